Context: an optimization exercise on an open-source flow, tuned for a short achievable clock period and few clock cycles. The choices shown serve that exercise and are no tape-out recipe. Where RTL was checked, it was by simulation tests only, not by an equivalence proof against the original. The runs stand in the order in which they began. Some may have run side by side, so a run need not build on the results above it, and the first need not be the original design. Not every run is shown, and edits may drop behaviour that the tests do not exercise. Only the layout flow was run in runs 1 to 3 and 5 to 7; the RTL was not checked for function there. No activity file was given, so power comes from the tool's default toggle rates.

File: constraint.sdc
create_clock -name core_clock -period 5.0 [get_ports {clk}]
set_input_delay 1.0000 -clock core_clock [delete_from_list [all_inputs] [get_ports {clk}]]
set_output_delay 1.0000 -clock core_clock [all_outputs]
set_load 0.01 [all_outputs]
File: run.sh
#!/bin/bash
# synth_recipe.tcl (not shown) runs the flow's synth.tcl, then flattens the netlist and writes it again
# the make line also repeats each setting of config.mk as NAME=value (left out here)
make -C /OpenROAD-flow-scripts/flow DESIGN_CONFIG=/design/flow/config.mk WORK_HOME=/design/flow/orfs CLKGATE_MAP_FILE= SYNTH_SCRIPT=/design/flow/synth_recipe.tcl finish
File: design.v
module instruction_fetch (
  input clk,
  input rstn,
  input suspend_cpu,
  input       pc_take_branch,    
  input [7:0] pc_branch_target,  
  output [7:0] pc_instruction_address
);
reg [7:0] pc;
always @(posedge clk or negedge rstn) begin
  if (rstn == 1'b0) begin
    pc <= 8'd0;
  end else if (pc_take_branch == 1'b1) begin
    pc <= pc_branch_target;
  end else if (suspend_cpu == 1'b0) begin
    pc <= pc + 8'd1;
  end
end
assign pc_instruction_address = pc;
endmodule
module instruction_decode (
  input clk,
  input rstn,
  input suspend_cpu,
  input [20:0] instruction,
  input [15:0] wb_regfile_writeback,  
  input  [3:0] wb_rd_id,              
  input        wb_reg_write,          
  output reg [4:0] opcode,
  output reg alu_src,
  output reg mem_branch,
  output reg mem_write,
  output reg mem_read,
  output reg reg_write,
  output reg mem_to_reg,
  output reg sema_read,
  output reg sema_write,
  output reg  [3:0] rd_id,
  output reg [15:0] rs1,
  output reg [15:0] rs2,
  output reg [15:0] imm
);
localparam ADD = 5'd0;
localparam SUB = 5'd1;
localparam MUL = 5'd2;
localparam DIV = 5'd3;
localparam AND = 5'd4;
localparam OR = 5'd5;
localparam XOR = 5'd6;
localparam NOT = 5'd7;
localparam ADDI = 5'd8;
localparam SUBI = 5'd9;
localparam MULI = 5'd10;
localparam DIVI = 5'd11;
localparam ANDI = 5'd12;
localparam ORI = 5'd13;
localparam XORI = 5'd14;
localparam SHL = 5'd15;
localparam SHR = 5'd16;
localparam SHLI = 5'd17;
localparam SHRI = 5'd18;
localparam BEQ = 5'd19;
localparam BNE = 5'd20;
localparam BGT = 5'd21;
localparam BLT = 5'd22;
localparam CEQ = 5'd23;
localparam CNE = 5'd24;
localparam CGT = 5'd25;
localparam CLT = 5'd26;
localparam LD = 5'd27;
localparam ST = 5'd28;
localparam SEMA_RD = 5'd29;
localparam SEMA_WR = 5'd30;
localparam JALR = 5'd31;
wire [4:0] op_i;
wire [3:0] rs1_id;
wire [3:0] rs2_id;
wire [7:0] i_imm;
wire [7:0] b_imm;
reg [15:0] regfile [1:15];
assign op_i   = instruction[4:0];
assign i_imm  = instruction[20:13];
assign b_imm  = {instruction[20:17], instruction[8:5]};
assign rs1_id = instruction[12:9];
assign rs2_id = instruction[16:13];
wire [15:0] rs1_val = (rs1_id == 4'd0) ? 16'd0 : regfile[rs1_id];
wire [15:0] rs2_val = (rs2_id == 4'd0) ? 16'd0 : regfile[rs2_id];
always @(posedge clk or negedge rstn) begin
  if (rstn == 1'b0) begin
    opcode <= 5'd0;
    alu_src <= 1'b0;
    mem_branch <= 1'b0;
    mem_write <= 1'b0;
    mem_read <= 1'b0;
    reg_write <= 1'b0;
    mem_to_reg <= 1'b0;
    sema_read <= 1'b0;
    sema_write <= 1'b0;
    rd_id <= 4'd0;
    rs1 <= 16'd0;
    rs2 <= 16'd0;
    imm <= 16'd0;
  end else if (suspend_cpu == 1'b0) begin
    opcode <= op_i;
    rd_id <= instruction[8:5];
    rs1 <= rs1_val;
    rs2 <= rs2_val;
    alu_src <= 1'b0;
    mem_branch <= 1'b0;
    mem_write <= 1'b0;
    mem_read <= 1'b0;
    reg_write <= 1'b0;
    mem_to_reg <= 1'b0;
    sema_read <= 1'b0;
    sema_write <= 1'b0;
    imm <= 16'd0;
    case (op_i)
      ADD, SUB, MUL, DIV, AND, OR, XOR, NOT, SHL, SHR: begin
        reg_write <= 1'b1;
      end
      ADDI, SUBI, MULI, DIVI, ANDI, ORI, XORI, SHLI, SHRI: begin
        alu_src <= 1'b1;
        reg_write <= 1'b1;
        imm <= {8'd0, i_imm};
      end
      BEQ, BNE, BGT, BLT: begin
        mem_branch <= 1'b1;
        imm <= {8'd0, b_imm};
      end
      CEQ, CNE, CGT, CLT: begin
        sema_write <= 1'b1;
      end
      LD: begin
        mem_read <= 1'b1;
        reg_write <= 1'b1;
        mem_to_reg <= 1'b1;
        imm <= {8'd0, i_imm};
      end
      ST: begin
        mem_write <= 1'b1;
        imm <= {8'd0, i_imm};
      end
      SEMA_RD: begin
        reg_write <= 1'b1;
        mem_to_reg <= 1'b1;
        sema_read <= 1'b1;
      end
      SEMA_WR: begin
        sema_write <= 1'b1;
      end
      JALR: begin
        mem_branch <= 1'b1;
        reg_write <= 1'b1;
      end
      default: begin
      end
    endcase
  end
end
integer i_reg;
always @(posedge clk or negedge rstn) begin
  if (rstn == 1'b0) begin
    for (i_reg = 1; i_reg < 16; i_reg = i_reg + 1) begin
      regfile[i_reg] <= 16'd0;
    end
  end else if ((wb_reg_write == 1'b1) && (wb_rd_id != 4'd0)) begin
    regfile[wb_rd_id] <= wb_regfile_writeback;
  end
end
endmodule
module instruction_execute (
  input  clk,
  input  rstn,
  input  suspend_cpu,
  output phase_done,
  input [4:0] id_opcode,
  input [7:0] id_pc,       
  input id_alu_src,
  input id_mem_branch,
  input id_mem_write,
  input id_mem_read,
  input id_reg_write,
  input id_mem_to_reg,
  input id_sema_read,
  input id_sema_write,
  input [3:0]  id_rd_id,
  input [15:0] id_rs1,
  input [15:0] id_rs2,
  input [15:0] id_imm,
  output reg [15:0] alu_result,
  output reg  [7:0] branch_target_address,
  output reg        branch_taken,
  output reg  [3:0] ex_rd_id,
  output reg        ex_mem_branch,
  output reg        ex_mem_write,
  output reg        ex_mem_read,
  output reg        ex_reg_write,
  output reg        ex_mem_to_reg,
  output reg        ex_sema_read,
  output reg        ex_sema_write,
  output reg  [7:0] ex_mem_addr,
  output reg [15:0] ex_mem_write_data
);
localparam ADD = 5'd0;
localparam SUB = 5'd1;
localparam MUL = 5'd2;
localparam DIV = 5'd3;
localparam AND = 5'd4;
localparam OR = 5'd5;
localparam XOR = 5'd6;
localparam NOT = 5'd7;
localparam ADDI = 5'd8;
localparam SUBI = 5'd9;
localparam MULI = 5'd10;
localparam DIVI = 5'd11;
localparam ANDI = 5'd12;
localparam ORI = 5'd13;
localparam XORI = 5'd14;
localparam SHL = 5'd15;
localparam SHR = 5'd16;
localparam SHLI = 5'd17;
localparam SHRI = 5'd18;
localparam BEQ = 5'd19;
localparam BNE = 5'd20;
localparam BGT = 5'd21;
localparam BLT = 5'd22;
localparam CEQ = 5'd23;
localparam CNE = 5'd24;
localparam CGT = 5'd25;
localparam CLT = 5'd26;
localparam JALR = 5'd31;
wire [15:0] alu_in1;
wire [15:0] alu_in2;
reg  [15:0] alu_single_cycle_out;
reg         cond;
wire is_multi_cycle = (id_opcode == MUL) || (id_opcode == MULI) ||
                      (id_opcode == DIV) || (id_opcode == DIVI);
wire is_div = (id_opcode == DIV) || (id_opcode == DIVI);
assign alu_in1 = id_rs1;
assign alu_in2 = (id_alu_src == 1'b1) ? id_imm : id_rs2;
always @(*) begin
  case (id_opcode)
    ADD, ADDI: alu_single_cycle_out = alu_in1 + alu_in2;
    SUB, SUBI: alu_single_cycle_out = alu_in1 - alu_in2;
    AND, ANDI: alu_single_cycle_out = alu_in1 & alu_in2;
    OR, ORI:   alu_single_cycle_out = alu_in1 | alu_in2;
    XOR, XORI: alu_single_cycle_out = alu_in1 ^ alu_in2;
    NOT:       alu_single_cycle_out = ~alu_in1;
    SHL, SHLI: alu_single_cycle_out = alu_in1 << alu_in2[3:0];
    SHR, SHRI: alu_single_cycle_out = alu_in1 >> alu_in2[3:0];
    JALR:      alu_single_cycle_out = {8'd0, id_pc};
    default:   alu_single_cycle_out = 16'b0;
  endcase
end
always @(*) begin
  case (id_opcode)
    BEQ, CEQ: cond = (alu_in1 == alu_in2);
    BNE, CNE: cond = (alu_in1 != alu_in2);
    BGT, CGT: cond = (alu_in1 > alu_in2);
    BLT, CLT: cond = (alu_in1 < alu_in2);
    JALR:     cond = 1'b1;
    default:  cond = 1'b0;
  endcase
end
reg [15:0] mul_acc;
reg [16:0] div_temp;
reg [15:0] dividend;
reg [15:0] divisor;
reg [15:0] multiplicand;
reg  [4:0] cycle_count;
wire [16:0] div_shift = {div_temp[15:0], dividend[15]};
wire [16:0] div_diff  = div_shift - {1'b0, divisor};
always @(posedge clk or negedge rstn) begin
  if (rstn == 1'b0) begin
    mul_acc <= 16'd0;
    div_temp <= 17'd0;
    dividend <= 16'd0;
    divisor <= 16'd0;
    multiplicand <= 16'd0;
    cycle_count <= 5'd0;
  end else if ((suspend_cpu == 1'b0) && is_multi_cycle) begin
    if (cycle_count == 5'd0) begin
      mul_acc <= 16'd0;
      div_temp <= 17'd0;
      multiplicand <= alu_in1;
      dividend <= is_div ? alu_in1 : alu_in2;
      divisor <= alu_in2;
      cycle_count <= 5'd1;
    end else if (cycle_count <= 5'd16) begin
      if (is_div) begin
        if (div_diff[16] == 1'b0) begin
          div_temp <= div_diff;
          dividend <= {dividend[14:0], 1'b1};
        end else begin
          div_temp <= div_shift;
          dividend <= {dividend[14:0], 1'b0};
        end
      end else begin
        if (dividend[0]) begin
          mul_acc <= mul_acc + multiplicand;
        end
        multiplicand <= multiplicand << 1;
        dividend <= dividend >> 1;
      end
      cycle_count <= cycle_count + 5'd1;
    end
  end else begin
    cycle_count <= 5'd0;
  end
end
assign phase_done = is_multi_cycle ? (cycle_count == 5'd17) : 1'b1;
always @(posedge clk or negedge rstn) begin
  if (rstn == 1'b0) begin
    alu_result    <= 16'd0;
    branch_target_address <= 8'd0;
    branch_taken  <= 1'b0;
    ex_rd_id      <= 4'b0;
    ex_mem_branch <= 1'b0;
    ex_mem_write  <= 1'b0;
    ex_mem_read   <= 1'b0;
    ex_reg_write  <= 1'b0;
    ex_mem_to_reg <= 1'b0;
    ex_sema_read  <= 1'b0;
    ex_sema_write <= 1'b0;
    ex_mem_addr   <= 8'd0;
    ex_mem_write_data <= 16'd0;
  end else if ((suspend_cpu == 1'b0) && phase_done) begin
    alu_result    <= is_multi_cycle ? (is_div ? dividend : mul_acc) : alu_single_cycle_out;
    branch_target_address <= (id_opcode == JALR) ? alu_in1[7:0] : id_imm[7:0];
    branch_taken  <= cond;
    ex_rd_id      <= id_rd_id;
    ex_mem_branch <= id_mem_branch;
    ex_mem_write  <= id_mem_write;
    ex_mem_read   <= id_mem_read;
    ex_reg_write  <= id_reg_write;
    ex_mem_to_reg <= id_mem_to_reg;
    ex_sema_read  <= id_sema_read;
    ex_sema_write <= id_sema_write;
    ex_mem_addr   <= id_imm[7:0];
    ex_mem_write_data <= (id_opcode == CEQ || id_opcode == CNE ||
                          id_opcode == CGT || id_opcode == CLT) ? {15'd0, cond} : id_rs1;
  end
end
endmodule
module memory_access (
  input clk,
  input rstn,
  input suspend_cpu,
  output phase_done,
  input sema_valid,
  input sema_data_in,
  input sema_is_empty,
  output sema_ready,
  output sema_write,
  output sema_data_out,
  input [15:0] ex_alu_result,
  input  [7:0] ex_branch_target_address,
  input        ex_branch_taken,
  input  [3:0] ex_rd_id,
  input        ex_mem_branch,
  input        ex_mem_write,
  input        ex_mem_read,
  input        ex_reg_write,
  input        ex_mem_to_reg,
  input        ex_sema_read,
  input        ex_sema_write,
  input  [7:0] ex_mem_addr,
  input [15:0] ex_mem_write_data,
  input [15:0] data_memory_read_data,
  output  [7:0] data_memory_address,
  output        data_memory_write_en,
  output [15:0] data_memory_write_data,
  output reg [15:0] mem_alu_result,
  output reg  [3:0] mem_rd_id,
  output reg        mem_reg_write,
  output            mem_take_branch,
  output      [7:0] mem_branch_target_address
);
assign data_memory_address = ex_mem_addr;
assign data_memory_write_en = ex_mem_write & ~suspend_cpu;
assign data_memory_write_data = ex_mem_write_data;
assign mem_take_branch = ex_branch_taken & ex_mem_branch & ~suspend_cpu;
assign mem_branch_target_address = ex_branch_target_address;
assign sema_write    = ex_sema_write & ~suspend_cpu;
assign sema_data_out = ex_mem_write_data[0];
assign sema_ready    = ex_sema_read & ~suspend_cpu;
assign phase_done = ex_sema_write ? sema_is_empty :
                    ex_sema_read  ? sema_valid    : 1'b1;
always @(posedge clk or negedge rstn) begin
  if (rstn == 1'b0) begin
    mem_alu_result <= 16'd0;
    mem_rd_id      <= 4'd0;
    mem_reg_write  <= 1'b0;
  end else if ((suspend_cpu == 1'b0) && phase_done) begin
    if (ex_mem_to_reg == 1'b1) begin
      mem_alu_result <= ex_sema_read ? {15'd0, sema_data_in} : data_memory_read_data;
    end else begin
      mem_alu_result <= ex_alu_result;
    end
    mem_rd_id      <= ex_rd_id;
    mem_reg_write  <= ex_reg_write;
  end
end
endmodule
module register_writeback (
  input suspend_cpu,
  input [15:0] mem_alu_result,
  input  [3:0] mem_rd_id,
  input        mem_reg_write,
  output [15:0] wb_regfile_writeback,
  output  [3:0] wb_rd_id,
  output        wb_reg_write
);
assign wb_reg_write = mem_reg_write & ~suspend_cpu;
assign wb_rd_id = mem_rd_id;
assign wb_regfile_writeback = mem_alu_result;
endmodule
module byte_unit_top (
  input clk,
  input rstn,
  output  [7:0] imem_addr,
  input  [20:0] imem_data,
  output  [7:0] dmem_addr,
  output        dmem_we,
  output [15:0] dmem_wdata,
  input  [15:0] dmem_rdata,
  input  sema_valid_i,  
  input  sema_data_i,   
  output sema_ready_o,  
  input  sema_is_empty_i,  
  output sema_write_o,     
  output sema_data_o,      
  output halted
);
wire [7:0]  if_instruction_address_o;
reg  [20:0] if_instruction;
wire [4:0]  id_opcode_o;
wire        id_alu_src_o;
wire        id_mem_branch_o;
wire        id_mem_write_o;
wire        id_mem_read_o;
wire        id_reg_write_o;
wire        id_mem_to_reg_o;
wire        id_sema_read_o;
wire        id_sema_write_o;
wire [3:0]  id_rd_id_o;
wire [15:0] id_rs1_o;
wire [15:0] id_rs2_o;
wire [15:0] id_imm_o;
wire        ex_phase_done_o;
wire [15:0] ex_alu_result_o;
wire  [7:0] ex_branch_target_address_o;
wire        ex_branch_taken_o;
wire  [3:0] ex_rd_id_o;
wire        ex_mem_branch_o;
wire        ex_mem_write_o;
wire        ex_mem_read_o;
wire        ex_reg_write_o;
wire        ex_mem_to_reg_o;
wire        ex_sema_read_o;
wire        ex_sema_write_o;
wire  [7:0] ex_mem_addr_o;
wire [15:0] ex_mem_write_data_o;
wire        mem_phase_done_o;
wire [15:0] mem_alu_result_o;
wire [3:0]  mem_rd_id_o;
wire        mem_reg_write_o;
wire        mem_take_branch_o;
wire  [7:0] mem_branch_target_address_o;
wire [15:0] wb_regfile_writeback_o;
wire  [3:0] wb_rd_id_o;
wire        wb_reg_write_o;
localparam [2:0] IF = 3'd0, ID = 3'd1, EX = 3'd2, MEM = 3'd3, WB = 3'd4, HALT = 3'd5;
reg [2:0] cpu_phase;
wire if_suspend_cpu_i  = (cpu_phase != IF);
wire id_suspend_cpu_i  = (cpu_phase != ID);
wire ex_suspend_cpu_i  = (cpu_phase != EX);
wire mem_suspend_cpu_i = (cpu_phase != MEM);
wire wb_suspend_cpu_i  = (cpu_phase != WB);
always @(posedge clk or negedge rstn) begin
  if (rstn == 1'b0) begin
    cpu_phase <= IF;
  end else begin
    case (cpu_phase)
      IF:  cpu_phase <= (&imem_data) ? HALT : ID;
      ID:  cpu_phase <= EX;
      EX:  if (ex_phase_done_o) cpu_phase <= MEM;
      MEM: if (mem_phase_done_o) cpu_phase <= WB;
      WB:  cpu_phase <= IF;
      default: cpu_phase <= HALT;
    endcase
  end
end
always @(posedge clk or negedge rstn) begin
  if (rstn == 1'b0) begin
    if_instruction <= {{16{1'b0}}, 5'b01111};  
  end else if (if_suspend_cpu_i == 1'b0) begin
    if_instruction <= imem_data;
  end
end
assign imem_addr = if_instruction_address_o;
assign halted = (cpu_phase == HALT);
instruction_fetch instruction_fetch_inst (
  .clk (clk),
  .rstn (rstn),
  .suspend_cpu (if_suspend_cpu_i),
  .pc_take_branch (mem_take_branch_o),
  .pc_branch_target (mem_branch_target_address_o),
  .pc_instruction_address (if_instruction_address_o)
);
instruction_decode instruction_decode_inst (
  .clk (clk),
  .rstn (rstn),
  .suspend_cpu (id_suspend_cpu_i),
  .instruction (if_instruction),
  .wb_regfile_writeback (wb_regfile_writeback_o),
  .wb_reg_write (wb_reg_write_o),
  .wb_rd_id (wb_rd_id_o),
  .opcode (id_opcode_o),
  .alu_src (id_alu_src_o),
  .mem_branch (id_mem_branch_o),
  .mem_write (id_mem_write_o),
  .mem_read (id_mem_read_o),
  .reg_write (id_reg_write_o),
  .mem_to_reg (id_mem_to_reg_o),
  .sema_read (id_sema_read_o),
  .sema_write (id_sema_write_o),
  .rd_id (id_rd_id_o),
  .rs1 (id_rs1_o),
  .rs2 (id_rs2_o),
  .imm (id_imm_o)
);
instruction_execute instruction_execute_inst (
  .clk (clk),
  .rstn (rstn),
  .suspend_cpu (ex_suspend_cpu_i),
  .phase_done (ex_phase_done_o),
  .id_opcode (id_opcode_o),
  .id_pc (if_instruction_address_o),
  .id_alu_src (id_alu_src_o),
  .id_mem_branch (id_mem_branch_o),
  .id_mem_write (id_mem_write_o),
  .id_mem_read (id_mem_read_o),
  .id_reg_write (id_reg_write_o),
  .id_mem_to_reg (id_mem_to_reg_o),
  .id_sema_read (id_sema_read_o),
  .id_sema_write (id_sema_write_o),
  .id_rd_id (id_rd_id_o),
  .id_rs1 (id_rs1_o),
  .id_rs2 (id_rs2_o),
  .id_imm (id_imm_o),
  .alu_result (ex_alu_result_o),
  .branch_target_address (ex_branch_target_address_o),
  .branch_taken (ex_branch_taken_o),
  .ex_rd_id (ex_rd_id_o),
  .ex_mem_branch (ex_mem_branch_o),
  .ex_mem_write (ex_mem_write_o),
  .ex_mem_read (ex_mem_read_o),
  .ex_reg_write (ex_reg_write_o),
  .ex_mem_to_reg (ex_mem_to_reg_o),
  .ex_sema_read (ex_sema_read_o),
  .ex_sema_write (ex_sema_write_o),
  .ex_mem_addr (ex_mem_addr_o),
  .ex_mem_write_data (ex_mem_write_data_o)
);
memory_access memory_access_inst (
  .clk (clk),
  .rstn (rstn),
  .suspend_cpu (mem_suspend_cpu_i),
  .phase_done (mem_phase_done_o),
  .sema_valid (sema_valid_i),
  .sema_data_in (sema_data_i),
  .sema_is_empty (sema_is_empty_i),
  .sema_ready (sema_ready_o),
  .sema_write (sema_write_o),
  .sema_data_out (sema_data_o),
  .ex_alu_result (ex_alu_result_o),
  .ex_branch_target_address (ex_branch_target_address_o),
  .ex_branch_taken (ex_branch_taken_o),
  .ex_rd_id (ex_rd_id_o),
  .ex_mem_branch (ex_mem_branch_o),
  .ex_mem_write (ex_mem_write_o),
  .ex_mem_read (ex_mem_read_o),
  .ex_reg_write (ex_reg_write_o),
  .ex_mem_to_reg (ex_mem_to_reg_o),
  .ex_sema_read (ex_sema_read_o),
  .ex_sema_write (ex_sema_write_o),
  .ex_mem_addr (ex_mem_addr_o),
  .ex_mem_write_data (ex_mem_write_data_o),
  .data_memory_read_data (dmem_rdata),
  .data_memory_address (dmem_addr),
  .data_memory_write_en (dmem_we),
  .data_memory_write_data (dmem_wdata),
  .mem_alu_result (mem_alu_result_o),
  .mem_rd_id (mem_rd_id_o),
  .mem_reg_write (mem_reg_write_o),
  .mem_take_branch (mem_take_branch_o),
  .mem_branch_target_address (mem_branch_target_address_o)
);
register_writeback register_writeback_inst (
  .suspend_cpu (wb_suspend_cpu_i),
  .mem_alu_result (mem_alu_result_o),
  .mem_rd_id (mem_rd_id_o),
  .mem_reg_write (mem_reg_write_o),
  .wb_regfile_writeback (wb_regfile_writeback_o),
  .wb_rd_id (wb_rd_id_o),
  .wb_reg_write (wb_reg_write_o)
);
endmodule
File: config.mk
export PLATFORM = sky130hd
export DESIGN_NAME = byte_unit_top
export DESIGN_NICKNAME = byte_unit_top
export VERILOG_FILES = /design/flow/design.v
export SDC_FILE = /design/flow/constraint.sdc
export NUM_CORES = 4
export LEC_CHECK = 0
export CAP_MARGIN = 20
export CORE_MARGIN = 2
export CORE_UTILIZATION = 40
export SLEW_MARGIN = 20
==> results of run 1 <==
## routing by layer
layer / track usage (%) / up-vias
li1: - / 10640
met1: 36.48 / 12400
met2: 44.56 / 1309
met3: 5.450 / 334
met4: 11.66 / 0
met5: 0 / -
## cell usage after synthesis (42+ instances only)
cell	count
a21oi_1	122
a22o_1	54
a22oi_1	112
clkbuf_1	150
dfrtp_1	489
ha_1	84
inv_1	76
mux2_2	266
mux2i_1	73
nand2_1	359
nand3_1	76
nand4_1	44
nor2_1	180
nor3_1	53
o21ai_0	105
o221ai_1	42
## area by class of cell
cell class,count,area (µm²),area share [%]
multi-input combinational,2080,15240,47.06
sequential,493,12340,38.12
clock buffer,76,1543,4.764
timing repair buffer,157,1490,4.602
tap,940,1176,3.632
inverter,81,306.5,0.9466
clock inverter,22,285.3,0.8810
## metrics by stage
stage,hold slack [ns],utilization [%],area (µm²),std cells
after floorplan,0.4374,-,28510,2858
after global placement,0.4516,43.27,30410,3744
after detailed placement,0.4563,43.35,30470,3747
after CTS,0.4384,45.96,32290,3845
after global routing,0.4588,46.08,32380,3849
final,0.3847,46.08,32380,3849
## path summary, 6_finish.rpt
check / end / slack (ns) / cells past startpoint
min in group core_clock: instruction_execute_inst.ex_sema_write / 0.47 / 2
worst min-delay path: instruction_execute_inst.cycle_count[0] / 0.38 / 1
worst min register to register: instruction_execute_inst.ex_sema_write / 0.47 / 2
max in group asynchronous: instruction_decode_inst.regfile[14][9] / 3.32 / 2
worst max-delay path: instruction_execute_inst.alu_result[12] / 1.21 / 10
worst max register to register: instruction_execute_inst.alu_result[12] / 1.21 / 10
## logic make-up after synthesis
logic type,count (synthesis)
simple gates,880
compound gates,713
flops,493
mux,363
buf+inv,285
fa+ha+maj,88
xor+xnor,36
## worst max-delay path, stage by stage (launching register included)
cell	delay (ns)
dfrtp_1	0.55
buf_4	0.31
mux2i_1	0.32
ha_1	0.42
or3b_1	0.20
a31oi_2	0.14
o311ai_0	0.82
a31oi_1	0.23
o31a_1	0.35
o21ai_0	0.19
a21oi_1	0.10
==> metrics.cfg, run 1 <==
[synthesis]
synth_seq_area_share_pct=43.29
synthTopCellsByArea=dfrtp_1, mux2_2, nand2_1
syn_nets=2988
yosysWarnings=6
netlist.area_leader.share_pct=42.92
synth-compound-area-share_pct=18.20
synth_edf_count=0
synth.area.mux_share_pct=14.96
synth_top_family_by_area=compound AO/OA/AOI/OAI gates
synth-simple-area-share_pct=14.38
syn_area_um2=28510
synth-adder-area-share_pct=3.967
ys_types=98
async_reset_ff_share_pct=100.0
synth_top_flop_cell=dfrtp_1
yosysTopAreaCell=dfrtp_1
ys_ff_latch=493
synth_cells=2858
syn_area_per_cell_um2=9.976
synth_xor_area_share_pct=1.106

[final_layout]
largest_registers=instruction_decode_inst.regfile (240), if_instruction (21)
diodes=0
fin_nets=2996
regMostFlops=instruction_decode_inst.regfile
layout_common_cells=dfrtp_1, nand2_1, mux2_2
layout-drive-gt1-share_pct=18.73
fill_cells=6595
final_common_cell=dfrtp_1
largest_register_ffs=240
area_delta_synth_final_pct=13.58

[sta]
fmax_mhz=263.9
skew_ns=0.03631
rsz0062_at_grt=no
slew_violations=0
setup_violations=0
finalCritPeriodShare_pct=75.78
worstMarginPinSlew_ns=1.220
hold_violations=0
fin_crit_ns=3.789
tns_ns=0
slew-limit-headroom_pct=18.60
setup_ws_ns=1.211

[routing]
top_layer_used=met4
route.met2.wl_um=47740
viasPerCell=6.414
drt-pass1-iter-count=9
drc=0
wire_per_inst_um=26.88
met1_length_um=42750
routed_wl_um=103500
first_iter_violations=3239
met3_wirelength_um=8375
vias=24690
drtAntennaViolNets=0

[clock_network]
cts_resized=0
clkTransAtPathRegs_ns=0.06
cts_setup_buffers=0
cts.sinks=493
clk_latency_ns=0.66
cts_tree=done
numCtsBuffers=53
hold_buffers=0
clock_path_buffers=3
htreeDepth=2
cts-root-buf=clkbuf_16

[min_path]
hold_path_class=in -> async

[place]
gp_congestion=0.9618
io_buffers=78
dp_hpwl_um=69180
pre_cts_ws_ns=1.271

[global_route]
grt_remaining_overflow=0
antenna_found_initial=1
grt_max_degree=103
grt_pass1_vias=24640
grt_util_all_layers_pct=27.73
grt_pass1_wl_um=156900

[floorplanning]
die_x_um=271.0
dieArea_um2=73430
coreArea_um2=70270
die_y_um=271.0
fp-row-count=97
io_pins=79
start_util_pct=40.57

[worst_setup_path]
critPathLaunchType=flip-flop
critical_path_class=reg -> reg
worstPathMaxFanout=14
crit_required_ns=5.49
crit_start=instruction_decode_inst.alu_src
worstSetupEndpointType=flip-flop
r2r_start=instruction_decode_inst.alu_src
crit_arrival_ns=4.28

[run_status]
status=finished clean

[run]
drv_cap=0

Power of run 1 is not shown: the default activity estimate is doubtful for this run.
==> run 2, diff against run 1 <==
==> design.v (replaced) <==
module byte_unit_top (
  input clk,
  input rstn,
  output  [7:0] imem_addr,
  input  [20:0] imem_data,
  output  [7:0] dmem_addr,
  output        dmem_we,
  output [15:0] dmem_wdata,
  input  [15:0] dmem_rdata,
  input  sema_valid_i,
  input  sema_data_i,
  output sema_ready_o,
  input  sema_is_empty_i,
  output sema_write_o,
  output sema_data_o,
  output halted
);
localparam [4:0] ADD = 5'd0, SUB = 5'd1, MUL = 5'd2, DIV = 5'd3, AND = 5'd4, OR = 5'd5,
  XOR = 5'd6, NOT = 5'd7, ADDI = 5'd8, SUBI = 5'd9, MULI = 5'd10, DIVI = 5'd11, ANDI = 5'd12,
  ORI = 5'd13, XORI = 5'd14, SHL = 5'd15, SHR = 5'd16, SHLI = 5'd17, SHRI = 5'd18, BEQ = 5'd19,
  BNE = 5'd20, BGT = 5'd21, BLT = 5'd22, CEQ = 5'd23, CNE = 5'd24, CGT = 5'd25, CLT = 5'd26,
  LD = 5'd27, ST = 5'd28, SEMA_RD = 5'd29, SEMA_WR = 5'd30, JALR = 5'd31;
reg  [7:0] pc;
reg [20:0] ir;
reg        ir_v;
reg  [7:0] ir_pcn;      
reg        ir_pt;       
reg  [7:0] ir_ptgt;     
reg        e_v;
reg  [3:0] e_rd;
reg        e_wen;       
reg        e_mres;      
reg [15:0] e_a, e_b;
reg        e_fa, e_fb;  
reg  [7:0] e_imm8;
reg  [7:0] e_bt;
reg  [7:0] e_pcn;
reg        e_pt;
reg  [7:0] e_ptgt;
reg        e_halt;
reg        e_isbr, e_isjalr, e_iscmp, e_isld, e_isst, e_issr, e_issw, e_ismul, e_isdiv;
reg  [1:0] e_cc;        
reg        e_sadd, e_ssub, e_sand, e_sor, e_sxor, e_snot, e_sshl, e_sshr, e_slink;
reg        m_wen;
reg  [3:0] m_rd;
reg [15:0] m_res;
reg        m_isld, m_issr, m_ismul;
reg        m_we;
reg  [7:0] m_addr;
reg [15:0] m_sdata;
reg        m_sw, m_sr, m_sbit;
reg        m_halt;
reg [15:0] m_mr0, m_mr1, m_mr2, m_mr3;
reg [15:0] rf [1:15];
wire gstall = m_halt | (m_sw & ~sema_is_empty_i) | (m_sr & ~sema_valid_i);
wire e_ready;           
wire d_haz;             
wire e_mispred;
wire [7:0] e_redir_pc;
wire e_adv    = ~gstall & (~e_v | e_ready);           
wire d_go     = e_adv & ir_v & ~d_haz;                
wire redirect = ~gstall & e_v & e_mispred;            
wire f_take   = ~gstall & (~ir_v | d_go);             
wire [4:0] f_op   = imem_data[4:0];
wire       f_halt = &imem_data;
wire [7:0] f_bt   = {imem_data[20:17], imem_data[8:5]};
wire       f_li   = ir_v & (ir[4:0] == ADDI) & (ir[12:9] == 4'd0) & (ir[8:5] == imem_data[12:9]) &
                    (ir[8:5] != 4'd0);
wire       f_pbne = (f_op == BNE);
wire       f_pj   = (f_op == JALR) & ~f_halt & f_li;
wire [7:0] f_pcn  = pc + 8'd1;
always @(posedge clk or negedge rstn) begin
  if (!rstn) begin
    pc <= 8'd0;
    ir_v <= 1'b0;
  end else if (redirect) begin
    pc <= e_redir_pc;
    ir_v <= 1'b0;
  end else if (f_take) begin
    pc <= f_halt ? pc : f_pbne ? f_bt : f_pj ? ir[20:13] : f_pcn;
    ir_v <= 1'b1;
  end else if (d_go) begin
    ir_v <= 1'b0;
  end
end
always @(posedge clk) begin
  if (f_take) begin
    ir      <= imem_data;
    ir_pcn  <= f_pcn;
    ir_pt   <= f_pbne | f_pj;
    ir_ptgt <= ir[20:13];
  end
end
assign imem_addr = pc;
wire [4:0] d_op   = ir[4:0];
wire [3:0] d_rd   = ir[8:5];
wire [3:0] d_rs1  = ir[12:9];
wire [3:0] d_rs2  = ir[16:13];
wire [7:0] d_imm8 = ir[20:13];
wire       d_halt = &ir;
wire d_immop  = (d_op >= ADDI && d_op <= XORI) || d_op == SHLI || d_op == SHRI;
wire d_use1   = ~(d_op == LD || d_op == SEMA_RD) & ~d_halt;
wire d_use2   = ((d_op <= XOR) || d_op == SHL || d_op == SHR || (d_op >= BEQ && d_op <= CLT));
wire d_wr     = ((d_op <= SHRI) || d_op == LD || d_op == SEMA_RD || d_op == JALR) & ~d_halt &
                (d_rd != 4'd0);
wire d_mres   = d_op == MUL || d_op == MULI || d_op == LD || d_op == SEMA_RD;
wire [15:0] wb_data;
wire [15:0] rf1 = (d_rs1 == 4'd0) ? 16'd0 : rf[d_rs1];
wire [15:0] rf2 = (d_rs2 == 4'd0) ? 16'd0 : rf[d_rs2];
wire        byp1 = m_wen & (m_rd == d_rs1);
wire        byp2 = m_wen & (m_rd == d_rs2);
wire [15:0] d_v1 = byp1 ? wb_data : rf1;
wire [15:0] d_v2 = byp2 ? wb_data : rf2;
wire hit1 = e_v & e_wen & (e_rd == d_rs1) & d_use1;
wire hit2 = e_v & e_wen & (e_rd == d_rs2) & d_use2;
assign d_haz = (hit1 | hit2) & e_mres;
always @(posedge clk or negedge rstn) begin
  if (!rstn) begin
    e_v <= 1'b0;
  end else if (e_adv) begin
    e_v <= d_go & ~redirect;
  end
end
always @(posedge clk) begin
  if (e_adv & d_go) begin
    e_rd    <= d_rd;
    e_wen   <= d_wr;
    e_mres  <= d_mres;
    e_a     <= d_v1;
    e_b     <= d_immop ? {8'd0, d_imm8} : d_v2;
    e_fa    <= hit1 & ~e_mres;
    e_fb    <= hit2 & ~e_mres & ~d_immop;
    e_imm8  <= d_imm8;
    e_bt    <= {ir[20:17], ir[8:5]};
    e_pcn   <= ir_pcn;
    e_pt    <= ir_pt;
    e_ptgt  <= ir_ptgt;
    e_halt  <= d_halt;
    e_isbr  <= d_op >= BEQ && d_op <= BLT;
    e_isjalr <= d_op == JALR && ~d_halt;
    e_iscmp <= d_op >= CEQ && d_op <= CLT;
    e_isld  <= d_op == LD;
    e_isst  <= d_op == ST;
    e_issr  <= d_op == SEMA_RD;
    e_issw  <= d_op == SEMA_WR;
    e_ismul <= d_op == MUL || d_op == MULI;
    e_isdiv <= d_op == DIV || d_op == DIVI;
    e_cc    <= (d_op >= CEQ) ? (d_op - CEQ) : (d_op - BEQ);
    e_sadd  <= d_op == ADD || d_op == ADDI;
    e_ssub  <= d_op == SUB || d_op == SUBI;
    e_sand  <= d_op == AND || d_op == ANDI;
    e_sor   <= d_op == OR || d_op == ORI;
    e_sxor  <= d_op == XOR || d_op == XORI;
    e_snot  <= d_op == NOT;
    e_sshl  <= d_op == SHL || d_op == SHLI;
    e_sshr  <= d_op == SHR || d_op == SHRI;
    e_slink <= d_op == JALR;
  end
end
wire [15:0] a = e_fa ? m_res : e_a;
wire [15:0] b = e_fb ? m_res : e_b;
wire [16:0] diff = {1'b0, a} - {1'b0, b};
wire        lt   = diff[16];
wire        eq   = (a == b);
wire        gt   = ~lt & ~eq;
reg         cond;
always @(*) begin
  case (e_cc)
    2'd0: cond = eq;
    2'd1: cond = ~eq;
    2'd2: cond = gt;
    default: cond = lt;
  endcase
end
assign e_mispred = (e_isbr & (cond != e_pt)) | (e_isjalr & (~e_pt | (e_ptgt != a[7:0])));
assign e_redir_pc = e_isjalr ? a[7:0] : (cond ? e_bt : e_pcn);
localparam [1:0] DV_IDLE = 2'd0, DV_SETUP = 2'd1, DV_ITER = 2'd2;
reg  [1:0] dv_st;
reg [15:0] dv_A, dv_B;
reg [15:0] dv_R;
reg [16:0] dv_X;        
reg [17:0] dv_X3;       
reg [15:0] dv_Q;
reg  [3:0] dv_cnt;
function [4:0] bitlen(input [15:0] v);
  integer i;
  begin
    bitlen = 5'd0;
    for (i = 0; i < 16; i = i + 1)
      if (v[i]) bitlen = i + 1;
  end
endfunction
wire        b_zero = (b == 16'd0);
wire  [4:0] la = bitlen(dv_A);
wire  [4:0] lb = bitlen(dv_B);
wire  [4:0] dv_s = la - lb;                  
wire  [3:0] dv_np = (dv_s + 5'd2) >> 1;      
wire  [4:0] dv_sh = {dv_np, 1'b0} - 5'd2;    
wire [17:0] dv_B3 = {2'b00, dv_B} + {1'b0, dv_B, 1'b0};
wire [18:0] dv_r1 = {3'b000, dv_R} - {2'b00, dv_X};
wire [18:0] dv_r2 = {3'b000, dv_R} - {1'b0, dv_X, 1'b0};
wire [18:0] dv_r3 = {3'b000, dv_R} - {1'b0, dv_X3};
wire  [1:0] dv_q  = ~dv_r3[18] ? 2'd3 : ~dv_r2[18] ? 2'd2 : ~dv_r1[18] ? 2'd1 : 2'd0;
wire [15:0] dv_Rn = ~dv_r3[18] ? dv_r3[15:0] : ~dv_r2[18] ? dv_r2[15:0] :
                    ~dv_r1[18] ? dv_r1[15:0] : dv_R;
wire [15:0] dv_Qn = {dv_Q[13:0], dv_q};
wire dv_triv = b_zero | lt;
wire dv_last = (dv_st == DV_ITER) & (dv_cnt == 4'd1);
wire [15:0] div_res = (dv_st == DV_ITER) ? dv_Qn : {16{b_zero}};
always @(posedge clk or negedge rstn) begin
  if (!rstn) begin
    dv_st <= DV_IDLE;
  end else if (~gstall & e_v & e_isdiv) begin
    case (dv_st)
      DV_IDLE:  if (~dv_triv) dv_st <= DV_SETUP;
      DV_SETUP: dv_st <= DV_ITER;
      default:  if (dv_cnt == 4'd1) dv_st <= DV_IDLE;
    endcase
  end
end
always @(posedge clk) begin
  if (~gstall & e_v & e_isdiv) begin
    case (dv_st)
      DV_IDLE: begin
        dv_A <= a;
        dv_B <= b;
      end
      DV_SETUP: begin
        dv_R   <= dv_A;
        dv_X   <= {1'b0, dv_B} << dv_sh;
        dv_X3  <= dv_B3 << dv_sh;
        dv_Q   <= 16'd0;
        dv_cnt <= dv_np;
      end
      default: begin
        dv_R   <= dv_Rn;
        dv_X   <= dv_X >> 2;
        dv_X3  <= dv_X3 >> 2;
        dv_Q   <= dv_Qn;
        dv_cnt <= dv_cnt - 4'd1;
      end
    endcase
  end
end
assign e_ready = ~e_isdiv | (dv_st == DV_IDLE & dv_triv) | dv_last;
function [31:0] csa(input [15:0] x, input [15:0] y, input [15:0] z);
  reg [15:0] s, c;
  begin
    s = x ^ y ^ z;
    c = (x & y) | (x & z) | (y & z);
    csa = {c[14:0], 1'b0, s};
  end
endfunction
wire [15:0] pp [0:15];
genvar gi;
generate
  for (gi = 0; gi < 16; gi = gi + 1) begin : g_pp
    assign pp[gi] = b[gi] ? (a << gi) : 16'd0;
  end
endgenerate
wire [31:0] l1_0 = csa(pp[0], pp[1], pp[2]);
wire [31:0] l1_1 = csa(pp[3], pp[4], pp[5]);
wire [31:0] l1_2 = csa(pp[6], pp[7], pp[8]);
wire [31:0] l1_3 = csa(pp[9], pp[10], pp[11]);
wire [31:0] l1_4 = csa(pp[12], pp[13], pp[14]);
wire [31:0] l2_0 = csa(l1_0[15:0], l1_0[31:16], l1_1[15:0]);
wire [31:0] l2_1 = csa(l1_1[31:16], l1_2[15:0], l1_2[31:16]);
wire [31:0] l2_2 = csa(l1_3[15:0], l1_3[31:16], l1_4[15:0]);
wire [31:0] l3_0 = csa(l2_0[15:0], l2_0[31:16], l2_1[15:0]);
wire [31:0] l3_1 = csa(l2_1[31:16], l2_2[15:0], l2_2[31:16]);
wire [31:0] l4_0 = csa(l3_0[15:0], l3_0[31:16], l3_1[15:0]);
wire [31:0] l4_1 = csa(l3_1[31:16], l1_4[31:16], pp[15]);
wire [15:0] alu_res =
    ({16{e_sadd}} & (a + b)) |
    ({16{e_ssub}} & diff[15:0]) |
    ({16{e_sand}} & (a & b)) |
    ({16{e_sor}}  & (a | b)) |
    ({16{e_sxor}} & (a ^ b)) |
    ({16{e_snot}} & ~a) |
    ({16{e_sshl}} & (a << b[3:0])) |
    ({16{e_sshr}} & (a >> b[3:0])) |
    ({16{e_slink}} & {8'd0, e_pcn}) |
    ({16{e_isdiv}} & div_res);
wire e_go = e_v & e_ready;
always @(posedge clk or negedge rstn) begin
  if (!rstn) begin
    m_wen  <= 1'b0;
    m_we   <= 1'b0;
    m_sw   <= 1'b0;
    m_sr   <= 1'b0;
    m_halt <= 1'b0;
  end else if (~gstall) begin
    m_wen  <= e_go & e_wen;
    m_we   <= e_go & e_isst;
    m_sw   <= e_go & (e_issw | e_iscmp);
    m_sr   <= e_go & e_issr;
    m_halt <= e_go & e_halt;
  end
end
always @(posedge clk) begin
  if (~gstall & e_go) begin
    m_rd    <= e_rd;
    m_res   <= alu_res;
    m_isld  <= e_isld;
    m_issr  <= e_issr;
    m_ismul <= e_ismul;
    m_addr  <= e_imm8;
    m_sdata <= a;
    m_sbit  <= e_iscmp ? cond : a[0];
    m_mr0   <= l4_0[15:0];
    m_mr1   <= l4_0[31:16];
    m_mr2   <= l4_1[15:0];
    m_mr3   <= l4_1[31:16];
  end
end
wire [31:0] l5_0 = csa(m_mr0, m_mr1, m_mr2);
wire [31:0] l6_0 = csa(l5_0[15:0], l5_0[31:16], m_mr3);
wire [15:0] mul_res = l6_0[15:0] + l6_0[31:16];
assign wb_data = m_isld  ? dmem_rdata :
                 m_issr  ? {15'd0, sema_data_i} :
                 m_ismul ? mul_res : m_res;
integer k;
always @(posedge clk or negedge rstn) begin
  if (!rstn) begin
    for (k = 1; k < 16; k = k + 1) rf[k] <= 16'd0;
  end else if (~gstall & m_wen) begin
    rf[m_rd] <= wb_data;
  end
end
assign dmem_addr    = m_addr;
assign dmem_we      = m_we;
assign dmem_wdata   = m_sdata;
assign sema_write_o = m_sw;
assign sema_data_o  = m_sbit;
assign sema_ready_o = m_sr;
assign halted       = m_halt;
endmodule
==> run 2 against run 1 <==
Net effect: utilization about the same; die area grew 28%; cell count increased by 33%.
==> metrics.cfg, run 2 <==
[synthesis]
synth_top_flop_cell=edfxtp_1  ; was dfrtp_1
synth_common_cells=nor2_1, nand2_1, a21oi_1  ; was dfrtp_1, nand2_1, mux2_2
yosysWarnings=2  ; was 6
synth_edf_count=307  ; was 0
synth_seq_area_share_pct=42.76  ; was 43.29%
netlist.area_leader.share_pct=25.19  ; was 42.92%
yosysTopAreaCell=edfxtp_1  ; was dfrtp_1
synth.most_common_cell=nor2_1  ; was dfrtp_1
syn_nets=4134  ; was 2,988
syn_area_per_cell_um2=9.557  ; was 9.976 µm²
syn_area_um2=36600  ; was 28,510 µm²
ys_ff_latch=564  ; was 493
synth_cells=3830  ; was 2,858
async_reset_ff_share_pct=45.57  ; was 100.0%
ys_types=103  ; was 98
synthTopCellsByArea=edfxtp_1, dfrtp_1, ha_1  ; was dfrtp_1, mux2_2, nand2_1

[sta]
setup_violations=0  ; unchanged
skew_ns=0.05539  ; was 0.03631 ns
finalCritPeriodShare_pct=93.43  ; was 75.78%
setup_ws_ns=0.3283  ; was 1.211 ns
fmax_mhz=214.1  ; was 263.9 MHz
hold_violations=0  ; unchanged
fin_crit_ns=4.672  ; was 3.789 ns
slew_violations=0  ; unchanged
hold_ws_ns=0.3647  ; was 0.3847 ns
worstMarginPinSlew_ns=1.280  ; was 1.220 ns
slew-limit-headroom_pct=14.40  ; was 18.60%
rsz0062_at_grt=no  ; unchanged
tns_ns=0  ; unchanged

[place]
dp_hpwl_um=94020  ; was 69,180 µm
pre_cts_ws_ns=0.4029  ; was 1.271 ns
gp_congestion=1.005  ; was 0.9618
io_buffers=78  ; unchanged
place_area_um2=39320  ; was 30,470 µm²

[floorplanning]
die_y_um=306.5  ; was 271.0 µm
io_pins=79  ; unchanged
coreArea_um2=90290  ; was 70,270 µm²
fp-row-count=110  ; was 97
die_x_um=306.5  ; was 271.0 µm
start_util_pct=40.54  ; was 40.57%
dieArea_um2=93950  ; was 73,430 µm²

[pwr]
power.leakage_nw=16.62
ir_drop_mv=0.3236
p_per_area_nw_per_um2=572.5

[routing]
first_iter_violations=3502  ; was 3,239
drtAntennaViolNets=0  ; unchanged
wire_per_inst_um=26.23  ; was 26.88 µm
routed_wl_um=134400  ; was 103,500 µm
drc=0  ; unchanged
vias=31420  ; was 24,690
viasPerCell=6.134  ; was 6.414
drt-pass1-iter-count=8  ; was 9

[clock_network]
cts_setup_buffers=0  ; unchanged
cts_tree=done  ; unchanged
cts-root-buf=clkbuf_16  ; unchanged
cts.sinks=564  ; was 493
clkTransAtPathRegs_ns=0.06  ; about the same
hold_buffers=0  ; unchanged
cts_resized=0  ; unchanged
numCtsBuffers=68  ; was 53
clk_latency_ns=0.65  ; was 0.66 ns
htreeDepth=3  ; was 2
clock_path_buffers=3  ; unchanged

[worst_setup_path]
critical_path_class=reg -> reg  ; unchanged
crit_arrival_ns=5.04  ; was 4.28 ns
worstSetupEndpointType=flip-flop  ; unchanged
ff2ff_path_depth=19  ; was 10
critPathLaunchType=flip-flop  ; unchanged
worstPathMaxFanout=12  ; was 14
crit_required_ns=5.36  ; was 5.49 ns

[run]
drv_cap=0  ; unchanged

[global_route]
grt_util_all_layers_pct=28.49  ; was 27.73%
grt_pass1_wl_um=201200  ; was 156,900 µm
antenna_found_initial=3  ; was 1
grt_max_degree=102  ; was 103
grt_remaining_overflow=0  ; unchanged
grt_pass1_vias=30900  ; was 24,640

[run_status]
status=finished clean  ; unchanged

[final_layout]
multi_input_area_um2=19430  ; was 15,240 µm²
final_area_um2=41650  ; was 32,380 µm²
final_common_cell=nor2_1  ; was dfrtp_1
fin_nets=4195  ; was 2,996
regMostFlops=rf  ; was instruction_decode_inst.regfile
post-route-util_pct=46.13  ; was 46.08%
largest_registers=rf (240), ir (21), dv_X3 (18)  ; was instruction_decode_inst.regfile (240), if_instruction (21)
area_delta_synth_final_pct=13.78  ; was 13.58%
layout-drive-gt1-share_pct=9.252  ; was 18.73%
register_area_um2=15650  ; was 12,340 µm²
fill_cells=8644  ; was 6,595
layout_common_cells=nor2_1, nand2_1, edfxtp_1  ; was dfrtp_1, nand2_1, mux2_2
largest_register_ffs=240  ; unchanged

[min_path]
hold_path_class=in -> async  ; unchanged

[run 2: cell types whose count changed after synthesis, sizes merged, moves of 53 or more]
cell	delta
xnor2	+53
dfrtp	-232
a21oi	+187
edfxtp	+307
o21ai	+191
inv	+113
fa	+87
nor2	+232
clkbuf	+59
mux2	-249
ha	+87
[run 2: layout make-up]
class / count / area share [%]
multi-input cells: 2825 / 46.66
flip-flops and latches: 564 / 37.58
repair buffers: 237 / 4.951
clock buffers: 75 / 4.275
well taps: 1176 / 3.533
inverters: 195 / 1.758
clock inverters: 49 / 1.238
diodes: 1 / 0.006009
[run 2: through the flow]
step	std cells	power [mW]
2_1_floorplan	3830	14.68
3_3_place_gp	4994	18.38
3_5_place_dp	4996	18.58
4_1_cts	5120	23.79
5_1_grt	5121	25.44
6_report	5122	23.84
[run 2: worst max-delay path, cell delays in order (launching register included)]
cell,delay [ns]
edfxtp_1,0.46
inv_1,0.21
ha_1,0.18
o21bai_1,0.07
a21oi_1,0.15
o21ai_0,0.09
a21oi_1,0.15
o21bai_1,0.08
a21oi_1,0.16
o21bai_1,0.08
a221o_1,0.27
ha_1,0.24
fa_1,0.57
inv_1,0.06
ha_1,0.52
inv_1,0.31
a221oi_1,0.42
nor3_1,0.10
o2bb2ai_1,0.23
a41oi_1,0.07
[run 2: logic make-up (layout without fill, tap and decap cells)]
| family | after synthesis | after routing | synth area share, % |
|---|---|---|---|
| XOR/XNOR | 126 | 126 | 3.015 |
| other | 0 | 1 | 0 |
| buffers and inverters | 441 | 556 | 4.844 |
| multiplexers | 125 | 125 | 3.736 |
| AND/OR/NAND/NOR | 1144 | 1144 | 14.24 |
| AO/OA/AOI/OAI | 1168 | 1168 | 20.59 |
| flip-flops | 564 | 564 | 42.76 |
| adder cells (fa/ha/maj) | 262 | 262 | 10.82 |
[run 2: final timing paths]
kind	slack (ns)	endpoint	start
worst max-delay path	0.33	dv_X3[16]	dv_B[1]
worst min-delay path	0.36	rf[5][8]	rstn
worst max register to register	0.33	dv_X3[16]	dv_B[1]
worst min register to register	0.42	e_ptgt[7]	ir_ptgt[7]
max in group asynchronous	3.61	dv_st[1]	rstn
min in group core_clock	0.42	e_ptgt[7]	ir_ptgt[7]
[run 2: per-layer routing]
layer	GRT usage [%]	up-vias	part of all wire (%)
met4	17.09	4	7.0
li1	-	14120	-
met1	35.46	15200	39
met5	0	-	0.014
met3	4.817	503	7.4
met2	46.58	1592	47
[run 2: report_power, final]
part	switching [mW]	internal [mW]
sequential	1.18	6.70
clock	2.15	2.98
combinational	6.66	4.18
total	9.99	13.9
==> run 3, diff against run 2 <==
--- a/config.mk
+++ b/config.mk
@@ -6,6 +6,8 @@
 export NUM_CORES = 4
 export LEC_CHECK = 0
+export ABC_CLOCK_PERIOD_IN_PS = 2400
 export CAP_MARGIN = 20
 export CORE_MARGIN = 2
 export CORE_UTILIZATION = 40
+export SETUP_SLACK_MARGIN = 2.6
 export SLEW_MARGIN = 20
==> run 3 against run 2 <==
Net effect: still clean; wire length is 24% higher; worst hold slack gained 0.0032 ns; area after synthesis is the same; non-clock buffer count rose by 511; first-iteration DRC count is 59% higher; critical endpoint is now dv_X[15].
==> metrics.cfg, run 3 <==
[floorplanning]
die_x_um=306.5  ; unchanged
fp-row-count=110  ; unchanged
coreArea_um2=90290  ; unchanged
die_y_um=306.5  ; unchanged
dieArea_um2=93950  ; unchanged
start_util_pct=40.54  ; unchanged
io_pins=79  ; unchanged

[worst_setup_path]
cp_common_cell=ha_4
r2r_end=dv_X[15]  ; was dv_X3[16]
crit_arrival_ns=4.48  ; was 5.04 ns
r2r_start=dv_B[1]  ; unchanged
critical_path_class=reg -> reg  ; unchanged
critPathTopFamily=adder cells  ; was compound AO/OA/AOI/OAI gates
r2r_slack_ns=0.90  ; was 0.33 ns
critPathBufInv=8  ; was 3
cpMaxStageDelayCell=fa_2  ; was fa_1
worstSetupEndpointType=flip-flop  ; unchanged
worstPathCellList=inv_4 > buf_6 > ha_4 > o31ai_4 > a311oi_2 > nor3_1 > nor3_1 > nor2_1 > ha_2 > inv_2 > ha_4 > fa_2 > inv_2 > ha_4 > buf_8 > buf_12 > buf_4 > buf_6 > mux4_2 > nand2_1 > a21oi_1  ; was inv_1 > ha_1 > o21bai_1 > a21oi_1 > o21ai_0 > a21oi_1 > o21bai_1 > a21oi_1 > o21bai_1 > a221o_1 > ha_1 > fa_1 > inv_1 > ha_1 > inv_1 > a221oi_1 > nor3_1 > o2bb2ai_1 > a41oi_1
critPathLaunchType=flip-flop  ; unchanged
ff2ff_path_depth=21  ; was 19
slowest_delay_ns=0.56  ; was 0.57 ns
worstPathMaxFanout=6  ; was 12
crit_required_ns=5.38  ; was 5.36 ns

[routing]
drt-pass1-iter-count=10  ; was 8
drtAntennaViolNets=0  ; unchanged
wire_per_inst_um=29.47  ; was 26.23 µm
first_iter_violations=5553  ; was 3,502
viasPerCell=6.437  ; was 6.134
vias=36320  ; was 31,420
drc=0  ; unchanged
routed_wl_um=166300  ; was 134,400 µm

[sta]
setup_violations=0  ; unchanged
slew-limit-headroom_pct=30.06  ; was 14.40%
worstMarginPinSlew_ns=1.038  ; was 1.280 ns
hold_violations=0  ; unchanged
skew_ns=0.03787  ; was 0.05539 ns
finalCritPeriodShare_pct=81.99  ; was 93.43%
fin_crit_ns=4.099  ; was 4.672 ns
tns_ns=0  ; unchanged
fmax_mhz=243.9  ; was 214.1 MHz
rsz0062_at_grt=yes  ; was no
slew_violations=0  ; unchanged

[global_route]
grt_pass1_wl_um=229900  ; was 201,200 µm
grt_max_degree=99  ; was 102
grt_remaining_overflow=0  ; unchanged
grt_pass1_vias=34650  ; was 30,900
grt_util_all_layers_pct=32.79  ; was 28.49%
antenna_found_initial=6  ; was 3

[synthesis]
netlist.area_leader.share_pct=25.19  ; unchanged
syn_nets=4134  ; unchanged
async_reset_ff_share_pct=45.57  ; unchanged
synth_common_cells=nor2_1, nand2_1, a21oi_1  ; unchanged
ys_types=103  ; unchanged
yosysWarnings=2  ; unchanged
synth_top_flop_cell=edfxtp_1  ; unchanged
yosysTopAreaCell=edfxtp_1  ; unchanged
syn_area_per_cell_um2=9.557  ; unchanged
syn_area_um2=36600  ; unchanged
synth.most_common_cell=nor2_1  ; unchanged
ys_ff_latch=564  ; unchanged
synthTopCellsByArea=edfxtp_1, dfrtp_1, ha_1  ; unchanged
synth_edf_count=307  ; unchanged
synth_seq_area_share_pct=42.76  ; unchanged
synth_cells=3830  ; unchanged

[pwr]
ir_drop_mv=0.3510  ; was 0.3236 mV
clkPwrFrac_pct=16.9  ; was 21.5%
intPower_mw=17.21  ; was 13.86 mW
p_per_area_nw_per_um2=569.5  ; was 572.5 nW/µm²
switching_power_mw=12.62  ; was 9.986 mW
power.leakage_nw=20.70  ; was 16.62 nW
pwr-share-comb_pct=56.5  ; was 45.5%
seq_power_share_pct=26.6  ; was 33.0%
swShare_pct=42.30  ; was 41.88%
total_power_mw=29.83  ; was 23.84 mW

[final_layout]
diodes=0  ; was 1
fin_nets=4718  ; was 4,195
fill_cells=7288  ; was 8,644
regMostFlops=rf  ; unchanged
largest_register_ffs=240  ; unchanged
final_common_cell=nand2_1  ; was nor2_1
largest_registers=rf (240), ir (21), dv_X3 (18)  ; unchanged
register_area_um2=15660  ; was 15,650 µm²
layout_common_cells=nand2_1, nor2_1, buf_4  ; was nor2_1, nand2_1, edfxtp_1
multi_input_area_um2=23480  ; was 19,430 µm²
layout-drive-gt1-share_pct=33.54  ; was 9.252%
area_delta_synth_final_pct=43.07  ; was 13.78%

[clock_network]
clk_latency_ns=0.66  ; was 0.65 ns
htreeDepth=3  ; unchanged
hold_buffers=0  ; unchanged
clock_path_buffers=3  ; unchanged
cts.sinks=564  ; unchanged
numCtsBuffers=67  ; was 68
cts-root-buf=clkbuf_16  ; unchanged
cts_tree=done  ; unchanged
clkTransAtPathRegs_ns=0.06  ; about the same

[run_status]
status=finished clean  ; unchanged

[place]
io_buffers=78  ; unchanged
dp_hpwl_um=97260  ; was 94,020 µm
gp_congestion=1.029  ; was 1.005

[min_path]
hold_path_class=in -> async  ; unchanged

[run]
drv_cap=0  ; unchanged

run 3: cell counts after synthesis:
No cell type changed its count.
run 3: routing by layer:
layer / vias to the layer above / wire length, µm / global-route usage (%)
met1: 17500 / 57190 / 38.86
met3: 929 / 17960 / 7.367
li1: 15230 / - / -
met4: 6 / 15860 / 22.97
met2: 2660 / 75230 / 52.99
met5: - / 40 / 0
run 3: power groups by stage:
| stage | logic (mW) | clock network [mW] | registers, mW |
|---|---|---|---|
| final | 16.9 | 5.05 | 7.92 |
| after global routing | 17.9 | 5.22 | 8.01 |
| after CTS | 14.7 | 5.05 | 7.82 |
| after detailed placement | 11.0 | 0 | 7.91 |
| after global placement | 10.7 | 0 | 7.91 |
| after floorplan | 7.58 | 0 | 7.44 |
run 3: what timing repair did:
item / CTS / global route
gates resized for setup: 911 / 445
buffers inserted: 328 / 117
endpoints found under the setup margin: 702 / 684
pin swaps: 248 / 211
hold endpoints to repair: 0 / 0
gates cloned: 50 / 21
run 3: cells by family after synthesis:
| family | after synthesis | share of synthesized area [%] |
|---|---|---|
| AOI/OAI and AO/OA | 1168 | 20.59 |
| buffers and inverters | 441 | 4.844 |
| muxes | 125 | 3.736 |
| adders and majority gates | 262 | 10.82 |
| DFF | 564 | 42.76 |
| and+or+nand+nor | 1144 | 14.24 |
| xor gates and xnor gates | 126 | 3.015 |
run 3: per-stage QoR:
step	util (%)	setup slack, ns	cells	hold slack, ns	cell area, µm²
global placement	43.97	0.5696	5005	0.4007	39700
detailed placement	43.97	0.5094	5005	0.4045	39700
CTS	54.51	1.000	5504	0.4078	49220
finish	58.00	0.9005	5642	0.3679	52370
global route	58.00	0.7742	5642	0.4224	52370
floorplan	-	0.5476	3830	0.4003	37280
run 3: worst max-delay path by stage:
stage / startpoint / end / slack [ns] / cells after the start
final: dv_B[1] / dv_X[15] / 0.90 / 21
after global routing: dv_B[1] / dv_X[13] / 0.77 / 22
after CTS: dv_B[1] / dv_X[14] / 1.00 / 20
after detailed placement: dv_B[1] / dv_X3[17] / 0.51 / 19
after global placement: e_fb / m_mr0[8] / 0.57 / 10
after floorplan: e_fb / ir[0] / 0.55 / 15
run 3: layout make-up:
class	instances	share of cell area, %
Timing Repair Buffer	748	16.66
Clock inverter	29	0.5184
Inverter	195	1.551
Tap cell	1176	2.810
Clock buffer	92	3.718
Timing Repair inverter	1	0.01195
Sequential cell	564	29.90
Multi-Input combinational cell	2837	44.83
==> run 4, diff against run 3 <==
--- a/design.v
+++ b/design.v
@@ -31,6 +31,6 @@
 reg        e_wen;       
 reg        e_mres;      
-reg [15:0] e_a, e_b;
-reg        e_fa, e_fb;  
+reg        e_ismul;
+reg        e_isdiv;
 reg  [7:0] e_imm8;
 reg  [7:0] e_bt;
@@ -39,11 +39,13 @@
 reg  [7:0] e_ptgt;
 reg        e_halt;
-reg        e_isbr, e_isjalr, e_iscmp, e_isld, e_isst, e_issr, e_issw, e_ismul, e_isdiv;
+reg        e_isbr, e_isjalr, e_iscmp, e_isld, e_isst, e_issr, e_issw;
 reg  [1:0] e_cc;        
 reg        e_sadd, e_ssub, e_sand, e_sor, e_sxor, e_snot, e_sshl, e_sshr, e_slink;
+reg [15:0] ea_a, ea_b, el_a, el_b, ex_a, ex_b, ev_a, ev_b;
+reg        ea_fa, ea_fb, el_fa, el_fb, ex_fa, ex_fb, ev_fa, ev_fb;
 reg        m_wen;
 reg  [3:0] m_rd;
-reg [15:0] m_res;
-reg        m_isld, m_issr, m_ismul;
+reg [15:0] m_res;       
+reg        m_isld, m_issr;
 reg        m_we;
 reg  [7:0] m_addr;
@@ -51,7 +53,12 @@
 reg        m_sw, m_sr, m_sbit;
 reg        m_halt;
-reg [15:0] m_mr0, m_mr1, m_mr2, m_mr3;
+reg        m_mul;       
+reg [15:0] m_mr0, m_mr1, m_mr2, m_mr3, m_mr4, m_mr5;
+reg        w_mul;
+reg  [3:0] w_rd;
+reg [15:0] w_s, w_c;
 reg [15:0] rf [1:15];
-wire gstall = m_halt | (m_sw & ~sema_is_empty_i) | (m_sr & ~sema_valid_i);
+wire sstall = (m_sw & ~sema_is_empty_i) | (m_sr & ~sema_valid_i);
+wire gstall = m_halt | sstall;
 wire e_ready;           
 wire d_haz;             
@@ -70,16 +77,19 @@
 wire       f_pj   = (f_op == JALR) & ~f_halt & f_li;
 wire [7:0] f_pcn  = pc + 8'd1;
+wire [7:0] f_next = f_halt ? pc : f_pbne ? f_bt : f_pj ? ir[20:13] : f_pcn;
 always @(posedge clk or negedge rstn) begin
   if (!rstn) begin
     pc <= 8'd0;
-    ir_v <= 1'b0;
   end else if (redirect) begin
     pc <= e_redir_pc;
-    ir_v <= 1'b0;
   end else if (f_take) begin
-    pc <= f_halt ? pc : f_pbne ? f_bt : f_pj ? ir[20:13] : f_pcn;
-    ir_v <= 1'b1;
-  end else if (d_go) begin
+    pc <= f_next;
+  end
+end
+always @(posedge clk or negedge rstn) begin
+  if (!rstn) begin
     ir_v <= 1'b0;
+  end else if (~gstall) begin
+    ir_v <= ~redirect & (f_take | ~d_go & ir_v);
   end
 end
@@ -104,5 +114,13 @@
 wire d_wr     = ((d_op <= SHRI) || d_op == LD || d_op == SEMA_RD || d_op == JALR) & ~d_halt &
                 (d_rd != 4'd0);
-wire d_mres   = d_op == MUL || d_op == MULI || d_op == LD || d_op == SEMA_RD;
+wire d_mres   = d_op == LD || d_op == SEMA_RD;
+wire d_ismul  = d_op == MUL || d_op == MULI;
+wire d_isdiv  = d_op == DIV || d_op == DIVI;
+wire d_isadd  = d_op == ADD || d_op == ADDI || d_op == SUB || d_op == SUBI ||
+                (d_op >= BEQ && d_op <= CLT) || (d_op == JALR && ~d_halt);
+wire d_islog  = d_op == AND || d_op == ANDI || d_op == OR || d_op == ORI || d_op == XOR ||
+                d_op == XORI || d_op == NOT || d_op == SHL || d_op == SHLI || d_op == SHR ||
+                d_op == SHRI;
+wire d_isvop  = d_isdiv || d_op == ST || d_op == SEMA_WR;
 wire [15:0] wb_data;
 wire [15:0] rf1 = (d_rs1 == 4'd0) ? 16'd0 : rf[d_rs1];
@@ -112,7 +130,12 @@
 wire [15:0] d_v1 = byp1 ? wb_data : rf1;
 wire [15:0] d_v2 = byp2 ? wb_data : rf2;
+wire [15:0] d_b  = d_immop ? {8'd0, d_imm8} : d_v2;
 wire hit1 = e_v & e_wen & (e_rd == d_rs1) & d_use1;
 wire hit2 = e_v & e_wen & (e_rd == d_rs2) & d_use2;
-assign d_haz = (hit1 | hit2) & e_mres;
+wire mhit1 = d_use1 & ((m_mul & (m_rd == d_rs1)) | (w_mul & (w_rd == d_rs1)));
+wire mhit2 = d_use2 & ((m_mul & (m_rd == d_rs2)) | (w_mul & (w_rd == d_rs2)));
+assign d_haz = ((hit1 | hit2) & (e_mres | e_ismul)) | mhit1 | mhit2;
+wire f1 = hit1 & ~e_mres & ~e_ismul;
+wire f2 = hit2 & ~e_mres & ~e_ismul & ~d_immop;
 always @(posedge clk or negedge rstn) begin
   if (!rstn) begin
@@ -123,12 +146,10 @@
 end
 always @(posedge clk) begin
-  if (e_adv & d_go) begin
+  if (e_adv) begin
     e_rd    <= d_rd;
     e_wen   <= d_wr;
     e_mres  <= d_mres;
-    e_a     <= d_v1;
-    e_b     <= d_immop ? {8'd0, d_imm8} : d_v2;
-    e_fa    <= hit1 & ~e_mres;
-    e_fb    <= hit2 & ~e_mres & ~d_immop;
+    e_ismul <= d_ismul;
+    e_isdiv <= d_isdiv;
     e_imm8  <= d_imm8;
     e_bt    <= {ir[20:17], ir[8:5]};
@@ -144,6 +165,4 @@
     e_issr  <= d_op == SEMA_RD;
     e_issw  <= d_op == SEMA_WR;
-    e_ismul <= d_op == MUL || d_op == MULI;
-    e_isdiv <= d_op == DIV || d_op == DIVI;
     e_cc    <= (d_op >= CEQ) ? (d_op - CEQ) : (d_op - BEQ);
     e_sadd  <= d_op == ADD || d_op == ADDI;
@@ -157,10 +176,28 @@
     e_slink <= d_op == JALR;
   end
+  if (e_adv & d_isadd) begin
+    ea_a <= d_v1; ea_b <= d_b; ea_fa <= f1; ea_fb <= f2;
+  end
+  if (e_adv & d_islog) begin
+    el_a <= d_v1; el_b <= d_b; el_fa <= f1; el_fb <= f2;
+  end
+  if (e_adv & d_ismul) begin
+    ex_a <= d_v1; ex_b <= d_b; ex_fa <= f1; ex_fb <= f2;
+  end
+  if (e_adv & d_isvop) begin
+    ev_a <= d_v1; ev_b <= d_b; ev_fa <= f1; ev_fb <= f2;
+  end
 end
-wire [15:0] a = e_fa ? m_res : e_a;
-wire [15:0] b = e_fb ? m_res : e_b;
-wire [16:0] diff = {1'b0, a} - {1'b0, b};
+wire [15:0] aa = ea_fa ? m_res : ea_a;
+wire [15:0] ab = ea_fb ? m_res : ea_b;
+wire [15:0] la = el_fa ? m_res : el_a;
+wire [15:0] lb = el_fb ? m_res : el_b;
+wire [15:0] xa = ex_fa ? m_res : ex_a;
+wire [15:0] xb = ex_fb ? m_res : ex_b;
+wire [15:0] va = ev_fa ? m_res : ev_a;
+wire [15:0] vb = ev_fb ? m_res : ev_b;
+wire [16:0] diff = {1'b0, aa} - {1'b0, ab};
 wire        lt   = diff[16];
-wire        eq   = (a == b);
+wire        eq   = (aa == ab);
 wire        gt   = ~lt & ~eq;
 reg         cond;
@@ -173,9 +210,13 @@
   endcase
 end
-assign e_mispred = (e_isbr & (cond != e_pt)) | (e_isjalr & (~e_pt | (e_ptgt != a[7:0])));
-assign e_redir_pc = e_isjalr ? a[7:0] : (cond ? e_bt : e_pcn);
-localparam [1:0] DV_IDLE = 2'd0, DV_SETUP = 2'd1, DV_ITER = 2'd2;
+assign e_mispred = (e_isbr & (cond != e_pt)) | (e_isjalr & (~e_pt | (e_ptgt != aa[7:0])));
+assign e_redir_pc = e_isjalr ? aa[7:0] : (e_pt ? e_pcn : e_bt);
+localparam [1:0] DV_IDLE = 2'd0, DV_CHK = 2'd1, DV_ITER = 2'd2;
 reg  [1:0] dv_st;
-reg [15:0] dv_A, dv_B;
+reg [15:0] dv_A;
+reg [15:0] dv_B;
+reg [17:0] dv_B3;
+reg  [4:0] dv_la, dv_lb;
+reg        dv_triv, dv_bz;
 reg [15:0] dv_R;
 reg [16:0] dv_X;        
@@ -191,11 +232,7 @@
   end
 endfunction
-wire        b_zero = (b == 16'd0);
-wire  [4:0] la = bitlen(dv_A);
-wire  [4:0] lb = bitlen(dv_B);
-wire  [4:0] dv_s = la - lb;                  
-wire  [3:0] dv_np = (dv_s + 5'd2) >> 1;      
-wire  [4:0] dv_sh = {dv_np, 1'b0} - 5'd2;    
-wire [17:0] dv_B3 = {2'b00, dv_B} + {1'b0, dv_B, 1'b0};
+wire  [4:0] dv_s  = dv_la - dv_lb;               
+wire  [3:0] dv_np = (dv_s + 5'd2) >> 1;          
+wire  [4:0] dv_sh = {dv_np, 1'b0} - 5'd2;        
 wire [18:0] dv_r1 = {3'b000, dv_R} - {2'b00, dv_X};
 wire [18:0] dv_r2 = {3'b000, dv_R} - {1'b0, dv_X, 1'b0};
@@ -205,7 +242,6 @@
                     ~dv_r1[18] ? dv_r1[15:0] : dv_R;
 wire [15:0] dv_Qn = {dv_Q[13:0], dv_q};
-wire dv_triv = b_zero | lt;
 wire dv_last = (dv_st == DV_ITER) & (dv_cnt == 4'd1);
-wire [15:0] div_res = (dv_st == DV_ITER) ? dv_Qn : {16{b_zero}};
+wire [15:0] div_res = (dv_st == DV_ITER) ? dv_Qn : {16{dv_bz}};
 always @(posedge clk or negedge rstn) begin
   if (!rstn) begin
@@ -213,7 +249,7 @@
   end else if (~gstall & e_v & e_isdiv) begin
     case (dv_st)
-      DV_IDLE:  if (~dv_triv) dv_st <= DV_SETUP;
-      DV_SETUP: dv_st <= DV_ITER;
-      default:  if (dv_cnt == 4'd1) dv_st <= DV_IDLE;
+      DV_IDLE: dv_st <= DV_CHK;
+      DV_CHK:  dv_st <= dv_triv ? DV_IDLE : DV_ITER;
+      default: if (dv_cnt == 4'd1) dv_st <= DV_IDLE;
     endcase
   end
@@ -223,8 +259,13 @@
     case (dv_st)
       DV_IDLE: begin
-        dv_A <= a;
-        dv_B <= b;
+        dv_A    <= va;
+        dv_B    <= vb;
+        dv_B3   <= {2'b00, vb} + {1'b0, vb, 1'b0};
+        dv_la   <= bitlen(va);
+        dv_lb   <= bitlen(vb);
+        dv_bz   <= (vb == 16'd0);
+        dv_triv <= (vb == 16'd0) | (va < vb);
       end
-      DV_SETUP: begin
+      DV_CHK: begin
         dv_R   <= dv_A;
         dv_X   <= {1'b0, dv_B} << dv_sh;
@@ -243,5 +284,5 @@
   end
 end
-assign e_ready = ~e_isdiv | (dv_st == DV_IDLE & dv_triv) | dv_last;
+assign e_ready = ~e_isdiv | (dv_st == DV_CHK & dv_triv) | dv_last;
 function [31:0] csa(input [15:0] x, input [15:0] y, input [15:0] z);
   reg [15:0] s, c;
@@ -256,5 +297,5 @@
 generate
   for (gi = 0; gi < 16; gi = gi + 1) begin : g_pp
-    assign pp[gi] = b[gi] ? (a << gi) : 16'd0;
+    assign pp[gi] = xb[gi] ? (xa << gi) : 16'd0;
   end
 endgenerate
@@ -269,16 +310,14 @@
 wire [31:0] l3_0 = csa(l2_0[15:0], l2_0[31:16], l2_1[15:0]);
 wire [31:0] l3_1 = csa(l2_1[31:16], l2_2[15:0], l2_2[31:16]);
-wire [31:0] l4_0 = csa(l3_0[15:0], l3_0[31:16], l3_1[15:0]);
-wire [31:0] l4_1 = csa(l3_1[31:16], l1_4[31:16], pp[15]);
 wire [15:0] alu_res =
-    ({16{e_sadd}} & (a + b)) |
+    ({16{e_sadd}} & (aa + ab)) |
     ({16{e_ssub}} & diff[15:0]) |
-    ({16{e_sand}} & (a & b)) |
-    ({16{e_sor}}  & (a | b)) |
-    ({16{e_sxor}} & (a ^ b)) |
-    ({16{e_snot}} & ~a) |
-    ({16{e_sshl}} & (a << b[3:0])) |
-    ({16{e_sshr}} & (a >> b[3:0])) |
     ({16{e_slink}} & {8'd0, e_pcn}) |
+    ({16{e_sand}} & (la & lb)) |
+    ({16{e_sor}}  & (la | lb)) |
+    ({16{e_sxor}} & (la ^ lb)) |
+    ({16{e_snot}} & ~la) |
+    ({16{e_sshl}} & (la << lb[3:0])) |
+    ({16{e_sshr}} & (la >> lb[3:0])) |
     ({16{e_isdiv}} & div_res);
 wire e_go = e_v & e_ready;
@@ -290,10 +329,12 @@
     m_sr   <= 1'b0;
     m_halt <= 1'b0;
+    m_mul  <= 1'b0;
   end else if (~gstall) begin
-    m_wen  <= e_go & e_wen;
+    m_wen  <= e_go & e_wen & ~e_ismul;
     m_we   <= e_go & e_isst;
     m_sw   <= e_go & (e_issw | e_iscmp);
     m_sr   <= e_go & e_issr;
     m_halt <= e_go & e_halt;
+    m_mul  <= e_go & e_wen & e_ismul;
   end
 end
@@ -304,26 +345,49 @@
     m_isld  <= e_isld;
     m_issr  <= e_issr;
-    m_ismul <= e_ismul;
     m_addr  <= e_imm8;
-    m_sdata <= a;
-    m_sbit  <= e_iscmp ? cond : a[0];
-    m_mr0   <= l4_0[15:0];
-    m_mr1   <= l4_0[31:16];
-    m_mr2   <= l4_1[15:0];
-    m_mr3   <= l4_1[31:16];
+    m_sdata <= va;
+    m_sbit  <= e_iscmp ? cond : va[0];
+  end
+  if (~gstall & e_go & e_ismul) begin
+    m_mr0   <= l3_0[15:0];
+    m_mr1   <= l3_0[31:16];
+    m_mr2   <= l3_1[15:0];
+    m_mr3   <= l3_1[31:16];
+    m_mr4   <= l1_4[31:16];
+    m_mr5   <= pp[15];
+  end
+end
+wire [31:0] l4_0 = csa(m_mr0, m_mr1, m_mr2);
+wire [31:0] l4_1 = csa(m_mr3, m_mr4, m_mr5);
+wire [31:0] l5_0 = csa(l4_0[15:0], l4_0[31:16], l4_1[15:0]);
+wire [31:0] l6_0 = csa(l5_0[15:0], l5_0[31:16], l4_1[31:16]);
+assign wb_data = m_isld ? dmem_rdata :
+                 m_issr ? {15'd0, sema_data_i} : m_res;
+always @(posedge clk or negedge rstn) begin
+  if (!rstn) begin
+    w_mul <= 1'b0;
+  end else begin
+    w_mul <= ~gstall & m_mul;
+  end
+end
+always @(posedge clk) begin
+  if (~gstall & m_mul) begin
+    w_rd <= m_rd;
+    w_s  <= l6_0[15:0];
+    w_c  <= l6_0[31:16];
   end
 end
-wire [31:0] l5_0 = csa(m_mr0, m_mr1, m_mr2);
-wire [31:0] l6_0 = csa(l5_0[15:0], l5_0[31:16], m_mr3);
-wire [15:0] mul_res = l6_0[15:0] + l6_0[31:16];
-assign wb_data = m_isld  ? dmem_rdata :
-                 m_issr  ? {15'd0, sema_data_i} :
-                 m_ismul ? mul_res : m_res;
+wire [15:0] mul_res = w_s + w_c;
 integer k;
 always @(posedge clk or negedge rstn) begin
   if (!rstn) begin
     for (k = 1; k < 16; k = k + 1) rf[k] <= 16'd0;
-  end else if (~gstall & m_wen) begin
-    rf[m_rd] <= wb_data;
+  end else begin
+    for (k = 1; k < 16; k = k + 1) begin
+      if (~gstall & m_wen & (m_rd == k))
+        rf[k] <= wb_data;
+      else if (w_mul & (w_rd == k))
+        rf[k] <= mul_res;
+    end
   end
 end
--- a/config.mk
+++ b/config.mk
@@ -6,8 +6,9 @@
 export NUM_CORES = 4
 export LEC_CHECK = 0
-export ABC_CLOCK_PERIOD_IN_PS = 2400
+export ABC_CLOCK_PERIOD_IN_PS = 2000
 export CAP_MARGIN = 20
 export CORE_MARGIN = 2
-export CORE_UTILIZATION = 40
-export SETUP_SLACK_MARGIN = 2.6
+export CORE_UTILIZATION = 30
+export PLACE_DENSITY = 0.5
+export SETUP_SLACK_MARGIN = 2.2
 export SLEW_MARGIN = 20
==> run 4 against run 3 <==
Net effect: sequential cell count is 173 higher; synthesized cell count increased by 25%; register-to-register slack better by 0.82 ns; fmax grew 25%; cell count is 29% higher; clock power grew 37%; wire length rose by 17%; highest routed layer unchanged.
==> metrics.cfg, run 4 <==
[synthesis]
syn_area_um2=46760  ; was 36,600 µm²
async_reset_ff_share_pct=35.14  ; was 45.57%
synth_top_flop_cell=edfxtp_1  ; unchanged
ys_ff_latch=737  ; was 564
netlist.area_leader.share_pct=30.70  ; was 25.19%
synth_edf_count=478  ; was 307
synthTopCellsByArea=edfxtp_1, dfrtp_1, ha_1  ; unchanged
yosysWarnings=18  ; was 2
synth_cells=4804  ; was 3,830
synth.most_common_cell=nand2_1  ; was nor2_1
ys_types=96  ; was 103
syn_nets=5146  ; was 4,134
synth_common_cells=nand2_1, edfxtp_1, nor2_1  ; was nor2_1, nand2_1, a21oi_1
syn_area_per_cell_um2=9.733  ; was 9.557 µm²
synth_seq_area_share_pct=44.56  ; was 42.76%
yosysTopAreaCell=edfxtp_1  ; unchanged

[sta]
hold_violations=0  ; unchanged
worstMarginPinSlew_ns=1.141  ; was 1.038 ns
skew_ns=0.04476  ; was 0.03787 ns
fin_crit_ns=3.281  ; was 4.099 ns
hold_ws_ns=0.3313  ; was 0.3679 ns
slew-limit-headroom_pct=23.82  ; was 30.06%
rsz0062_at_grt=yes  ; unchanged
finalCritPeriodShare_pct=65.61  ; was 81.99%
fmax_mhz=304.8  ; was 243.9 MHz
setup_violations=0  ; unchanged
tns_ns=0  ; unchanged
slew_violations=0  ; unchanged

[worst_setup_path]
worstSetupEndpointType=flip-flop  ; unchanged
crit_arrival_ns=3.73  ; was 4.48 ns
worstPathMaxFanout=9  ; was 6
r2r_start=m_res[8]  ; was dv_B[1]
r2r_end=m_res[13]  ; was dv_X[15]
critical_path_class=reg -> reg  ; unchanged
r2r_slack_ns=1.72  ; was 0.90 ns
ff2ff_path_depth=10  ; was 21
crit_required_ns=5.45  ; was 5.38 ns
crit_start=m_res[8]  ; was dv_B[1]
critPathLaunchType=flip-flop  ; unchanged

[pwr]
p_per_area_nw_per_um2=428.9  ; was 569.5 nW/µm²
power.leakage_nw=23.50  ; was 20.70 nW
ir_drop_mv=0.2882  ; was 0.3510 mV
total_power_mw=26.16  ; was 29.83 mW

[floorplanning]
start_util_pct=30.28  ; was 40.54%
die_x_um=398.8  ; was 306.5 µm
fp-row-count=144  ; was 110
dieArea_um2=159000  ; was 93,950 µm²
io_pins=79  ; unchanged
die_y_um=398.8  ; was 306.5 µm
coreArea_um2=154400  ; was 90,290 µm²

[clock_network]
cts_tree=done  ; unchanged
clkTransAtPathRegs_ns=0.06  ; about the same
numCtsBuffers=90  ; was 67
cts-root-buf=clkbuf_16  ; unchanged
htreeDepth=3  ; unchanged
cts.sinks=737  ; was 564
hold_buffers=0  ; unchanged
clk_latency_ns=0.73  ; was 0.66 ns
clock_path_buffers=3  ; unchanged

[global_route]
grt_remaining_overflow=0  ; unchanged
grt_pass1_vias=39970  ; was 34,650
antenna_found_initial=5  ; was 6
grt_max_degree=88  ; was 99
grt_pass1_wl_um=279800  ; was 229,900 µm
grt_util_all_layers_pct=23.81  ; was 32.79%

[routing]
viasPerCell=5.673  ; was 6.437
routed_wl_um=195300  ; was 166,300 µm
drtAntennaViolNets=0  ; unchanged
drc=0  ; unchanged
wire_per_inst_um=26.76  ; was 29.47 µm
first_iter_violations=5417  ; was 5,553
drt-pass1-iter-count=9  ; was 10
vias=41410  ; was 36,320

[final_layout]
largest_registers=rf (240), ir (21), dv_X3 (18)  ; unchanged
final_common_cell=nand2_1  ; unchanged
final_cells=7299  ; was 5,642
fin_nets=5523  ; was 4,718
layout-drive-gt1-share_pct=25.60  ; was 33.54%
regMostFlops=rf  ; unchanged
area_delta_synth_final_pct=30.43  ; was 43.07%
largest_register_ffs=240  ; unchanged
layout_common_cells=nand2_1, edfxtp_1, nor2_1  ; was nand2_1, nor2_1, buf_4

[run]
drv_cap=0  ; unchanged

[place]
gp_congestion=0.9208  ; was 1.029
io_buffers=78  ; unchanged
dp_hpwl_um=126900  ; was 97,260 µm
dp_cells=6763  ; was 5,005

[run_status]
status=finished clean  ; unchanged

[min_path]
hold_path_class=in -> async  ; unchanged

run 4: worst max-delay path by stage:
stage	to
after floorplan	dv_A[0]
after global placement	pc[0]
after detailed placement	pc[6]
after CTS	pc[0]
after global routing	m_res[14]
final	m_res[13]
run 4: cell families after synthesis:
group,after synthesis,synth area share [%]
multiplexers,302,7.172
XOR/XNOR,128,2.398
AND/OR/NAND/NOR,1551,14.80
AO/OA/AOI/OAI,1237,17.02
flip-flops,737,44.56
adder cells (fa/ha/maj),300,9.489
buffers and inverters,549,4.560
run 4: cell type report:
| cell class | count | area (µm²) |
|---|---|---|
| Antenna cell | 5 | 12.51 |
| Clock buffer | 111 | 2381 |
| Clock inverter | 50 | 680.7 |
| Fill cell | 14830 | 93420 |
| Inverter | 231 | 894.6 |
| Multi-Input combinational cell | 3525 | 27650 |
| Sequential cell | 737 | 20840 |
| Tap cell | 2044 | 2557 |
| Timing Repair Buffer | 595 | 5963 |
| Timing Repair inverter | 1 | 7.507 |
run 4: worst max-delay path: stages (launching register included):
cell and delay, ns:
edfxtp_1 0.39, buf_4 0.23, mux2i_1 0.68, inv_1 0.24, mux2i_1 0.28, mux4_2 0.29, nand2b_1 0.11, o211ai_1 0.18
nand3b_1 0.25, o21bai_1 0.18, a32o_1 0.20
run 4: stage by stage:
step | worst slack (ns) | util, % | area [µm²]
after floorplan | 1.553 | - | 47340
after global placement | 0.7753 | 32.79 | 50630
after detailed placement | 0.7198 | 32.79 | 50640
after CTS | 1.846 | 38.05 | 58760
after global routing | 1.682 | 39.49 | 60970
final | 1.719 | 39.50 | 60990
run 4: what timing repair did:
item | CTS | global route
gates cloned | 12 | 8
setup buffers | 257 | 92
gates resized for setup | 546 | 306
setup endpoints to repair | 626 | 562
pin swaps | 159 | 167
run 4: metal layers:
layer | routed length, µm | track usage (%) | up-vias | share of wire [%]
li1 | - | - | 18280 | -
met1 | 81890 | 32.29 | 20580 | 42
met2 | 87690 | 37.04 | 2077 | 45
met3 | 17460 | 5.024 | 476 | 8.9
met4 | 8277 | 9.178 | 2 | 4.2
met5 | 13 | 0.3329 | - | 0.0067
run 4: report_power, final:
group	switching (mW)	internal [mW]	total, mW	leakage [nW]
registers	1.44	8.31	9.75	7.27
logic	5.56	3.91	9.47	14.7
clock network	2.89	4.04	6.94	1.49
total	9.90	16.3	26.2	23.5
Testbench counts for the RTL of run 4, summed over its fixed seeds: cycles 21,809.
==> run 5, diff against run 4 <==
--- a/design.v
+++ b/design.v
@@ -61,9 +61,8 @@
 wire sstall = (m_sw & ~sema_is_empty_i) | (m_sr & ~sema_valid_i);
 wire gstall = m_halt | sstall;
-wire e_ready;           
 wire d_haz;             
 wire e_mispred;
 wire [7:0] e_redir_pc;
-wire e_adv    = ~gstall & (~e_v | e_ready);           
+wire e_adv    = ~gstall;                              
 wire d_go     = e_adv & ir_v & ~d_haz;                
 wire redirect = ~gstall & e_v & e_mispred;            
@@ -74,5 +73,6 @@
 wire       f_li   = ir_v & (ir[4:0] == ADDI) & (ir[12:9] == 4'd0) & (ir[8:5] == imem_data[12:9]) &
                     (ir[8:5] != 4'd0);
-wire       f_pbne = (f_op == BNE);
+wire       f_same = (imem_data[12:9] == imem_data[16:13]);
+wire       f_pbne = ((f_op == BNE) & ~f_same) | ((f_op == BEQ) & f_same);
 wire       f_pj   = (f_op == JALR) & ~f_halt & f_li;
 wire [7:0] f_pcn  = pc + 8'd1;
@@ -135,7 +135,16 @@
 wire mhit1 = d_use1 & ((m_mul & (m_rd == d_rs1)) | (w_mul & (w_rd == d_rs1)));
 wire mhit2 = d_use2 & ((m_mul & (m_rd == d_rs2)) | (w_mul & (w_rd == d_rs2)));
-assign d_haz = ((hit1 | hit2) & (e_mres | e_ismul)) | mhit1 | mhit2;
-wire f1 = hit1 & ~e_mres & ~e_ismul;
-wire f2 = hit2 & ~e_mres & ~e_ismul & ~d_immop;
+wire dv_busy;
+wire dv_free;           
+reg  [3:0] dv_rd;
+reg        dv_wen;
+wire vhit1 = d_use1 & dv_busy & dv_wen & (dv_rd == d_rs1);
+wire vhit2 = d_use2 & dv_busy & dv_wen & (dv_rd == d_rs2);
+wire e_div = e_v & e_isdiv;
+assign d_haz = ((hit1 | hit2) & (e_mres | e_ismul | e_isdiv)) | mhit1 | mhit2 | vhit1 | vhit2 |
+               ((d_isdiv | d_halt) & (e_div | ~dv_free));
+wire f1 = hit1 & ~e_mres & ~e_ismul & ~e_isdiv;
+wire f2 = hit2 & ~e_mres & ~e_ismul & ~e_isdiv & ~d_immop;
+wire d_kill = d_go & ~redirect & d_wr;
 always @(posedge clk or negedge rstn) begin
   if (!rstn) begin
@@ -189,16 +198,36 @@
   end
 end
-wire [15:0] aa = ea_fa ? m_res : ea_a;
-wire [15:0] ab = ea_fb ? m_res : ea_b;
-wire [15:0] la = el_fa ? m_res : el_a;
-wire [15:0] lb = el_fb ? m_res : el_b;
-wire [15:0] xa = ex_fa ? m_res : ex_a;
-wire [15:0] xb = ex_fb ? m_res : ex_b;
-wire [15:0] va = ev_fa ? m_res : ev_a;
-wire [15:0] vb = ev_fb ? m_res : ev_b;
-wire [16:0] diff = {1'b0, aa} - {1'b0, ab};
+reg [15:0] mra, mrl, mrx, mrv;
+wire [15:0] la = el_fa ? mrl : el_a;
+wire [15:0] lb = el_fb ? mrl : el_b;
+wire [15:0] xa = ex_fa ? mrx : ex_a;
+wire [15:0] xb = ex_fb ? mrx : ex_b;
+wire [15:0] va = ev_fa ? mrv : ev_a;
+wire [15:0] vb = ev_fb ? mrv : ev_b;
+wire [16:0] d00 = {1'b0, ea_a} - {1'b0, ea_b};
+wire [16:0] d10 = {1'b0, mra} - {1'b0, ea_b};
+wire [16:0] d01 = {1'b0, ea_a} - {1'b0, mra};
+wire [15:0] s00 = ea_a + ea_b;
+wire [15:0] s10 = mra + ea_b;
+wire [15:0] s01 = ea_a + mra;
+wire [15:0] s11 = {mra[14:0], 1'b0};
+wire        q00 = (ea_a == ea_b);
+wire        q10 = (mra == ea_b);
+wire        q01 = (ea_a == mra);
+reg  [16:0] diff;
+reg  [15:0] sum;
+reg         eq;
+always @(*) begin
+  case ({ea_fa, ea_fb})
+    2'b00: begin diff = d00; sum = s00; eq = q00; end
+    2'b10: begin diff = d10; sum = s10; eq = q10; end
+    2'b01: begin diff = d01; sum = s01; eq = q01; end
+    default: begin diff = 17'd0; sum = s11; eq = 1'b1; end
+  endcase
+end
 wire        lt   = diff[16];
-wire        eq   = (aa == ab);
 wire        gt   = ~lt & ~eq;
+wire  [7:0] aa8  = ea_fa ? mra[7:0] : ea_a[7:0];
+wire        jbad = ea_fa ? (e_ptgt != mra[7:0]) : (e_ptgt != ea_a[7:0]);
 reg         cond;
 always @(*) begin
@@ -210,6 +239,6 @@
   endcase
 end
-assign e_mispred = (e_isbr & (cond != e_pt)) | (e_isjalr & (~e_pt | (e_ptgt != aa[7:0])));
-assign e_redir_pc = e_isjalr ? aa[7:0] : (e_pt ? e_pcn : e_bt);
+assign e_mispred = (e_isbr & (cond != e_pt)) | (e_isjalr & (~e_pt | jbad));
+assign e_redir_pc = e_isjalr ? aa8 : (e_pt ? e_pcn : e_bt);
 localparam [1:0] DV_IDLE = 2'd0, DV_CHK = 2'd1, DV_ITER = 2'd2;
 reg  [1:0] dv_st;
@@ -242,47 +271,56 @@
                     ~dv_r1[18] ? dv_r1[15:0] : dv_R;
 wire [15:0] dv_Qn = {dv_Q[13:0], dv_q};
-wire dv_last = (dv_st == DV_ITER) & (dv_cnt == 4'd1);
+wire dv_done = ((dv_st == DV_CHK) & dv_triv) | ((dv_st == DV_ITER) & (dv_cnt == 4'd1));
 wire [15:0] div_res = (dv_st == DV_ITER) ? dv_Qn : {16{dv_bz}};
+assign dv_busy = (dv_st != DV_IDLE);
+assign dv_free = ~dv_busy | dv_done;
+wire dv_take = ~gstall & e_div;
 always @(posedge clk or negedge rstn) begin
   if (!rstn) begin
-    dv_st <= DV_IDLE;
-  end else if (~gstall & e_v & e_isdiv) begin
+    dv_st  <= DV_IDLE;
+    dv_wen <= 1'b0;
+  end else begin
     case (dv_st)
-      DV_IDLE: dv_st <= DV_CHK;
       DV_CHK:  dv_st <= dv_triv ? DV_IDLE : DV_ITER;
-      default: if (dv_cnt == 4'd1) dv_st <= DV_IDLE;
+      DV_ITER: if (dv_cnt == 4'd1) dv_st <= DV_IDLE;
+      default: ;
     endcase
+    if (dv_take) begin
+      dv_st  <= DV_CHK;
+      dv_wen <= e_wen & ~(d_kill & (d_rd == e_rd));
+    end else if (d_kill & (d_rd == dv_rd)) begin
+      dv_wen <= 1'b0;
+    end
   end
 end
 always @(posedge clk) begin
-  if (~gstall & e_v & e_isdiv) begin
-    case (dv_st)
-      DV_IDLE: begin
-        dv_A    <= va;
-        dv_B    <= vb;
-        dv_B3   <= {2'b00, vb} + {1'b0, vb, 1'b0};
-        dv_la   <= bitlen(va);
-        dv_lb   <= bitlen(vb);
-        dv_bz   <= (vb == 16'd0);
-        dv_triv <= (vb == 16'd0) | (va < vb);
-      end
-      DV_CHK: begin
-        dv_R   <= dv_A;
-        dv_X   <= {1'b0, dv_B} << dv_sh;
-        dv_X3  <= dv_B3 << dv_sh;
-        dv_Q   <= 16'd0;
-        dv_cnt <= dv_np;
-      end
-      default: begin
-        dv_R   <= dv_Rn;
-        dv_X   <= dv_X >> 2;
-        dv_X3  <= dv_X3 >> 2;
-        dv_Q   <= dv_Qn;
-        dv_cnt <= dv_cnt - 4'd1;
-      end
-    endcase
-  end
+  if (dv_take) begin
+    dv_rd   <= e_rd;
+    dv_A    <= va;
+    dv_B    <= vb;
+    dv_B3   <= {2'b00, vb} + {1'b0, vb, 1'b0};
+    dv_la   <= bitlen(va);
+    dv_lb   <= bitlen(vb);
+    dv_bz   <= (vb == 16'd0);
+    dv_triv <= (vb == 16'd0) | (va < vb);
+  end
+  case (dv_st)
+    DV_CHK: begin
+      dv_R   <= dv_A;
+      dv_X   <= {1'b0, dv_B} << dv_sh;
+      dv_X3  <= dv_B3 << dv_sh;
+      dv_Q   <= 16'd0;
+      dv_cnt <= dv_np;
+    end
+    DV_ITER: begin
+      dv_R   <= dv_Rn;
+      dv_X   <= dv_X >> 2;
+      dv_X3  <= dv_X3 >> 2;
+      dv_Q   <= dv_Qn;
+      dv_cnt <= dv_cnt - 4'd1;
+    end
+    default: ;
+  endcase
 end
-assign e_ready = ~e_isdiv | (dv_st == DV_CHK & dv_triv) | dv_last;
 function [31:0] csa(input [15:0] x, input [15:0] y, input [15:0] z);
   reg [15:0] s, c;
@@ -311,5 +349,5 @@
 wire [31:0] l3_1 = csa(l2_1[31:16], l2_2[15:0], l2_2[31:16]);
 wire [15:0] alu_res =
-    ({16{e_sadd}} & (aa + ab)) |
+    ({16{e_sadd}} & sum) |
     ({16{e_ssub}} & diff[15:0]) |
     ({16{e_slink}} & {8'd0, e_pcn}) |
@@ -319,7 +357,6 @@
     ({16{e_snot}} & ~la) |
     ({16{e_sshl}} & (la << lb[3:0])) |
-    ({16{e_sshr}} & (la >> lb[3:0])) |
-    ({16{e_isdiv}} & div_res);
-wire e_go = e_v & e_ready;
+    ({16{e_sshr}} & (la >> lb[3:0]));
+wire e_go = e_v;
 always @(posedge clk or negedge rstn) begin
   if (!rstn) begin
@@ -331,5 +368,5 @@
     m_mul  <= 1'b0;
   end else if (~gstall) begin
-    m_wen  <= e_go & e_wen & ~e_ismul;
+    m_wen  <= e_go & e_wen & ~e_ismul & ~e_isdiv;
     m_we   <= e_go & e_isst;
     m_sw   <= e_go & (e_issw | e_iscmp);
@@ -349,4 +386,8 @@
     m_sbit  <= e_iscmp ? cond : va[0];
   end
+  if (~gstall & d_isadd) mra <= alu_res;
+  if (~gstall & d_islog) mrl <= alu_res;
+  if (~gstall & d_ismul) mrx <= alu_res;
+  if (~gstall & d_isvop) mrv <= alu_res;
   if (~gstall & e_go & e_ismul) begin
     m_mr0   <= l3_0[15:0];
@@ -387,4 +428,6 @@
       if (~gstall & m_wen & (m_rd == k))
         rf[k] <= wb_data;
+      else if (dv_done & dv_wen & (dv_rd == k))
+        rf[k] <= div_res;
       else if (w_mul & (w_rd == k))
         rf[k] <= mul_res;
--- a/config.mk
+++ b/config.mk
@@ -6,9 +6,8 @@
 export NUM_CORES = 4
 export LEC_CHECK = 0
-export ABC_CLOCK_PERIOD_IN_PS = 2000
+export ABC_CLOCK_PERIOD_IN_PS = 2400
 export CAP_MARGIN = 20
 export CORE_MARGIN = 2
-export CORE_UTILIZATION = 30
-export PLACE_DENSITY = 0.5
-export SETUP_SLACK_MARGIN = 2.2
+export CORE_UTILIZATION = 40
+export SETUP_SLACK_MARGIN = 2.6
 export SLEW_MARGIN = 20
==> run 5 against run 4 <==
Net effect: critical path type unchanged; critical endpoint is now pc[7]; sequential power rose by 11%; wire length rose by 41%; total power rose by 30%; fmax fell by 14%; largest cell class unchanged; largest power group is now combinational logic; sequential cell count rose by 69; global-route usage rose by 13 points; synthesized cell count rose by 17%; clock skew rose by 0.0029 ns; worst hold slack got worse by 0.029 ns.
==> metrics.cfg, run 5 <==
[run_status]
status=finished clean  ; unchanged

[synthesis]
async_reset_ff_share_pct=32.26  ; was 35.14%
syn_nets=6021  ; was 5,146
ys_ff_latch=806  ; was 737
syn_area_per_cell_um2=9.410  ; was 9.733 µm²
ys_types=89  ; was 96
synthTopCellsByArea=edfxtp_1, dfrtp_1, ha_1  ; unchanged
synth_common_cells=nor2_1, nand2_1, edfxtp_1  ; was nand2_1, edfxtp_1, nor2_1
yosysWarnings=18  ; unchanged
synth_top_flop_cell=edfxtp_1  ; unchanged
netlist.area_leader.share_pct=30.97  ; was 30.70%
syn_area_um2=52940  ; was 46,760 µm²
synth_edf_count=546  ; was 478
yosysTopAreaCell=edfxtp_1  ; unchanged
synth.most_common_cell=nor2_1  ; was nand2_1
synth_seq_area_share_pct=43.26  ; was 44.56%
synth_cells=5626  ; was 4,804

[sta]
tns_ns=0  ; unchanged
setup_violations=0  ; unchanged
fmax_mhz=262.7  ; was 304.8 MHz
hold_ws_ns=0.3027  ; was 0.3313 ns
hold_violations=0  ; unchanged
fin_crit_ns=3.807  ; was 3.281 ns
finalCritPeriodShare_pct=76.13  ; was 65.61%
rsz0062_at_grt=yes  ; unchanged
worstMarginPinSlew_ns=1.222  ; was 1.141 ns
slew_violations=0  ; unchanged
slew-limit-headroom_pct=18.20  ; was 23.82%
skew_ns=0.04770  ; was 0.04476 ns
setup_ws_ns=1.193  ; was 1.719 ns

[floorplanning]
fp-row-count=133  ; was 144
coreArea_um2=131500  ; was 154,400 µm²
start_util_pct=40.27  ; was 30.28%
die_x_um=367.8  ; was 398.8 µm
dieArea_um2=135300  ; was 159,000 µm²
io_pins=79  ; unchanged
die_y_um=367.8  ; was 398.8 µm

[final_layout]
area_delta_synth_final_pct=46.11  ; was 30.43%
layout_common_cells=edfxtp_1, buf_4, nand2_1  ; was nand2_1, edfxtp_1, nor2_1
fin_nets=6905  ; was 5,523
final_common_cell=edfxtp_1  ; was nand2_1
regMostFlops=rf  ; unchanged
layout-drive-gt1-share_pct=37.13  ; was 25.60%
final_cells=8365  ; was 7,299
largest_registers=rf (240), ir (21), dv_X3 (18)  ; unchanged
largest_register_ffs=240  ; unchanged

[clock_network]
clock_path_buffers=3  ; unchanged
cts_tree=done  ; unchanged
hold_buffers=0  ; unchanged
htreeDepth=3  ; unchanged
numCtsBuffers=92  ; was 90
cts.sinks=806  ; was 737
clk_latency_ns=0.74  ; was 0.73 ns
cts-root-buf=clkbuf_16  ; unchanged
clkTransAtPathRegs_ns=0.06  ; about the same

[pwr]
ir_drop_mv=0.3574  ; was 0.2882 mV
p_per_area_nw_per_um2=439.2  ; was 428.9 nW/µm²
power.leakage_nw=30.17  ; was 23.50 nW
switching_power_mw=14.05  ; was 9.895 mW
intPower_mw=19.92  ; was 16.26 mW
pwr-share-comb_pct=47.3  ; was 36.2%
clkPwrFrac_pct=21.0  ; was 26.5%
seq_power_share_pct=31.6  ; was 37.3%
swShare_pct=41.36  ; was 37.83%

[worst_setup_path]
worstSetupEndpointType=flip-flop  ; unchanged
critPathLaunchType=flip-flop  ; unchanged
ff2ff_path_depth=15  ; was 10
critical_path_class=reg -> reg  ; unchanged
crit_required_ns=5.61  ; was 5.45 ns
crit_arrival_ns=4.42  ; was 3.73 ns
worstPathMaxFanout=5  ; was 9

[global_route]
grt_remaining_overflow=0  ; unchanged
grt_pass1_vias=50980  ; was 39,970
grt_util_all_layers_pct=37.16  ; was 23.81%
grt_max_degree=100  ; was 88
grt_pass1_wl_um=364900  ; was 279,800 µm
antenna_found_initial=20  ; was 5

[min_path]
hold_path_class=in -> async  ; unchanged

[routing]
drt-pass1-iter-count=12  ; was 9
viasPerCell=6.678  ; was 5.673
drc=0  ; unchanged
routed_wl_um=274700  ; was 195,300 µm
vias=55860  ; was 41,410
first_iter_violations=8655  ; was 5,417
wire_per_inst_um=32.84  ; was 26.76 µm
drtAntennaViolNets=0  ; unchanged

[place]
io_buffers=78  ; unchanged
gp_congestion=1.028  ; was 0.9208
pre_cts_ws_ns=0.5862  ; was 0.7198 ns
dp_cells=7347  ; was 6,763
dp_hpwl_um=160100  ; was 126,900 µm

[run]
drv_cap=0  ; unchanged

[run 5: changes by cell type after synthesis, moves of 34 or more]
cell      change
a21oi_1     +214
nor2_1      +175
o21ai_0     +153
o21ai_1     -121
edfxtp_1     +68
mux2i_1      -56
o211ai_1     +56
xnor2_1      +55
ha_1         +50
clkbuf_1     +44
a211oi_1     +43
o22ai_1      +37
a31oi_1      -34
[run 5: final timing paths]
path | to | slack (ns) | from
hold reg to reg | e_ptgt[1] | 0.41 | ir_ptgt[1]
setup reg to reg | pc[7] | 1.19 | mra[0]
setup / recovery | pc[7] | 1.19 | mra[0]
hold / removal | rf[14][9] | 0.30 | rstn
max in group asynchronous | pc[3] | 3.31 | rstn
min in group core_clock | e_ptgt[1] | 0.41 | ir_ptgt[1]
[run 5: through the flow]
step / total power [mW] / instance area, µm² / utilization, %
floorplan: 17.17 / 53580 / -
global route: 35.05 / 77310 / 58.81
global placement: 21.33 / 56930 / 43.30
detailed placement: 21.47 / 56930 / 43.31
finish: 33.97 / 77360 / 58.84
CTS: 31.15 / 70990 / 54.00
[run 5: critical path, stage by stage, from the launching register on]
cell,delay (ns)
edfxtp_1,0.44
inv_2,0.13
ha_4,0.14
inv_2,0.03
fa_2,0.36
nand3_4,0.11
a21oi_2,0.06
or3_4,0.37
a31oi_1,0.18
a31o_2,0.26
o32ai_4,0.16
or4b_4,0.57
a311oi_4,0.25
buf_4,0.17
buf_12,0.12
mux2_2,0.34
[run 5: kinds of logic (layout without fill, tap and decap cells)]
family                   after synthesis  in the layout  share of synthesized area [%]
AO/OA/AOI/OAI                       1679           1691                          20.19
adder cells (fa/ha/maj)              353            353                          9.676
multiplexers                         227            229                          4.436
other                                  0             22                              0
XOR/XNOR                             211            211                          3.491
flip-flops                           806            806                          43.26
AND/OR/NAND/NOR                     1740           1751                          14.53
buffers and inverters                610           1547                          4.429
[run 5: timing repair]
item	4_1_cts	5_1_grt
gates resized for setup	1482	992
setup buffers	516	223
pin swaps	454	483
endpoints found under the setup margin	1105	915
cloned	60	25
[run 5: layout make-up]
cell class / count / area, µm²
fillers: 10460 / 54110
well taps: 1755 / 2196
multi-input cells: 4235 / 35020
inverters: 258 / 1001
flip-flops and latches: 806 / 22910
clock inverters: 48 / 490.5
clock buffers: 124 / 2587
repair buffers: 1117 / 13100
diodes: 22 / 55.05
[run 5: metal layers]
layer	vias up	wire, µm	global-route usage, %
li1	22480	-	-
met1	27050	95710	45.64
met2	4619	113200	54.16
met3	1693	39610	14.52
met4	18	25960	23.87
met5	-	233	0.9259
[run 5: power by group through the flow]
stage / clock (mW) / combinational (mW) / sequential (mW)
3_3_place_gp: 0 / 10.7 / 10.6
5_1_grt: 7.36 / 16.9 / 10.8
6_report: 7.14 / 16.1 / 10.8
4_1_cts: 7.10 / 13.6 / 10.5
3_5_place_dp: 0 / 10.8 / 10.6
2_1_floorplan: 0 / 7.22 / 9.95
==> run 6, diff against run 5 <==
--- a/design.v
+++ b/design.v
@@ -43,5 +43,5 @@
 reg        e_sadd, e_ssub, e_sand, e_sor, e_sxor, e_snot, e_sshl, e_sshr, e_slink;
 reg [15:0] ea_a, ea_b, el_a, el_b, ex_a, ex_b, ev_a, ev_b;
-reg        ea_fa, ea_fb, el_fa, el_fb, ex_fa, ex_fb, ev_fa, ev_fb;
+reg        ea_fa, ea_fb, el_fa, el_fb, ev_fa, ev_fb;
 reg        m_wen;
 reg  [3:0] m_rd;
@@ -142,5 +142,6 @@
 wire vhit2 = d_use2 & dv_busy & dv_wen & (dv_rd == d_rs2);
 wire e_div = e_v & e_isdiv;
-assign d_haz = ((hit1 | hit2) & (e_mres | e_ismul | e_isdiv)) | mhit1 | mhit2 | vhit1 | vhit2 |
+assign d_haz = ((hit1 | hit2) & (e_mres | e_ismul | e_isdiv | d_ismul | d_isdiv)) |
+               mhit1 | mhit2 | vhit1 | vhit2 |
                ((d_isdiv | d_halt) & (e_div | ~dv_free));
 wire f1 = hit1 & ~e_mres & ~e_ismul & ~e_isdiv;
@@ -192,5 +193,5 @@
   end
   if (e_adv & d_ismul) begin
-    ex_a <= d_v1; ex_b <= d_b; ex_fa <= f1; ex_fb <= f2;
+    ex_a <= d_v1; ex_b <= d_b;
   end
   if (e_adv & d_isvop) begin
@@ -198,11 +199,12 @@
   end
 end
-reg [15:0] mra, mrl, mrx, mrv;
+reg [15:0] mra, mrl, mrv;
 wire [15:0] la = el_fa ? mrl : el_a;
 wire [15:0] lb = el_fb ? mrl : el_b;
-wire [15:0] xa = ex_fa ? mrx : ex_a;
-wire [15:0] xb = ex_fb ? mrx : ex_b;
-wire [15:0] va = ev_fa ? mrv : ev_a;
-wire [15:0] vb = ev_fb ? mrv : ev_b;
+wire [15:0] xa = ex_a;
+wire [15:0] xb = ex_b;
+wire [15:0] va = ev_fa ? mrv : ev_a;    
+wire [15:0] da = ev_a;                  
+wire [15:0] db = ev_b;
 wire [16:0] d00 = {1'b0, ea_a} - {1'b0, ea_b};
 wire [16:0] d10 = {1'b0, mra} - {1'b0, ea_b};
@@ -297,11 +299,11 @@
   if (dv_take) begin
     dv_rd   <= e_rd;
-    dv_A    <= va;
-    dv_B    <= vb;
-    dv_B3   <= {2'b00, vb} + {1'b0, vb, 1'b0};
-    dv_la   <= bitlen(va);
-    dv_lb   <= bitlen(vb);
-    dv_bz   <= (vb == 16'd0);
-    dv_triv <= (vb == 16'd0) | (va < vb);
+    dv_A    <= da;
+    dv_B    <= db;
+    dv_B3   <= {2'b00, db} + {1'b0, db, 1'b0};
+    dv_la   <= bitlen(da);
+    dv_lb   <= bitlen(db);
+    dv_bz   <= (db == 16'd0);
+    dv_triv <= (db == 16'd0) | (da < db);
   end
   case (dv_st)
@@ -388,6 +390,5 @@
   if (~gstall & d_isadd) mra <= alu_res;
   if (~gstall & d_islog) mrl <= alu_res;
-  if (~gstall & d_ismul) mrx <= alu_res;
-  if (~gstall & d_isvop) mrv <= alu_res;
+  if (~gstall & d_isvop & ~d_isdiv) mrv <= alu_res;
   if (~gstall & e_go & e_ismul) begin
     m_mr0   <= l3_0[15:0];
==> run 6 against run 5 <==
Net effect: largest power group unchanged; critical path depth fell by 8; sequential share of layout area fell by 0.43 points; via count fell by 0.89%; critical path type unchanged; utilization rose by 0.42 points; cell count fell by 0.26%; first-iteration DRC count rose by 17%; sequential power fell by 6%; still clean; register-to-register slack barely moved; clock skew rose by 0.0055 ns; non-clock buffer count rose by 63.
==> metrics.cfg, run 6 <==
[run_status]
status=finished clean  ; unchanged

[final_layout]
final_cells=8343  ; was 8,365
largest_register_ffs=240  ; unchanged
fill_cells=10290  ; was 10,460
post-route-util_pct=59.27  ; was 58.84%
area_delta_synth_final_pct=47.33  ; was 46.11%
final_common_cell=edfxtp_1  ; unchanged
layout-drive-gt1-share_pct=38.67  ; was 37.13%
multi_input_area_um2=34650  ; was 35,020 µm²
register_area_um2=22340  ; was 22,910 µm²
layout_common_cells=edfxtp_1, buf_4, nand2_1  ; unchanged
regMostFlops=rf  ; unchanged
final_area_um2=76540  ; was 77,360 µm²
largest_registers=rf (240), ir (21), dv_X3 (18)  ; unchanged
fin_nets=6911  ; was 6,905

[synthesis]
synth_top_flop_cell=edfxtp_1  ; unchanged
ys_types=97  ; was 89
syn_area_um2=51950  ; was 52,940 µm²
ys_ff_latch=787  ; was 806
synth_common_cells=nand2_1, nor2_1, edfxtp_1  ; was nor2_1, nand2_1, edfxtp_1
synth_seq_area_share_pct=42.98  ; was 43.26%
yosysTopAreaCell=edfxtp_1  ; unchanged
syn_nets=5956  ; was 6,021
synth_cells=5561  ; was 5,626
yosysWarnings=18  ; unchanged
async_reset_ff_share_pct=33.04  ; was 32.26%
synthTopCellsByArea=edfxtp_1, dfrtp_1, ha_1  ; unchanged
synth_edf_count=527  ; was 546
netlist.area_leader.share_pct=30.46  ; was 30.97%
synth.most_common_cell=nand2_1  ; was nor2_1
syn_area_per_cell_um2=9.343  ; was 9.410 µm²

[worst_setup_path]
crit_start=w_rd[0]  ; was mra[0]
worstSetupEndpointType=flip-flop  ; unchanged
crit_required_ns=5.62  ; was 5.61 ns
r2r_slack_ns=1.18  ; was 1.19 ns
worstPathMaxFanout=8  ; was 5
crit_arrival_ns=4.44  ; was 4.42 ns
critical_path_class=reg -> reg  ; unchanged
r2r_start=w_rd[0]  ; was mra[0]
critPathLaunchType=flip-flop  ; unchanged

[min_path]
hold_path_class=in -> async  ; unchanged

[sta]
skew_ns=0.05317  ; was 0.04770 ns
worstMarginPinSlew_ns=1.289  ; was 1.222 ns
setup_violations=0  ; unchanged
finalCritPeriodShare_pct=76.41  ; was 76.13%
setup_ws_ns=1.180  ; was 1.193 ns
rsz0062_at_grt=yes  ; unchanged
slew_violations=0  ; unchanged
slew-limit-headroom_pct=13.78  ; was 18.20%
fmax_mhz=261.7  ; was 262.7 MHz
tns_ns=0  ; unchanged
hold_violations=0  ; unchanged
fin_crit_ns=3.821  ; was 3.807 ns

[pwr]
ir_drop_mv=0.3629  ; was 0.3574 mV
power.leakage_nw=29.96  ; was 30.17 nW
p_per_area_nw_per_um2=410.9  ; was 439.2 nW/µm²

[routing]
vias=55360  ; was 55,860
drc=0  ; unchanged
routed_wl_um=266800  ; was 274,700 µm
wire_per_inst_um=31.98  ; was 32.84 µm
first_iter_violations=10130  ; was 8,655
viasPerCell=6.636  ; was 6.678
drt-pass1-iter-count=14  ; was 12
drtAntennaViolNets=0  ; unchanged

[clock_network]
clk_latency_ns=0.76  ; was 0.74 ns
htreeDepth=3  ; unchanged
cts_tree=done  ; unchanged
hold_buffers=0  ; unchanged
clkTransAtPathRegs_ns=0.06  ; about the same
cts-root-buf=clkbuf_16  ; unchanged
cts.sinks=787  ; was 806
clock_path_buffers=3  ; unchanged
numCtsBuffers=90  ; was 92

[floorplanning]
die_y_um=364.4  ; was 367.8 µm
die_x_um=364.4  ; was 367.8 µm
dieArea_um2=132800  ; was 135,300 µm²
coreArea_um2=129200  ; was 131,500 µm²
io_pins=79  ; unchanged
fp-row-count=132  ; was 133
start_util_pct=40.23  ; was 40.27%

[global_route]
grt_remaining_overflow=0  ; unchanged
grt_pass1_wl_um=357900  ; was 364,900 µm
grt_pass1_vias=50990  ; was 50,980
antenna_found_initial=12  ; was 20
grt_max_degree=116  ; was 100
grt_util_all_layers_pct=37.13  ; was 37.16%

[place]
dp_hpwl_um=154700  ; was 160,100 µm
dp_cells=7260  ; was 7,347
gp_congestion=1.096  ; was 1.028
io_buffers=78  ; unchanged
pre_cts_ws_ns=0.7567  ; was 0.5862 ns
place_area_um2=56050  ; was 56,930 µm²

[run]
drv_cap=0  ; unchanged

-- run 6: layout make-up --
class / instances / share of cell area [%]
flip-flops and latches: 787 / 29.18
multi-input cells: 4176 / 45.27
clock buffers: 114 / 3.125
repair buffers: 1180 / 17.42
repair inverters: 2 / 0.01798
diodes: 14 / 0.04577
inverters: 279 / 1.420
clock inverters: 49 / 0.6800
well taps: 1742 / 2.847
-- run 6: path summary, 6_finish.rpt --
kind,cells after the start,endpoint
max reg2reg,7,rf[9][0]
min in group core_clock,0,e_ptgt[5]
max,7,rf[9][0]
min,1,rf[15][14]
max in group asynchronous,2,pc[0]
min reg2reg,0,e_ptgt[5]
-- run 6: stage by stage --
stage	power, mW	hold slack [ns]
2_1_floorplan	15.63	0.4003
3_3_place_gp	18.89	0.4015
3_5_place_dp	19.01	0.4045
4_1_cts	29.18	0.1735
5_1_grt	32.48	0.1787
6_report	31.45	0.1532
-- run 6: per-layer routing --
layer	share of wire (%)	wire length, µm	up-vias	global-route usage [%]
met5	0.36	956	-	1.779
li1	-	-	22340	-
met1	35	93350	26660	45.64
met4	9.3	24740	32	25.07
met3	14	38210	1752	13.51
met2	41	109600	4585	54.25
-- run 6: worst max-delay path: stages, from the launching register on --
cell      delay, ns
edfxtp_1       1.00
nand2_1        0.16
nor2_1         0.94
nand2_1        0.77
nand2_1        0.27
nand2_1        0.17
o22ai_2        0.30
a21oi_2        0.05
-- run 6: what timing repair did --
item / CTS / global route
gates resized for setup: 1611 / 813
endpoints found under the setup margin: 1044 / 808
pin swaps: 528 / 470
setup buffers: 587 / 208
gates cloned: 77 / 26
-- run 6: power by group --
group,leakage [nW],total [mW],switching [mW],internal (mW)
logic,20.7,14.6,8.24,6.36
clock network,1.42,6.79,3.10,3.69
registers,7.82,10.1,1.52,8.54
-- run 6: kinds of logic (layout without fill, tap and decap cells) --
| family | after synthesis | in the layout | share of synthesized area, % |
|---|---|---|---|
| AOI/OAI and AO/OA | 1721 | 1734 | 20.89 |
| adders and majority gates | 353 | 353 | 9.859 |
| buffers and inverters | 631 | 1624 | 4.715 |
| muxes | 147 | 147 | 3.005 |
| and+or+nand+nor | 1704 | 1723 | 14.87 |
| DFF | 787 | 787 | 42.98 |
| other | 0 | 14 | 0 |
| xor gates and xnor gates | 218 | 219 | 3.675 |
==> run 7, diff against run 6 <==
--- a/design.v
+++ b/design.v
@@ -59,4 +59,41 @@
 reg [15:0] w_s, w_c;
 reg [15:0] rf [1:15];
+function [16:0] ks16(input [15:0] a, input [15:0] b, input cin);
+  reg [15:0] p, g, pp, gg;
+  integer i, d;
+  begin
+    p = a ^ b;
+    g = a & b;
+    g[0] = g[0] | (p[0] & cin);
+    gg = g;
+    pp = p;
+    for (d = 1; d < 16; d = d * 2)
+      for (i = 15; i >= d; i = i - 1) begin
+        gg[i] = gg[i] | (pp[i] & gg[i-d]);
+        pp[i] = pp[i] & pp[i-d];
+      end
+    ks16[0] = p[0] ^ cin;
+    for (i = 1; i < 16; i = i + 1) ks16[i] = p[i] ^ gg[i-1];
+    ks16[16] = gg[15];
+  end
+endfunction
+function [19:0] ks20(input [19:0] a, input [19:0] b, input cin);
+  reg [19:0] p, g, pp, gg;
+  integer i, d;
+  begin
+    p = a ^ b;
+    g = a & b;
+    g[0] = g[0] | (p[0] & cin);
+    gg = g;
+    pp = p;
+    for (d = 1; d < 20; d = d * 2)
+      for (i = 19; i >= d; i = i - 1) begin
+        gg[i] = gg[i] | (pp[i] & gg[i-d]);
+        pp[i] = pp[i] & pp[i-d];
+      end
+    ks20[0] = p[0] ^ cin;
+    for (i = 1; i < 20; i = i + 1) ks20[i] = p[i] ^ gg[i-1];
+  end
+endfunction
 wire sstall = (m_sw & ~sema_is_empty_i) | (m_sr & ~sema_valid_i);
 wire gstall = m_halt | sstall;
@@ -207,10 +244,10 @@
 wire [15:0] da = ev_a;                  
 wire [15:0] db = ev_b;
-wire [16:0] d00 = {1'b0, ea_a} - {1'b0, ea_b};
-wire [16:0] d10 = {1'b0, mra} - {1'b0, ea_b};
-wire [16:0] d01 = {1'b0, ea_a} - {1'b0, mra};
-wire [15:0] s00 = ea_a + ea_b;
-wire [15:0] s10 = mra + ea_b;
-wire [15:0] s01 = ea_a + mra;
+wire [16:0] d00 = ks16(ea_a, ~ea_b, 1'b1);
+wire [16:0] d10 = ks16(mra, ~ea_b, 1'b1);
+wire [16:0] d01 = ks16(ea_a, ~mra, 1'b1);
+wire [15:0] s00 = ks16(ea_a, ea_b, 1'b0);
+wire [15:0] s10 = ks16(mra, ea_b, 1'b0);
+wire [15:0] s01 = ks16(ea_a, mra, 1'b0);
 wire [15:0] s11 = {mra[14:0], 1'b0};
 wire        q00 = (ea_a == ea_b);
@@ -225,8 +262,8 @@
     2'b10: begin diff = d10; sum = s10; eq = q10; end
     2'b01: begin diff = d01; sum = s01; eq = q01; end
-    default: begin diff = 17'd0; sum = s11; eq = 1'b1; end
+    default: begin diff = 17'h10000; sum = s11; eq = 1'b1; end
   endcase
 end
-wire        lt   = diff[16];
+wire        lt   = ~diff[16];
 wire        gt   = ~lt & ~eq;
 wire  [7:0] aa8  = ea_fa ? mra[7:0] : ea_a[7:0];
@@ -266,10 +303,10 @@
 wire  [3:0] dv_np = (dv_s + 5'd2) >> 1;          
 wire  [4:0] dv_sh = {dv_np, 1'b0} - 5'd2;        
-wire [18:0] dv_r1 = {3'b000, dv_R} - {2'b00, dv_X};
-wire [18:0] dv_r2 = {3'b000, dv_R} - {1'b0, dv_X, 1'b0};
-wire [18:0] dv_r3 = {3'b000, dv_R} - {1'b0, dv_X3};
-wire  [1:0] dv_q  = ~dv_r3[18] ? 2'd3 : ~dv_r2[18] ? 2'd2 : ~dv_r1[18] ? 2'd1 : 2'd0;
-wire [15:0] dv_Rn = ~dv_r3[18] ? dv_r3[15:0] : ~dv_r2[18] ? dv_r2[15:0] :
-                    ~dv_r1[18] ? dv_r1[15:0] : dv_R;
+wire [19:0] dv_r1 = ks20({4'd0, dv_R}, ~{3'd0, dv_X}, 1'b1);
+wire [19:0] dv_r2 = ks20({4'd0, dv_R}, ~{2'd0, dv_X, 1'b0}, 1'b1);
+wire [19:0] dv_r3 = ks20({4'd0, dv_R}, ~{2'd0, dv_X3}, 1'b1);
+wire  [1:0] dv_q  = ~dv_r3[19] ? 2'd3 : ~dv_r2[19] ? 2'd2 : ~dv_r1[19] ? 2'd1 : 2'd0;
+wire [15:0] dv_Rn = ~dv_r3[19] ? dv_r3[15:0] : ~dv_r2[19] ? dv_r2[15:0] :
+                    ~dv_r1[19] ? dv_r1[15:0] : dv_R;
 wire [15:0] dv_Qn = {dv_Q[13:0], dv_q};
 wire dv_done = ((dv_st == DV_CHK) & dv_triv) | ((dv_st == DV_ITER) & (dv_cnt == 4'd1));
@@ -278,4 +315,5 @@
 assign dv_free = ~dv_busy | dv_done;
 wire dv_take = ~gstall & e_div;
+wire [16:0] dv_ge = ks16(da, ~db, 1'b1);        
 always @(posedge clk or negedge rstn) begin
   if (!rstn) begin
@@ -305,5 +343,5 @@
     dv_lb   <= bitlen(db);
     dv_bz   <= (db == 16'd0);
-    dv_triv <= (db == 16'd0) | (da < db);
+    dv_triv <= (db == 16'd0) | ~dv_ge[16];
   end
   case (dv_st)
@@ -420,5 +458,5 @@
   end
 end
-wire [15:0] mul_res = w_s + w_c;
+wire [15:0] mul_res = ks16(w_s, w_c, 1'b0);
 integer k;
 always @(posedge clk or negedge rstn) begin
==> run 7 against run 6 <==
Net effect: first-iteration DRC count is 30% lower; die area increased by 1.2%; synthesized cell count increased by 1.0%; total power grew 3.2%; setup slack got worse by 0.0018 ns; wire length decreased by 9.1%; cell count shrank 1.8%; critical path depth increased by 7; utilization down 2.4 points; register-to-register slack hardly changed; largest cell class unchanged; largest power group unchanged.
==> metrics.cfg, run 7 <==
[place]
io_buffers=78  ; unchanged
dp_cells=7256  ; was 7,260
place_area_um2=56480  ; was 56,050 µm²
gp_congestion=1.001  ; was 1.096
dp_hpwl_um=152900  ; was 154,700 µm

[global_route]
grt_pass1_vias=48790  ; was 50,990
grt_max_degree=102  ; was 116
antenna_found_initial=8  ; was 12
grt_pass1_wl_um=331400  ; was 357,900 µm
grt_remaining_overflow=0  ; unchanged
grt_util_all_layers_pct=33.05  ; was 37.13%

[clock_network]
cts.sinks=787  ; unchanged
cts-root-buf=clkbuf_16  ; unchanged
htreeDepth=3  ; unchanged
clkTransAtPathRegs_ns=0.06  ; about the same
hold_buffers=0  ; unchanged
numCtsBuffers=90  ; unchanged
clock_path_buffers=3  ; unchanged
cts_tree=done  ; unchanged
clk_latency_ns=0.72  ; was 0.76 ns

[floorplanning]
dieArea_um2=134400  ; was 132,800 µm²
coreArea_um2=131000  ; was 129,200 µm²
die_y_um=366.6  ; was 364.4 µm
start_util_pct=40.16  ; was 40.23%
die_x_um=366.6  ; was 364.4 µm
fp-row-count=133  ; was 132
io_pins=79  ; unchanged

[worst_setup_path]
ff2ff_path_depth=14  ; was 7
cpMaxStageDelayCell=or4_4  ; was edfxtp_1
r2r_start=ea_a[0]  ; was w_rd[0]
critPathLaunchType=flip-flop  ; unchanged
critPathBufInv=2  ; was 0
crit_arrival_ns=4.40  ; was 4.44 ns
worstPathCellList=inv_2 > ha_4 > inv_2 > fa_2 > a21o_1 > a41o_1 > or4_4 > a31o_1 > a211o_4 > o2111a_2 > o21ai_2 > nand2_2 > nor2_4 > mux2_4  ; was nand2_1 > nor2_1 > nand2_1 > nand2_1 > nand2_1 > o22ai_2 > a21oi_2
slowest_delay_ns=0.43  ; was 1.00 ns
crit_required_ns=5.58  ; was 5.62 ns
r2r_slack_ns=1.18  ; about the same
critical_path_class=reg -> reg  ; unchanged
worstSetupEndpointType=flip-flop  ; unchanged
r2r_end=pc[1]  ; was rf[9][0]
worstPathMaxFanout=5  ; was 8
cp_common_cell=inv_2  ; was nand2_1
critPathTopFamily=compound AO/OA/AOI/OAI gates  ; was simple AND/OR/NAND/NOR gates

[sta]
slew_violations=0  ; unchanged
hold_violations=0  ; unchanged
setup_violations=0  ; unchanged
finalCritPeriodShare_pct=76.45  ; was 76.41%
hold_ws_ns=0.3213  ; was 0.1532 ns
fmax_mhz=261.6  ; was 261.7 MHz
worstMarginPinSlew_ns=1.398  ; was 1.289 ns
fin_crit_ns=3.822  ; was 3.821 ns
slew-limit-headroom_pct=6.831  ; was 13.78%
tns_ns=0  ; unchanged
rsz0062_at_grt=yes  ; unchanged
skew_ns=0.04590  ; was 0.05317 ns

[synthesis]
netlist.area_leader.share_pct=30.09  ; was 30.46%
synth_top_flop_cell=edfxtp_1  ; unchanged
syn_area_um2=52590  ; was 51,950 µm²
async_reset_ff_share_pct=33.04  ; unchanged
synthTopCellsByArea=edfxtp_1, dfrtp_1, ha_1  ; unchanged
syn_nets=6028  ; was 5,956
synth_common_cells=a21oi_1, nor2_1, edfxtp_1  ; was nand2_1, nor2_1, edfxtp_1
synth.most_common_cell=a21oi_1  ; was nand2_1
ys_ff_latch=787  ; unchanged
syn_area_per_cell_um2=9.363  ; was 9.343 µm²
synth_cells=5617  ; was 5,561
synth_seq_area_share_pct=42.46  ; was 42.98%
yosysTopAreaCell=edfxtp_1  ; unchanged
synth_edf_count=527  ; unchanged
ys_types=85  ; was 97
yosysWarnings=18  ; unchanged

[min_path]
hold_path_class=in -> async  ; unchanged

[run_status]
status=finished clean  ; unchanged

[pwr]
p_per_area_nw_per_um2=436.0  ; was 410.9 nW/µm²
power.leakage_nw=29.30  ; was 29.96 nW
ir_drop_mv=0.3122  ; was 0.3629 mV
total_power_mw=32.47  ; was 31.45 mW

[final_layout]
regMostFlops=rf  ; unchanged
final_common_cell=edfxtp_1  ; unchanged
largest_register_ffs=240  ; unchanged
fin_nets=6766  ; was 6,911
final_cells=8192  ; was 8,343
layout-drive-gt1-share_pct=35.82  ; was 38.67%
area_delta_synth_final_pct=41.58  ; was 47.33%
largest_registers=rf (240), ir (21)  ; was rf (240), ir (21), dv_X3 (18)
final_area_um2=74470  ; was 76,540 µm²
layout_common_cells=edfxtp_1, buf_4, a21oi_1  ; was edfxtp_1, buf_4, nand2_1

[routing]
drt-pass1-iter-count=9  ; was 14
drtAntennaViolNets=0  ; unchanged
drc=0  ; unchanged
viasPerCell=6.354  ; was 6.636
wire_per_inst_um=29.59  ; was 31.98 µm
routed_wl_um=242400  ; was 266,800 µm
vias=52050  ; was 55,360
first_iter_violations=7078  ; was 10,130

[run]
drv_cap=0  ; unchanged

[run 7: cell types whose count changed in the layout (fill, tap and decap cells not counted), moves of 25 or more]
| cell | change |
|---|---|
| buf_6 | -82 |
| nand2_1 | -77 |
| buf_4 | -68 |
| o21ai_0 | -51 |
| ha_1 | +38 |
| a22oi_2 | +34 |
| a21oi_1 | +32 |
| mux2i_1 | +32 |
| buf_12 | -29 |
| o22ai_1 | +29 |
| nor2_1 | +25 |
| o21ai_1 | +25 |
[run 7: routing by layer]
metal | share of wire (%) | global-route usage (%) | vias to the layer above
met5 | 0.0054 | 0.1425 | -
met4 | 8.1 | 18.30 | 2
met3 | 12 | 7.841 | 1087
met2 | 44 | 51.51 | 3529
met1 | 37 | 42.23 | 25320
li1 | - | - | 22110
[run 7: repair_timing]
action / 4_1_cts / 5_1_grt
gates resized for setup: 1160 / 812
buffers inserted: 486 / 184
pin swaps: 435 / 509
cloned: 56 / 36
setup endpoints to repair: 982 / 780
[run 7: cell families (layout without fill, tap and decap cells)]
kind of cell               count (synthesis)  count (layout)  share of synthesized area, %
DFF                                      787             787                         42.46
buffers and inverters                    647            1424                         4.639
adders and majority gates                369             369                         10.12
muxes                                    174             174                         3.647
AOI/OAI and AO/OA                       1776            1780                         21.04
xor gates and xnor gates                 237             238                         3.947
and+or+nand+nor                         1627            1660                         14.14
other                                      0               5                             0
[run 7: worst max path at each step]
stage                 startpoint    endpoint  slack (ns)  depth (start not counted)
finish                   ea_a[0]       pc[1]        1.18                         14
global route             ea_a[0]       pc[0]        1.08                         14
CTS                      ea_a[0]       pc[1]        1.17                         14
detailed placement  sema_valid_i  rf[15][14]        0.82                          9
global placement    sema_valid_i  rf[15][14]        0.80                          9
floorplan                ea_a[0]       pc[0]        1.34                         14
[run 7: report_power, final]
group | leakage [nW] | switching [mW] | internal [mW]
combinational | 19.7 | 8.52 | 6.19
sequential | 8.05 | 1.80 | 8.76
clock | 1.53 | 3.02 | 4.17
[run 7: area by class of cell]
type / instances / area [µm²]
Clock buffer: 113 / 2400
Antenna cell: 5 / 12.51
Clock inverter: 56 / 753.2
Tap cell: 1755 / 2196
Fill cell: 10940 / 56500
Sequential cell: 787 / 22340
Multi-Input combinational cell: 4221 / 34820
Timing Repair Buffer: 974 / 10850
Inverter: 281 / 1091
[run 7: per-stage QoR]
step | util [%] | setup WS, ns
after floorplan | - | 1.340
after global placement | 43.10 | 0.8025
after CTS | 52.77 | 1.172
after global routing | 56.85 | 1.076
after detailed placement | 43.12 | 0.8213
final | 56.86 | 1.178
==> run 8, diff against run 7 <==
--- a/design.v
+++ b/design.v
@@ -43,5 +43,5 @@
 reg        e_sadd, e_ssub, e_sand, e_sor, e_sxor, e_snot, e_sshl, e_sshr, e_slink;
 reg [15:0] ea_a, ea_b, el_a, el_b, ex_a, ex_b, ev_a, ev_b;
-reg        ea_fa, ea_fb, el_fa, el_fb, ev_fa, ev_fb;
+reg        ea_fa, ea_fb, el_fa, el_fb, ex_fa, ex_fb, ev_fa, ev_fb;
 reg        m_wen;
 reg  [3:0] m_rd;
@@ -59,41 +59,4 @@
 reg [15:0] w_s, w_c;
 reg [15:0] rf [1:15];
-function [16:0] ks16(input [15:0] a, input [15:0] b, input cin);
-  reg [15:0] p, g, pp, gg;
-  integer i, d;
-  begin
-    p = a ^ b;
-    g = a & b;
-    g[0] = g[0] | (p[0] & cin);
-    gg = g;
-    pp = p;
-    for (d = 1; d < 16; d = d * 2)
-      for (i = 15; i >= d; i = i - 1) begin
-        gg[i] = gg[i] | (pp[i] & gg[i-d]);
-        pp[i] = pp[i] & pp[i-d];
-      end
-    ks16[0] = p[0] ^ cin;
-    for (i = 1; i < 16; i = i + 1) ks16[i] = p[i] ^ gg[i-1];
-    ks16[16] = gg[15];
-  end
-endfunction
-function [19:0] ks20(input [19:0] a, input [19:0] b, input cin);
-  reg [19:0] p, g, pp, gg;
-  integer i, d;
-  begin
-    p = a ^ b;
-    g = a & b;
-    g[0] = g[0] | (p[0] & cin);
-    gg = g;
-    pp = p;
-    for (d = 1; d < 20; d = d * 2)
-      for (i = 19; i >= d; i = i - 1) begin
-        gg[i] = gg[i] | (pp[i] & gg[i-d]);
-        pp[i] = pp[i] & pp[i-d];
-      end
-    ks20[0] = p[0] ^ cin;
-    for (i = 1; i < 20; i = i + 1) ks20[i] = p[i] ^ gg[i-1];
-  end
-endfunction
 wire sstall = (m_sw & ~sema_is_empty_i) | (m_sr & ~sema_valid_i);
 wire gstall = m_halt | sstall;
@@ -179,6 +142,5 @@
 wire vhit2 = d_use2 & dv_busy & dv_wen & (dv_rd == d_rs2);
 wire e_div = e_v & e_isdiv;
-assign d_haz = ((hit1 | hit2) & (e_mres | e_ismul | e_isdiv | d_ismul | d_isdiv)) |
-               mhit1 | mhit2 | vhit1 | vhit2 |
+assign d_haz = ((hit1 | hit2) & (e_mres | e_ismul | e_isdiv)) | mhit1 | mhit2 | vhit1 | vhit2 |
                ((d_isdiv | d_halt) & (e_div | ~dv_free));
 wire f1 = hit1 & ~e_mres & ~e_ismul & ~e_isdiv;
@@ -230,5 +192,5 @@
   end
   if (e_adv & d_ismul) begin
-    ex_a <= d_v1; ex_b <= d_b;
+    ex_a <= d_v1; ex_b <= d_b; ex_fa <= f1; ex_fb <= f2;
   end
   if (e_adv & d_isvop) begin
@@ -236,37 +198,16 @@
   end
 end
-reg [15:0] mra, mrl, mrv;
-wire [15:0] la = el_fa ? mrl : el_a;
-wire [15:0] lb = el_fb ? mrl : el_b;
-wire [15:0] xa = ex_a;
-wire [15:0] xb = ex_b;
-wire [15:0] va = ev_fa ? mrv : ev_a;    
-wire [15:0] da = ev_a;                  
-wire [15:0] db = ev_b;
-wire [16:0] d00 = ks16(ea_a, ~ea_b, 1'b1);
-wire [16:0] d10 = ks16(mra, ~ea_b, 1'b1);
-wire [16:0] d01 = ks16(ea_a, ~mra, 1'b1);
-wire [15:0] s00 = ks16(ea_a, ea_b, 1'b0);
-wire [15:0] s10 = ks16(mra, ea_b, 1'b0);
-wire [15:0] s01 = ks16(ea_a, mra, 1'b0);
-wire [15:0] s11 = {mra[14:0], 1'b0};
-wire        q00 = (ea_a == ea_b);
-wire        q10 = (mra == ea_b);
-wire        q01 = (ea_a == mra);
-reg  [16:0] diff;
-reg  [15:0] sum;
-reg         eq;
-always @(*) begin
-  case ({ea_fa, ea_fb})
-    2'b00: begin diff = d00; sum = s00; eq = q00; end
-    2'b10: begin diff = d10; sum = s10; eq = q10; end
-    2'b01: begin diff = d01; sum = s01; eq = q01; end
-    default: begin diff = 17'h10000; sum = s11; eq = 1'b1; end
-  endcase
-end
-wire        lt   = ~diff[16];
+wire [15:0] aa = ea_fa ? m_res : ea_a;
+wire [15:0] ab = ea_fb ? m_res : ea_b;
+wire [15:0] la = el_fa ? m_res : el_a;
+wire [15:0] lb = el_fb ? m_res : el_b;
+wire [15:0] xa = ex_fa ? m_res : ex_a;
+wire [15:0] xb = ex_fb ? m_res : ex_b;
+wire [15:0] va = ev_fa ? m_res : ev_a;
+wire [15:0] vb = ev_fb ? m_res : ev_b;
+wire [16:0] diff = {1'b0, aa} - {1'b0, ab};
+wire        lt   = diff[16];
+wire        eq   = (aa == ab);
 wire        gt   = ~lt & ~eq;
-wire  [7:0] aa8  = ea_fa ? mra[7:0] : ea_a[7:0];
-wire        jbad = ea_fa ? (e_ptgt != mra[7:0]) : (e_ptgt != ea_a[7:0]);
 reg         cond;
 always @(*) begin
@@ -278,6 +219,6 @@
   endcase
 end
-assign e_mispred = (e_isbr & (cond != e_pt)) | (e_isjalr & (~e_pt | jbad));
-assign e_redir_pc = e_isjalr ? aa8 : (e_pt ? e_pcn : e_bt);
+assign e_mispred = (e_isbr & (cond != e_pt)) | (e_isjalr & (~e_pt | (e_ptgt != aa[7:0])));
+assign e_redir_pc = e_isjalr ? aa[7:0] : (e_pt ? e_pcn : e_bt);
 localparam [1:0] DV_IDLE = 2'd0, DV_CHK = 2'd1, DV_ITER = 2'd2;
 reg  [1:0] dv_st;
@@ -303,10 +244,10 @@
 wire  [3:0] dv_np = (dv_s + 5'd2) >> 1;          
 wire  [4:0] dv_sh = {dv_np, 1'b0} - 5'd2;        
-wire [19:0] dv_r1 = ks20({4'd0, dv_R}, ~{3'd0, dv_X}, 1'b1);
-wire [19:0] dv_r2 = ks20({4'd0, dv_R}, ~{2'd0, dv_X, 1'b0}, 1'b1);
-wire [19:0] dv_r3 = ks20({4'd0, dv_R}, ~{2'd0, dv_X3}, 1'b1);
-wire  [1:0] dv_q  = ~dv_r3[19] ? 2'd3 : ~dv_r2[19] ? 2'd2 : ~dv_r1[19] ? 2'd1 : 2'd0;
-wire [15:0] dv_Rn = ~dv_r3[19] ? dv_r3[15:0] : ~dv_r2[19] ? dv_r2[15:0] :
-                    ~dv_r1[19] ? dv_r1[15:0] : dv_R;
+wire [18:0] dv_r1 = {3'b000, dv_R} - {2'b00, dv_X};
+wire [18:0] dv_r2 = {3'b000, dv_R} - {1'b0, dv_X, 1'b0};
+wire [18:0] dv_r3 = {3'b000, dv_R} - {1'b0, dv_X3};
+wire  [1:0] dv_q  = ~dv_r3[18] ? 2'd3 : ~dv_r2[18] ? 2'd2 : ~dv_r1[18] ? 2'd1 : 2'd0;
+wire [15:0] dv_Rn = ~dv_r3[18] ? dv_r3[15:0] : ~dv_r2[18] ? dv_r2[15:0] :
+                    ~dv_r1[18] ? dv_r1[15:0] : dv_R;
 wire [15:0] dv_Qn = {dv_Q[13:0], dv_q};
 wire dv_done = ((dv_st == DV_CHK) & dv_triv) | ((dv_st == DV_ITER) & (dv_cnt == 4'd1));
@@ -315,5 +256,4 @@
 assign dv_free = ~dv_busy | dv_done;
 wire dv_take = ~gstall & e_div;
-wire [16:0] dv_ge = ks16(da, ~db, 1'b1);        
 always @(posedge clk or negedge rstn) begin
   if (!rstn) begin
@@ -337,11 +277,11 @@
   if (dv_take) begin
     dv_rd   <= e_rd;
-    dv_A    <= da;
-    dv_B    <= db;
-    dv_B3   <= {2'b00, db} + {1'b0, db, 1'b0};
-    dv_la   <= bitlen(da);
-    dv_lb   <= bitlen(db);
-    dv_bz   <= (db == 16'd0);
-    dv_triv <= (db == 16'd0) | ~dv_ge[16];
+    dv_A    <= va;
+    dv_B    <= vb;
+    dv_B3   <= {2'b00, vb} + {1'b0, vb, 1'b0};
+    dv_la   <= bitlen(va);
+    dv_lb   <= bitlen(vb);
+    dv_bz   <= (vb == 16'd0);
+    dv_triv <= (vb == 16'd0) | (va < vb);
   end
   case (dv_st)
@@ -389,5 +329,5 @@
 wire [31:0] l3_1 = csa(l2_1[31:16], l2_2[15:0], l2_2[31:16]);
 wire [15:0] alu_res =
-    ({16{e_sadd}} & sum) |
+    ({16{e_sadd}} & (aa + ab)) |
     ({16{e_ssub}} & diff[15:0]) |
     ({16{e_slink}} & {8'd0, e_pcn}) |
@@ -426,7 +366,4 @@
     m_sbit  <= e_iscmp ? cond : va[0];
   end
-  if (~gstall & d_isadd) mra <= alu_res;
-  if (~gstall & d_islog) mrl <= alu_res;
-  if (~gstall & d_isvop & ~d_isdiv) mrv <= alu_res;
   if (~gstall & e_go & e_ismul) begin
     m_mr0   <= l3_0[15:0];
@@ -458,5 +395,5 @@
   end
 end
-wire [15:0] mul_res = ks16(w_s, w_c, 1'b0);
+wire [15:0] mul_res = w_s + w_c;
 integer k;
 always @(posedge clk or negedge rstn) begin
==> run 8 against run 7 <==
Net effect: now fails the layout checks on capacitance limit, slew limit; setup slack improved by 0.29 ns; clock power fell by 5.1%; cell count fell by 5.5%; area after synthesis fell by 7.0%; combinational power rose by 12%; largest power group unchanged.
==> metrics.cfg, run 8 <==
[run_status]
status=failed layout checks  ; was finished clean
violations=capacitance limit, slew limit

[place]
gp_congestion=1.023  ; was 1.001
dp_cells=6721  ; was 7,256
io_buffers=78  ; unchanged
pre_cts_ws_ns=0.6634  ; was 0.8213 ns
dp_hpwl_um=147400  ; was 152,900 µm

[synthesis]
ys_ff_latch=742  ; was 787
synth-simple-area-share_pct=14.27  ; was 14.14%
syn_area_um2=48890  ; was 52,590 µm²
synth_common_cells=nor2_1, a21oi_1, edfxtp_1  ; was a21oi_1, nor2_1, edfxtp_1
yosysTopAreaCell=edfxtp_1  ; unchanged
synth_edf_count=482  ; was 527
ys_types=96  ; was 85
synth-adder-area-share_pct=9.151  ; was 10.12%
synth_cells=5189  ; was 5,617
syn_nets=5534  ; was 6,028
synth_top_flop_cell=edfxtp_1  ; unchanged
synth.area.mux_share_pct=5.940  ; was 3.647%
synth_xor_area_share_pct=2.651  ; was 3.947%
yosysWarnings=18  ; unchanged
synth.most_common_cell=nor2_1  ; was a21oi_1
async_reset_ff_share_pct=35.04  ; was 33.04%
syn_area_per_cell_um2=9.422  ; was 9.363 µm²
netlist.area_leader.share_pct=29.60  ; was 30.09%
synth-compound-area-share_pct=20.36  ; was 21.04%
synth_seq_area_share_pct=42.91  ; was 42.46%
synthTopCellsByArea=edfxtp_1, dfrtp_1, ha_1  ; unchanged
synth_top_family_by_area=compound AO/OA/AOI/OAI gates  ; unchanged

[sta]
setup_violations=0  ; unchanged
rsz0062_at_grt=yes  ; unchanged
tns_ns=0  ; unchanged
slew_violations=35  ; was 0
worstMarginPinSlew_ns=1.578  ; was 1.398 ns
fmax_mhz=283.1  ; was 261.6 MHz
fin_crit_ns=3.533  ; was 3.822 ns
slew-limit-headroom_pct=-5.199  ; was 6.831%
skew_ns=0.06315  ; was 0.04590 ns
setup_ws_ns=1.467  ; was 1.178 ns
hold_violations=0  ; unchanged
finalCritPeriodShare_pct=70.66  ; was 76.45%
hold_ws_ns=0.3660  ; was 0.3213 ns

[floorplanning]
die_y_um=353.6  ; was 366.6 µm
fp-row-count=128  ; was 133
coreArea_um2=121600  ; was 131,000 µm²
start_util_pct=40.22  ; was 40.16%
die_x_um=353.6  ; was 366.6 µm
dieArea_um2=125000  ; was 134,400 µm²
io_pins=79  ; unchanged

[worst_setup_path]
r2r_slack_ns=1.47  ; was 1.18 ns
worstSetupEndpointType=flip-flop  ; unchanged
critPathLaunchType=flip-flop  ; unchanged
r2r_start=ea_fa  ; was ea_a[0]
crit_required_ns=5.61  ; was 5.58 ns
crit_arrival_ns=4.15  ; was 4.40 ns
worstPathMaxFanout=3  ; was 5
critical_path_class=reg -> reg  ; unchanged
ff2ff_path_depth=15  ; was 14
r2r_end=dv_wen  ; was pc[1]

[global_route]
grt_max_degree=115  ; was 102
grt_util_all_layers_pct=37.72  ; was 33.05%
grt_remaining_overflow=0  ; unchanged
grt_pass1_wl_um=342300  ; was 331,400 µm
grt_pass1_vias=47310  ; was 48,790
antenna_found_initial=24  ; was 8

[routing]
drt-pass1-iter-count=19  ; was 9
drc=0  ; unchanged
wire_per_inst_um=33.35  ; was 29.59 µm
viasPerCell=6.731  ; was 6.354
routed_wl_um=258200  ; was 242,400 µm
drtAntennaViolNets=0  ; unchanged
vias=52110  ; was 52,050
first_iter_violations=9140  ; was 7,078

[final_layout]
area_delta_synth_final_pct=49.95  ; was 41.58%
final_cells=7742  ; was 8,192
fin_nets=6361  ; was 6,766
layout_common_cells=edfxtp_1, nor2_1, buf_4  ; was edfxtp_1, buf_4, a21oi_1
largest_registers=rf (240), ir (21), dv_X3 (18)  ; was rf (240), ir (21)
layout-drive-gt1-share_pct=40.18  ; was 35.82%
largest_register_ffs=240  ; unchanged
regMostFlops=rf  ; unchanged
final_common_cell=edfxtp_1  ; unchanged

[clock_network]
cts-root-buf=clkbuf_16  ; unchanged
cts.sinks=742  ; was 787
clock_path_buffers=3  ; unchanged
numCtsBuffers=87  ; was 90
clkTransAtPathRegs_ns=0.06  ; about the same
cts_tree=done  ; unchanged
htreeDepth=3  ; unchanged
clk_latency_ns=0.72  ; about the same

[pwr]
p_per_area_nw_per_um2=454.7  ; was 436.0 nW/µm²
total_power_mw=33.34  ; was 32.47 mW
power.leakage_nw=28.23  ; was 29.30 nW
ir_drop_mv=0.4833  ; was 0.3122 mV

[run]
drv_cap=3  ; was 0

[min_path]
hold_path_class=in -> async  ; unchanged

## run 8: cell count changes after synthesis, moves of 36 or more
cell,change
mux2i_1,+73
o21ai_0,-67
o22ai_1,+37
a21oi_1,-90
nand2_1,-88
buf_2,+36
xnor2_1,-69
inv_1,-50
clkbuf_1,-51
and2_1,-81
edfxtp_1,-45
nor2_1,+128
ha_1,-63
## run 8: area by class of cell
| cell class | count | area [µm²] |
|---|---|---|
| well taps | 1625 | 2033 |
| repair buffers | 1077 | 12860 |
| clock inverters | 43 | 533.0 |
| inverters | 228 | 908.4 |
| diodes | 29 | 72.57 |
| multi-input cells | 3879 | 33460 |
| repair inverters | 1 | 11.26 |
| fillers | 9328 | 48240 |
| flip-flops and latches | 742 | 20990 |
| clock buffers | 118 | 2445 |
## run 8: worst max path at each step
stage                          from   endpoint
floorplan           sema_is_empty_i     dv_wen
global placement    sema_is_empty_i  rf[9][12]
detailed placement  sema_is_empty_i  rf[9][14]
CTS                           ea_fa  m_res[14]
global route                  ea_fa  m_res[14]
finish                        ea_fa     dv_wen
## run 8: stage by stage
| stage | instance area, µm² | util (%) |
|---|---|---|
| 2_1_floorplan | 50980 | - |
| 3_3_place_gp | 53400 | 43.93 |
| 3_5_place_dp | 53420 | 43.95 |
| 4_1_cts | 67410 | 55.45 |
| 5_1_grt | 73270 | 60.27 |
| 6_report | 73320 | 60.31 |
## run 8: cell families after synthesis
group,Yosys count
compound gates,1566
xor+xnor,148
fa+ha+maj,303
buf+inv,593
flops,742
mux,273
simple gates,1564
## run 8: power by group
group / switching [mW] / internal [mW]
Clock: 2.90 / 3.92
Combinational: 9.19 / 7.23
Sequential: 1.70 / 8.41
## run 8: timing repair
action,4_1_cts,5_1_grt
hold buffers,0,0
buffers inserted,524,217
pin swaps,418,477
endpoints found under the setup margin,981,726
cloned,63,25
gates resized for setup,1243,794
## run 8: per-layer routing
metal  up-vias  track usage (%)  part of all wire [%]
li1      20810                -                     -
met1     25120            46.50                    35
met2      4585            52.67                    40
met3      1558            17.76                    16
met4        36            23.75                   9.2
met5         -            2.226                  0.39
## run 8: critical path: stages (launching register included)
cell,delay [ns]
edfxtp_1,0.41
buf_6,0.16
mux2i_4,0.31
ha_4,0.18
inv_2,0.04
fa_2,0.41
a21oi_4,0.21
nor2b_4,0.07
o311ai_4,0.31
nand2_1,0.11
a211o_4,0.38
o311ai_4,0.37
o21ai_4,0.11
buf_6,0.13
buf_6,0.11
a41oi_2,0.14
Testbench counts for the RTL of run 8, summed over its fixed seeds: cycles 20,189.
==> run 9, diff against run 8 <==
==> design.v: back to that of run 4 <==
==> run 9 against run 8 <==
Net effect: the run now finishes clean; die area is 4.3% lower; via count is 13% lower; worst hold slack better by 0.012 ns; fmax is 6.8% higher; utilization is 4.4 points lower; global-route usage is 5.2 points lower; non-clock buffer count is 238 lower; critical endpoint is now pc[2]; largest cell class unchanged; highest routed layer unchanged.
==> metrics.cfg, run 9 <==
[run_status]
status=finished clean  ; was failed layout checks

[floorplanning]
die_x_um=345.9  ; was 353.6 µm
start_util_pct=40.29  ; was 40.22%
fp-row-count=125  ; was 128
io_pins=79  ; unchanged
dieArea_um2=119600  ; was 125,000 µm²
coreArea_um2=116000  ; was 121,600 µm²
die_y_um=345.9  ; was 353.6 µm

[routing]
drtAntennaViolNets=0  ; unchanged
drc=0  ; unchanged
viasPerCell=6.442  ; was 6.731
first_iter_violations=7305  ; was 9,140
drt-pass1-iter-count=11  ; was 19
vias=45350  ; was 52,110
routed_wl_um=207000  ; was 258,200 µm
wire_per_inst_um=29.41  ; was 33.35 µm

[place]
dp_hpwl_um=117300  ; was 147,400 µm
place_area_um2=50050  ; was 53,420 µm²
gp_congestion=0.9718  ; was 1.023
dp_cells=6246  ; was 6,721
io_buffers=78  ; unchanged

[synthesis]
synthTopCellsByArea=edfxtp_1, dfrtp_1, ha_1  ; unchanged
synth_cells=4804  ; was 5,189
syn_nets=5146  ; was 5,534
synth_xor_area_share_pct=2.398  ; was 2.651%
synth.most_common_cell=nand2_1  ; was nor2_1
ys_types=96  ; unchanged
syn_area_um2=46760  ; was 48,890 µm²
yosysWarnings=18  ; unchanged
synth_top_flop_cell=edfxtp_1  ; unchanged
netlist.area_leader.share_pct=30.70  ; was 29.60%
synth_seq_area_share_pct=44.56  ; was 42.91%
syn_area_per_cell_um2=9.733  ; was 9.422 µm²
synth_common_cells=nand2_1, edfxtp_1, nor2_1  ; was nor2_1, a21oi_1, edfxtp_1
synth-simple-area-share_pct=14.80  ; was 14.27%
async_reset_ff_share_pct=35.14  ; was 35.04%
yosysTopAreaCell=edfxtp_1  ; unchanged
ys_ff_latch=737  ; was 742
synth-adder-area-share_pct=9.489  ; was 9.151%
synth-compound-area-share_pct=17.02  ; was 20.36%
synth_edf_count=478  ; was 482
synth_top_family_by_area=compound AO/OA/AOI/OAI gates  ; unchanged
synth.area.mux_share_pct=7.172  ; was 5.940%

[final_layout]
final_common_cell=nand2_1  ; was edfxtp_1
regMostFlops=rf  ; unchanged
fin_nets=5783  ; was 6,361
largest_registers=rf (240), ir (21), dv_X3 (18)  ; unchanged
layout-drive-gt1-share_pct=31.59  ; was 40.18%
largest_register_ffs=240  ; unchanged
post-route-util_pct=55.94  ; was 60.31%
final_area_um2=64920  ; was 73,320 µm²
final_cells=7040  ; was 7,742
layout_common_cells=nand2_1, edfxtp_1, buf_4  ; was edfxtp_1, nor2_1, buf_4
area_delta_synth_final_pct=38.85  ; was 49.95%

[pwr]
p_per_area_nw_per_um2=421.7  ; was 454.7 nW/µm²
power.leakage_nw=25.75  ; was 28.23 nW
total_power_mw=27.37  ; was 33.34 mW
ir_drop_mv=0.3772  ; was 0.4833 mV

[clock_network]
htreeDepth=3  ; unchanged
numCtsBuffers=85  ; was 87
clk_latency_ns=0.71  ; was 0.72 ns
clkTransAtPathRegs_ns=0.06  ; about the same
cts.sinks=737  ; was 742
clock_path_buffers=3  ; unchanged
cts-root-buf=clkbuf_16  ; unchanged
cts_tree=done  ; unchanged

[global_route]
use_met2_pct=47.74  ; was 52.67%
grt_pass1_wl_um=288900  ; was 342,300 µm
met1_usage_pct=41.26  ; was 46.50%
grt_pass1_vias=42500  ; was 47,310
antenna_found_initial=9  ; was 24
grt_util_all_layers_pct=32.48  ; was 37.72%
grt_remaining_overflow=0  ; unchanged
grtUsageMet3_pct=10.81  ; was 17.76%
grt_busiest_layer=met2  ; unchanged
grt_max_degree=111  ; was 115

[sta]
slew_violations=0  ; was 35
hold_violations=0  ; unchanged
tns_ns=0  ; unchanged
fmax_mhz=302.3  ; was 283.1 MHz
skew_ns=0.07708  ; was 0.06315 ns
worstMarginPinSlew_ns=1.137  ; was 1.578 ns
fin_crit_ns=3.308  ; was 3.533 ns
rsz0062_at_grt=yes  ; unchanged
slew-limit-headroom_pct=23.97  ; was -5.199%
finalCritPeriodShare_pct=66.16  ; was 70.66%
setup_violations=0  ; unchanged

[worst_setup_path]
r2r_end=pc[2]  ; was dv_wen
ff2ff_path_depth=14  ; was 15
crit_arrival_ns=3.90  ; was 4.15 ns
crit_required_ns=5.59  ; was 5.61 ns
worstPathMaxFanout=5  ; was 3
critPathLaunchType=flip-flop  ; unchanged
r2r_slack_ns=1.69  ; was 1.47 ns
r2r_start=ea_fa  ; unchanged
worstSetupEndpointType=flip-flop  ; unchanged
crit_start=ea_fa  ; unchanged
critical_path_class=reg -> reg  ; unchanged
endpoint=pc[2]  ; was dv_wen

[min_path]
hold_path_class=in -> async  ; unchanged

[run]
drv_cap=0  ; was 3

run 9: cells by family after synthesis:
logic type / after synthesis
AOI/OAI and AO/OA: 1237
xor gates and xnor gates: 128
adders and majority gates: 300
buffers and inverters: 549
DFF: 737
muxes: 302
and+or+nand+nor: 1551
run 9: how the worst min path moves through the flow:
stage | start | end | slack [ns] | cells past startpoint
after floorplan | ir_pcn[0] | e_pcn[0] | 0.40 | 0
after global placement | m_mr0[2] | w_s[2] | 0.40 | 0
after detailed placement | ir_pcn[2] | e_pcn[2] | 0.40 | 0
after CTS | rstn | rf[12][3] | 0.41 | 1
after global routing | ir_pcn[2] | e_pcn[2] | 0.42 | 0
final | rstn | rf[9][3] | 0.38 | 1
run 9: area by class of cell:
type | count | area [µm²]
Antenna cell | 5 | 12.51
Sequential cell | 737 | 20840
Multi-Input combinational cell | 3546 | 28970
Clock inverter | 49 | 700.7
Clock buffer | 108 | 2253
Timing Repair inverter | 1 | 7.507
Inverter | 231 | 900.9
Timing Repair Buffer | 839 | 9339
Tap cell | 1524 | 1907
Fill cell | 9503 | 51130
run 9: timing repair:
action                     in CTS  in global routing
pin swaps                     305                332
buffers inserted              407                158
setup endpoints to repair     925                721
gates resized for setup       928                475
cloned                         45                 21
hold buffers                    0                  0
run 9: through the flow:
stage	setup slack (ns)	hold WS [ns]
6_report	1.692	0.3784
5_1_grt	1.595	0.4154
4_1_cts	1.832	0.4061
3_5_place_dp	0.7996	0.4045
3_3_place_gp	0.7936	0.4010
2_1_floorplan	1.557	0.4003
run 9: power breakdown:
| group | internal (mW) | leakage, nW | switching, mW |
|---|---|---|---|
| clock network | 3.95 | 1.42 | 2.87 |
| logic | 4.63 | 17.1 | 6.13 |
| registers | 8.30 | 7.27 | 1.49 |
run 9: per-layer routing:
layer / share of wire [%] / wire length [µm] / vias up
li1: - / - / 18870
met1: 36 / 75450 / 22020
met2: 42 / 87080 / 3417
met3: 13 / 27780 / 1032
met4: 8.0 / 16560 / 10
met5: 0.079 / 163 / -
run 9: critical path, stage by stage (launching register included):
cell	delay (ns)
edfxtp_1	0.45
buf_4	0.18
buf_6	0.12
buf_16	0.13
mux2_4	0.34
ha_4	0.25
a211oi_2	0.24
nor2_2	0.09
buf_6	0.13
o311a_1	0.34
o21ai_2	0.17
a31oi_4	0.14
mux2i_4	0.23
o21ai_4	0.16
mux2i_1	0.25
Testbench counts for the RTL of run 9, summed over its fixed seeds: cycles 21,809.
==> run 10, diff against run 9 <==
--- a/design.v
+++ b/design.v
@@ -1,2 +1,96 @@
+module divider (
+  input             clk,
+  input             rstn,
+  input             take,       
+  input      [15:0] a,
+  input      [15:0] b,
+  input       [3:0] rd,
+  input             wen,
+  input             kill,       
+  output            busy,
+  output            done,
+  output            idle,
+  output reg  [3:0] q_rd,
+  output reg        q_wen,
+  output reg [15:0] q
+);
+localparam [1:0] DV_IDLE = 2'd0, DV_CHK = 2'd1, DV_ITER = 2'd2, DV_DONE = 2'd3;
+reg  [1:0] st;
+reg [15:0] dA;
+reg [15:0] dB;
+reg [17:0] dB3;
+reg  [3:0] np;          
+reg [15:0] R;
+reg [16:0] X;           
+reg [17:0] X3;          
+reg  [3:0] cnt;
+function [4:0] bitlen(input [15:0] v);
+  integer i;
+  begin
+    bitlen = 5'd0;
+    for (i = 0; i < 16; i = i + 1)
+      if (v[i]) bitlen = i + 1;
+  end
+endfunction
+wire  [4:0] a_len = bitlen(a);
+wire  [4:0] b_len = bitlen(b);
+wire  [4:0] a_s   = a_len - b_len;              
+wire        bz    = (b == 16'd0);
+wire        triv  = bz | (a < b);
+wire  [4:0] sh    = {np, 1'b0} - 5'd2;          
+wire [18:0] r1 = {3'b000, R} - {2'b00, X};
+wire [18:0] r2 = {3'b000, R} - {1'b0, X, 1'b0};
+wire [18:0] r3 = {3'b000, R} - {1'b0, X3};
+wire  [1:0] qd = ~r3[18] ? 2'd3 : ~r2[18] ? 2'd2 : ~r1[18] ? 2'd1 : 2'd0;
+wire [15:0] Rn = ~r3[18] ? r3[15:0] : ~r2[18] ? r2[15:0] : ~r1[18] ? r1[15:0] : R;
+assign done = (st == DV_DONE);
+assign idle = (st == DV_IDLE);
+assign busy = ~idle;
+always @(posedge clk or negedge rstn) begin
+  if (!rstn) begin
+    st    <= DV_IDLE;
+    q_wen <= 1'b0;
+  end else begin
+    case (st)
+      DV_CHK:  st <= DV_ITER;
+      DV_ITER: if (cnt == 4'd1) st <= DV_DONE;
+      DV_DONE: st <= DV_IDLE;
+      default: ;
+    endcase
+    if (take) begin
+      st    <= triv ? DV_DONE : DV_CHK;
+      q_wen <= wen;
+    end else if (kill) begin
+      q_wen <= 1'b0;
+    end
+  end
+end
+always @(posedge clk) begin
+  if (take) begin
+    q_rd <= rd;
+    dA   <= a;
+    dB   <= b;
+    dB3  <= {2'b00, b} + {1'b0, b, 1'b0};
+    np   <= (a_s + 5'd2) >> 1;
+    q    <= {16{bz}};
+  end
+  case (st)
+    DV_CHK: begin
+      R   <= dA;
+      X   <= {1'b0, dB} << sh;
+      X3  <= dB3 << sh;
+      cnt <= np;
+    end
+    DV_ITER: begin
+      R   <= Rn;
+      X   <= X >> 2;
+      X3  <= X3 >> 2;
+      q   <= {q[13:0], qd};
+      cnt <= cnt - 4'd1;
+    end
+    default: ;
+  endcase
+end
+endmodule
 module byte_unit_top (
   input clk,
@@ -43,5 +137,5 @@
 reg        e_sadd, e_ssub, e_sand, e_sor, e_sxor, e_snot, e_sshl, e_sshr, e_slink;
 reg [15:0] ea_a, ea_b, el_a, el_b, ex_a, ex_b, ev_a, ev_b;
-reg        ea_fa, ea_fb, el_fa, el_fb, ex_fa, ex_fb, ev_fa, ev_fb;
+reg        ea_fa, ea_fb, el_fa, el_fb, ev_fa, ev_fb;
 reg        m_wen;
 reg  [3:0] m_rd;
@@ -61,9 +155,8 @@
 wire sstall = (m_sw & ~sema_is_empty_i) | (m_sr & ~sema_valid_i);
 wire gstall = m_halt | sstall;
-wire e_ready;           
 wire d_haz;             
 wire e_mispred;
 wire [7:0] e_redir_pc;
-wire e_adv    = ~gstall & (~e_v | e_ready);           
+wire e_adv    = ~gstall;                              
 wire d_go     = e_adv & ir_v & ~d_haz;                
 wire redirect = ~gstall & e_v & e_mispred;            
@@ -74,5 +167,75 @@
 wire       f_li   = ir_v & (ir[4:0] == ADDI) & (ir[12:9] == 4'd0) & (ir[8:5] == imem_data[12:9]) &
                     (ir[8:5] != 4'd0);
-wire       f_pbne = (f_op == BNE);
+wire [3:0] f_rd   = imem_data[8:5];
+wire [3:0] f_rs1  = imem_data[12:9];
+wire [3:0] f_rs2  = imem_data[16:13];
+wire [7:0] f_imm  = imem_data[20:13];
+wire       f_same = (f_rs1 == f_rs2);
+reg        tk_v   [0:2];
+reg  [3:0] tk_r   [0:2];
+reg  [7:0] tk_val [0:2];
+wire [4:0] i_op   = ir[4:0];
+wire [3:0] i_rd   = ir[8:5];
+wire [3:0] i_rs1  = ir[12:9];
+wire [7:0] i_imm  = ir[20:13];
+wire       i_wrd  = ir_v & ((i_op <= SHRI) || i_op == LD || i_op == SEMA_RD || i_op == JALR) & ~(&ir);
+wire       i_li0  = ir_v & (i_op == ADDI) & (i_rs1 == 4'd0) & (i_rd != 4'd0);
+wire       i_dec1 = (i_op == SUBI) & (i_rd == i_rs1) & (i_imm == 8'd1);
+wire       f_bz   = (f_op == BEQ || f_op == BNE) & ((f_rs2 == 4'd0) | (f_rs1 == 4'd0));
+wire [3:0] f_bzr  = (f_rs2 == 4'd0) ? f_rs1 : f_rs2;
+reg        f_tkz, f_zero;
+reg        tkn_v   [0:2];
+reg  [7:0] tkn_val [0:2];
+reg        t_wr, t_step;
+integer t;
+always @(*) begin
+  f_tkz = 1'b0;
+  f_zero = 1'b0;
+  for (t = 2; t >= 0; t = t - 1) begin
+    t_wr       = i_wrd & (i_rd == tk_r[t]);
+    t_step     = t_wr & i_dec1;
+    tkn_v[t]   = tk_v[t] & ~(t_wr & ~t_step);
+    tkn_val[t] = t_step ? tk_val[t] - 8'd1 : tk_val[t];
+    if (tkn_v[t] & f_bz & (tk_r[t] == f_bzr) & (f_bzr != 4'd0)) begin
+      f_tkz = 1'b1;
+      f_zero = t_step ? (tk_val[t] == 8'd1) : (tk_val[t] == 8'd0);
+    end
+  end
+end
+always @(posedge clk or negedge rstn) begin
+  if (!rstn) begin
+    tk_v[0] <= 1'b0;
+    tk_v[1] <= 1'b0;
+    tk_v[2] <= 1'b0;
+  end else if (d_go) begin
+    if (i_li0) begin
+      tk_v[0] <= 1'b1;
+      tk_v[1] <= tkn_v[0];
+      tk_v[2] <= tkn_v[1];
+    end else begin
+      tk_v[0] <= tkn_v[0];
+      tk_v[1] <= tkn_v[1];
+      tk_v[2] <= tkn_v[2];
+    end
+  end
+end
+always @(posedge clk) begin
+  if (d_go) begin
+    if (i_li0) begin
+      tk_r[0]   <= i_rd;
+      tk_val[0] <= i_imm;
+      tk_r[1]   <= tk_r[0];
+      tk_val[1] <= tkn_val[0];
+      tk_r[2]   <= tk_r[1];
+      tk_val[2] <= tkn_val[1];
+    end else begin
+      tk_val[0] <= tkn_val[0];
+      tk_val[1] <= tkn_val[1];
+      tk_val[2] <= tkn_val[2];
+    end
+  end
+end
+wire       f_pbne = f_tkz ? ((f_op == BNE) ^ f_zero) :
+                    ((f_op == BNE) & ~f_same) | ((f_op == BEQ) & f_same);
 wire       f_pj   = (f_op == JALR) & ~f_halt & f_li;
 wire [7:0] f_pcn  = pc + 8'd1;
@@ -135,7 +298,21 @@
 wire mhit1 = d_use1 & ((m_mul & (m_rd == d_rs1)) | (w_mul & (w_rd == d_rs1)));
 wire mhit2 = d_use2 & ((m_mul & (m_rd == d_rs2)) | (w_mul & (w_rd == d_rs2)));
-assign d_haz = ((hit1 | hit2) & (e_mres | e_ismul)) | mhit1 | mhit2;
-wire f1 = hit1 & ~e_mres & ~e_ismul;
-wire f2 = hit2 & ~e_mres & ~e_ismul & ~d_immop;
+wire       dv0_busy, dv0_done, dv0_idle, dv0_wen;
+wire       dv1_busy, dv1_done, dv1_idle, dv1_wen;
+wire [3:0] dv0_rd, dv1_rd;
+wire [15:0] dv0_q, dv1_q;
+wire vhit1 = d_use1 & ((dv0_busy & dv0_wen & (dv0_rd == d_rs1)) |
+                       (dv1_busy & dv1_wen & (dv1_rd == d_rs1)));
+wire vhit2 = d_use2 & ((dv0_busy & dv0_wen & (dv0_rd == d_rs2)) |
+                       (dv1_busy & dv1_wen & (dv1_rd == d_rs2)));
+wire e_div = e_v & e_isdiv;
+wire dv0_free = dv0_idle | dv0_done;
+wire dv1_free = dv1_idle | dv1_done;
+wire dv_room  = e_div ? (dv0_free & dv1_free) : (dv0_free | dv1_free);
+wire dv_quiet = ~e_div & dv0_free & dv1_free;
+assign d_haz = ((hit1 | hit2) & (e_mres | e_ismul | e_isdiv | d_isdiv | d_ismul)) | mhit1 | mhit2 |
+               vhit1 | vhit2 | (d_isdiv & ~dv_room) | (d_halt & ~dv_quiet);
+wire f1 = hit1 & ~e_mres & ~e_ismul & ~e_isdiv;
+wire f2 = hit2 & ~e_mres & ~e_ismul & ~e_isdiv & ~d_immop;
 always @(posedge clk or negedge rstn) begin
   if (!rstn) begin
@@ -183,5 +360,5 @@
   end
   if (e_adv & d_ismul) begin
-    ex_a <= d_v1; ex_b <= d_b; ex_fa <= f1; ex_fb <= f2;
+    ex_a <= d_v1; ex_b <= d_b;
   end
   if (e_adv & d_isvop) begin
@@ -193,6 +370,6 @@
 wire [15:0] la = el_fa ? m_res : el_a;
 wire [15:0] lb = el_fb ? m_res : el_b;
-wire [15:0] xa = ex_fa ? m_res : ex_a;
-wire [15:0] xb = ex_fb ? m_res : ex_b;
+wire [15:0] xa = ex_a;                  
+wire [15:0] xb = ex_b;
 wire [15:0] va = ev_fa ? m_res : ev_a;
 wire [15:0] vb = ev_fb ? m_res : ev_b;
@@ -212,77 +389,20 @@
 assign e_mispred = (e_isbr & (cond != e_pt)) | (e_isjalr & (~e_pt | (e_ptgt != aa[7:0])));
 assign e_redir_pc = e_isjalr ? aa[7:0] : (e_pt ? e_pcn : e_bt);
-localparam [1:0] DV_IDLE = 2'd0, DV_CHK = 2'd1, DV_ITER = 2'd2;
-reg  [1:0] dv_st;
-reg [15:0] dv_A;
-reg [15:0] dv_B;
-reg [17:0] dv_B3;
-reg  [4:0] dv_la, dv_lb;
-reg        dv_triv, dv_bz;
-reg [15:0] dv_R;
-reg [16:0] dv_X;        
-reg [17:0] dv_X3;       
-reg [15:0] dv_Q;
-reg  [3:0] dv_cnt;
-function [4:0] bitlen(input [15:0] v);
-  integer i;
-  begin
-    bitlen = 5'd0;
-    for (i = 0; i < 16; i = i + 1)
-      if (v[i]) bitlen = i + 1;
-  end
-endfunction
-wire  [4:0] dv_s  = dv_la - dv_lb;               
-wire  [3:0] dv_np = (dv_s + 5'd2) >> 1;          
-wire  [4:0] dv_sh = {dv_np, 1'b0} - 5'd2;        
-wire [18:0] dv_r1 = {3'b000, dv_R} - {2'b00, dv_X};
-wire [18:0] dv_r2 = {3'b000, dv_R} - {1'b0, dv_X, 1'b0};
-wire [18:0] dv_r3 = {3'b000, dv_R} - {1'b0, dv_X3};
-wire  [1:0] dv_q  = ~dv_r3[18] ? 2'd3 : ~dv_r2[18] ? 2'd2 : ~dv_r1[18] ? 2'd1 : 2'd0;
-wire [15:0] dv_Rn = ~dv_r3[18] ? dv_r3[15:0] : ~dv_r2[18] ? dv_r2[15:0] :
-                    ~dv_r1[18] ? dv_r1[15:0] : dv_R;
-wire [15:0] dv_Qn = {dv_Q[13:0], dv_q};
-wire dv_last = (dv_st == DV_ITER) & (dv_cnt == 4'd1);
-wire [15:0] div_res = (dv_st == DV_ITER) ? dv_Qn : {16{dv_bz}};
-always @(posedge clk or negedge rstn) begin
-  if (!rstn) begin
-    dv_st <= DV_IDLE;
-  end else if (~gstall & e_v & e_isdiv) begin
-    case (dv_st)
-      DV_IDLE: dv_st <= DV_CHK;
-      DV_CHK:  dv_st <= dv_triv ? DV_IDLE : DV_ITER;
-      default: if (dv_cnt == 4'd1) dv_st <= DV_IDLE;
-    endcase
-  end
-end
-always @(posedge clk) begin
-  if (~gstall & e_v & e_isdiv) begin
-    case (dv_st)
-      DV_IDLE: begin
-        dv_A    <= va;
-        dv_B    <= vb;
-        dv_B3   <= {2'b00, vb} + {1'b0, vb, 1'b0};
-        dv_la   <= bitlen(va);
-        dv_lb   <= bitlen(vb);
-        dv_bz   <= (vb == 16'd0);
-        dv_triv <= (vb == 16'd0) | (va < vb);
-      end
-      DV_CHK: begin
-        dv_R   <= dv_A;
-        dv_X   <= {1'b0, dv_B} << dv_sh;
-        dv_X3  <= dv_B3 << dv_sh;
-        dv_Q   <= 16'd0;
-        dv_cnt <= dv_np;
-      end
-      default: begin
-        dv_R   <= dv_Rn;
-        dv_X   <= dv_X >> 2;
-        dv_X3  <= dv_X3 >> 2;
-        dv_Q   <= dv_Qn;
-        dv_cnt <= dv_cnt - 4'd1;
-      end
-    endcase
-  end
-end
-assign e_ready = ~e_isdiv | (dv_st == DV_CHK & dv_triv) | dv_last;
+wire [15:0] da = ev_a;                           
+wire [15:0] db = ev_b;
+wire dv0_take = ~gstall & e_div & dv0_idle;
+wire dv1_take = ~gstall & e_div & ~dv0_idle;
+wire dv0_kill = ~gstall & e_v & e_wen & (e_rd == dv0_rd);
+wire dv1_kill = ~gstall & e_v & e_wen & (e_rd == dv1_rd);
+divider dv0 (
+  .clk(clk), .rstn(rstn), .take(dv0_take), .a(da), .b(db), .rd(e_rd), .wen(e_wen),
+  .kill(dv0_kill), .busy(dv0_busy), .done(dv0_done), .idle(dv0_idle),
+  .q_rd(dv0_rd), .q_wen(dv0_wen), .q(dv0_q)
+);
+divider dv1 (
+  .clk(clk), .rstn(rstn), .take(dv1_take), .a(da), .b(db), .rd(e_rd), .wen(e_wen),
+  .kill(dv1_kill), .busy(dv1_busy), .done(dv1_done), .idle(dv1_idle),
+  .q_rd(dv1_rd), .q_wen(dv1_wen), .q(dv1_q)
+);
 function [31:0] csa(input [15:0] x, input [15:0] y, input [15:0] z);
   reg [15:0] s, c;
@@ -319,7 +439,6 @@
     ({16{e_snot}} & ~la) |
     ({16{e_sshl}} & (la << lb[3:0])) |
-    ({16{e_sshr}} & (la >> lb[3:0])) |
-    ({16{e_isdiv}} & div_res);
-wire e_go = e_v & e_ready;
+    ({16{e_sshr}} & (la >> lb[3:0]));
+wire e_go = e_v;
 always @(posedge clk or negedge rstn) begin
   if (!rstn) begin
@@ -331,5 +450,5 @@
     m_mul  <= 1'b0;
   end else if (~gstall) begin
-    m_wen  <= e_go & e_wen & ~e_ismul;
+    m_wen  <= e_go & e_wen & ~e_ismul & ~e_isdiv;
     m_we   <= e_go & e_isst;
     m_sw   <= e_go & (e_issw | e_iscmp);
@@ -342,5 +461,4 @@
   if (~gstall & e_go) begin
     m_rd    <= e_rd;
-    m_res   <= alu_res;
     m_isld  <= e_isld;
     m_issr  <= e_issr;
@@ -349,5 +467,8 @@
     m_sbit  <= e_iscmp ? cond : va[0];
   end
-  if (~gstall & e_go & e_ismul) begin
+end
+always @(posedge clk) begin
+  m_res <= alu_res;
+  begin
     m_mr0   <= l3_0[15:0];
     m_mr1   <= l3_0[31:16];
@@ -372,5 +493,5 @@
 end
 always @(posedge clk) begin
-  if (~gstall & m_mul) begin
+  begin
     w_rd <= m_rd;
     w_s  <= l6_0[15:0];
@@ -387,4 +508,8 @@
       if (~gstall & m_wen & (m_rd == k))
         rf[k] <= wb_data;
+      else if (dv0_done & dv0_wen & (dv0_rd == k))
+        rf[k] <= dv0_q;
+      else if (dv1_done & dv1_wen & (dv1_rd == k))
+        rf[k] <= dv1_q;
       else if (w_mul & (w_rd == k))
         rf[k] <= mul_res;
--- a/config.mk
+++ b/config.mk
@@ -7,7 +7,7 @@
 export LEC_CHECK = 0
 export ABC_CLOCK_PERIOD_IN_PS = 2400
-export CAP_MARGIN = 20
+export CAP_MARGIN = 40
 export CORE_MARGIN = 2
 export CORE_UTILIZATION = 40
 export SETUP_SLACK_MARGIN = 2.6
-export SLEW_MARGIN = 20
+export SLEW_MARGIN = 40
==> run 10 against run 9 <==
Net effect: non-clock buffer count grew 246; design area grew 28%; via count grew 39%; wire length grew 44%; total power grew 64%; utilization shrank 0.30 points; sequential cell count grew 166; fmax shrank 2.2%; area after synthesis grew 29%; critical path type unchanged; largest power group unchanged; highest routed layer unchanged.
==> metrics.cfg, run 10 <==
[place]
gp_congestion=1.021  ; was 0.9718
io_buffers=78  ; unchanged
dp_hpwl_um=165400  ; was 117,300 µm
dp_cells=8462  ; was 6,246
place_area_um2=64240  ; was 50,050 µm²

[sta]
slew_violations=0  ; unchanged
fmax_mhz=295.7  ; was 302.3 MHz
finalCritPeriodShare_pct=67.63  ; was 66.16%
hold_violations=0  ; unchanged
tns_ns=0  ; unchanged
fin_crit_ns=3.382  ; was 3.308 ns
rsz0062_at_grt=yes  ; unchanged
slew-limit-headroom_pct=3.150  ; was 23.97%
skew_ns=0.1244  ; was 0.07708 ns
setup_violations=0  ; unchanged
worstMarginPinSlew_ns=1.451  ; was 1.137 ns
hold_ws_ns=0.09293  ; was 0.3784 ns

[routing]
viasPerCell=6.635  ; was 6.442
drt-pass1-iter-count=22  ; was 11
drc=0  ; unchanged
wire_per_inst_um=31.40  ; was 29.41 µm
vias=62960  ; was 45,350
drtAntennaViolNets=0  ; unchanged
routed_wl_um=298000  ; was 207,000 µm
first_iter_violations=11040  ; was 7,305

[run]
drv_cap=0  ; unchanged

[floorplanning]
die_y_um=392.5  ; was 345.9 µm
coreArea_um2=149800  ; was 116,000 µm²
fp-row-count=142  ; was 125
die_x_um=392.5  ; was 345.9 µm
start_util_pct=40.31  ; was 40.29%
dieArea_um2=154100  ; was 119,600 µm²
io_pins=79  ; unchanged

[synthesis]
syn_area_per_cell_um2=9.118  ; was 9.733 µm²
synth_top_flop_cell=edfxtp_1  ; unchanged
yosysTopAreaCell=edfxtp_1  ; unchanged
ys_types=95  ; was 96
synth_edf_count=546  ; was 478
synthTopCellsByArea=edfxtp_1, dfrtp_1, ha_1  ; unchanged
syn_area_um2=60370  ; was 46,760 µm²
ys_ff_latch=903  ; was 737
async_reset_ff_share_pct=29.46  ; was 35.14%
synth_common_cells=nor2_1, a21oi_1, nand2_1  ; was nand2_1, edfxtp_1, nor2_1
synth_cells=6621  ; was 4,804
syn_nets=7032  ; was 5,146
netlist.area_leader.share_pct=27.16  ; was 30.70%
synth.most_common_cell=nor2_1  ; was nand2_1
synth_seq_area_share_pct=41.20  ; was 44.56%
yosysWarnings=24  ; was 18

[worst_setup_path]
r2r_end=pc[0]  ; was pc[2]
r2r_start=ea_fa  ; unchanged
worstPathMaxFanout=7  ; was 5
critPathLaunchType=flip-flop  ; unchanged
crit_arrival_ns=4.01  ; was 3.90 ns
ff2ff_path_depth=23  ; was 14
worstSetupEndpointType=flip-flop  ; unchanged
r2r_slack_ns=1.62  ; was 1.69 ns
critical_path_class=reg -> reg  ; unchanged
crit_required_ns=5.62  ; was 5.59 ns

[min_path]
hold_path_class=in -> async  ; unchanged

[clock_network]
htreeDepth=3  ; unchanged
clock_path_buffers=3  ; unchanged
clkTransAtPathRegs_ns=0.07  ; was 0.06 ns
clk_latency_ns=0.81  ; was 0.71 ns
numCtsBuffers=104  ; was 85
cts_tree=done  ; unchanged
cts-root-buf=clkbuf_16  ; unchanged
cts.sinks=903  ; was 737

[global_route]
grt_pass1_vias=56230  ; was 42,500
grt_util_all_layers_pct=34.18  ; was 32.48%
grt_pass1_wl_um=385200  ; was 288,900 µm
grt_max_degree=124  ; was 111
grt_remaining_overflow=0  ; unchanged
antenna_found_initial=21  ; was 9

[final_layout]
layout-drive-gt1-share_pct=30.65  ; was 31.59%
largest_registers=rf (240), tk_val (24), ir (21)  ; was rf (240), ir (21), dv_X3 (18)
final_common_cell=nor2_1  ; was nand2_1
largest_register_ffs=240  ; unchanged
final_cells=9490  ; was 7,040
post-route-util_pct=55.64  ; was 55.94%
final_area_um2=83330  ; was 64,920 µm²
regMostFlops=rf  ; unchanged
layout_common_cells=nor2_1, nand2_1, a21oi_1  ; was nand2_1, edfxtp_1, buf_4
fill_cells=12400  ; was 9,503
area_delta_synth_final_pct=38.03  ; was 38.85%
fin_nets=7771  ; was 5,783

[run_status]
status=finished clean  ; unchanged

[pwr]
ir_drop_mv=0.3468  ; was 0.3772 mV
power.leakage_nw=33.10  ; was 25.75 nW
p_per_area_nw_per_um2=540.0  ; was 421.7 nW/µm²

==> run 10: critical path: stages (launching register included) <==
cell and delay, ns:
edfxtp_1 0.38, buf_6 0.12, buf_12 0.15, mux2i_4 0.32
inv_2 0.09, buf_4 0.14, buf_4 0.13, buf_4 0.13
buf_4 0.12, buf_4 0.13, buf_4 0.12, buf_4 0.12
buf_4 0.12, buf_4 0.12, buf_4 0.12, buf_4 0.12
buf_4 0.12, buf_4 0.12, buf_4 0.12, buf_4 0.13
o21ai_2 0.13, nand2_1 0.07, o21ai_0 0.07, a31oi_1 0.06
==> run 10: report_power, final <==
part | leakage, nW | total [mW] | switching [mW] | internal [mW]
registers | 8.70 | 13.6 | 2.98 | 10.6
logic | 22.6 | 23.1 | 13.0 | 10.1
clock network | 1.75 | 8.30 | 3.61 | 4.69
==> run 10: per-stage QoR <==
stage,power (mW),setup slack [ns]
final,45.00,1.618
after global routing,46.82,1.518
after CTS,41.39,1.756
after detailed placement,29.22,0.6237
after floorplan,23.50,1.399
after global placement,28.85,0.6441
==> run 10: final cells by class <==
class / count / area (µm²) / area share [%]
flip-flops and latches: 903 / 24900 / 29.87
repair inverters: 3 / 22.52 / 0.02703
clock buffers: 137 / 2848 / 3.417
inverters: 318 / 1239 / 1.486
clock inverters: 61 / 792.0 / 0.9504
diodes: 22 / 55.05 / 0.06606
well taps: 2016 / 2522 / 3.027
repair buffers: 1085 / 12210 / 14.66
multi-input cells: 4945 / 38750 / 46.50
==> run 10: worst max path at each step <==
stage | start | endpoint | slack, ns | cells after the start
global placement | imem_data[13] | pc[6] | 0.64 | 12
global route | ea_fa | pc[2] | 1.52 | 16
floorplan | sema_valid_i | dv1.q[0] | 1.40 | 9
finish | ea_fa | pc[0] | 1.62 | 23
detailed placement | imem_data[13] | pc[5] | 0.62 | 12
CTS | ir[1] | pc[5] | 1.76 | 14
==> run 10: kinds of logic (layout without fill, tap and decap cells) <==
family,Yosys count,in the layout,share of synthesized area [%]
flip-flops,903,903,41.20
AND/OR/NAND/NOR,2007,2013,14.91
multiplexers,329,329,6.041
XOR/XNOR,247,247,3.583
other,0,22,0
adder cells (fa/ha/maj),369,369,8.816
buffers and inverters,785,1604,4.941
AO/OA/AOI/OAI,1981,1987,20.51
==> run 10: layer usage <==
metal  vias to the layer above  routed length (µm)  track usage [%]
li1                      25500                   -                -
met1                     30380              105400            43.45
met2                      5200              119200            49.41
met3                      1844               45080            12.20
met4                        45               26840            20.61
met5                         -                1487            1.850
==> run 10: timing repair <==
item | CTS | global route
setup buffers | 453 | 266
gates resized for setup | 1136 | 984
pin swaps | 371 | 479
hold buffers | 0 | 0
cloned | 44 | 38
endpoints found under the setup margin | 964 | 707
Testbench counts for the RTL of run 10, summed over its fixed seeds: cycles 19,378.
==> run 11, diff against run 10 <==
--- a/config.mk
+++ b/config.mk
@@ -6,8 +6,8 @@
 export NUM_CORES = 4
 export LEC_CHECK = 0
-export ABC_CLOCK_PERIOD_IN_PS = 2400
+export ABC_CLOCK_PERIOD_IN_PS = 2000
 export CAP_MARGIN = 40
 export CORE_MARGIN = 2
-export CORE_UTILIZATION = 40
+export CORE_UTILIZATION = 45
 export SETUP_SLACK_MARGIN = 2.6
 export SLEW_MARGIN = 40
==> run 11 against run 10 <==
Net effect: still clean on timing, DRC and antenna; combinational power rose by 2%; first-iteration DRC count is 1.9% lower; clock power down 3.9%; critical path depth shrank 10; synthesized cell count did not move; non-clock buffer count shrank 21; utilization up 6.2 points; sequential share of layout area is 0.34 points higher; cell count shrank 3.0%; setup slack worse by 0.052 ns; largest cell class unchanged; largest power group unchanged.
==> metrics.cfg, run 11 <==
[run_status]
status=finished clean  ; unchanged

[synthesis]
ys_ff_latch=903  ; unchanged
async_reset_ff_share_pct=29.46  ; unchanged
syn_area_um2=60370  ; unchanged
netlist.area_leader.share_pct=27.16  ; unchanged
synth_edf_count=546  ; unchanged
synth_cells=6621  ; unchanged
synth_common_cells=nor2_1, a21oi_1, nand2_1  ; unchanged
syn_area_per_cell_um2=9.118  ; unchanged
synthTopCellsByArea=edfxtp_1, dfrtp_1, ha_1  ; unchanged
yosysTopAreaCell=edfxtp_1  ; unchanged
synth_seq_area_share_pct=41.20  ; unchanged
yosysWarnings=24  ; unchanged
synth.most_common_cell=nor2_1  ; unchanged
syn_nets=7032  ; unchanged
ys_types=95  ; unchanged
synth_top_flop_cell=edfxtp_1  ; unchanged

[sta]
hold_ws_ns=0.09578  ; was 0.09293 ns
hold_violations=0  ; unchanged
slew-limit-headroom_pct=28.77  ; was 3.150%
setup_violations=0  ; unchanged
skew_ns=0.1250  ; was 0.1244 ns
worstMarginPinSlew_ns=1.068  ; was 1.451 ns
slew_violations=0  ; unchanged
rsz0062_at_grt=yes  ; unchanged
fin_crit_ns=3.434  ; was 3.382 ns
tns_ns=0  ; unchanged
finalCritPeriodShare_pct=68.67  ; was 67.63%
fmax_mhz=291.2  ; was 295.7 MHz

[pwr]
ir_drop_mv=0.3623  ; was 0.3468 mV
p_per_area_nw_per_um2=548.1  ; was 540.0 nW/µm²
power.leakage_nw=32.94  ; was 33.10 nW
total_power_mw=45.17  ; was 45.00 mW

[place]
io_buffers=78  ; unchanged
gp_congestion=1.009  ; was 1.021
dp_hpwl_um=163100  ; was 165,400 µm

[floorplanning]
fp-row-count=134  ; was 142
start_util_pct=45.29  ; was 40.31%
coreArea_um2=133300  ; was 149,800 µm²
die_y_um=370.3  ; was 392.5 µm
die_x_um=370.3  ; was 392.5 µm
dieArea_um2=137100  ; was 154,100 µm²
io_pins=79  ; unchanged

[clock_network]
htreeDepth=3  ; unchanged
clk_latency_ns=0.85  ; was 0.81 ns
clkTransAtPathRegs_ns=0.07  ; about the same
numCtsBuffers=103  ; was 104
cts-root-buf=clkbuf_16  ; unchanged
cts.sinks=903  ; unchanged
cts_tree=done  ; unchanged
clock_path_buffers=3  ; unchanged

[worst_setup_path]
critical_path_class=reg -> reg  ; unchanged
worstPathMaxFanout=8  ; was 7
critPathLaunchType=flip-flop  ; unchanged
worstSetupEndpointType=flip-flop  ; unchanged
crit_arrival_ns=4.10  ; was 4.01 ns
ff2ff_path_depth=13  ; was 23
r2r_start=ea_fb  ; was ea_fa
r2r_slack_ns=1.57  ; was 1.62 ns
r2r_end=pc[1]  ; was pc[0]
crit_required_ns=5.67  ; was 5.62 ns

[global_route]
antenna_found_initial=18  ; was 21
met1_usage_pct=47.84  ; was 43.45%
grt_pass1_vias=56290  ; was 56,230
grt_pass1_wl_um=385000  ; was 385,200 µm
grt_max_degree=74  ; was 124
grtUsageMet3_pct=16.48  ; was 12.20%
grt_util_all_layers_pct=38.40  ; was 34.18%
grt_remaining_overflow=0  ; unchanged
use_met2_pct=55.39  ; was 49.41%
grt_busiest_layer=met2  ; unchanged

[final_layout]
largest_registers=rf (240), tk_val (24), ir (21)  ; unchanged
final_common_cell=nor2_1  ; unchanged
layout_common_cells=nor2_1, a21oi_1, nand2_1  ; was nor2_1, nand2_1, a21oi_1
layout-drive-gt1-share_pct=30.15  ; was 30.65%
largest_register_ffs=240  ; unchanged
fin_nets=7744  ; was 7,771
fill_cells=10550  ; was 12,400
regMostFlops=rf  ; unchanged
area_delta_synth_final_pct=36.49  ; was 38.03%

[routing]
drt-pass1-iter-count=29  ; was 22
drc=0  ; unchanged
first_iter_violations=10840  ; was 11,040
routed_wl_um=292000  ; was 298,000 µm
wire_per_inst_um=31.71  ; was 31.40 µm
viasPerCell=6.782  ; was 6.635
drtAntennaViolNets=0  ; unchanged
vias=62450  ; was 62,960

[min_path]
hold_path_class=in -> async  ; unchanged

[run]
drv_cap=0  ; unchanged

[run 11: cell counts after synthesis]
Identical to the previous run, type by type.
[run 11: power by group]
group	total [mW]	internal [mW]	switching (mW)
registers	13.6	10.6	2.92
clock network	7.98	4.53	3.45
logic	23.6	10.4	13.2
[run 11: timing repair]
item	in CTS	in global routing
buffers inserted	437	259
setup endpoints to repair	924	763
cloned	42	37
hold buffers	0	0
gates resized for setup	1114	939
pin swaps	313	474
[run 11: how the worst max path moves through the flow]
stage / from / end / slack, ns / cells after the start
6_report: ea_fb / pc[1] / 1.57 / 13
5_1_grt: ea_fb / pc[5] / 1.50 / 15
3_5_place_dp: ea_fa / pc[1] / 0.55 / 14
3_3_place_gp: imem_data[13] / pc[5] / 0.62 / 12
4_1_cts: ir[1] / pc[7] / 1.67 / 14
2_1_floorplan: sema_valid_i / dv1.q[0] / 1.40 / 9
[run 11: worst max-delay path: stages (launching register included)]
cell and delay (ns):
edfxtp_1 0.52, buf_8 0.22, mux2i_4 0.20, ha_4 0.30
nand4_1 0.22, nor4_4 0.38, a211o_1 0.18, nand3_2 0.09
nor3_4 0.29, xnor2_1 0.15, o21ai_1 0.09, buf_6 0.14
nor2_2 0.33, a311o_1 0.23
[run 11: cells by family (layout without fill, tap and decap cells)]
kind of cell    after synthesis  after routing  synth area share, %
mux                         329            329                6.041
other cells                   0             23                    0
flops                       903            903                41.20
simple gates               2007           2011                14.91
xor+xnor                    247            247                3.583
fa+ha+maj                   369            369                8.816
compound gates             1981           1985                20.51
buf+inv                     785           1573                4.941
[run 11: cell type report]
type / count / area [µm²] / area share (%)
repair buffers: 1064 / 11930 / 14.48
flip-flops and latches: 903 / 24900 / 30.21
well taps: 1768 / 2212 / 2.684
inverters: 318 / 1245 / 1.511
clock buffers: 138 / 2894 / 3.512
diodes: 23 / 57.56 / 0.06985
repair inverters: 2 / 15.01 / 0.01822
clock inverters: 51 / 546.8 / 0.6635
multi-input cells: 4941 / 38600 / 46.85
[run 11: through the flow]
step | instances | cell area, µm² | worst slack (ns) | utilization, %
floorplan | 6621 | 60460 | 1.399 | -
global placement | 8204 | 63640 | 0.6242 | 47.75
detailed placement | 8216 | 63950 | 0.5476 | 47.98
CTS | 8884 | 75760 | 1.666 | 56.84
global route | 9191 | 82360 | 1.499 | 61.79
finish | 9208 | 82400 | 1.566 | 61.82
[run 11: routing by layer]
layer / vias to the layer above / wire (µm)
li1: 25470 / -
met1: 29850 / 102800
met2: 5151 / 116800
met3: 1926 / 44170
met4: 52 / 26860
met5: - / 1376

-- static timing again, ports no longer ideal --
In the flow no input, the clock included, has a driving cell. The finished layouts below were timed again as built, in two steps. Step 1 sets driving cells, clkbuf_16 on the clock port and buf_2 on the other inputs (assumed; they add their load-dependent delay and slew). Step 2 adds t to the input delays and takes it off the output delays; t is the mean of the earliest and latest rising clock arrival at the registers after step 1. Input paths then give back, and output paths get back, about the clock's delay inside the block. Three values: ideal ports, drivers, drivers and shift; two values: the first two.
run | t (ns) | slack for setup (ns) | hold WS [ns] | worst setup path at the end | worst register clock-pin slew, ns
run 1 | 0.700 | 1.211 / 1.211 / 1.211 | 0.385 / 0.373 / 0.466 | register to register | 0.07 / 0.07
run 2 | 0.694 | 0.328 / 0.328 / 0.328 | 0.365 / 0.344 / 0.418 | register to register | 0.07 / 0.07
run 3 | 0.711 | 0.901 / 0.901 / 0.901 | 0.368 / 0.349 / 0.399 | register to register | 0.07 / 0.07
run 4 | 0.788 | 1.719 / 1.719 / 1.244 | 0.331 / 0.331 / 0.411 | input to register | 0.07 / 0.07
run 5 | 0.790 | 1.193 / 1.193 / 1.193 | 0.303 / 0.276 / 0.410 | register to register | 0.07 / 0.07
run 6 | 0.826 | 1.180 / 1.180 / 1.180 | 0.153 / 0.114 / 0.419 | register to register | 0.07 / 0.07
run 7 | 0.776 | 1.178 / 1.178 / 1.178 | 0.321 / 0.288 / 0.417 | register to register | 0.07 / 0.07
run 8 | 0.765 | 1.467 / 1.467 / 1.379 | 0.366 / 0.334 / 0.395 | input to register | 0.07 / 0.07
run 9 | 0.742 | 1.692 / 1.692 / 1.519 | 0.378 / 0.369 / 0.406 | input to register | 0.07 / 0.07
run 10 | 0.831 | 1.618 / 1.618 / 0.979 | 0.093 / 0.072 / 0.330 | input to register | 0.08 / 0.08
run 11 | 0.867 | 1.566 / 1.566 / 0.850 | 0.096 / 0.061 / 0.329 | input to register | 0.07 / 0.07
The setup slack of run 11, which loses most, moves by 0.000 ns with the drivers and by -0.716 ns with both steps.
